This design comes from an exercise in tuning for small area on the open sky130 flow, not from production work.
At most, simulation tests tie the RTL to the original design; equivalence was not proved.
The runs stand in the order in which they began. Some may have run side by side, so a run need not build on the results above it, and the first need not be the original design.
The series may have gaps, and a smaller design here may also do less where the tests do not look.
The RTL of runs 2 to 4 was laid out without a check of its function.
Power figures rest on the tool's default switching activity, not on a simulated workload. The clock port is modelled as an ideal driver; clocking choices that lean on that would not hold on a real chip.

--- design/flow/config.mk ---
export PLATFORM = sky130hd
export DESIGN_NAME = UART_Top_Module
export DESIGN_NICKNAME = UART_Top_Module
export VERILOG_FILES = /design/flow/design.v
export SDC_FILE = /design/flow/constraint.sdc
export NUM_CORES = 4
export LEC_CHECK = 0
export CAP_MARGIN = 20
export CORE_MARGIN = 2
export CORE_UTILIZATION = 40
export SLEW_MARGIN = 20
--- design/flow/run.sh ---
#!/bin/bash
# synth_recipe.tcl (not shown) runs the flow's synth.tcl, then flattens the netlist and writes it again
# the make line also repeats each setting of config.mk as NAME=value (left out here)
make -C /OpenROAD-flow-scripts/flow DESIGN_CONFIG=/design/flow/config.mk WORK_HOME=/design/flow/orfs CLKGATE_MAP_FILE= SYNTH_SCRIPT=/design/flow/synth_recipe.tcl finish
--- design/flow/design.v ---
`timescale 1ns / 1ps
module fifo
(
 input we,  
 input re,
 input clk,
 input rst,
 input [7:0] data_in,
 output full,
 output reg [7:0] data_o,
 output  empty
);
integer i;
reg [4:0] pr,pw;
reg [7:0] mem [31:0];
assign empty = (pw == pr);
assign full  = ((pw + 5'd1) == pr);
 always@(posedge clk )
begin
 if(!rst)
  begin
   pr<=5'd1;
   pw<=5'd1;
   for(i=0;i<=31;i=i+1)
    begin
      mem[i]<=8'b0;
    end
  end
else
begin
  if(re&&!empty)
   begin
     data_o<=mem[pr];
     pr<=pr+5'd1;
   end
  if(we&&!full )
   begin
     mem[pw]<=data_in;
     pw<=pw+5'd1;
   end
end
end
endmodule
`timescale 1ns / 1ps
module UART_User_interface(
input [7:0]data_in,
input [2:0]addr,
input wr_en,
input rd_en,
input rst,
input clk,
input fifo_full,
output reg [7:0]AXI_data_out,
output reg [7:0]data_fifo,
output reg fifo_wr_en,
output     [7:0]reg_array0,
output     [7:0]reg_array1,
output     [7:0]reg_array3,
output     [7:0]reg_array4
    );
 reg [7:0] mem [0:7];
assign reg_array0=mem[0];    
assign reg_array1=mem[1];    
assign reg_array3=mem[3];    
assign reg_array4=mem[4];    
always @ (posedge clk) begin
 if (!rst) begin
   mem[0] <= 8'b0;
   mem[1] <= 8'b0;
   mem[2] <= 8'b0;
   mem[3] <= 8'b0;
   mem[4] <= 8'b0;
   mem[5] <= 8'b0;
   mem[6] <= 8'b0;
   mem[7] <= 8'b0;
   AXI_data_out <= 8'b0;
   data_fifo <= 8'b0;
   fifo_wr_en <= 1'b0;
    end
 else begin
   if (wr_en) 
      begin
       mem[addr] <= data_in;
       AXI_data_out <= 0;
         if (addr== 3'b000&& !fifo_full && reg_array3[7] == 0)
         begin                              
            fifo_wr_en <= 1'b1;             
            data_fifo <= data_in;
            mem[5] <= 8'b11111101;
         end 
         else 
         begin
            mem[5]<= 8'b11111111;
            fifo_wr_en <= 1'b0;
            data_fifo <= 8'b0;
         end  
   end	  
   else if (rd_en) begin
	       AXI_data_out <= mem[addr];
	       fifo_wr_en <= 1'b0;
   end
   else begin
	      AXI_data_out <= 0;
	      fifo_wr_en <= 1'b0;
	      mem[5]<= 8'b11111111;
   end	 
 end
end
endmodule
`timescale 1ns / 1ps
module c_div
(
input control,               
input clk_cpu,               
input rst,
input [7:0] tx,              
input [7:0] rate,            
output reg baud_clock,       
output reg baud_tick         
);
reg [15:0] value_rate;
reg  [22:0] int_counter;
reg generate_clk;
always @( posedge clk_cpu)
begin
	if (!rst)
		begin
         value_rate <=16'b0;
		 int_counter <= 0;
	     baud_clock <=1;
         generate_clk <= 0;
         baud_tick <= 0;
		end
    else if (control) begin
         value_rate <= {rate,tx};
         generate_clk <= 1;
         baud_tick <= 0;
    end
    else if (generate_clk) begin
	      if (int_counter == ((value_rate/2)))   
		     begin
		      int_counter <= 0;
		      baud_clock <= ~baud_clock;
		      baud_tick <= ~baud_clock;
		      end
	      else begin
		      int_counter <= int_counter + 1;
		      baud_tick <= 0;
	      end
          end
    else begin
             value_rate <= 16'b0;
		     int_counter <= 0;
	         baud_clock <=1;
	         baud_tick <= 0;
         end
end
endmodule
`timescale 1ns / 1ps
module Process(
    input LCR0,                            
    input LCR1,
    input LCR2,                            
    input LCR3,                            
    input LCR4,                           
    input LCR5,
    input [7:0] data_in,  
    input fifo_empty,                      
    input clk,
    input reset,
    input tx_ready,                       
    output reg  fifo_read,                
    output reg [8:0] data_out,  
    output reg  [3:0] data_length,
    output reg [1:0] num_stop_bit,     
    output reg data_out_active         
    );
 reg  [3:0] data_in_length ;
 reg [7:0] data;
 reg [2:0] state;
 reg [2:0] next_state;
 reg parity;
 parameter  IDLE = 1'b0;
 parameter  data_processing = 1'b1;
always @(posedge clk)
begin
  if (reset==0)  state<= IDLE;
  else           state<= next_state;
end
always @*
 begin
   data_out_active =  0;
   data_out =0;
   num_stop_bit =0;
   data_length =0;
   fifo_read = 0;
   data = 0;
   data_in_length = 0;
   parity = 0;
   next_state = IDLE;
   case (state)
   IDLE:
     begin
    if ( fifo_empty == 0 && tx_ready)   
       begin                            
      fifo_read = 1;                     
     next_state = data_processing ;
       end
 end
data_processing:
    begin
    data_out_active=1;
 case({LCR0,LCR1})               
      2'b00:   begin data_in_length =5; data = {3'b000, data_in[4:0]}; end
      2'b01:   begin data_in_length =6; data = {2'b00,  data_in[5:0]}; end
      2'b10:   begin data_in_length =7; data = {1'b0,   data_in[6:0]}; end
      default: begin data_in_length =8; data = data_in;               end
 endcase
 parity = (^data) ^ LCR5;
     if (LCR3==1)
 begin
      data_length = data_in_length + 4'd1 ;
      data_out = {1'b0,data} | ({8'b0,parity} << data_in_length) ;
     end
 else
      begin
      data_length =  data_in_length;
      data_out = {1'b0,data};
      end
 case (LCR2)                             
 1'b0:    num_stop_bit=2'b01;    
 default: begin
        case({LCR0,LCR1})
        2'b00:   num_stop_bit=2'b10 ;     
        default: num_stop_bit= 2'b11 ;    
        endcase
     end
endcase
    if(!tx_ready)
       next_state=  IDLE;
    else
       next_state=  data_processing ;
    end
 default: begin
    next_state = IDLE;
 end
endcase
 end
endmodule
`timescale 1ns / 1ps
module transmitter(
    input [8:0] data_in,           
    input [1:0] num_stop_bit,
    input reset,
    input [3:0] data_length,            
    input MCR1,                   
    input clk,                   
    input baud_tick,             
    input data_valid ,            
    input n_CTS ,
    output reg  serial_data_out,
    output reg  n_RTS,                       
    output reg  tx_done,          
    output tx_ready              
    );
  reg  [9:0] data;
  reg [13:0] clk_counter;
  reg [3:0] length;
  reg [3:0] bit_counter;  
  reg start_transmit;
  reg tx;
  assign tx_ready = !tx_done;
always @(posedge clk)
 begin
   if (!reset) begin
        data <= 0;
        length <= 0;
        clk_counter <=0;
        bit_counter <= 0;
        n_RTS <= 1;
        tx_done <=0;
        serial_data_out <= 1;
        tx <=1;
       end
   else if (!baud_tick) begin
   end
   else if (data_valid && MCR1 && tx && !n_CTS) begin
         data <= {data_in[8:0],1'b0};      
         length <= data_length;
         bit_counter <= 0;
         tx_done <= 0;
         n_RTS <= 1;    
         tx <=0;
   end 
  else if ( MCR1 && !tx)begin
    n_RTS <= 0;   
    if (bit_counter <= length) begin
       if (clk_counter == 15) begin              
          clk_counter <=  0;                     
          bit_counter <= bit_counter + 1;
          serial_data_out <= data[0];
          data <= {1'b0,data[9:1]};
          end
       else  begin
          serial_data_out <= data[0];
          clk_counter <= clk_counter +1;
        end      
     end
    else begin
     n_RTS <= 0;
        case (num_stop_bit)
      2'b01: begin
           if (clk_counter == 15)begin             
             clk_counter <=  0;
             tx_done <= 1;
             tx<=1;       
             serial_data_out <= 1;
              end
           else  begin
             serial_data_out <=1;
             clk_counter <= clk_counter +1;            
           end
       end
      2'b10:begin                         
           if (clk_counter == 23)begin            
             clk_counter <=  0;
             tx_done <= 1;
             tx<=1;     
             serial_data_out <=1;
              end
           else  begin
             clk_counter <= clk_counter +1;
              serial_data_out <=1;              
              end         
       end
    2'b11:begin
           if (clk_counter == 31)begin             
             clk_counter <=  0;
             tx_done <= 1;
             tx<=1;      
             serial_data_out <=1;
              end
           else  begin
             clk_counter <= clk_counter +1;
             serial_data_out <=1;             
              end         
      end
    default begin
           if (clk_counter == 15)begin             
             clk_counter <=  0;
             tx_done <= 1;
             tx<=1;         
             serial_data_out <=1;
              end
           else  begin
             clk_counter <= clk_counter +1; 
             serial_data_out <=1;            
              end       
     end
     endcase
    end    
 end
 else begin
       data <= 0;
       length <= 0;
       clk_counter <=0;
       bit_counter <= 0;
       n_RTS <= 1;
       tx_done <=0;
       serial_data_out <= 1;
       tx <= 1;
 end 
end
endmodule
`timescale 1ns / 1ps
module UART_Top_Module(
input clk,                      
input rst,                      
input [7:0] data_in,            
input wr_en,rd_en,              
input [2:0] address,            
output  [7:0]data_o,            
output  serial_data_out,        
output  n_RTS,                  
output  tx_done,                
input   n_CTS                 
);
wire b1;
wire [7:0]b2;
wire b3;
wire [7:0]ar0;
wire [7:0]ar1;
wire [7:0]ar3;
wire [7:0]ar4;
wire e1, e2;
wire [8:0]e3;
wire [1:0]e4;
wire [3:0]e5;
wire e6;
wire c1, c3;
wire [7:0]c2;
wire  d1, d2;
assign tx_done = e6;
 UART_User_interface UI1 ( .clk(clk), .rst(rst),
  .wr_en(wr_en), .rd_en(rd_en), .data_in(data_in)
  , .addr(address), .fifo_full(b1),
  .data_fifo(b2), .fifo_wr_en(b3), .AXI_data_out(data_o),
  .reg_array0(ar0), .reg_array1(ar1), .reg_array3(ar3)
  , .reg_array4(ar4)
  );
  fifo F1( .clk(clk), .rst(rst),
  .we(b3), .data_in(b2), .re(c1),
  .full(b1), .data_o(c2), .empty(c3));
  c_div CD1( .rst(rst),
  .clk_cpu(clk), .tx(ar0), .rate(ar1), .control(ar3[7]),
  .baud_clock(d1), .baud_tick(d2));
  Process pr(
  .clk(clk), 
  .reset(rst),
  .data_in(c2), 
  .fifo_empty(c3), 
  .tx_ready(e1),
  .LCR0(ar3[0]), 
  .LCR1(ar3[1]),
  .LCR2(ar3[2]),
  .LCR3(ar3[3]),
  .LCR4(ar3[4]),
  .LCR5(ar3[5]),
  .fifo_read(c1), 
  .data_out_active(e2),
  .data_out(e3), 
  .num_stop_bit(e4),
  .data_length(e5));
  transmitter TX(  .reset(rst),
  .data_valid(e2), .data_in(e3), .num_stop_bit(e4), .data_length(e5), .MCR1(ar4[1]), .clk(clk), .baud_tick(d2),
  .serial_data_out(serial_data_out), .n_RTS(n_RTS), .tx_done(e6),.tx_ready(e1),.n_CTS(n_CTS));
 endmodule
--- design/flow/constraint.sdc ---
create_clock -name core_clock -period 5.0 [get_ports {clk}]
set_input_delay 1.0000 -clock core_clock [delete_from_list [all_inputs] [get_ports {clk}]]
set_output_delay 1.0000 -clock core_clock [all_outputs]
set_load 0.01 [all_outputs]
==> flow_summary_export.csv, run 1 <==
group,metric,value,unit
run_status,outcome,"timing/DRC/antenna clean",
die,dieHeight,224.6,microns
synth,yosysMostFrequentCell,"nor2_1",
global_routing,antenna_found_initial,0,
placement,gp_congestion,0.7913,
synth,yosys_warnings,5,
sta,setup_viol_count_final,0,
synth,synth.area.top_cells,"edfxtp_1 (51%), mux4_2 (11%), dfxtp_1 (11%)",
cells_and_area,syn_to_final_growth,13.17,%
critical_path,cp_common_cell,"buf_4",
drt,drt_wl_total,46160,microns
clock_network,clk_path_buf_depth,3,
cells_and_area,drive_gt1_share,15.15,%
critical_path,cp-start-kind,"register",
clock_network,root_buffer,"clkbuf_16",
hold_path,hold_end,"CD1.baud_tick",
sta,fmax,0.2844,GHz
clock_network,clk_latency,0.58,ns
critical_path,cp_max_fo,17,
synth,synthMuxAreaShare,12.14,%
clock_network,clock_sinks,433,
synth,synth-simple-area-share,14.86,%
synth,synth_nets,1574,
die,coreArea,47850,sq um
sta,hold_viol,0,
die,dieArea,50440,sq um
die,start_util,40.68,%
placement,io_buffers,26,
synth,synth_top_area_cell,"edfxtp_1",
drt,wl_per_cell,20.80,microns
run,maxCapViolCount,0,
synth,synth_top_area_share,50.61,%
critical_path,critPathArrivalTime,3.79,ns
placement,dpl.cell_count,2130,
clock_network,clk_pin_slew,0.06,ns
sta,layout_setup_ws,1.484,ns
cells_and_area,layout.nets,1597,
clock_network,cts_setup_buffers,0,
critical_path,end_kind,"register",
synth,netlist_area,19460,sq um
drt,drc,0,
critical_path,crit_path_top_delay_cell,"nand4_1",
sta,grt_setup_unrepaired,"false",
cells_and_area,multi_input_area,6994,sq um
clock_network,cts_resized,0,
cells_and_area,finalNonFillerCells,2219,
cells_and_area,regArea,11960,sq um
die,die_w,224.6,microns
drt,drt_iter0_drc,1089,
placement,dpl-instance-area,20430,sq um
sta,fin_skew,0.03112,ns
cells_and_area,fillerInstances,4286,
synth,synthTopCellsByCount,"nor2_1 (360), edfxtp_1 (328), nand2_1 (109)",
hold_path,holdCritPathClass,"reg -> reg",
sta,setup_tns,0,ns
global_routing,overflow,0,
synth,yosysUniqueCellTypes,59,
cells_and_area,utilization,46.04,%
critical_path,r2r_end,"F1.mem[30][0]",
critical_path,reg2reg_depth,7,
cells_and_area,n_antenna_cell,0,
critical_path,slowest_delay,0.73,ns
synth,synth_edf_count,328,
sta,slew_headroom,26.11,%
placement,dp_hpwl,30010,microns
critical_path,worstReg2RegStart,"F1.pw[2]",
clock_network,tritoncts,"built",
synth,synth_compound_area_share,4.468,%
hold_path,worstHoldPathCells,1,
die,rows,80,
global_routing,grt_pass1_wl,72310,microns
sta,fin_hold_ws,0.4422,ns
synth,synth_flop_cell,"edfxtp_1",
clock_network,h-tree-depth,2,
sta,finalCriticalPeriod,3.516,ns
clock_network,cts_made_buffers,47,
global_routing,grt_max_degree,69,
global_routing,grt_usage,18.77,%
clock_network,postCtsHoldBufs,0,
critical_path,path_cells,"xor2_1, nor2_1, o311ai_4, nand4_1, buf_4, o21ai_0, buf_4",
synth,avgSynthCellArea,12.62,sq um
critical_path,worstPathRequired,5.28,ns
power,power_leakage,7.225,nW
drt,via_count,12140,
synth,async_flop_share,0,%
global_routing,grt_pass1_vias,12180,
power,ir_worst_vdd,0.2682,mV
power,finalPower,8.734,mW
synth,synth_top_family_by_area,"simple AND/OR/NAND/NOR gates",
cells_and_area,finalInstanceArea,22030,sq um
sta,slew_viol_final,0,
synth,synth-seq-cells,433,
synth,synthAdderAreaFrac,1.029,%
power,power_density,396.5,nW/um^2
critical_path,regToRegSetupSlack,1.48,ns
sta,period_share,70.32,%
synth,synth-xor-area-share,3.401,%
drt,first_pass_iters,6,
drt,drt-vias-per-instance,5.471,
synth,synth-seq-area-share,61.41,%
synth,netlist_instances,1542,
placement,place_ws,1.376,ns
sta,worstMarginPinSlew,1.097,ns
drt,ant_nets,0,
hold_path,hp-start,"CD1.baud_clock",
die,ios,27,
critical_path,path_class,"reg -> reg",
==> layer usage <==
layer  wire [microns]  global-route usage [%]  share of wire [%]
met5                0                       0                  0
met4             1582                   7.028                3.4
met3             2967                   3.344                6.4
met2            22110                   30.47                 48
met1            19490                   25.29                 42
==> report_power, final <==
group          internal (mW)  total [mW]  switching, mW
clock network           2.11        3.55           1.44
logic                  0.512        1.09          0.578
registers               4.02        4.10         0.0778
total                   6.64        8.73           2.10
==> placed cells by master, fill, tap and decap left out, types with 4 or more instances in the layout <==
cell type and n:
inv_1 15, o21ai_1 5, bufinv_16 6, mux4_2 96, xnor2_1 41, buf_4 50
clkdlybuf4s50_1 25, a22oi_1 24, nor2_1 360, nand2b_1 11, ha_1 16, nand4b_1 4
or3_1 5, o21ai_0 44, mux2i_1 11, a21oi_1 24, xor2_1 32, nor2b_1 7
and2_1 61, edfxtp_1 328, nand2_1 109, nand4_1 19, nor3_1 16, clkinv_2 11
clkinv_1 14, nor4_1 11, dfxtp_1 103, clkbuf_16 48, mux2_2 8, a22o_1 8
nand3_1 24, a211oi_1 6
==> critical path, delay by kind of cell (launching register included) <==
kind	cells	cell delay, ns
AOI/OAI and AO/OA	2	0.81
xor gates and xnor gates	1	0.25
buffers and inverters	2	0.70
DFF	1	0.62
and+or+nand+nor	2	0.83
==> registers in the layout (all words and copies together), names as in the netlist, 4 cells and up <==
name,cells
TX.data,10
CD1.int_counter,23
UI1.data_fifo,8
F1.mem,256
CD1.value_rate,15
TX.length,4
TX.bit_counter,4
F1.pw,5
UI1.AXI_data_out,8
UI1.mem,64
F1.pr,5
F1.data_o,8
TX.clk_counter,14
==> how the worst max path moves through the flow <==
stage | start | end | slack, ns | cells past startpoint
6_report | F1.pw[2] | F1.mem[30][0] | 1.48 | 7
3_5_place_dp | address[0] | UI1.mem[1][6] | 1.38 | 5
4_1_cts | F1.pw[2] | F1.mem[3][4] | 1.48 | 5
5_1_grt | F1.pw[4] | F1.mem[30][3] | 1.22 | 6
3_3_place_gp | address[0] | UI1.mem[4][0] | 1.49 | 4
2_1_floorplan | rst | F1.mem[16][0] | 2.02 | 5
==> cell type report <==
class                   instances  share of cell area (%)
flip-flops and latches        433                   54.28
clock inverters                35                   1.528
inverters                      17                  0.2897
clock buffers                  53                   5.675
multi-input cells             988                   31.75
repair buffers                 78                   2.977
well taps                     615                   3.494
==> kinds of logic (layout without fill, tap and decap cells) <==
family,count (synthesis),in the layout
and+or+nand+nor,649,649
muxes,115,115
AOI/OAI and AO/OA,134,134
buffers and inverters,121,183
DFF,433,433
adders and majority gates,16,16
xor gates and xnor gates,74,74
==> run 2, diff against run 1 <==
==> design/flow/design.v (replaced) <==
`timescale 1ns / 1ps
module UART_Top_Module(
input clk,
input rst,
input [7:0] data_in,
input wr_en, rd_en,
input [2:0] address,
output [7:0] data_o,
output serial_data_out,
output n_RTS,
output tx_done,
input n_CTS
);
reg [7:0] r0, r1, r2, r3, r4, r6, r7;
reg m5z, m5b;               
reg rv;                     
reg [2:0] ra;               
wire full, fifo_read;
wire push = wr_en && address == 3'd0 && !full && !r3[7];
wire [7:0] r5 = {{6{m5z}}, m5b, m5z};
always @(posedge clk) begin
  if (!rst) begin
    r0 <= 0; r1 <= 0; r2 <= 0; r3 <= 0; r4 <= 0; r6 <= 0; r7 <= 0;
    m5z <= 0; m5b <= 0; rv <= 0;
  end else begin
    if (wr_en) begin
      case (address)
        3'd0: r0 <= data_in;
        3'd1: r1 <= data_in;
        3'd2: r2 <= data_in;
        3'd3: r3 <= data_in;
        3'd4: r4 <= data_in;
        3'd6: r6 <= data_in;
        3'd7: r7 <= data_in;
        default: ;
      endcase
      m5z <= 1; m5b <= !push;
    end else if (!rd_en) begin
      m5z <= 1; m5b <= 1;
    end
    rv <= rd_en && !wr_en;
  end
end
always @(posedge clk)
  ra <= address;
reg [7:0] rdata;
always @* begin
  case (ra)
    3'd0: rdata = r0;
    3'd1: rdata = r1;
    3'd2: rdata = r2;
    3'd3: rdata = r3;
    3'd4: rdata = r4;
    3'd5: rdata = r5;
    3'd6: rdata = r6;
    default: rdata = r7;
  endcase
end
assign data_o = rv ? rdata : 8'd0;
reg [7:0] slot [0:31];
reg [4:0] nc;
reg pend;
reg st;                     
wire tx_ready;
wire empty = (nc == {4'd0, pend});
assign full = !pend && nc == 5'd31;
assign fifo_read = !st && !empty && tx_ready;
wire acc = push && (nc != 5'd31 || fifo_read);
always @(posedge clk) begin
  if (!rst) begin
    nc <= 0; pend <= 0; st <= 0;
  end else begin
    nc <= nc + {4'd0, acc} - {4'd0, fifo_read};
    pend <= acc;
    st <= tx_ready && (st || !empty);
  end
end
integer i;
always @(posedge clk)
  if (acc) begin
    slot[0] <= data_in;
    for (i = 1; i < 32; i = i + 1) slot[i] <= slot[i-1];
  end
wire [7:0] c2 = slot[nc];
reg [14:0] vr;              
reg [22:0] ic;
reg bclk, btick, gen;
always @(posedge clk) begin
  if (!rst) begin
    ic <= 0; bclk <= 1; btick <= 0; gen <= 0;
  end else if (r3[7]) begin
    gen <= 1; btick <= 0;
  end else if (gen) begin
    if (ic == {8'd0, vr}) begin
      ic <= 0; bclk <= ~bclk; btick <= ~bclk;
    end else begin
      ic <= ic + 23'd1; btick <= 0;
    end
  end
end
always @(posedge clk)
  if (r3[7]) vr <= {r1, r0[7:1]};
reg tx;                     
reg S;                      
reg [13:0] K;               
reg [1:0] L;                
reg P;                      
reg par;                    
reg sdo, nrts;
assign tx_done = tx & S;
assign tx_ready = !tx_done;
assign serial_data_out = sdo;
assign n_RTS = nrts;
wire [3:0] b = K[7:4];
wire [3:0] lend = 4'd5 + {2'd0, L};
wire [3:0] len = lend + {3'd0, P};
wire [7:0] c2r = {c2[6:0], c2[7]};
wire dbit = c2r[b[2:0]];
wire fb = (b == 4'd0) ? 1'b0 : (b <= lend) ? dbit : par;
wire [4:0] T = !r3[2] ? 5'd15 : (r3[1:0] == 2'b00) ? 5'd23 : 5'd31;
wire kend = S ? (K == {9'd0, T}) : (K[3:0] == 4'hf && b == len);
wire load = st && r4[1] && tx && !n_CTS;
wire run = r4[1] && !tx;
always @(posedge clk) begin
  if (!rst) begin
    tx <= 1; S <= 0; K <= 0; sdo <= 1; nrts <= 1;
  end else if (btick) begin
    if (load) begin
      tx <= 0; S <= 0; nrts <= 1;
    end else if (run) begin
      nrts <= 0;
      sdo <= S ? 1'b1 : fb;
      if (kend) begin
        K <= 0;
        if (S) tx <= 1;
        S <= 1;
      end else
        K <= K + 14'd1;
    end else begin
      tx <= 1; S <= 0; K <= 0; sdo <= 1; nrts <= 1;
    end
  end
end
always @(posedge clk) begin
  if (btick && load) begin
    L <= {r3[0], r3[1]}; P <= r3[3]; par <= r3[5];
  end else if (btick && run && !S && K[3:0] == 4'hf && b != 4'd0 && b <= lend)
    par <= par ^ dbit;
end
endmodule
--- a/design/flow/config.mk
+++ b/design/flow/config.mk
@@ -7,5 +7,7 @@
 export LEC_CHECK = 0
 export CAP_MARGIN = 20
 export CORE_MARGIN = 2
-export CORE_UTILIZATION = 40
+export CORE_UTILIZATION = 60
+export CTS_BUF_LIST = sky130_fd_sc_hd__clkbuf_8
+export CTS_CLUSTER_SIZE = 30
 export SLEW_MARGIN = 20
==> run 2 against run 1 <==
Global-route usage is 11 points higher. Largest cell class unchanged. Clock skew is 0.0082 ns lower. Utilization is 22 points higher. Final area is 19% lower. Routed wire length is 11% lower. Combinational power is 53% higher. Sequential power is 11% lower. Largest power group unchanged. Critical path depth is 2 lower. Sequential share of layout area is 4.4 points higher.
==> flow_summary_export.csv, run 2 <==
group,metric,value,unit
critical_path,crit_end,"data_o[1]",
critical_path,critPathLaunch,"ra[2]",
placement,gp_congestion,0.8837,
clock_network,postCtsHoldBufs,0,
clock_network,tritoncts,"built",
synth,synth_edf_count,275,
power,switching_share,31.58,%
drt,drt_iter0_drc,1439,
die,start_util,61.38,%
synth,synth.area.top_cells,"edfxtp_1 (51%), dfxtp_1 (14%), nand2_1 (3.9%)",
cells_and_area,top_regs,"slot (256), ic (23), vr (15)",
hold_path,holdCritPathClass,"reg -> reg",
sta,hold_viol,0,
power,comb_power_share,21.6,%
sta,fin_skew,0.02293,ns
drt,drc,0,
global_routing,overflow,0,
critical_path,crit_family,"flip-flops",
clock_network,h-tree-depth,2,
synth,synth_nets,1325,
power,power_density,431.6,nW/um^2
power,pwr-share-clk,31.2,%
cells_and_area,fillerInstances,1910,
critical_path,crit_path_top_delay_cell,"dfxtp_1",
die,dieArea,28140,sq um
power,finalPower,7.743,mW
drt,drt-vias-per-instance,6.385,
synth,avgSynthCellArea,12.46,sq um
sta,fin_hold_ws,0.4409,ns
critical_path,end_kind,"output pin",
critical_path,worstReg2RegStart,"nc[2]",
critical_path,r2r_end,"par",
clock_network,clock_sinks,388,
critical_path,path_cells,"nor2_1, a211oi_1, a31oi_1, o221a_2, clkdlybuf4s50_1",
die,dieHeight,167.7,microns
drt,wl_per_cell,23.70,microns
placement,dp_hpwl,27080,microns
critical_path,slowest_delay,0.93,ns
synth,netlist_area,16090,sq um
cells_and_area,final_cell_mix,"edfxtp_1 (275), nand2_1 (165), dfxtp_1 (110)",
synth,yosysUniqueCellTypes,76,
clock_network,cts_made_buffers,60,
die,coreArea,26210,sq um
synth,async_flop_share,0,%
synth,yosys_warnings,2,
cells_and_area,finalInstanceArea,17940,sq um
synth,synth_top_area_cell,"edfxtp_1",
clock_network,root_buffer,"clkbuf_8",
synth,synth_top_area_share,51.33,%
sta,period_share,79.31,%
drt,first_pass_iters,6,
cells_and_area,syn_to_final_growth,11.52,%
synth,synth-simple-area-share,12.83,%
sta,fmax,0.2522,GHz
synth,yosysMostFrequentCell,"edfxtp_1",
power,pwr-share-seq,47.2,%
critical_path,reg2reg_depth,11,
synth,synthTopCellsByCount,"edfxtp_1 (275), nand2_1 (165), dfxtp_1 (113)",
synth,netlist_instances,1291,
sta,worstMarginPinSlew,1.025,ns
global_routing,grt_usage,29.28,%
synth,synthMuxAreaShare,3.321,%
run_status,outcome,"timing/DRC/antenna clean",
drt,via_count,11050,
drt,drt_wl_total,41010,microns
cells_and_area,layout.nets,1380,
global_routing,grt_pass1_wl,62690,microns
global_routing,grt_pass1_vias,10560,
global_routing,antenna_found_initial,1,
critical_path,critPathArrivalTime,2.97,ns
sta,setup_viol_count_final,0,
critical_path,regToRegSetupSlack,1.15,ns
cells_and_area,layout_commonest_cell,"edfxtp_1",
critical_path,path_class,"reg -> out",
critical_path,cp_max_fo,25,
clock_network,clk_pin_slew,0.06,ns
cells_and_area,finalNonFillerCells,1730,
drt,ant_nets,0,
power,power_leakage,6.018,nW
cells_and_area,n_antenna_cell,0,
clock_network,clk_path_buf_depth,3,
synth,synth-seq-area-share,65.40,%
power,ir_worst_vdd,0.2837,mV
cells_and_area,top_register,"slot",
power,switchingPower,2.445,mW
clock_network,cts_resized,0,
global_routing,grt_max_degree,52,
cells_and_area,drive_gt1_share,11.83,%
power,p_int,5.298,mW
clock_network,cts_setup_buffers,0,
sta,slew_viol_final,0,
cells_and_area,largest_reg_flops,256,
synth,synth-seq-cells,388,
run,maxCapViolCount,0,
synth,synth_compound_area_share,11.37,%
synth,synth-xor-area-share,3.158,%
placement,dpl.cell_count,1619,
die,ios,27,
synth,synthAdderAreaFrac,1.493,%
placement,dpl-instance-area,16840,sq um
critical_path,crit_cells,5,
die,rows,59,
synth,synth_top_family_by_area,"simple AND/OR/NAND/NOR gates",
clock_network,clk_latency,0.60,ns
critical_path,critPathBufInv,1,
sta,finalCriticalPeriod,3.966,ns
sta,slew_headroom,31.12,%
critical_path,worstPathRequired,4.00,ns
synth,synth_flop_cell,"edfxtp_1",
critical_path,cp-start-kind,"register",
sta,grt_setup_unrepaired,"false",
placement,io_buffers,26,
die,die_w,167.7,microns
sta,setup_tns,0,ns
## run 2: cell types whose count changed after synthesis, moves of 21 or more
| cell | change |
|---|---|
| buf_1 | -23 |
| and2_1 | -55 |
| nand2_1 | +56 |
| mux4_2 | -92 |
| a21oi_1 | +42 |
| edfxtp_1 | -53 |
| a32oi_1 | +26 |
| nor2_1 | -271 |
| buf_2 | -21 |
## run 2: layout make-up
class / instances / area (sq um) / share of cell area [%]
multi-input cells: 815 / 5243 / 29.22
clock buffers: 65 / 894.6 / 4.987
flip-flops and latches: 388 / 10520 / 58.66
repair buffers: 63 / 588.1 / 3.278
well taps: 335 / 419.2 / 2.336
clock inverters: 46 / 200.2 / 1.116
inverters: 18 / 71.32 / 0.3975
## run 2: cell families after synthesis
logic type | Yosys count
DFF | 388
and+or+nand+nor | 431
xor gates and xnor gates | 58
AOI/OAI and AO/OA | 262
muxes | 46
buffers and inverters | 88
adders and majority gates | 18
## run 2: through the flow
stage | worst slack (ns) | util (%)
5_1_grt | 0.8928 | 68.46
3_5_place_dp | 0.8182 | 64.28
2_1_floorplan | -0.8093 | -
4_1_cts | 1.100 | 68.46
3_3_place_gp | 0.8980 | 64.28
6_report | 1.034 | 68.46
## run 2: how the worst min path moves through the flow
stage           startpoint          end  slack, ns  cells after the start
3_3_place_gp    slot[6][6]   slot[7][6]       0.42                      0
2_1_floorplan   slot[6][6]   slot[7][6]       0.42                      0
3_5_place_dp    slot[6][6]   slot[7][6]       0.43                      0
4_1_cts        slot[26][7]  slot[27][7]       0.44                      0
6_report       slot[26][7]  slot[27][7]       0.44                      0
5_1_grt        slot[28][2]  slot[29][2]       0.46                      0
## run 2: metal layers
metal	vias to the layer above	global-route usage [%]	routed length, microns	share of wire [%]
li1	4988	-	-	-
met1	5382	45.11	18470	45
met2	594	41.39	17530	43
met3	82	6.523	3950	9.6
met4	0	9.527	1058	2.6
met5	-	0	0	0
## run 2: power groups by stage
stage | logic (mW) | registers (mW) | clock network [mW]
after floorplan | 1.18 | 3.60 | 0
after global placement | 1.60 | 3.71 | 0
after detailed placement | 1.62 | 3.72 | 0
after CTS | 1.62 | 3.65 | 2.46
after global routing | 1.77 | 3.66 | 2.61
final | 1.67 | 3.65 | 2.42
==> run 3, diff against run 2 <==
--- a/design/flow/config.mk
+++ b/design/flow/config.mk
@@ -8,6 +8,5 @@
 export CAP_MARGIN = 20
 export CORE_MARGIN = 2
 export CORE_UTILIZATION = 60
-export CTS_BUF_LIST = sky130_fd_sc_hd__clkbuf_8
-export CTS_CLUSTER_SIZE = 30
+export CTS_BUF_LIST = sky130_fd_sc_hd__clkbuf_4
 export SLEW_MARGIN = 20
==> run 3 against run 2 <==
Critical path depth did not move. Clock power is 18% higher. Via count rose by 2.8%. First-iteration DRC count increased by 2.4%. Final area rose by 1.5%. Sequential power is essentially flat. Clock skew up 0.015 ns. Critical path type unchanged.
==> flow_summary_export.csv, run 3 <==
group,metric,value,unit
synth,synth_edf_count,275,
sta,slew_headroom,30.74,%
drt,drt-vias-per-instance,6.314,
die,dieArea,28140,sq um
sta,worstMarginPinSlew,1.038,ns
cells_and_area,largest_reg_flops,256,
critical_path,critPathArrivalTime,3.05,ns
drt,first_pass_iters,5,
clock_network,clock_sinks,388,
critical_path,reg2reg_depth,11,
cells_and_area,layout_commonest_cell,"edfxtp_1",
cells_and_area,fillerInstances,1938,
placement,dpl.cell_count,1619,
clock_network,clk_latency,0.72,ns
clock_network,clk_path_buf_depth,3,
placement,dpl-instance-area,16840,sq um
hold_path,hold_end,"slot[20][5]",
synth,synth_flop_cell,"edfxtp_1",
global_routing,overflow,0,
drt,drt_iter0_drc,1474,
synth,async_flop_share,0,%
critical_path,cp_max_fo,25,
clock_network,root_buffer,"clkbuf_4",
clock_network,h-tree-depth,3,
die,rows,59,
hold_path,holdCritPathClass,"reg -> reg",
clock_network,tritoncts,"built",
cells_and_area,final_cell_mix,"edfxtp_1 (275), clkbuf_4 (168), nand2_1 (165)",
sta,finalCriticalPeriod,4.050,ns
synth,avgSynthCellArea,12.46,sq um
sta,fmax,0.2469,GHz
critical_path,cp-start-kind,"register",
placement,gp_congestion,0.8837,
synth,yosysMostFrequentCell,"edfxtp_1",
synth,synth_top_area_cell,"edfxtp_1",
sta,fin_skew,0.03778,ns
clock_network,clk_pin_slew,0.07,ns
synth,synth_nets,1325,
drt,wl_met3,4285,microns
global_routing,grt_pass1_vias,10990,
clock_network,postCtsHoldBufs,0,
die,ios,27,
power,power_density,449.7,nW/um^2
synth,netlist_area,16090,sq um
synth,netlist_instances,1291,
drt,ant_nets,0,
placement,io_buffers,26,
hold_path,worstHoldPathCells,0,
synth,synth_top_area_share,51.33,%
synth,synthTopCellsByCount,"edfxtp_1 (275), nand2_1 (165), dfxtp_1 (113)",
sta,slew_viol_final,0,
drt,wl_per_cell,23.15,microns
global_routing,grt_max_degree,52,
critical_path,path_class,"reg -> out",
run,maxCapViolCount,0,
cells_and_area,drive_gt1_share,17.74,%
die,start_util,61.38,%
global_routing,grt_usage,29.82,%
power,power_leakage,6.200,nW
global_routing,grt_pass1_wl,63630,microns
die,coreArea,26210,sq um
drt,drt_wl_total,41630,microns
sta,hold_viol,0,
critical_path,regToRegSetupSlack,1.17,ns
placement,dp_hpwl,27080,microns
critical_path,worstPathRequired,4.00,ns
synth,synth-seq-cells,388,
hold_path,hp-start,"slot[19][5]",
drt,top_layer_used,"met4",
sta,layout_setup_ws,0.9504,ns
synth,yosysUniqueCellTypes,76,
cells_and_area,utilization,69.49,%
critical_path,end_kind,"output pin",
placement,place_ws,0.8182,ns
drt,via_count,11350,
clock_network,cts_made_buffers,98,
power,ir_worst_vdd,0.3033,mV
sta,setup_tns,0,ns
clock_network,cts_setup_buffers,0,
cells_and_area,syn_to_final_growth,13.20,%
clock_network,cts_resized,0,
cells_and_area,layout.nets,1418,
sta,setup_viol_count_final,0,
cells_and_area,regArea,10520,sq um
synth,synth.area.top_cells,"edfxtp_1 (51%), dfxtp_1 (14%), nand2_1 (3.9%)",
critical_path,r2r_end,"par",
sta,fin_hold_ws,0.4408,ns
drt,drc,0,
cells_and_area,top_register,"slot",
die,die_w,167.7,microns
cells_and_area,multi_input_area,5243,sq um
run_status,outcome,"timing/DRC/antenna clean",
synth,synth-seq-area-share,65.40,%
cells_and_area,finalNonFillerCells,1798,
sta,period_share,80.99,%
drt,m1WireLength,18270,microns
sta,grt_setup_unrepaired,"false",
die,dieHeight,167.7,microns
critical_path,critPathLaunch,"ra[2]",
drt,wl_met2,17930,microns
cells_and_area,top_regs,"slot (256), ic (23), vr (15)",
critical_path,worstReg2RegStart,"nc[2]",
power,finalPower,8.188,mW
global_routing,antenna_found_initial,2,
cells_and_area,finalInstanceArea,18210,sq um
synth,yosys_warnings,2,
[run 3: cell counts after synthesis]
Identical to the previous run, type by type.
[run 3: cell type report]
cell class	instances	share of cell area, %
clock inverters	8	0.5291
inverters	18	0.3916
clock buffers	168	6.926
repair buffers	63	3.229
flip-flops and latches	388	57.79
multi-input cells	815	28.79
well taps	335	2.302
diodes	3	0.04123
[run 3: how the worst max path moves through the flow]
stage | endpoint | slack (ns)
final | data_o[1] | 0.95
after global routing | data_o[1] | 0.74
after CTS | data_o[1] | 0.97
after detailed placement | nc[4] | 0.82
after global placement | nc[4] | 0.90
after floorplan | slot[0][0] | -0.81
[run 3: report_power, final]
group          total (mW)  switching, mW  leakage, nW  internal [mW]
logic                1.68           1.07         1.95          0.604
clock network        2.86           1.26        0.815           1.60
registers            3.65          0.160         3.44           3.49
[run 3: cells by family after synthesis]
family                     share of synthesized area, %
buffers and inverters                             2.427
and+or+nand+nor                                   12.83
adders and majority gates                         1.493
AOI/OAI and AO/OA                                 11.37
muxes                                             3.321
DFF                                               65.40
xor gates and xnor gates                          3.158
[run 3: worst max-delay path: stages, from the launching register on]
cell and delay [ns]:
dfxtp_1 0.95, nor2_1 0.15, a211oi_1 0.38, a31oi_1 0.11, o221a_2 0.27, clkdlybuf4s50_1 0.47
[run 3: metal layers]
| layer | up-vias | global-route usage [%] |
|---|---|---|
| met3 | 95 | 8.390 |
| met1 | 5497 | 44.19 |
| met4 | 0 | 10.28 |
| met5 | - | 0 |
| li1 | 5136 | - |
| met2 | 624 | 42.51 |
==> run 4, diff against run 3 <==
--- a/design/flow/design.v
+++ b/design/flow/design.v
@@ -58,30 +58,37 @@
 end
 assign data_o = rv ? rdata : 8'd0;
 reg [7:0] slot [0:31];
-reg [4:0] nc;
-reg pend;
+reg [4:0] n;
+reg sh, shn;                
+reg [7:0] dfifo;            
 reg st;                     
+reg [2:0] ph;
 wire tx_ready;
-wire empty = (nc == {4'd0, pend});
-assign full = !pend && nc == 5'd31;
+wire empty = (n == 5'd0);
+assign full = (n == 5'd31);
 assign fifo_read = !st && !empty && tx_ready;
-wire acc = push && (nc != 5'd31 || fifo_read);
+wire acc = push && !(n == 5'd30 && sh && !fifo_read);
 always @(posedge clk) begin
   if (!rst) begin
-    nc <= 0; pend <= 0; st <= 0;
+    n <= 0; sh <= 0; shn <= 1; st <= 0; ph <= 0;
   end else begin
-    nc <= nc + {4'd0, acc} - {4'd0, fifo_read};
-    pend <= acc;
+    n <= n + {4'd0, sh} - {4'd0, fifo_read};
+    sh <= acc;
+    shn <= !acc;
     st <= tx_ready && (st || !empty);
+    ph <= ph + 3'd1;
   end
 end
+always @(posedge clk)
+  dfifo <= data_in;
+wire [15:0] din2 = {dfifo, dfifo} >> (ph + 3'd1);
+wire [7:0] din_rot = din2[7:0] ^ {8{ph[0]}};
 integer i;
-always @(posedge clk)
-  if (acc) begin
-    slot[0] <= data_in;
-    for (i = 1; i < 32; i = i + 1) slot[i] <= slot[i-1];
-  end
-wire [7:0] c2 = slot[nc];
+always @(posedge clk) begin
+  slot[0] <= ~((din_rot | {8{shn}}) & ({slot[0][0], slot[0][7:1]} | {8{sh}}));
+  for (i = 1; i < 32; i = i + 1)
+    slot[i] <= ~(({slot[i-1][0], slot[i-1][7:1]} | {8{shn}}) & ({slot[i][0], slot[i][7:1]} | {8{sh}}));
+end
 reg [14:0] vr;              
 reg [22:0] ic;
 reg bclk, btick, gen;
@@ -106,6 +113,7 @@
 reg [1:0] L;                
 reg P;                      
 reg par;                    
+reg nxt;                    
 reg sdo, nrts;
 assign tx_done = tx & S;
 assign tx_ready = !tx_done;
@@ -114,9 +122,8 @@
 wire [3:0] b = K[7:4];
 wire [3:0] lend = 4'd5 + {2'd0, L};
 wire [3:0] len = lend + {3'd0, P};
-wire [7:0] c2r = {c2[6:0], c2[7]};
-wire dbit = c2r[b[2:0]];
-wire fb = (b == 4'd0) ? 1'b0 : (b <= lend) ? dbit : par;
+wire fb = (b == 4'd0) ? 1'b0 : (b <= lend) ? nxt : par;
+wire first = (K[3:0] == 4'd0);
 wire [4:0] T = !r3[2] ? 5'd15 : (r3[1:0] == 2'b00) ? 5'd23 : 5'd31;
 wire kend = S ? (K == {9'd0, T}) : (K[3:0] == 4'hf && b == len);
 wire load = st && r4[1] && tx && !n_CTS;
@@ -129,7 +136,8 @@
       tx <= 0; S <= 0; nrts <= 1;
     end else if (run) begin
       nrts <= 0;
-      sdo <= S ? 1'b1 : fb;
+      if (S) sdo <= 1'b1;
+      else if (first) sdo <= fb;
       if (kend) begin
         K <= 0;
         if (S) tx <= 1;
@@ -145,6 +153,9 @@
   if (btick && load) begin
     L <= {r3[0], r3[1]}; P <= r3[3]; par <= r3[5];
   end else if (btick && run && !S && K[3:0] == 4'hf && b != 4'd0 && b <= lend)
-    par <= par ^ dbit;
+    par <= par ^ sdo;
 end
+always @(posedge clk)
+  if (!tx && !S && !first && ph == b[2:0])
+    nxt <= slot[n][0] ^ ph[0];
 endmodule
--- a/design/flow/config.mk
+++ b/design/flow/config.mk
@@ -8,5 +8,7 @@
 export CAP_MARGIN = 20
 export CORE_MARGIN = 2
 export CORE_UTILIZATION = 60
-export CTS_BUF_LIST = sky130_fd_sc_hd__clkbuf_4
+export CTS_BUF_LIST = sky130_fd_sc_hd__clkbuf_16
+export CTS_CLUSTER_DIAMETER = 100
+export CTS_CLUSTER_SIZE = 30
 export SLEW_MARGIN = 20
==> run 4 against run 3 <==
Still clean. Synthesized cell count is 7.3% higher. Fmax is 1.1% higher. Routed wire length is 33% lower. Sequential power is 18% higher.
==> flow_summary_export.csv, run 4 <==
group,metric,value,unit
run_status,outcome,"timing/DRC/antenna clean",
cells_and_area,drive_gt1_share,4.296,%
sta,grt_setup_unrepaired,"false",
run,maxCapViolCount,0,
critical_path,regToRegSetupSlack,2.28,ns
die,die_w,157.2,microns
cells_and_area,final_cell_mix,"dfxtp_1 (379), o22ai_1 (258), nand2_1 (135)",
sta,hold_viol,0,
placement,dpl-instance-area,14470,sq um
cells_and_area,n_antenna_cell,0,
critical_path,crit_path_top_delay_cell,"dfxtp_1",
cells_and_area,fillerInstances,1963,
global_routing,overflow,0,
clock_network,clk_path_buf_depth,3,
synth,yosys_warnings,2,
hold_path,worstHoldPathCells,1,
drt,drt_wl_total,28080,microns
die,coreArea,23260,sq um
global_routing,grt_usage,22.47,%
hold_path,hp-start,"slot[31][4]",
synth,yosysMostFrequentCell,"dfxtp_1",
synth,synth-xor-area-share,4.538,%
synth,synth_compound_area_share,16.96,%
cells_and_area,top_regs,"slot (256), ic (23), vr (15)",
cells_and_area,largest_reg_flops,256,
sta,setup_tns,0,ns
sta,period_share,80.12,%
die,dieArea,24720,sq um
critical_path,crit_family,"flip-flops",
clock_network,tritoncts,"built",
synth,avgSynthCellArea,10.17,sq um
power,power_density,461.3,nW/um^2
drt,drt-vias-per-instance,5.798,
sta,setup_viol_count_final,0,
synth,netlist_instances,1385,
critical_path,path_class,"reg -> out",
cells_and_area,multi_input_area,5416,sq um
die,ios,27,
cells_and_area,finalInstanceArea,14950,sq um
power,power_leakage,5.351,nW
synth,yosysUniqueCellTypes,51,
cells_and_area,top_register,"slot",
synth,synth_nets,1421,
drt,drt_iter0_drc,696,
placement,io_buffers,26,
global_routing,antenna_found_initial,0,
sta,slew_headroom,25.65,%
global_routing,grt_pass1_vias,8882,
sta,finalCriticalPeriod,4.006,ns
critical_path,reg2reg_depth,11,
drt,first_pass_iters,5,
clock_network,clk_latency,0.52,ns
placement,gp_congestion,0.8702,
die,dieHeight,157.2,microns
drt,via_count,9677,
cells_and_area,regArea,8235,sq um
global_routing,grt_max_degree,257,
synth,synth_flop_cell,"dfxtp_1",
clock_network,h-tree-depth,1,
sta,slew_viol_final,0,
clock_network,postCtsHoldBufs,0,
critical_path,end_kind,"output pin",
synth,netlist_area,14090,sq um
synth,synth.area.top_cells,"dfxtp_1 (54%), o22ai_1 (11%), edfxtp_1 (4.3%)",
synth,async_flop_share,0,%
critical_path,critPathArrivalTime,3.01,ns
hold_path,hold_end,"slot[31][3]",
synth,synthAdderAreaFrac,1.883,%
synth,synthMuxAreaShare,4.129,%
critical_path,critPathBufInv,1,
sta,worstMarginPinSlew,1.115,ns
synth,synth-simple-area-share,10.93,%
sta,fmax,0.2496,GHz
drt,ant_nets,0,
critical_path,cp-start-kind,"register",
drt,wl_per_cell,16.82,microns
critical_path,worstPathRequired,4.00,ns
synth,synth_top_family_by_area,"compound AO/OA/AOI/OAI gates",
clock_network,cts_made_buffers,17,
clock_network,clk_pin_slew,0.10,ns
critical_path,slowest_delay,0.95,ns
clock_network,cts_resized,0,
die,start_util,60.57,%
synth,synth-seq-area-share,58.40,%
clock_network,clock_sinks,401,
critical_path,cp_max_fo,26,
sta,fin_skew,0.008641,ns
cells_and_area,layout.nets,1381,
global_routing,grt_pass1_wl,45130,microns
critical_path,worstReg2RegStart,"sh",
die,rows,56,
cells_and_area,layout_commonest_cell,"dfxtp_1",
placement,dp_hpwl,18390,microns
hold_path,holdCritPathClass,"reg -> reg",
synth,synth_top_area_share,54.13,%
drt,drc,0,
cells_and_area,syn_to_final_growth,6.092,%
synth,synthTopCellsByCount,"dfxtp_1 (381), o22ai_1 (258), nand2_1 (135)",
critical_path,path_cells,"mux2_2, a221oi_1, a21oi_1, o221a_2, clkdlybuf4s50_1",
critical_path,r2r_end,"n[4]",
synth,synth_top_area_cell,"dfxtp_1",
clock_network,cts_setup_buffers,0,
power,ir_worst_vdd,0.2715,mV
synth,synth-seq-cells,401,
synth,synth_edf_count,20,
clock_network,root_buffer,"clkbuf_16",
==> run 4: changes by cell type after synthesis, moves of 12 or more <==
| cell | change |
|---|---|
| o22ai_1 | +247 |
| clkbuf_1 | +36 |
| a32oi_1 | -26 |
| nand3_1 | -12 |
| mux2_2 | -14 |
| xnor2_1 | +21 |
| edfxtp_1 | -255 |
| a22oi_1 | -31 |
| dfxtp_1 | +268 |
| nand2_1 | -30 |
| buf_2 | -13 |
==> run 4: worst register-to-register path, stage by stage (launching register included) <==
cell,delay [ns]
dfxtp_4,0.99
inv_1,0.16
ha_1,0.31
inv_1,0.04
ha_1,0.18
inv_1,0.07
fa_1,0.20
inv_1,0.05
a21oi_1,0.12
nor2_1,0.07
or3_1,0.34
a21oi_1,0.14
==> run 4: where the power goes <==
group          leakage (nW)  switching, mW  internal, mW
clock                 0.247          0.954         0.637
sequential             3.37          0.427          3.89
combinational          1.74          0.456         0.535
==> run 4: worst max-delay path by stage <==
stage | to | from | depth (start not counted)
2_1_floorplan | data_o[6] | ra[0] | 5
3_3_place_gp | data_o[4] | ra[1] | 5
3_5_place_dp | data_o[4] | ra[1] | 5
4_1_cts | data_o[4] | ra[1] | 5
5_1_grt | data_o[4] | ra[1] | 5
6_report | data_o[4] | ra[1] | 5
==> run 4: per-stage QoR <==
step	power, mW	setup slack [ns]	hold slack (ns)	std cells	util [%]
finish	6.896	0.9942	0.4205	1669	64.26
global route	7.260	0.8431	0.4313	1669	64.26
CTS	6.943	1.018	0.4220	1669	64.26
detailed placement	5.373	1.564	0.4068	1645	62.22
global placement	5.345	1.618	0.4059	1645	62.22
floorplan	5.060	2.353	0.3993	1385	-
==> run 4: kinds of logic after synthesis <==
logic type / after synthesis
xor gates and xnor gates: 73
buffers and inverters: 117
adders and majority gates: 20
DFF: 401
muxes: 45
and+or+nand+nor: 339
AOI/OAI and AO/OA: 390
==> run 4: layout make-up <==
type | count | share of cell area (%)
Clock buffer | 17 | 2.846
Clock inverter | 7 | 0.3264
Inverter | 24 | 0.6027
Multi-Input combinational cell | 867 | 36.23
Sequential cell | 401 | 55.09
Tap cell | 319 | 2.670
Timing Repair Buffer | 34 | 2.226
==> run 4: routing by layer <==
metal	share of wire (%)	GRT usage, %	up-vias	routed length, microns
li1	-	-	4930	-
met1	49	32.32	4614	13620
met2	47	36.99	101	13240
met3	2.7	2.395	32	752
met4	1.6	4.589	0	459
met5	0	0	-	0
==> run 5, diff against run 4 <==
--- a/design/flow/design.v
+++ b/design/flow/design.v
@@ -18,22 +18,22 @@
 wire full, fifo_read;
 wire push = wr_en && address == 3'd0 && !full && !r3[7];
 wire [7:0] r5 = {{6{m5z}}, m5b, m5z};
+wire [7:0] wdata = data_in & {8{rst}};
+wire wr = wr_en || !rst;
+always @(posedge clk) begin
+  if (wr && (address == 3'd0 || !rst)) r0 <= wdata;
+  if (wr && (address == 3'd1 || !rst)) r1 <= wdata;
+  if (wr && (address == 3'd2 || !rst)) r2 <= wdata;
+  if (wr && (address == 3'd3 || !rst)) r3 <= wdata;
+  if (wr && (address == 3'd4 || !rst)) r4 <= wdata;
+  if (wr && (address == 3'd6 || !rst)) r6 <= wdata;
+  if (wr && (address == 3'd7 || !rst)) r7 <= wdata;
+end
 always @(posedge clk) begin
   if (!rst) begin
-    r0 <= 0; r1 <= 0; r2 <= 0; r3 <= 0; r4 <= 0; r6 <= 0; r7 <= 0;
     m5z <= 0; m5b <= 0; rv <= 0;
   end else begin
     if (wr_en) begin
-      case (address)
-        3'd0: r0 <= data_in;
-        3'd1: r1 <= data_in;
-        3'd2: r2 <= data_in;
-        3'd3: r3 <= data_in;
-        3'd4: r4 <= data_in;
-        3'd6: r6 <= data_in;
-        3'd7: r7 <= data_in;
-        default: ;
-      endcase
       m5z <= 1; m5b <= !push;
     end else if (!rd_en) begin
       m5z <= 1; m5b <= 1;
==> run 5 against run 4 <==
Die area is 0.43% lower. Clock skew increased by 0.012 ns. Combinational power shrank 7.3%. Non-clock buffer count down 2. Register-to-register slack improved by 0.13 ns. Count of clock-buffer cells in the layout is the same. Sequential power barely moved. Critical path type unchanged. Critical endpoint is now data_o[5]. Largest power group unchanged.
==> flow_summary_export.csv, run 5 <==
group,metric,value,unit
synth,synth_compound_area_share,15.68,%
die,rows,55,
cells_and_area,regArea,8796,sq um
clock_network,root_buffer,"clkbuf_16",
critical_path,worstPathRequired,4.00,ns
global_routing,grt_pass1_wl,43400,microns
die,dieHeight,156.9,microns
global_routing,grt_pass1_vias,8396,
synth,avgSynthCellArea,11.46,sq um
synth,synthAdderAreaFrac,1.891,%
sta,worstMarginPinSlew,1.028,ns
run,maxCapViolCount,0,
critical_path,critPathBufInv,1,
placement,gp_congestion,0.8569,
die,coreArea,22780,sq um
sta,finalCriticalPeriod,4.023,ns
synth,netlist_area,14030,sq um
synth,yosys_warnings,2,
cells_and_area,top_regs,"slot (256), ic (23), vr (15)",
synth,synth-seq-area-share,62.65,%
critical_path,regToRegSetupSlack,2.41,ns
critical_path,crit_family,"flip-flops",
drt,via_count,8951,
run_status,outcome,"timing/DRC/antenna clean",
critical_path,critPathLaunch,"ra[1]",
drt,drt_wl_total,27090,microns
hold_path,holdCritPathClass,"reg -> reg",
synth,synth_top_area_cell,"dfxtp_1",
drt,drc,0,
critical_path,r2r_end,"n[4]",
clock_network,h-tree-depth,1,
power,comb_power_share,13.5,%
power,switchingPower,1.776,mW
cells_and_area,final_cell_mix,"dfxtp_1 (323), o22ai_1 (260), edfxtp_1 (76)",
synth,synth_edf_count,76,
sta,hold_viol,0,
critical_path,crit_path_top_delay_cell,"dfxtp_1",
synth,synth.area.top_cells,"dfxtp_1 (46%), edfxtp_1 (16%), o22ai_1 (12%)",
drt,drt_iter0_drc,765,
synth,async_flop_share,0,%
placement,io_buffers,26,
cells_and_area,finalInstanceArea,14820,sq um
critical_path,path_class,"reg -> out",
critical_path,crit_cells,6,
synth,synth_flop_cell,"dfxtp_1",
critical_path,critPathArrivalTime,3.02,ns
sta,slew_headroom,30.72,%
cells_and_area,top_register,"slot",
sta,fin_skew,0.02028,ns
global_routing,grt_max_degree,169,
synth,synth_nets,1260,
power,pwr-share-seq,63.5,%
power,power_density,460.9,nW/um^2
critical_path,slowest_delay,1.00,ns
placement,dp_hpwl,18060,microns
clock_network,clk_pin_slew,0.11,ns
synth,synthTopCellsByCount,"dfxtp_1 (325), o22ai_1 (260), edfxtp_1 (76)",
clock_network,clk_latency,0.52,ns
global_routing,overflow,0,
clock_network,cts_setup_buffers,0,
clock_network,clk_path_buf_depth,3,
clock_network,tritoncts,"built",
critical_path,cp-start-kind,"register",
cells_and_area,fillerInstances,1806,
sta,setup_tns,0,ns
sta,slew_viol_final,0,
synth,synth_top_area_share,46.38,%
critical_path,worstReg2RegStart,"n[2]",
cells_and_area,layout.nets,1220,
clock_network,cts_made_buffers,17,
drt,wl_per_cell,18.03,microns
critical_path,end_kind,"output pin",
sta,grt_setup_unrepaired,"false",
critical_path,reg2reg_depth,15,
critical_path,cp_max_fo,29,
sta,fmax,0.2486,GHz
cells_and_area,syn_to_final_growth,5.628,%
cells_and_area,largest_reg_flops,256,
drt,first_pass_iters,5,
cells_and_area,layout_commonest_cell,"dfxtp_1",
clock_network,postCtsHoldBufs,0,
power,p_int,5.053,mW
critical_path,crit_end,"data_o[5]",
power,ir_worst_vdd,0.3935,mV
synth,netlist_instances,1224,
sta,period_share,80.46,%
power,pwr-share-clk,23.1,%
global_routing,grt_usage,22.07,%
synth,synth-seq-cells,401,
die,start_util,61.59,%
power,switching_share,26.01,%
drt,ant_nets,0,
synth,synthMuxAreaShare,3.095,%
synth,synth-simple-area-share,8.651,%
drt,drt-vias-per-instance,5.959,
clock_network,cts_resized,0,
synth,yosysMostFrequentCell,"dfxtp_1",
cells_and_area,n_antenna_cell,0,
clock_network,clock_sinks,401,
die,ios,27,
cells_and_area,drive_gt1_share,5.046,%
die,dieArea,24620,sq um
synth,synth-xor-area-share,4.486,%
power,power_leakage,5.351,nW
die,die_w,156.9,microns
global_routing,antenna_found_initial,0,
sta,setup_viol_count_final,0,
synth,synth_top_family_by_area,"compound AO/OA/AOI/OAI gates",
cells_and_area,multi_input_area,4742,sq um
placement,dpl-instance-area,14350,sq um
critical_path,path_cells,"mux2_2, a221oi_1, a31oi_1, a21oi_1, nor2_1, clkdlybuf4s50_1",
synth,yosysUniqueCellTypes,65,
[run 5: worst reg2reg max path: stages (launching register included)]
cell      delay, ns
dfxtp_1        0.38
inv_1          0.09
ha_1           0.26
nand2b_1       0.15
nor3_1         0.06
nor3_1         0.19
ha_1           0.26
inv_1          0.05
ha_1           0.15
inv_1          0.06
fa_1           0.39
inv_1          0.08
a21oi_1        0.06
nor2_1         0.12
or3_1          0.12
a21oi_1        0.06
[run 5: layout make-up]
class	count	area share [%]
Tap cell	313	2.643
Inverter	26	0.6586
Multi-Input combinational cell	706	32.00
Sequential cell	401	59.36
Clock buffer	17	2.871
Timing Repair Buffer	32	2.145
Clock inverter	7	0.3209
[run 5: worst min path at each step]
stage / startpoint / end / slack [ns] / cells after the start
2_1_floorplan: slot[31][1] / slot[31][0] / 0.40 / 1
5_1_grt: slot[8][1] / slot[9][0] / 0.43 / 1
4_1_cts: slot[31][6] / slot[31][5] / 0.42 / 1
3_5_place_dp: slot[31][6] / slot[31][5] / 0.41 / 1
3_3_place_gp: slot[31][5] / slot[31][4] / 0.40 / 1
6_report: slot[31][6] / slot[31][5] / 0.42 / 1
[run 5: routing by layer]
| metal | global-route usage [%] | up-vias | wire length [microns] |
|---|---|---|---|
| met5 | 0 | - | 0 |
| met4 | 4.325 | 0 | 357 |
| met3 | 3.414 | 23 | 1160 |
| met2 | 33.69 | 131 | 11850 |
| met1 | 33.62 | 4329 | 13720 |
| li1 | - | 4468 | - |
[run 5: through the flow]
step | hold slack [ns] | setup WS, ns | util [%] | power (mW) | std cells
after floorplan | 0.3993 | 2.463 | - | 5.028 | 1224
after global placement | 0.4038 | 1.537 | 62.98 | 5.299 | 1478
after CTS | 0.4206 | 0.9657 | 65.05 | 6.881 | 1502
final | 0.4169 | 0.9769 | 65.05 | 6.830 | 1502
after detailed placement | 0.4051 | 1.551 | 62.98 | 5.323 | 1478
after global routing | 0.4343 | 0.8058 | 65.05 | 7.178 | 1502
[run 5: kinds of logic after synthesis]
group	count (synthesis)
adder cells (fa/ha/maj)	20
flip-flops	401
buffers and inverters	117
AND/OR/NAND/NOR	238
AO/OA/AOI/OAI	348
multiplexers	29
XOR/XNOR	71
[run 5: power groups by stage]
| stage | sequential, mW | clock, mW | combinational [mW] |
|---|---|---|---|
| final | 4.33 | 1.58 | 0.919 |
| after global routing | 4.41 | 1.73 | 1.03 |
| after CTS | 4.33 | 1.62 | 0.923 |
| after detailed placement | 4.41 | 0 | 0.915 |
| after global placement | 4.41 | 0 | 0.892 |
| after floorplan | 4.22 | 0 | 0.804 |
==> run 6, diff against run 5 <==
==> design/flow/flow/run.sh (new file) <==
#!/bin/bash
# Standard layout with two changes: the clock tree uses only clkbuf_16 cells in
# clusters of up to 30 registers and no dummy loads, and the ports are buffered
# with buf_1 cells. Every tool's output goes to orfs/logs and to standard.log.
set -euo pipefail
export CTS_ARGS="-sink_clustering_enable -repair_clock_nets -dont_use_dummy_load -buf_list sky130_fd_sc_hd__clkbuf_16 -sink_clustering_size 30 -sink_clustering_max_diameter 100"
export BUFFER_PORTS_ARGS="-buffer_cell sky130_fd_sc_hd__buf_1"
bash standard.sh > standard.log 2>&1
==> design/flow/standard.sh (new file) <==
#!/bin/bash
# synth_recipe.tcl (not shown) runs the flow's synth.tcl, then flattens the netlist and writes it again
# the make line also repeats each setting of config.mk as NAME=value (left out here)
make -C /OpenROAD-flow-scripts/flow DESIGN_CONFIG=/design/flow/config.mk WORK_HOME=/design/flow/orfs CLKGATE_MAP_FILE= SYNTH_SCRIPT=/design/flow/synth_recipe.tcl "${@:-finish}"
removed: design/flow/run.sh
==> run 6 against run 5 <==
Sequential cell count unchanged. Worst hold slack lost 0.023 ns. Critical endpoint unchanged. Still clean. Register-to-register slack lost 0.02 ns. Highest routed layer unchanged. Sequential power about the same. Largest cell class unchanged.
==> flow_summary_export.csv, run 6 <==
group,metric,value,unit
hold_path,worstHoldPathCells,1,
synth,synth_top_area_share,46.38,%
critical_path,critPathArrivalTime,2.65,ns
clock_network,tritoncts,"built",
critical_path,worstReg2RegStart,"n[2]",
clock_network,postCtsHoldBufs,0,
global_routing,grt_usage,21.99,%
drt,ant_nets,0,
cells_and_area,final_cell_mix,"dfxtp_1 (323), o22ai_1 (260), edfxtp_1 (76)",
cells_and_area,layout_commonest_cell,"dfxtp_1",
clock_network,clock_sinks,401,
cells_and_area,layout.nets,1224,
critical_path,path_class,"reg -> out",
global_routing,overflow,0,
synth,synth-seq-area-share,62.65,%
synth,avgSynthCellArea,11.46,sq um
sta,fin_skew,0.04378,ns
placement,dp_hpwl,18230,microns
clock_network,clk_path_buf_depth,3,
clock_network,root_buffer,"clkbuf_16",
synth,yosysUniqueCellTypes,65,
die,rows,55,
drt,via_count,8953,
hold_path,hold_end,"slot[8][2]",
sta,slew_headroom,30.11,%
cells_and_area,top_register,"slot",
placement,gp_congestion,0.8666,
sta,setup_viol_count_final,0,
drt,wl_per_cell,18.05,microns
synth,synth.area.top_cells,"dfxtp_1 (46%), edfxtp_1 (16%), o22ai_1 (12%)",
global_routing,grt_max_degree,166,
run_status,outcome,"timing/DRC/antenna clean",
cells_and_area,syn_to_final_growth,4.379,%
global_routing,grt_pass1_wl,43280,microns
clock_network,clk_pin_slew,0.11,ns
sta,worstMarginPinSlew,1.048,ns
cells_and_area,top_regs,"slot (256), ic (23), vr (15)",
synth,yosysMostFrequentCell,"dfxtp_1",
global_routing,grt_pass1_vias,8335,
critical_path,slowest_delay,1.00,ns
synth,synth_compound_area_share,15.68,%
synth,synth_edf_count,76,
drt,drt_wl_total,27050,microns
synth,synth_nets,1260,
drt,drt-vias-per-instance,5.973,
die,dieHeight,156.9,microns
cells_and_area,regArea,8796,sq um
die,die_w,156.9,microns
synth,async_flop_share,0,%
sta,period_share,72.96,%
critical_path,regToRegSetupSlack,2.39,ns
critical_path,path_cells,"mux2_2, a221oi_1, a31oi_1, a21oi_1, nor2_1, buf_1",
power,power_density,462.0,nW/um^2
drt,drt_iter0_drc,805,
cells_and_area,utilization,64.28,%
synth,synthMuxAreaShare,3.095,%
die,start_util,61.59,%
synth,synth_top_family_by_area,"compound AO/OA/AOI/OAI gates",
run,maxCapViolCount,0,
clock_network,cts_setup_buffers,0,
synth,synth-xor-area-share,4.486,%
sta,fmax,0.2741,GHz
cells_and_area,drive_gt1_share,5.312,%
synth,netlist_instances,1224,
critical_path,cp_max_fo,29,
global_routing,antenna_found_initial,0,
critical_path,worstPathRequired,4.00,ns
hold_path,holdCritPathClass,"reg -> reg",
critical_path,r2r_end,"n[4]",
clock_network,cts_resized,0,
critical_path,reg2reg_depth,15,
sta,grt_setup_unrepaired,"false",
power,finalPower,6.765,mW
synth,synth-seq-cells,401,
sta,hold_viol,0,
power,ir_worst_vdd,0.3552,mV
critical_path,end_kind,"output pin",
sta,finalCriticalPeriod,3.648,ns
sta,slew_viol_final,0,
clock_network,cts_made_buffers,17,
synth,netlist_area,14030,sq um
die,ios,27,
synth,yosys_warnings,2,
synth,synth_top_area_cell,"dfxtp_1",
drt,first_pass_iters,5,
critical_path,crit_path_top_delay_cell,"dfxtp_1",
die,dieArea,24620,sq um
power,power_leakage,5.263,nW
synth,synthTopCellsByCount,"dfxtp_1 (325), o22ai_1 (260), edfxtp_1 (76)",
die,coreArea,22780,sq um
cells_and_area,multi_input_area,4747,sq um
synth,synth-simple-area-share,8.651,%
synth,synthAdderAreaFrac,1.891,%
placement,io_buffers,26,
drt,drc,0,
cells_and_area,n_antenna_cell,0,
clock_network,clk_latency,0.52,ns
hold_path,hp-start,"slot[8][3]",
cells_and_area,fillerInstances,1841,
sta,setup_tns,0,ns
critical_path,cp-start-kind,"register",
synth,synth_flop_cell,"dfxtp_1",
cells_and_area,largest_reg_flops,256,
clock_network,h-tree-depth,1,
## run 6: cell counts after synthesis
Identical to the previous run, type by type.
## run 6: power by group
group / total, mW / internal, mW / switching, mW
registers: 4.33 / 3.91 / 0.418
clock network: 1.52 / 0.617 / 0.903
logic: 0.914 / 0.494 / 0.420
## run 6: layout make-up
class	instances	share of cell area, %
Sequential cell	401	60.07
Clock buffer	17	2.905
Tap cell	313	2.675
Inverter	26	0.6665
Multi-Input combinational cell	706	32.42
Timing Repair Buffer	36	1.265
## run 6: per-layer routing
metal,track usage [%],up-vias,share of wire (%)
met5,0,-,0
met4,3.757,0,1.1
met3,2.781,23,3.8
met2,33.58,136,44
met1,34.10,4333,51
li1,-,4461,-
## run 6: stage by stage
stage | hold WS (ns) | cells | instance area, sq um | worst slack, ns
floorplan | 0.3993 | 1224 | 14030 | 2.463
global placement | 0.4046 | 1482 | 14220 | 1.916
detailed placement | 0.4053 | 1482 | 14220 | 1.877
CTS | 0.3958 | 1499 | 14640 | 1.334
global route | 0.4150 | 1499 | 14640 | 1.137
finish | 0.3941 | 1499 | 14640 | 1.352
## run 6: worst max-delay path by stage
stage | from | endpoint | slack, ns | cells past startpoint
after floorplan | sh | n[4] | 2.46 | 14
final | ra[1] | data_o[5] | 1.35 | 6
after CTS | ra[1] | data_o[5] | 1.33 | 6
after detailed placement | ra[1] | data_o[5] | 1.88 | 6
after global routing | ra[1] | data_o[5] | 1.14 | 6
after global placement | ra[1] | data_o[5] | 1.92 | 6
## run 6: kinds of logic after synthesis
| family | after synthesis |
|---|---|
| and+or+nand+nor | 238 |
| muxes | 29 |
| DFF | 401 |
| AOI/OAI and AO/OA | 348 |
| xor gates and xnor gates | 71 |
| buffers and inverters | 117 |
| adders and majority gates | 20 |
## run 6: worst max-delay path: cells and delay by family, from the launching register on
kind	cells	cell delay, ns
AO/OA/AOI/OAI	3	0.52
buffers and inverters	1	0.13
flip-flops	1	1.00
multiplexers	1	0.43
AND/OR/NAND/NOR	1	0.07
==> run 7, diff against run 6 <==
==> design/flow/flow/run.sh (replaced) <==
#!/bin/bash
# Standard layout with two changes: the clock tree uses clkbuf_8 and clkbuf_16 cells in
# clusters of up to 24 registers and no dummy loads, and the ports are buffered
# with buf_1 cells. Every tool's output goes to orfs/logs and to standard.log.
set -euo pipefail
export CTS_ARGS="-sink_clustering_enable -repair_clock_nets -dont_use_dummy_load -buf_list {sky130_fd_sc_hd__clkbuf_8 sky130_fd_sc_hd__clkbuf_16} -sink_clustering_size 24 -sink_clustering_max_diameter 90"
export BUFFER_PORTS_ARGS="-buffer_cell sky130_fd_sc_hd__buf_1"
bash standard.sh > standard.log 2>&1
==> run 7 against run 6 <==
Synthesized cell count unchanged. Worst setup slack got worse by 0.026 ns. Critical endpoint unchanged. Power up 2.0%. Still clean on timing, DRC and antenna. Sequential cell count stayed put. Fmax shrank 0.71%. Combinational power about the same. Clock skew down 0.0074 ns. Critical path depth unchanged. Worst hold slack improved by 0.015 ns. Final cell count up 0.20%. First-iteration DRC count shrank 1.6%. Count of clock-buffer cells in the layout rose by 3. Critical path type unchanged.
==> flow_summary_export.csv, run 7 <==
group,metric,value,unit
clock_network,h-tree-depth,1,
global_routing,globalRouteMet3Util,2.808,%
clock_network,clk_pin_slew,0.09,ns
placement,dpl-instance-area,14220,sq um
die,dieHeight,156.9,microns
placement,dp_hpwl,18230,microns
die,start_util,61.59,%
sta,period_share,73.48,%
die,ios,27,
power,comb_power_share,13.3,%
synth,avgSynthCellArea,11.46,sq um
critical_path,worstPathRequired,4.00,ns
global_routing,overflow,0,
cells_and_area,layout_commonest_cell,"dfxtp_1",
global_routing,grt_max_degree,166,
synth,yosys_warnings,2,
clock_network,cts_made_buffers,20,
drt,first_pass_iters,5,
global_routing,grt_pass1_wl,43480,microns
power,power_leakage,5.300,nW
die,dieArea,24620,sq um
synth,netlist_instances,1224,
power,p_int,5.125,mW
drt,wl_per_cell,18.13,microns
power,finalPower,6.898,mW
cells_and_area,top_regs,"slot (256), ic (23), vr (15)",
synth,synth-seq-cells,401,
sta,grt_setup_unrepaired,"false",
synth,synth_top_area_share,46.38,%
global_routing,antenna_found_initial,0,
sta,slew_headroom,29.56,%
power,pwr-share-seq,62.8,%
die,rows,55,
global_routing,grt_pass1_vias,8374,
clock_network,clock_sinks,401,
clock_network,cts_setup_buffers,0,
global_routing,grtUsageMet2,33.83,%
critical_path,path_class,"reg -> out",
die,coreArea,22780,sq um
critical_path,critPathArrivalTime,2.67,ns
global_routing,grt_usage,22.06,%
run,maxCapViolCount,0,
cells_and_area,layout.nets,1227,
critical_path,cp-start-kind,"register",
synth,synth_nets,1260,
clock_network,root_buffer,"clkbuf_16",
hold_path,holdCritPathClass,"reg -> reg",
synth,yosysUniqueCellTypes,65,
placement,io_buffers,26,
drt,via_count,9020,
critical_path,slowest_delay,1.00,ns
run_status,outcome,"timing/DRC/antenna clean",
cells_and_area,n_antenna_cell,0,
power,pwr-share-clk,23.9,%
drt,drt_wl_total,27240,microns
die,die_w,156.9,microns
cells_and_area,drive_gt1_share,5.551,%
critical_path,end_kind,"output pin",
synth,synth_flop_cell,"dfxtp_1",
cells_and_area,largest_reg_flops,256,
global_routing,use_met1,33.95,%
synth,synth.area.top_cells,"dfxtp_1 (46%), edfxtp_1 (16%), o22ai_1 (12%)",
synth,async_flop_share,0,%
power,power_density,468.7,nW/um^2
power,switchingPower,1.773,mW
sta,slew_viol_final,0,
synth,yosysMostFrequentCell,"dfxtp_1",
power,ir_worst_vdd,0.3343,mV
sta,hold_viol,0,
synth,synth_top_area_cell,"dfxtp_1",
drt,drt-vias-per-instance,6.005,
critical_path,crit_path_top_delay_cell,"dfxtp_1",
synth,synthTopCellsByCount,"dfxtp_1 (325), o22ai_1 (260), edfxtp_1 (76)",
drt,drc,0,
cells_and_area,final_cell_mix,"dfxtp_1 (323), o22ai_1 (260), edfxtp_1 (76)",
cells_and_area,finalInstanceArea,14720,sq um
global_routing,top_usage_layer,"met1",
critical_path,path_cells,"mux2_2, a221oi_1, a31oi_1, a21oi_1, nor2_1, buf_1",
placement,gp_congestion,0.8666,
clock_network,tritoncts,"built",
sta,fmax,0.2722,GHz
critical_path,cp_max_fo,29,
sta,setup_tns,0,ns
clock_network,cts_resized,0,
sta,finalCriticalPeriod,3.674,ns
sta,setup_viol_count_final,0,
clock_network,clk_path_buf_depth,3,
drt,drt_iter0_drc,792,
power,switching_share,25.71,%
synth,synth_edf_count,76,
clock_network,postCtsHoldBufs,0,
synth,synth-seq-area-share,62.65,%
clock_network,clk_latency,0.52,ns
cells_and_area,top_register,"slot",
cells_and_area,syn_to_final_growth,4.915,%
sta,fin_skew,0.03634,ns
sta,fin_hold_ws,0.4092,ns
synth,netlist_area,14030,sq um
sta,worstMarginPinSlew,1.057,ns
drt,ant_nets,0,
-- run 7: cell types whose count changed in the layout (fill, tap and decap cells not counted), sizes merged --
| cell | previous run | this run |
|---|---|---|
| clkbuf | 17 | 20 |
-- run 7: layout make-up --
class,count,area (sq um)
inverters,26,97.59
clock buffers,20,500.5
flip-flops and latches,401,8796
repair buffers,36,185.2
multi-input cells,706,4747
well taps,313,391.6
fillers,1835,8060
-- run 7: metrics by stage --
stage                     utilization [%]  std cells  worst slack (ns)
after floorplan                         -       1224             2.463
after global placement              62.42       1482             1.916
after detailed placement            62.42       1482             1.877
after CTS                           64.61       1502             1.329
after global routing                64.61       1502             1.124
final                               64.61       1502             1.326
-- run 7: power by group through the flow --
stage | logic (mW) | clock network (mW) | registers [mW]
6_report | 0.914 | 1.65 | 4.34
5_1_grt | 1.03 | 1.79 | 4.41
4_1_cts | 0.918 | 1.69 | 4.34
3_5_place_dp | 0.911 | 0 | 4.41
3_3_place_gp | 0.891 | 0 | 4.40
2_1_floorplan | 0.804 | 0 | 4.22
-- run 7: worst paths after layout --
check | from | endpoint | slack, ns | cells past startpoint
worst min-delay path | slot[31][7] | slot[31][6] | 0.41 | 1
worst min register to register | slot[31][7] | slot[31][6] | 0.41 | 1
worst max-delay path | ra[1] | data_o[5] | 1.33 | 6
worst max register to register | n[2] | n[4] | 2.37 | 15
-- run 7: cell families after synthesis --
kind of cell | Yosys count | synth area share, %
flops | 401 | 62.65
compound gates | 348 | 15.68
simple gates | 238 | 8.652
buf+inv | 117 | 3.550
xor+xnor | 71 | 4.486
mux | 29 | 3.095
fa+ha+maj | 20 | 1.891
-- run 7: critical path: cells and delay by family, from the launching register on --
family                 cells  cell delay, ns
buffers and inverters      1            0.13
flip-flops                 1            1.00
AO/OA/AOI/OAI              3            0.52
AND/OR/NAND/NOR            1            0.07
multiplexers               1            0.43
-- run 7: routing by layer --
metal / vias up / wire, microns
li1: 4475 / -
met1: 4361 / 13790
met2: 156 / 11970
met3: 28 / 1051
met4: 0 / 427
met5: - / 0
==> run 8, diff against run 7 <==
--- a/design/flow/design.v
+++ b/design/flow/design.v
@@ -114,28 +114,27 @@
 reg P;                      
 reg par;                    
 reg nxt;                    
-reg sdo, nrts;
+reg sdo;
 assign tx_done = tx & S;
 assign tx_ready = !tx_done;
 assign serial_data_out = sdo;
-assign n_RTS = nrts;
 wire [3:0] b = K[7:4];
 wire [3:0] lend = 4'd5 + {2'd0, L};
 wire [3:0] len = lend + {3'd0, P};
-wire fb = (b == 4'd0) ? 1'b0 : (b <= lend) ? nxt : par;
+wire fb = (b <= lend) ? nxt : par;
 wire first = (K[3:0] == 4'd0);
+assign n_RTS = !S && (tx || (first && b == 4'd0));
 wire [4:0] T = !r3[2] ? 5'd15 : (r3[1:0] == 2'b00) ? 5'd23 : 5'd31;
 wire kend = S ? (K == {9'd0, T}) : (K[3:0] == 4'hf && b == len);
 wire load = st && r4[1] && tx && !n_CTS;
 wire run = r4[1] && !tx;
 always @(posedge clk) begin
   if (!rst) begin
-    tx <= 1; S <= 0; K <= 0; sdo <= 1; nrts <= 1;
+    tx <= 1; S <= 0; K <= 0; sdo <= 1;
   end else if (btick) begin
     if (load) begin
-      tx <= 0; S <= 0; nrts <= 1;
+      tx <= 0; S <= 0;
     end else if (run) begin
-      nrts <= 0;
       if (S) sdo <= 1'b1;
       else if (first) sdo <= fb;
       if (kend) begin
@@ -145,17 +144,19 @@
       end else
         K <= K + 14'd1;
     end else begin
-      tx <= 1; S <= 0; K <= 0; sdo <= 1; nrts <= 1;
+      tx <= 1; S <= 0; K <= 0; sdo <= 1;
     end
   end
 end
 always @(posedge clk) begin
   if (btick && load) begin
     L <= {r3[0], r3[1]}; P <= r3[3]; par <= r3[5];
-  end else if (btick && run && !S && K[3:0] == 4'hf && b != 4'd0 && b <= lend)
-    par <= par ^ sdo;
+  end else if (btick && run && !S && K[3:0] == 4'hf)
+    par <= par ^ sdo;       
 end
 always @(posedge clk)
-  if (!tx && !S && !first && ph == b[2:0])
+  if (btick && load)
+    nxt <= 1'b0;
+  else if (!tx && !S && !first && ph == b[2:0])
     nxt <= slot[n][0] ^ ph[0];
 endmodule
==> design/flow/flow/run.sh (replaced) <==
#!/bin/bash
# Standard layout with two changes: the clock tree uses only clkbuf_16 cells in
# clusters of up to 30 registers and no dummy loads, and the ports are buffered
# with buf_1 cells. Every tool's output goes to orfs/logs and to standard.log.
set -euo pipefail
export CTS_ARGS="-sink_clustering_enable -repair_clock_nets -dont_use_dummy_load -buf_list sky130_fd_sc_hd__clkbuf_16 -sink_clustering_size 30 -sink_clustering_max_diameter 100"
export BUFFER_PORTS_ARGS="-buffer_cell sky130_fd_sc_hd__buf_1"
bash standard.sh > standard.log 2>&1
==> run 8 against run 7 <==
Fmax up 4.7%. Final cell count down 3.7%. Clock power shrank 8%. Clock skew is 0.015 ns lower. Worst hold slack better by 0.0050 ns. Utilization is 0.67 points lower. Highest routed layer unchanged.
==> flow_summary_export.csv, run 8 <==
group,metric,value,unit
run_status,outcome,"timing/DRC/antenna clean",
die,die_w,156.1,microns
sta,hold_viol,0,
cells_and_area,multi_input_area,4682,sq um
synth,synth_top_area_share,46.90,%
power,finalPower,6.713,mW
drt,drt_iter0_drc,748,
drt,drt-vias-per-instance,6.081,
clock_network,cts_resized,0,
clock_network,clk_latency,0.52,ns
die,ios,27,
drt,wl_per_cell,17.88,microns
critical_path,cp_max_fo,18,
placement,io_buffers,26,
cells_and_area,largest_reg_flops,256,
clock_network,cts_setup_buffers,0,
sta,layout_setup_ws,1.493,ns
clock_network,clock_sinks,400,
synth,synth-seq-cells,400,
synth,netlist_area,13870,sq um
power,ir_worst_vdd,0.3628,mV
synth,yosysMostFrequentCell,"dfxtp_1",
die,start_util,61.27,%
drt,drc,0,
synth,yosys_warnings,2,
drt,via_count,8793,
power,power_leakage,5.259,nW
cells_and_area,layout_commonest_cell,"dfxtp_1",
clock_network,clk_path_buf_depth,3,
critical_path,worstPathRequired,4.00,ns
critical_path,path_class,"reg -> out",
sta,period_share,70.15,%
sta,worstMarginPinSlew,1.075,ns
cells_and_area,final_cell_mix,"dfxtp_1 (323), o22ai_1 (258), nor2_1 (79)",
clock_network,clk_pin_slew,0.11,ns
die,rows,55,
drt,drt_wl_total,25860,microns
global_routing,antenna_found_initial,0,
synth,synth_top_area_cell,"dfxtp_1",
cells_and_area,regArea,8766,sq um
clock_network,cts_made_buffers,17,
cells_and_area,finalInstanceArea,14480,sq um
cells_and_area,drive_gt1_share,4.565,%
cells_and_area,top_regs,"slot (256), ic (23), vr (15)",
critical_path,slowest_delay,0.58,ns
die,coreArea,22640,sq um
global_routing,grt_usage,21.10,%
run,maxCapViolCount,0,
critical_path,r2r_end,"ic[15]",
die,dieArea,24350,sq um
synth,synth.area.top_cells,"dfxtp_1 (47%), edfxtp_1 (16%), o22ai_1 (12%)",
clock_network,root_buffer,"clkbuf_16",
synth,synth_nets,1234,
sta,setup_tns,0,ns
placement,dpl-instance-area,14050,sq um
critical_path,crit_path_top_delay_cell,"dfxtp_1",
hold_path,holdCritPathClass,"reg -> reg",
placement,place_ws,2.048,ns
sta,grt_setup_unrepaired,"false",
cells_and_area,n_antenna_cell,0,
hold_path,worstHoldPathCells,1,
cells_and_area,layout.nets,1199,
critical_path,critPathArrivalTime,2.51,ns
sta,fin_hold_ws,0.4142,ns
global_routing,overflow,0,
placement,gp_congestion,0.8940,
critical_path,end_kind,"output pin",
synth,synth_edf_count,75,
sta,slew_headroom,28.35,%
clock_network,tritoncts,"built",
placement,dp_hpwl,16590,microns
drt,first_pass_iters,4,
global_routing,grt_pass1_vias,8182,
cells_and_area,fillerInstances,1844,
hold_path,hold_end,"slot[31][3]",
synth,synth_flop_cell,"dfxtp_1",
critical_path,regToRegSetupSlack,2.32,ns
cells_and_area,finalNonFillerCells,1446,
power,power_density,463.7,nW/um^2
global_routing,grt_max_degree,164,
critical_path,worstReg2RegStart,"r3[7]",
critical_path,path_cells,"buf_4, mux2_2, a221oi_1, a31oi_1, o221a_2, buf_1",
synth,synth-seq-area-share,63.14,%
sta,finalCriticalPeriod,3.507,ns
global_routing,grt_pass1_wl,41720,microns
clock_network,postCtsHoldBufs,0,
critical_path,cp-start-kind,"register",
cells_and_area,top_register,"slot",
sta,setup_viol_count_final,0,
sta,fin_skew,0.02180,ns
drt,ant_nets,0,
synth,yosysUniqueCellTypes,57,
die,dieHeight,156.1,microns
critical_path,reg2reg_depth,6,
clock_network,h-tree-depth,1,
placement,dpl.cell_count,1428,
cells_and_area,utilization,63.94,%
sta,slew_viol_final,0,
hold_path,hp-start,"slot[31][4]",
sta,fmax,0.2851,GHz
cells_and_area,syn_to_final_growth,4.357,%
synth,synthTopCellsByCount,"dfxtp_1 (325), o22ai_1 (258), nor2_1 (79)",
synth,async_flop_share,0,%
synth,netlist_instances,1198,
synth,avgSynthCellArea,11.58,sq um
-- run 8: how the worst max path moves through the flow --
stage	start	endpoint	depth (start not counted)	slack (ns)
detailed placement	ra[1]	data_o[5]	6	2.05
finish	ra[1]	data_o[5]	6	1.49
CTS	ra[1]	data_o[5]	6	1.48
global placement	ra[1]	data_o[5]	6	2.07
floorplan	ra[1]	data_o[2]	5	2.38
global route	ra[1]	data_o[5]	6	1.32
-- run 8: area by class of cell --
| class | count | share of cell area (%) |
|---|---|---|
| Clock buffer | 17 | 2.939 |
| Inverter | 23 | 0.5964 |
| Multi-Input combinational cell | 688 | 32.34 |
| Sequential cell | 400 | 60.55 |
| Tap cell | 285 | 2.463 |
| Timing Repair Buffer | 33 | 1.106 |
-- run 8: cell families (layout without fill, tap and decap cells) --
logic type      count (synthesis)  after routing  share of synthesized area [%]
fa+ha+maj                      20             20                          1.912
xor+xnor                       71             71                          4.483
simple gates                  225            225                          8.127
compound gates                337            337                          15.46
buf+inv                       110             73                          3.148
flops                         400            400                          63.14
mux                            35             35                          3.734
-- run 8: worst max-delay path: cells and delay by family (launching register included) --
| family | cells | cell delay (ns) |
|---|---|---|
| AOI/OAI and AO/OA | 3 | 0.62 |
| DFF | 1 | 0.58 |
| buffers and inverters | 2 | 0.44 |
| muxes | 1 | 0.36 |
-- run 8: routing by layer --
layer | vias to the layer above | track usage [%] | routed length, microns
li1 | 4389 | - | -
met1 | 4265 | 32.58 | 13230
met2 | 115 | 32.41 | 11380
met3 | 24 | 2.750 | 874
met4 | 0 | 3.670 | 380
met5 | - | 0 | 0
-- run 8: report_power, final --
group	internal (mW)	leakage (nW)	total, mW	switching [mW]
registers	3.90	3.43	4.32	0.416
logic	0.478	1.62	0.873	0.395
clock network	0.617	0.209	1.52	0.907
total	4.99	5.26	6.71	1.72
==> run 9, diff against run 8 <==
==> design/flow/flow/run.sh (replaced) <==
#!/bin/bash
# Standard layout with two changes: the clock tree uses only clkbuf_16 cells in
# clusters of up to 34 registers and no dummy loads, and the ports are buffered
# with buf_1 cells. Every tool's output goes to orfs/logs and to standard.log.
set -euo pipefail
export CTS_ARGS="-sink_clustering_enable -repair_clock_nets -dont_use_dummy_load -buf_list sky130_fd_sc_hd__clkbuf_16 -sink_clustering_size 34 -sink_clustering_max_diameter 70"
export BUFFER_PORTS_ARGS="-buffer_cell sky130_fd_sc_hd__buf_1"
bash standard.sh > standard.log 2>&1
--- a/design/flow/config.mk
+++ b/design/flow/config.mk
@@ -7,8 +7,9 @@
 export LEC_CHECK = 0
 export CAP_MARGIN = 20
 export CORE_MARGIN = 2
-export CORE_UTILIZATION = 60
+export CORE_UTILIZATION = 80
 export CTS_BUF_LIST = sky130_fd_sc_hd__clkbuf_16
 export CTS_CLUSTER_DIAMETER = 100
 export CTS_CLUSTER_SIZE = 30
+export PLACE_DENSITY = 0.85
 export SLEW_MARGIN = 20
==> run 9 against run 8 <==
Still clean. Fmax decreased by 6.3%. Register-to-register slack got worse by 0.15 ns. Combinational power increased by 4.5%.
==> flow_summary_export.csv, run 9 <==
group,metric,value,unit
die,start_util,81.05,%
synth,synth_flop_cell,"dfxtp_1",
sta,layout_setup_ws,1.255,ns
synth,synth_top_area_share,46.90,%
sta,fin_skew,0.04053,ns
drt,drt_iter0_drc,953,
synth,netlist_instances,1198,
critical_path,worstReg2RegStart,"r3[7]",
critical_path,crit_cells,5,
sta,fin_hold_ws,0.4225,ns
drt,m1WireLength,12350,microns
global_routing,grt_usage,29.49,%
hold_path,worstHoldPathCells,1,
sta,hold_viol,0,
synth,avgSynthCellArea,11.58,sq um
synth,synth_edf_count,75,
synth,yosys_warnings,2,
drt,wl_met2,13200,microns
global_routing,grt_pass1_vias,8458,
cells_and_area,final_cell_mix,"dfxtp_1 (323), o22ai_1 (258), nor2_1 (79)",
cells_and_area,syn_to_final_growth,3.572,%
sta,worstMarginPinSlew,1.100,ns
run,maxCapViolCount,0,
cells_and_area,layout_commonest_cell,"dfxtp_1",
critical_path,r2r_end,"ic[15]",
synth,synth_nets,1234,
power,ir_worst_vdd,0.4716,mV
critical_path,cp_max_fo,28,
clock_network,cts_resized,0,
die,rows,48,
clock_network,clk_path_buf_depth,3,
global_routing,overflow,0,
cells_and_area,finalInstanceArea,14370,sq um
synth,yosysMostFrequentCell,"dfxtp_1",
sta,finalCriticalPeriod,3.745,ns
placement,dpl.cell_count,1368,
clock_network,cts_setup_buffers,0,
clock_network,clk_latency,0.51,ns
drt,drt_wl_total,27810,microns
drt,top_layer_used,"met4",
critical_path,worstPathRequired,4.00,ns
critical_path,critPathBufInv,1,
placement,dpl-instance-area,13950,sq um
critical_path,crit_end,"data_o[5]",
drt,wl_met3,1750,microns
synth,yosysUniqueCellTypes,57,
sta,period_share,74.90,%
cells_and_area,top_register,"slot",
drt,ant_nets,0,
critical_path,crit_path_top_delay_cell,"dfxtp_1",
clock_network,h-tree-depth,1,
synth,synth-seq-area-share,63.14,%
clock_network,tritoncts,"built",
drt,wl_per_cell,20.05,microns
sta,setup_viol_count_final,0,
critical_path,end_kind,"output pin",
critical_path,reg2reg_depth,6,
cells_and_area,layout.nets,1199,
placement,place_ws,1.806,ns
synth,synth-seq-cells,400,
die,dieArea,18410,sq um
sta,setup_tns,0,ns
cells_and_area,largest_reg_flops,256,
placement,gp_congestion,0.9154,
global_routing,grt_max_degree,110,
critical_path,cp-start-kind,"register",
die,ios,27,
synth,synth_top_area_cell,"dfxtp_1",
sta,grt_setup_unrepaired,"false",
power,power_density,468.3,nW/um^2
synth,synth.area.top_cells,"dfxtp_1 (47%), edfxtp_1 (16%), o22ai_1 (12%)",
synth,netlist_area,13870,sq um
critical_path,path_cells,"mux2_2, a221oi_1, a31oi_1, o221a_2, buf_1",
critical_path,regToRegSetupSlack,2.17,ns
clock_network,cts_made_buffers,16,
synth,synthTopCellsByCount,"dfxtp_1 (325), o22ai_1 (258), nor2_1 (79)",
synth,async_flop_share,0,%
power,finalPower,6.728,mW
placement,io_buffers,26,
clock_network,clock_sinks,400,
critical_path,crit_family,"flip-flops",
sta,slew_headroom,26.54,%
clock_network,postCtsHoldBufs,0,
placement,dp_hpwl,18090,microns
sta,slew_viol_final,0,
drt,first_pass_iters,5,
drt,drt-vias-per-instance,6.652,
global_routing,antenna_found_initial,1,
cells_and_area,finalNonFillerCells,1387,
die,coreArea,17120,sq um
clock_network,root_buffer,"clkbuf_16",
drt,drc,0,
cells_and_area,utilization,83.94,%
die,dieHeight,135.7,microns
critical_path,slowest_delay,1.06,ns
sta,fmax,0.2670,GHz
power,power_leakage,5.245,nW
hold_path,holdCritPathClass,"reg -> reg",
cells_and_area,top_regs,"slot (256), ic (23), vr (15)",
global_routing,grt_pass1_wl,42960,microns
cells_and_area,drive_gt1_share,4.565,%
run_status,outcome,"timing/DRC/antenna clean",
critical_path,critPathLaunch,"ra[1]",
critical_path,path_class,"reg -> out",
drt,via_count,9227,
die,die_w,135.7,microns
critical_path,critPathArrivalTime,2.75,ns
clock_network,clk_pin_slew,0.11,ns
==> run 9: changes by cell type in the layout (fill, tap and decap cells not counted), sizes merged <==
cell	previous run	this run
clkbuf	18	19
diode	0	1
buf	32	31
==> run 9: worst min path at each step <==
stage	start	to	slack [ns]
final	slot[31][4]	slot[31][3]	0.42
after global routing	slot[31][4]	slot[31][3]	0.43
after CTS	slot[31][3]	slot[31][2]	0.42
after detailed placement	slot[31][3]	slot[31][2]	0.41
after global placement	slot[31][3]	slot[31][2]	0.40
after floorplan	slot[31][1]	slot[31][0]	0.40
==> run 9: kinds of logic after synthesis <==
logic type               after synthesis  share of synthesized area, %
adder cells (fa/ha/maj)               20                         1.912
flip-flops                           400                         63.14
multiplexers                          35                         3.734
XOR/XNOR                              71                         4.483
AO/OA/AOI/OAI                        337                         15.46
AND/OR/NAND/NOR                      225                         8.127
buffers and inverters                110                         3.148
==> run 9: report_power, final <==
| part | internal (mW) | switching (mW) | total (mW) |
|---|---|---|---|
| Sequential | 3.90 | 0.456 | 4.36 |
| Combinational | 0.480 | 0.431 | 0.912 |
| Clock | 0.582 | 0.877 | 1.46 |
| Total | 4.96 | 1.76 | 6.73 |
==> run 9: cell type report <==
| class | instances | area, sq um |
|---|---|---|
| antenna | 1 | 2.502 |
| clock buffer | 16 | 400.4 |
| fill | 910 | 2749 |
| inverter | 23 | 86.33 |
| multi-input combinational | 688 | 4677 |
| sequential | 400 | 8766 |
| tap | 225 | 281.5 |
| timing repair buffer | 34 | 153.9 |
==> run 9: worst reg2reg max path: stages (launching register included) <==
cell      delay, ns
edfxtp_1       0.75
nor2b_1        0.65
nand4_1        0.34
nor3_1         0.55
nand3_1        0.16
xor2_1         0.15
nor2_1         0.05
==> run 9: metal layers <==
metal	vias to the layer above	GRT usage, %
li1	4399	-
met1	4483	43.50
met2	300	47.33
met3	45	4.153
met4	0	6.366
met5	-	0
==> run 10, diff against run 9 <==
--- a/design/flow/design.v
+++ b/design/flow/design.v
@@ -60,7 +60,6 @@
 reg [7:0] slot [0:31];
 reg [4:0] n;
 reg sh, shn;                
-reg [7:0] dfifo;            
 reg st;                     
 reg [2:0] ph;
 wire tx_ready;
@@ -79,9 +78,7 @@
     ph <= ph + 3'd1;
   end
 end
-always @(posedge clk)
-  dfifo <= data_in;
-wire [15:0] din2 = {dfifo, dfifo} >> (ph + 3'd1);
+wire [15:0] din2 = {r0, r0} >> (ph + 3'd1);
 wire [7:0] din_rot = din2[7:0] ^ {8{ph[0]}};
 integer i;
 always @(posedge clk) begin
==> run 10 against run 9 <==
Still clean on timing, DRC and antenna. Via count down 1.0%. Register-to-register slack better by 0.05 ns. Critical path depth up 1. Combinational power up 4.9%. Clock power about the same. Worst setup slack worse by 0.0076 ns. First-iteration DRC count up 2.7%. Sequential cell count down 8. Final area down 1.2%. Global-route usage down 0.96 points. Worst hold slack worse by 0.0022 ns. Clock skew up 0.0048 ns. Largest cell class unchanged.
==> flow_summary_export.csv, run 10 <==
group,metric,value,unit
cells_and_area,n_antenna_cell,0,
synth,synth_top_area_cell,"dfxtp_1",
clock_network,clk_path_buf_depth,3,
cells_and_area,top_register,"slot",
clock_network,h-tree-depth,1,
synth,synth_top_area_share,46.21,%
critical_path,crit_cells,6,
synth,yosys_warnings,2,
global_routing,grt_pass1_wl,41920,microns
critical_path,path_cells,"mux2i_1, nor2_1, a311oi_1, a31oi_1, o221a_1, buf_1",
sta,grt_setup_unrepaired,"false",
critical_path,critPathArrivalTime,2.75,ns
critical_path,slowest_delay,1.06,ns
cells_and_area,drive_gt1_share,4.052,%
cells_and_area,syn_to_final_growth,3.399,%
power,power_leakage,5.080,nW
sta,worstMarginPinSlew,1.107,ns
cells_and_area,final_cell_mix,"dfxtp_1 (314), o22ai_1 (259), nor2_1 (78)",
critical_path,crit_family,"flip-flops",
hold_path,hp-start,"slot[31][3]",
power,p_int,4.922,mW
die,rows,47,
drt,first_pass_iters,5,
clock_network,clk_latency,0.51,ns
sta,setup_viol_count_final,0,
critical_path,path_class,"reg -> out",
clock_network,clock_sinks,392,
die,coreArea,16700,sq um
sta,setup_tns,0,ns
critical_path,crit_path_top_delay_cell,"dfxtp_1",
clock_network,clk_pin_slew,0.11,ns
sta,fin_hold_ws,0.4203,ns
die,die_w,135.0,microns
synth,synth_edf_count,75,
critical_path,end_kind,"output pin",
placement,place_ws,1.925,ns
sta,layout_setup_ws,1.247,ns
sta,period_share,75.06,%
drt,ant_nets,0,
clock_network,cts_setup_buffers,0,
global_routing,grt_pass1_vias,8560,
synth,yosysMostFrequentCell,"dfxtp_1",
hold_path,worstHoldPathCells,1,
die,dieHeight,135.0,microns
synth,async_flop_share,0,%
power,comb_power_share,14.3,%
synth,synthTopCellsByCount,"dfxtp_1 (317), o22ai_1 (259), nor2_1 (78)",
placement,dpl.cell_count,1364,
synth,netlist_area,13730,sq um
synth,yosysUniqueCellTypes,58,
power,ir_worst_vdd,0.4172,mV
hold_path,holdCritPathClass,"reg -> reg",
run_status,outcome,"timing/DRC/antenna clean",
cells_and_area,layout.nets,1198,
critical_path,reg2reg_depth,9,
critical_path,critPathLaunch,"ra[1]",
sta,slew_headroom,26.13,%
synth,synth_nets,1235,
cells_and_area,multi_input_area,4682,sq um
placement,dp_hpwl,16700,microns
power,pwr-share-seq,64.1,%
placement,io_buffers,26,
synth,synth-seq-area-share,62.62,%
global_routing,antenna_found_initial,0,
sta,slew_viol_final,0,
sta,fmax,0.2665,GHz
run,maxCapViolCount,0,
synth,synth.area.top_cells,"dfxtp_1 (46%), edfxtp_1 (16%), o22ai_1 (12%)",
cells_and_area,finalNonFillerCells,1380,
die,start_util,82.22,%
synth,avgSynthCellArea,11.45,sq um
synth,synth-seq-cells,392,
cells_and_area,largest_reg_flops,256,
drt,via_count,9132,
critical_path,cp_max_fo,30,
sta,fin_skew,0.04531,ns
drt,drc,0,
global_routing,overflow,0,
power,power_density,470.1,nW/um^2
cells_and_area,top_regs,"slot (256), ic (23), vr (15)",
critical_path,critPathBufInv,1,
global_routing,grt_usage,28.54,%
power,switching_share,26.25,%
drt,wl_per_cell,19.00,microns
critical_path,worstPathRequired,4.00,ns
clock_network,cts_made_buffers,16,
die,ios,27,
cells_and_area,layout_commonest_cell,"dfxtp_1",
clock_network,cts_resized,0,
clock_network,postCtsHoldBufs,0,
global_routing,grt_max_degree,180,
drt,drt-vias-per-instance,6.617,
sta,hold_viol,0,
critical_path,cp-start-kind,"register",
drt,drt_iter0_drc,979,
die,dieArea,18230,sq um
clock_network,tritoncts,"built",
cells_and_area,fillerInstances,945,
placement,dpl-instance-area,13800,sq um
cells_and_area,finalInstanceArea,14200,sq um
sta,finalCriticalPeriod,3.753,ns
clock_network,root_buffer,"clkbuf_16",
cells_and_area,regArea,8607,sq um
power,switchingPower,1.752,mW
synth,synth_flop_cell,"dfxtp_1",
placement,gp_congestion,0.8389,
power,pwr-share-clk,21.5,%
synth,netlist_instances,1199,
critical_path,worstReg2RegStart,"L[0]",
drt,drt_wl_total,26220,microns
## run 10: cell types whose count changed in the layout (fill, tap and decap cells not counted), sizes merged, moves of 4 or more
cell and delta:
nand2 +11, xnor2 -6, a21oi +5, dfxtp -8, xor2 +7, o211ai -4, and3 -7, a22oi -4
a221oi +7, nand4 -4
## run 10: path summary, 6_finish.rpt
path | end | slack, ns
max | data_o[3] | 1.25
min | slot[31][2] | 0.42
max reg2reg | K[8] | 2.22
min reg2reg | slot[31][2] | 0.42
## run 10: metrics by stage
step	power, mW	util (%)
6_report	6.674	85.02
5_1_grt	6.953	85.02
4_1_cts	6.670	85.01
3_5_place_dp	5.263	82.61
3_3_place_gp	5.188	82.61
2_1_floorplan	4.981	-
## run 10: logic make-up (layout without fill, tap and decap cells)
logic type               Yosys count  in the layout  synth area share, %
flip-flops                       392            392                62.62
adder cells (fa/ha/maj)           20             20                1.932
multiplexers                      34             34                3.444
XOR/XNOR                          72             72                4.647
buffers and inverters            109             70                3.289
AND/OR/NAND/NOR                  227            227                8.082
AO/OA/AOI/OAI                    345            345                15.99
## run 10: routing by layer
metal  vias up  global-route usage (%)  part of all wire (%)
li1       4373                       -                     -
met1      4447                   41.65                    45
met2       277                   46.36                    48
met3        35                   4.167                   5.7
met4         0                   5.903                   1.7
met5         -                       0                     0
## run 10: area by class of cell
cell class                 instances  area share, %
clock buffer                      16          2.820
inverter                          23         0.6080
multi-input combinational        698          32.98
sequential                       392          60.62
tap                              220          1.939
timing repair buffer              31          1.040
## run 10: power by group through the flow
stage / clock (mW) / sequential, mW / combinational (mW)
6_report: 1.44 / 4.28 / 0.957
5_1_grt: 1.56 / 4.34 / 1.05
4_1_cts: 1.45 / 4.27 / 0.950
3_5_place_dp: 0 / 4.33 / 0.932
3_3_place_gp: 0 / 4.30 / 0.884
2_1_floorplan: 0 / 4.15 / 0.833
## run 10: worst reg2reg max path, cell delays in order, from the launching register on
cell and delay [ns]:
edfxtp_1 0.44, inv_1 0.09, ha_1 0.21, fa_1 0.49, xnor2_1 0.11, nand2_1 0.07, nor4_1 0.29, nor3_1 0.15
o21ai_1 0.65, nor2_1 0.12
==> run 11, diff against run 10 <==
--- a/design/flow/design.v
+++ b/design/flow/design.v
@@ -116,13 +116,27 @@
 assign tx_ready = !tx_done;
 assign serial_data_out = sdo;
 wire [3:0] b = K[7:4];
-wire [3:0] lend = 4'd5 + {2'd0, L};
-wire [3:0] len = lend + {3'd0, P};
-wire fb = (b <= lend) ? nxt : par;
+reg bdata, blast;
+always @* begin
+  case (L)
+    2'd0: bdata = (b <= 4'd5);
+    2'd1: bdata = (b <= 4'd6);
+    2'd2: bdata = (b <= 4'd7);
+    default: bdata = (b <= 4'd8);
+  endcase
+  case ({L, P})
+    3'd0: blast = (b == 4'd5);
+    3'd1, 3'd2: blast = (b == 4'd6);
+    3'd3, 3'd4: blast = (b == 4'd7);
+    3'd5, 3'd6: blast = (b == 4'd8);
+    default: blast = (b == 4'd9);
+  endcase
+end
+wire fb = bdata ? nxt : par;
 wire first = (K[3:0] == 4'd0);
 assign n_RTS = !S && (tx || (first && b == 4'd0));
 wire [4:0] T = !r3[2] ? 5'd15 : (r3[1:0] == 2'b00) ? 5'd23 : 5'd31;
-wire kend = S ? (K == {9'd0, T}) : (K[3:0] == 4'hf && b == len);
+wire kend = S ? (K == {9'd0, T}) : (K[3:0] == 4'hf && blast);
 wire load = st && r4[1] && tx && !n_CTS;
 wire run = r4[1] && !tx;
 always @(posedge clk) begin
==> design/flow/flow/run.sh (replaced) <==
#!/bin/bash
# Standard layout (standard.sh) with three changes:
# - synthesis is the standard synthesis script, except that ABC maps the
#   logic with an area-oriented script (flow/abc_area.script, see synth_area.tcl);
# - the clock tree uses only clkbuf_16 cells in clusters of up to 34 registers
#   and no dummy loads;
# - the ports are buffered with buf_1 cells.
# Every tool's output goes to orfs/logs; make's output goes to standard.log.
set -euo pipefail
export FLOW_WORK="$(pwd)"
export CTS_ARGS="-sink_clustering_enable -repair_clock_nets -dont_use_dummy_load -buf_list sky130_fd_sc_hd__clkbuf_16 -sink_clustering_size 34 -sink_clustering_max_diameter 70"
export BUFFER_PORTS_ARGS="-buffer_cell sky130_fd_sc_hd__buf_1"
sed "s#SYNTH_SCRIPT=$FLOW_WORK/synth_recipe.tcl#SYNTH_SCRIPT=$FLOW_WORK/flow/synth_area.tcl#" standard.sh > standard_area.sh
grep -q "SYNTH_SCRIPT=$FLOW_WORK/flow/synth_area.tcl" standard_area.sh
bash standard_area.sh > standard.log 2>&1
==> design/flow/flow/abc_area.script (new file) <==
strash
&get -n
&fraig -x
&put
dc2
strash
&get -n
&dch -f
&nf -R 1000
&put
topo
stime -c
==> design/flow/flow/synth_area.tcl (new file) <==
# The standard synthesis (synth_recipe.tcl), with ABC run on an
# area-oriented script instead of ORFS's delay-oriented one. Only the ABC
# call changes, so the registers are the standard synthesis's.
proc abc {args} {
  set i [lsearch $args -script]
  lset args [expr {$i + 1}] $::env(FLOW_WORK)/flow/abc_area.script
  set j [lsearch $args -D]
  if {$j >= 0} {
    set args [lreplace $args $j [expr {$j + 1}]]
  }
  yosys abc {*}$args
}
source $::env(FLOW_WORK)/synth_recipe.tcl
==> run 11 against run 10 <==
Still clean on timing, DRC and antenna. Worst setup slack better by 0.38 ns. Final cell count increased by 0.80%. Worst hold slack worse by 0.036 ns. Utilization up 2.5 points. Sequential cell count stayed put.
==> flow_summary_export.csv, run 11 <==
group,metric,value,unit
sta,fin_skew,0.07079,ns
synth,synth-seq-area-share,66.14,%
synth,avgSynthCellArea,11.61,sq um
power,switching_share,26.80,%
clock_network,clk_path_buf_depth,3,
critical_path,crit_path_top_delay_cell,"a222oi_1",
drt,wl_per_cell,20.61,microns
die,dieHeight,131.5,microns
critical_path,cp-start-kind,"register",
critical_path,worstReg2RegStart,"gen",
cells_and_area,final_cell_mix,"dfxtp_1 (315), o22ai_1 (257), edfxtp_1 (75)",
critical_path,slowest_delay,0.49,ns
critical_path,critPathArrivalTime,2.37,ns
hold_path,hp-start,"slot[31][4]",
die,dieArea,17290,sq um
sta,hold_viol,0,
synth,synth-seq-cells,392,
critical_path,reg2reg_depth,14,
die,start_util,81.84,%
drt,first_pass_iters,6,
critical_path,path_class,"reg -> out",
hold_path,worstHoldPathCells,1,
power,switchingPower,1.774,mW
critical_path,crit_cells,6,
sta,worstMarginPinSlew,1.068,ns
drt,drc,0,
cells_and_area,finalNonFillerCells,1391,
critical_path,worstPathRequired,4.00,ns
synth,synth.area.top_cells,"dfxtp_1 (49%), edfxtp_1 (17%), o22ai_1 (12%)",
synth,yosys_warnings,2,
power,pwr-share-clk,21.8,%
drt,drt_iter0_drc,1106,
synth,synth_nets,1149,
hold_path,holdCritPathClass,"reg -> reg",
drt,ant_nets,0,
power,power_density,476.3,nW/um^2
cells_and_area,n_antenna_cell,0,
sta,slew_viol_final,0,
critical_path,crit_family,"compound AO/OA/AOI/OAI gates",
die,coreArea,15890,sq um
die,rows,46,
clock_network,h-tree-depth,1,
sta,period_share,67.44,%
cells_and_area,drive_gt1_share,2.809,%
cells_and_area,largest_reg_flops,256,
synth,synth_top_area_share,48.82,%
cells_and_area,layout_commonest_cell,"dfxtp_1",
cells_and_area,top_regs,"slot (256), ic (23), vr (15)",
power,ir_worst_vdd,0.4394,mV
cells_and_area,utilization,87.48,%
clock_network,clk_pin_slew,0.11,ns
sta,setup_viol_count_final,0,
global_routing,grt_max_degree,257,
synth,synthTopCellsByCount,"dfxtp_1 (317), o22ai_1 (257), edfxtp_1 (75)",
clock_network,clock_sinks,392,
die,die_w,131.5,microns
global_routing,antenna_found_initial,0,
synth,yosysUniqueCellTypes,45,
placement,io_buffers,26,
drt,via_count,9600,
sta,fmax,0.2966,GHz
cells_and_area,top_register,"slot",
sta,finalCriticalPeriod,3.372,ns
critical_path,cp_max_fo,8,
global_routing,overflow,0,
placement,gp_congestion,0.8970,
clock_network,clk_latency,0.52,ns
sta,grt_setup_unrepaired,"false",
synth,yosysMostFrequentCell,"dfxtp_1",
synth,synth_top_area_cell,"dfxtp_1",
cells_and_area,finalInstanceArea,13900,sq um
die,ios,27,
clock_network,tritoncts,"built",
synth,netlist_instances,1120,
hold_path,hold_end,"slot[31][3]",
synth,synth_edf_count,75,
run_status,outcome,"timing/DRC/antenna clean",
placement,dpl-instance-area,13490,sq um
synth,async_flop_share,0,%
power,p_int,4.845,mW
power,pwr-share-seq,64.5,%
run,maxCapViolCount,0,
clock_network,root_buffer,"clkbuf_16",
global_routing,grt_pass1_vias,8979,
synth,netlist_area,13000,sq um
drt,drt_wl_total,28670,microns
critical_path,path_cells,"and3b_1, a222oi_1, nand4_1, a21oi_1, nor2_1, buf_1",
critical_path,r2r_end,"ic[21]",
power,finalPower,6.618,mW
clock_network,cts_made_buffers,16,
placement,dp_hpwl,17800,microns
clock_network,postCtsHoldBufs,0,
sta,slew_headroom,28.72,%
critical_path,end_kind,"output pin",
global_routing,grt_usage,32.74,%
critical_path,regToRegSetupSlack,1.83,ns
clock_network,cts_resized,0,
power,comb_power_share,13.7,%
power,power_leakage,5.023,nW
cells_and_area,layout.nets,1206,
cells_and_area,syn_to_final_growth,6.891,%
synth,synth_flop_cell,"dfxtp_1",
sta,setup_tns,0,ns
global_routing,grt_pass1_wl,45770,microns
drt,drt-vias-per-instance,6.902,
clock_network,cts_setup_buffers,0,
critical_path,critPathBufInv,1,
placement,dpl.cell_count,1375,
## run 11: metrics by stage
stage,worst slack (ns),hold WS [ns]
3_5_place_dp,1.900,0.4084
2_1_floorplan,0.7091,0.3993
3_3_place_gp,2.037,0.4028
4_1_cts,1.318,0.3849
5_1_grt,1.515,0.3960
6_report,1.628,0.3844
## run 11: how the worst max path moves through the flow
stage | start | endpoint | slack (ns)
2_1_floorplan | sh | n[4] | 0.71
3_3_place_gp | ra[2] | data_o[0] | 2.04
3_5_place_dp | ra[2] | data_o[2] | 1.90
4_1_cts | ra[2] | data_o[2] | 1.32
5_1_grt | gen | ic[21] | 1.51
6_report | ra[2] | data_o[6] | 1.63
## run 11: kinds of logic after synthesis
group                      after synthesis  share of synthesized area [%]
xor gates and xnor gates                34                          2.291
adders and majority gates               13                          1.309
AOI/OAI and AO/OA                      397                          18.93
and+or+nand+nor                        248                          9.557
DFF                                    392                          66.14
buffers and inverters                   22                         0.6352
muxes                                   14                          1.136
## run 11: power by group through the flow
| stage | combinational [mW] | sequential [mW] | clock [mW] |
|---|---|---|---|
| after floorplan | 0.664 | 4.18 | 0 |
| after global placement | 0.807 | 4.26 | 0 |
| after detailed placement | 0.864 | 4.30 | 0 |
| after CTS | 0.893 | 4.25 | 1.45 |
| after global routing | 0.995 | 4.32 | 1.55 |
| final | 0.910 | 4.27 | 1.44 |
## run 11: area by class of cell
cell class | count | area (sq um)
Sequential cell | 392 | 8606
Multi-Input combinational cell | 706 | 4329
Fill cell | 781 | 1989
Clock buffer | 16 | 400.4
Tap cell | 216 | 270.3
Timing Repair Buffer | 39 | 207.7
Inverter | 22 | 82.58
## run 11: routing by layer
layer	global-route usage, %	up-vias	part of all wire, %
li1	-	4490	-
met1	46.24	4563	41
met2	54.16	471	49
met3	4.205	76	7.9
met4	9.058	0	2.5
met5	0	-	0
==> run 12, diff against run 11 <==
==> design/flow/flow/run.sh (replaced) <==
#!/bin/bash
# Standard layout (standard.sh) with three changes:
# - synthesis is the standard synthesis script, except that ABC maps the
#   logic with an area-oriented script (flow/abc_area.script, see synth_area.tcl),
#   and adders are left to ABC too: no full/half-adder cell extraction
#   (ADDER_MAP_FILE empty) and Yosys's own carry logic instead of ORFS's
#   Kogge-Stone map (SYNTH_OPERATIONS_ARGS set to a no-op flag);
# - the clock tree uses only clkbuf_16 cells in clusters of up to 34 registers
#   and no dummy loads;
# - the ports are buffered with buf_1 cells.
# Every tool's output goes to orfs/logs; make's output goes to standard.log.
set -euo pipefail
export FLOW_WORK="$(pwd)"
export CTS_ARGS="-sink_clustering_enable -repair_clock_nets -dont_use_dummy_load -buf_list sky130_fd_sc_hd__clkbuf_16 -sink_clustering_size 34 -sink_clustering_max_diameter 70"
export BUFFER_PORTS_ARGS="-buffer_cell sky130_fd_sc_hd__buf_1"
sed "s#SYNTH_SCRIPT=$FLOW_WORK/synth_recipe.tcl#SYNTH_SCRIPT=$FLOW_WORK/flow/synth_area.tcl ADDER_MAP_FILE= SYNTH_OPERATIONS_ARGS=-noshare#" standard.sh > standard_area.sh
grep -q "SYNTH_SCRIPT=$FLOW_WORK/flow/synth_area.tcl" standard_area.sh
bash standard_area.sh > standard.log 2>&1
==> run 12 against run 11 <==
Via count decreased by 2.2%. Register-to-register slack improved by 0.04 ns. Utilization decreased by 0.58 points. Clock power about the same. Critical path depth unchanged. Die area decreased by 1.2%. Count of clock-buffer cells in the layout unchanged. Fmax decreased by 5.2%. Sequential power increased by 0.9%. Global-route usage about the same. Sequential cell count unchanged. Largest cell class unchanged.
==> flow_summary_export.csv, run 12 <==
group,metric,value,unit
critical_path,worstReg2RegStart,"r3[7]",
sta,setup_viol_count_final,0,
synth,async_flop_share,0,%
drt,drt_iter0_drc,1032,
global_routing,overflow,0,
synth,synth_edf_count,75,
critical_path,slowest_delay,0.85,ns
cells_and_area,multi_input_area,4178,sq um
cells_and_area,syn_to_final_growth,6.765,%
drt,ant_nets,0,
cells_and_area,final_cell_mix,"dfxtp_1 (315), o22ai_1 (257), edfxtp_1 (75)",
clock_network,clk_pin_slew,0.11,ns
power,power_leakage,4.825,nW
power,comb_power_share,12.9,%
clock_network,postCtsHoldBufs,0,
global_routing,antenna_found_initial,0,
critical_path,path_cells,"nor3b_1, a222oi_1, nand3_1, a21oi_1, nor2_1, buf_1",
power,ir_worst_vdd,0.4426,mV
synth,synth.area.top_cells,"dfxtp_1 (49%), edfxtp_1 (18%), o22ai_1 (13%)",
drt,drc,0,
critical_path,end_kind,"output pin",
cells_and_area,top_regs,"slot (256), ic (23), vr (15)",
critical_path,crit_path_top_delay_cell,"nor3b_1",
sta,setup_tns,0,ns
cells_and_area,top_register,"slot",
clock_network,tritoncts,"built",
sta,fin_skew,0.04136,ns
placement,io_buffers,26,
sta,grt_setup_unrepaired,"false",
run,maxCapViolCount,0,
clock_network,cts_resized,0,
die,ios,27,
global_routing,grt_max_degree,133,
placement,gp_congestion,0.9034,
drt,drt-vias-per-instance,6.865,
clock_network,cts_setup_buffers,0,
placement,dp_hpwl,17640,microns
clock_network,clk_latency,0.51,ns
synth,synth-seq-cells,392,
synth,netlist_instances,1099,
synth,synthTopCellsByCount,"dfxtp_1 (317), o22ai_1 (257), edfxtp_1 (75)",
synth,yosysUniqueCellTypes,47,
clock_network,cts_made_buffers,16,
sta,hold_viol,0,
critical_path,critPathLaunch,"ra[1]",
die,rows,46,
drt,wl_per_cell,21.00,microns
global_routing,grt_pass1_vias,8461,
die,start_util,81.39,%
synth,yosysMostFrequentCell,"dfxtp_1",
critical_path,path_class,"reg -> out",
synth,avgSynthCellArea,11.68,sq um
cells_and_area,n_antenna_cell,0,
global_routing,grt_pass1_wl,43550,microns
drt,via_count,9385,
synth,synth_flop_cell,"dfxtp_1",
critical_path,cp-start-kind,"register",
synth,yosys_warnings,2,
critical_path,cp_max_fo,9,
synth,synth-seq-area-share,66.99,%
synth,synth_nets,1115,
sta,finalCriticalPeriod,3.559,ns
cells_and_area,layout_commonest_cell,"dfxtp_1",
power,switchingPower,1.801,mW
cells_and_area,fillerInstances,792,
critical_path,critPathArrivalTime,2.56,ns
power,pwr-share-seq,65.0,%
power,power_density,483.5,nW/um^2
cells_and_area,regArea,8606,sq um
cells_and_area,largest_reg_flops,256,
synth,synth_top_area_cell,"dfxtp_1",
die,dieArea,17070,sq um
hold_path,holdCritPathClass,"reg -> reg",
drt,drt_wl_total,28710,microns
sta,worstMarginPinSlew,1.139,ns
clock_network,clock_sinks,392,
sta,slew_viol_final,0,
die,die_w,130.7,microns
clock_network,clk_path_buf_depth,3,
critical_path,crit_family,"simple AND/OR/NAND/NOR gates",
clock_network,root_buffer,"clkbuf_16",
synth,synth_top_area_share,49.44,%
die,coreArea,15770,sq um
cells_and_area,layout.nets,1169,
run_status,outcome,"timing/DRC/antenna clean",
sta,fmax,0.2810,GHz
power,switching_share,27.19,%
clock_network,h-tree-depth,1,
global_routing,grt_usage,32.72,%
cells_and_area,drive_gt1_share,2.606,%
synth,netlist_area,12830,sq um
power,p_int,4.824,mW
power,pwr-share-clk,22.1,%
hold_path,hp-start,"slot[31][3]",
sta,fin_hold_ws,0.4210,ns
drt,first_pass_iters,6,
sta,period_share,71.17,%
sta,slew_headroom,23.99,%
critical_path,worstPathRequired,4.00,ns
critical_path,critPathBufInv,1,
die,dieHeight,130.7,microns
-- run 12: cell count changes after synthesis, moves of 4 or more --
cell      change
ha_1         -12
o21ai_0       +5
nor4_1        +5
a41oi_1       +4
nor2b_1       +4
a21oi_1      -18
a22oi_1       +5
nor3_1        -4
and3_1       -17
mux2i_1       +4
nand3_1       +6
nand2b_1      +4
-- run 12: area by class of cell --
class | instances | area share [%]
clock buffer | 16 | 2.922
inverter | 19 | 0.5205
multi-input combinational | 688 | 30.49
tap | 216 | 1.972
sequential | 392 | 62.80
timing repair buffer | 36 | 1.297
-- run 12: final timing paths --
kind,to,slack [ns],depth (start not counted)
worst max register to register,ic[14],1.87,9
worst min register to register,slot[31][2],0.42,1
worst min-delay path,slot[31][2],0.42,1
worst max-delay path,data_o[0],1.44,6
-- run 12: stage by stage --
step | util, % | area, sq um | std cells | total power, mW | setup WS, ns
6_report | 86.89 | 13700 | 1367 | 6.625 | 1.441
5_1_grt | 86.89 | 13700 | 1367 | 6.849 | 1.246
4_1_cts | 86.80 | 13690 | 1367 | 6.590 | 1.479
3_5_place_dp | 84.26 | 13290 | 1351 | 5.136 | 1.961
3_3_place_gp | 84.20 | 13280 | 1350 | 5.057 | 2.103
2_1_floorplan | - | 12840 | 1099 | 4.823 | 1.145
-- run 12: logic make-up (layout without fill, tap and decap cells) --
kind of cell | Yosys count | in the layout | synth area share [%]
XOR/XNOR | 35 | 35 | 2.388
flip-flops | 392 | 392 | 66.99
AO/OA/AOI/OAI | 394 | 394 | 19.26
AND/OR/NAND/NOR | 243 | 243 | 9.515
buffers and inverters | 19 | 71 | 0.5557
multiplexers | 16 | 16 | 1.287
-- run 12: layer usage --
metal / up-vias / wire, microns / GRT usage (%)
met5: - / 0 / 0
met4: 0 / 811 / 10.08
met1: 4475 / 11810 / 44.60
li1: 4403 / - / -
met2: 434 / 14010 / 55.09
met3: 73 / 2085 / 4.886
-- run 12: power groups by stage --
stage	Clock (mW)	Sequential (mW)	Combinational, mW
after global placement	0	4.29	0.766
after global routing	1.56	4.35	0.937
after detailed placement	0	4.32	0.811
after CTS	1.46	4.28	0.842
after floorplan	0	4.19	0.635
final	1.46	4.31	0.856
==> run 13, diff against run 12 <==
==> design/flow/flow/run.sh (replaced) <==
#!/bin/bash
# Standard layout (standard.sh) with three changes:
# - synthesis is the standard synthesis script, except that ABC maps the
#   logic with an area-oriented script (flow/abc_area.script, see synth_area.tcl),
#   and adders are left to ABC too: no full/half-adder cell extraction
#   (ADDER_MAP_FILE empty) and Yosys's own carry logic instead of ORFS's
#   Kogge-Stone map (SYNTH_OPERATIONS_ARGS set to a no-op flag);
# - the clock tree uses only clkbuf_8 cells in clusters of up to 20 registers
#   and no dummy loads;
# - the ports are buffered with buf_1 cells.
# Every tool's output goes to orfs/logs; make's output goes to standard.log.
set -euo pipefail
export FLOW_WORK="$(pwd)"
export CTS_ARGS="-sink_clustering_enable -repair_clock_nets -dont_use_dummy_load -buf_list sky130_fd_sc_hd__clkbuf_8 -sink_clustering_size 20 -sink_clustering_max_diameter 45"
export BUFFER_PORTS_ARGS="-buffer_cell sky130_fd_sc_hd__buf_1"
sed "s#SYNTH_SCRIPT=$FLOW_WORK/synth_recipe.tcl#SYNTH_SCRIPT=$FLOW_WORK/flow/synth_area.tcl ADDER_MAP_FILE= SYNTH_OPERATIONS_ARGS=-noshare#" standard.sh > standard_area.sh
grep -q "SYNTH_SCRIPT=$FLOW_WORK/flow/synth_area.tcl" standard_area.sh
bash standard_area.sh > standard.log 2>&1
==> run 13 against run 12 <==
Via count is 1.8% higher. Register-to-register slack improved by 0.02 ns. Critical endpoint unchanged. Sequential share of layout area fell by 0.37 points. Power grew 0.99%. Global-route usage fell by 0.14 points. Utilization increased by 0.52 points. Synthesized cell count unchanged. Sequential power about the same. Final cell count grew 1.4%. Die area did not move. Final area is 0.59% higher. Routed wire length shrank 0.54%.
==> flow_summary_export.csv, run 13 <==
group,metric,value,unit
drt,wl_per_cell,20.60,microns
synth,synth_nets,1115,
clock_network,clk_pin_slew,0.09,ns
drt,first_pass_iters,5,
synth,synth_top_area_share,49.44,%
synth,async_flop_share,0,%
hold_path,holdCritPathClass,"reg -> reg",
placement,dp_hpwl,17640,microns
die,die_w,130.7,microns
cells_and_area,fillerInstances,780,
synth,synth_flop_cell,"dfxtp_1",
die,ios,27,
critical_path,cp-start-kind,"register",
sta,fin_skew,0.04914,ns
drt,drt_iter0_drc,993,
synth,netlist_instances,1099,
critical_path,crit_path_top_delay_cell,"nor3b_1",
sta,layout_setup_ws,1.380,ns
synth,synth-seq-cells,392,
sta,slew_viol_final,0,
cells_and_area,final_cell_mix,"dfxtp_1 (315), o22ai_1 (257), edfxtp_1 (75)",
run,maxCapViolCount,0,
synth,synth-xor-area-share,2.388,%
drt,drt-vias-per-instance,6.892,
critical_path,path_class,"reg -> out",
sta,grt_setup_unrepaired,"false",
die,rows,46,
critical_path,worstPathRequired,4.00,ns
critical_path,slowest_delay,0.91,ns
global_routing,globalRouteMet3Util,4.805,%
power,ir_worst_vdd,0.3751,mV
critical_path,critPathArrivalTime,2.62,ns
sta,hold_viol,0,
cells_and_area,n_antenna_cell,0,
power,switching_share,27.16,%
synth,synthMuxAreaShare,1.287,%
sta,slew_headroom,26.60,%
placement,gp_congestion,0.9034,
global_routing,top_usage_layer,"met2",
clock_network,clk_path_buf_depth,3,
die,dieArea,17070,sq um
global_routing,grt_max_degree,133,
power,switchingPower,1.817,mW
sta,worstMarginPinSlew,1.099,ns
synth,yosys_warnings,2,
synth,synthAdderAreaFrac,0,%
synth,yosysMostFrequentCell,"dfxtp_1",
global_routing,overflow,0,
synth,synth-seq-area-share,66.99,%
clock_network,clock_sinks,392,
cells_and_area,top_regs,"slot (256), ic (23), vr (15)",
clock_network,cts_resized,0,
global_routing,grt_pass1_wl,43240,microns
synth,yosysUniqueCellTypes,47,
global_routing,antenna_found_initial,1,
cells_and_area,multi_input_area,4178,sq um
global_routing,grt_usage,32.58,%
cells_and_area,layout.nets,1188,
synth,avgSynthCellArea,11.68,sq um
power,pwr-share-clk,23.2,%
drt,drt_wl_total,28560,microns
power,finalPower,6.691,mW
global_routing,use_met1,45.46,%
critical_path,cp_max_fo,9,
sta,period_share,72.40,%
cells_and_area,drive_gt1_share,4.188,%
cells_and_area,layout_commonest_cell,"dfxtp_1",
power,power_density,485.4,nW/um^2
synth,synth_top_area_cell,"dfxtp_1",
placement,io_buffers,26,
clock_network,clk_latency,0.55,ns
synth,synthTopCellsByCount,"dfxtp_1 (317), o22ai_1 (257), edfxtp_1 (75)",
synth,netlist_area,12830,sq um
clock_network,postCtsHoldBufs,0,
critical_path,crit_family,"simple AND/OR/NAND/NOR gates",
synth,synth.area.top_cells,"dfxtp_1 (49%), edfxtp_1 (18%), o22ai_1 (13%)",
global_routing,grtUsageMet2,53.00,%
critical_path,critPathBufInv,1,
synth,synth_compound_area_share,19.26,%
clock_network,tritoncts,"built",
clock_network,cts_made_buffers,35,
sta,fin_hold_ws,0.3916,ns
power,p_int,4.873,mW
die,dieHeight,130.7,microns
synth,synth-simple-area-share,9.515,%
global_routing,grt_pass1_vias,8559,
sta,fmax,0.2763,GHz
cells_and_area,utilization,87.41,%
placement,place_ws,1.961,ns
critical_path,end_kind,"output pin",
drt,via_count,9552,
sta,setup_viol_count_final,0,
power,power_leakage,4.880,nW
cells_and_area,top_register,"slot",
critical_path,path_cells,"nor3b_1, a222oi_1, nand3_1, a21oi_1, nor2_1, buf_1",
sta,finalCriticalPeriod,3.620,ns
clock_network,root_buffer,"clkbuf_8",
clock_network,cts_setup_buffers,0,
run_status,outcome,"timing/DRC/antenna clean",
power,comb_power_share,12.7,%
power,pwr-share-seq,64.2,%
cells_and_area,regArea,8606,sq um
drt,ant_nets,0,
synth,synth_edf_count,75,
die,start_util,81.39,%
cells_and_area,syn_to_final_growth,7.399,%
sta,setup_tns,0,ns
synth,synth_top_family_by_area,"compound AO/OA/AOI/OAI gates",
cells_and_area,largest_reg_flops,256,
die,coreArea,15770,sq um
drt,drc,0,
clock_network,h-tree-depth,2,
## run 13: cell counts after synthesis
No cell type changed its count.
## run 13: worst paths after layout
check	start	end	slack, ns	depth (start not counted)
min reg2reg	slot[31][5]	slot[31][4]	0.39	1
min	slot[31][5]	slot[31][4]	0.39	1
max reg2reg	r3[7]	ic[14]	1.89	9
max	ra[1]	data_o[0]	1.38	6
## run 13: through the flow
step | area, sq um | cells
floorplan | 12840 | 1099
detailed placement | 13290 | 1351
finish | 13780 | 1386
global placement | 13280 | 1350
global route | 13780 | 1386
CTS | 13770 | 1386
## run 13: worst reg2reg max path, stage by stage (launching register included)
cell and delay, ns:
edfxtp_1 0.71, nor2b_1 0.43, nand2_1 0.17, nor3_1 0.50
nand4_1 0.20, nor2_1 0.29, nor3b_1 0.35, nand2_1 0.14
xor2_1 0.14, nor2_1 0.05
## run 13: logic make-up (layout without fill, tap and decap cells)
kind of cell / count (synthesis) / count (layout)
compound gates: 394 / 394
flops: 392 / 392
simple gates: 243 / 243
xor+xnor: 35 / 35
buf+inv: 19 / 90
mux: 16 / 16
## run 13: layout make-up
type	count	share of cell area, %
flip-flops and latches	392	62.43
well taps	216	1.961
multi-input cells	688	30.31
repair buffers	36	1.289
clock buffers	35	3.495
inverters	19	0.5174
## run 13: power groups by stage
stage	registers, mW	clock network (mW)	logic, mW
after detailed placement	4.32	0	0.811
after CTS	4.27	1.55	0.832
final	4.29	1.55	0.847
after global placement	4.29	0	0.766
after global routing	4.34	1.66	0.925
after floorplan	4.19	0	0.635
## run 13: routing by layer
layer  up-vias  wire [microns]
met2       431           13650
met5         -              11
met3        81            2106
li1       4448               -
met4         2             761
met1      4590           12030
==> run 14, diff against run 13 <==
==> design/flow/flow/run.sh (replaced) <==
#!/bin/bash
# Standard layout (standard.sh) with three changes:
# - synthesis is the standard synthesis script, except that ABC maps the
#   logic with an area-oriented script (flow/abc_area.script, see synth_area.tcl),
#   and adders are left to ABC too: no full/half-adder cell extraction
#   (ADDER_MAP_FILE empty) and Yosys's own carry logic instead of ORFS's
#   Kogge-Stone map (SYNTH_OPERATIONS_ARGS set to a no-op flag);
# - the clock tree uses only clkbuf_16 cells in clusters of up to 40 registers
#   and no dummy loads;
# - the ports are buffered with buf_1 cells.
# Every tool's output goes to orfs/logs; make's output goes to standard.log.
set -euo pipefail
export FLOW_WORK="$(pwd)"
export CTS_ARGS="-sink_clustering_enable -repair_clock_nets -dont_use_dummy_load -buf_list sky130_fd_sc_hd__clkbuf_16 -sink_clustering_size 40 -sink_clustering_max_diameter 50"
export BUFFER_PORTS_ARGS="-buffer_cell sky130_fd_sc_hd__buf_1"
sed "s#SYNTH_SCRIPT=$FLOW_WORK/synth_recipe.tcl#SYNTH_SCRIPT=$FLOW_WORK/flow/synth_area.tcl ADDER_MAP_FILE= SYNTH_OPERATIONS_ARGS=-noshare#" standard.sh > standard_area.sh
grep -q "SYNTH_SCRIPT=$FLOW_WORK/flow/synth_area.tcl" standard_area.sh
bash standard_area.sh > standard.log 2>&1
==> run 14 against run 13 <==
Critical endpoint is now data_o[7]. Critical path type unchanged. First-iteration DRC count grew 1.9%. Die area is the same. Sequential share of layout area shrank 0.78 points. Register-to-register slack lost 0.10 ns. Sequential cell count is the same. Combinational power grew 3.3%. Sequential power grew 0.9%. Non-clock buffer count is the same. Still clean. Count of clock-buffer cells in the layout shrank 9. Utilization grew 1.1 points. Worst hold slack gained 0.023 ns.
==> flow_summary_export.csv, run 14 <==
group,metric,value,unit
cells_and_area,largest_reg_flops,256,
cells_and_area,top_register,"slot",
sta,slew_viol_final,0,
global_routing,top_usage_layer,"met2",
clock_network,clk_pin_slew,0.08,ns
global_routing,grtUsageMet2,59.83,%
sta,worstMarginPinSlew,1.093,ns
clock_network,cts_resized,0,
placement,dp_hpwl,17640,microns
run,maxCapViolCount,0,
synth,synth_edf_count,75,
synth,synth-seq-cells,392,
synth,yosys_warnings,2,
synth,synthTopCellsByCount,"dfxtp_1 (317), o22ai_1 (257), edfxtp_1 (75)",
drt,drt_iter0_drc,1012,
global_routing,grt_pass1_vias,8880,
cells_and_area,finalNonFillerCells,1377,
global_routing,globalRouteMet3Util,5.863,%
drt,first_pass_iters,7,
cells_and_area,utilization,88.51,%
cells_and_area,layout.nets,1179,
sta,slew_headroom,27.00,%
cells_and_area,drive_gt1_share,3.531,%
critical_path,cp_max_fo,9,
synth,synth_top_area_share,49.44,%
sta,setup_viol_count_final,0,
placement,gp_congestion,0.9034,
sta,fin_skew,0.04516,ns
cells_and_area,multi_input_area,4183,sq um
synth,synth-seq-area-share,66.99,%
die,ios,27,
die,coreArea,15770,sq um
sta,period_share,71.75,%
synth,synth_flop_cell,"dfxtp_1",
sta,grt_setup_unrepaired,"false",
drt,drt-vias-per-instance,7.048,
synth,yosysUniqueCellTypes,47,
run_status,outcome,"timing/DRC/antenna clean",
placement,place_ws,1.961,ns
global_routing,antenna_found_initial,0,
synth,netlist_instances,1099,
drt,drt_wl_total,31120,microns
synth,synth.area.top_cells,"dfxtp_1 (49%), edfxtp_1 (18%), o22ai_1 (13%)",
global_routing,grt_usage,35.77,%
sta,layout_setup_ws,1.412,ns
clock_network,clock_sinks,392,
clock_network,tritoncts,"built",
die,dieHeight,130.7,microns
global_routing,grt_pass1_wl,47240,microns
hold_path,worstHoldPathCells,1,
cells_and_area,final_cell_mix,"dfxtp_1 (315), o22ai_1 (257), edfxtp_1 (75)",
drt,drc,0,
drt,via_count,9705,
power,ir_worst_vdd,0.4270,mV
sta,setup_tns,0,ns
critical_path,path_class,"reg -> out",
die,start_util,81.39,%
critical_path,critPathArrivalTime,2.59,ns
sta,fmax,0.2787,GHz
critical_path,worstPathRequired,4.00,ns
power,power_density,508.1,nW/um^2
placement,dpl.cell_count,1351,
synth,synth_top_area_cell,"dfxtp_1",
clock_network,postCtsHoldBufs,0,
synth,yosysMostFrequentCell,"dfxtp_1",
cells_and_area,layout_commonest_cell,"dfxtp_1",
clock_network,cts_setup_buffers,0,
global_routing,overflow,0,
die,dieArea,17070,sq um
clock_network,clk_path_buf_depth,3,
die,die_w,130.7,microns
synth,netlist_area,12830,sq um
drt,wl_per_cell,22.60,microns
critical_path,end_kind,"output pin",
global_routing,grt_max_degree,133,
synth,async_flop_share,0,%
cells_and_area,syn_to_final_growth,8.754,%
clock_network,clk_latency,0.55,ns
sta,finalCriticalPeriod,3.588,ns
cells_and_area,regArea,8606,sq um
synth,avgSynthCellArea,11.68,sq um
hold_path,holdCritPathClass,"reg -> reg",
cells_and_area,fillerInstances,716,
placement,io_buffers,26,
synth,synth_nets,1115,
critical_path,cp-start-kind,"register",
clock_network,root_buffer,"clkbuf_16",
drt,ant_nets,0,
clock_network,h-tree-depth,1,
cells_and_area,top_regs,"slot (256), ic (23), vr (15)",
sta,hold_viol,0,
global_routing,use_met1,47.89,%
critical_path,reg2reg_depth,9,
cells_and_area,n_antenna_cell,0,
clock_network,cts_made_buffers,26,
power,power_leakage,4.950,nW
die,rows,46,
## run 14: cell types whose count changed in the layout (fill, tap and decap cells not counted), sizes merged
cell    change
clkbuf      -9
## run 14: routing by layer
layer | vias up | part of all wire, %
met5 | - | 0
met3 | 103 | 8.1
met4 | 0 | 3.5
met1 | 4633 | 40
li1 | 4443 | -
met2 | 526 | 49
## run 14: worst paths after layout
kind               start  slack, ns          end
max                ra[2]       1.41    data_o[7]
min          slot[31][2]       0.41  slot[31][1]
max reg2reg        r3[7]       1.79       ic[14]
min reg2reg  slot[31][2]       0.41  slot[31][1]
## run 14: logic make-up after synthesis
family,after synthesis,synth area share (%)
buffers and inverters,19,0.5557
flip-flops,392,66.99
XOR/XNOR,35,2.388
AND/OR/NAND/NOR,243,9.515
multiplexers,16,1.287
AO/OA/AOI/OAI,394,19.26
## run 14: report_power, final
part	total [mW]	switching, mW	internal [mW]
Clock	1.89	0.970	0.918
Sequential	4.33	0.482	3.85
Combinational	0.875	0.476	0.400
Total	7.09	1.93	5.16
## run 14: cell type report
type | instances | share of cell area, %
Timing Repair Buffer | 36 | 1.273
Tap cell | 216 | 1.936
Sequential cell | 392 | 61.65
Clock buffer | 26 | 4.661
Multi-Input combinational cell | 688 | 29.97
Inverter | 19 | 0.5109
## run 14: critical path, stage by stage (launching register included)
cell	delay [ns]
dfxtp_1	0.49
nor3b_1	0.88
a22oi_1	0.25
a41oi_1	0.26
buf_1	0.18
## run 14: through the flow
step	power (mW)	hold slack, ns	cell area [sq um]
4_1_cts	7.028	0.4145	13940
2_1_floorplan	4.823	0.3993	12840
5_1_grt	7.291	0.4316	13960
3_3_place_gp	5.057	0.4008	13280
3_5_place_dp	5.136	0.4049	13290
6_report	7.092	0.4144	13960
==> run 15, diff against run 14 <==
==> design/flow/flow/run.sh (replaced) <==
#!/bin/bash
# Standard layout (standard.sh) with three changes:
# - synthesis is the standard synthesis script, except that ABC maps the
#   logic with an area-oriented script (flow/abc_area.script, see synth_area.tcl),
#   and adders are left to ABC too: no full/half-adder cell extraction
#   (ADDER_MAP_FILE empty) and Yosys's own carry logic instead of ORFS's
#   Kogge-Stone map (SYNTH_OPERATIONS_ARGS set to a no-op flag);
# - the clock tree uses only clkbuf_16 cells in clusters of up to 34 registers
#   and no dummy loads;
# - the ports are buffered with buf_1 cells.
# Every tool's output goes to orfs/logs; make's output goes to standard.log.
set -euo pipefail
export FLOW_WORK="$(pwd)"
export CTS_ARGS="-sink_clustering_enable -repair_clock_nets -dont_use_dummy_load -buf_list sky130_fd_sc_hd__clkbuf_16 -sink_clustering_size 34 -sink_clustering_max_diameter 70"
export BUFFER_PORTS_ARGS="-buffer_cell sky130_fd_sc_hd__buf_1"
sed "s#SYNTH_SCRIPT=$FLOW_WORK/synth_recipe.tcl#SYNTH_SCRIPT=$FLOW_WORK/flow/synth_area.tcl ADDER_MAP_FILE= SYNTH_OPERATIONS_ARGS=-noshare#" standard.sh > standard_area.sh
grep -q "SYNTH_SCRIPT=$FLOW_WORK/flow/synth_area.tcl" standard_area.sh
bash standard_area.sh > standard.log 2>&1
==> design/flow/flow/abc_area.script (replaced) <==
strash
&get -n
&fraig -x
&put
dc2
dc2
strash
&get -n
&dch -f
&nf -R 1000
&put
strash
dc2
strash
&get -n
&dch -f
&nf -R 1000
&put
strash
dc2
strash
&get -n
&dch -f
&nf -R 1000
&put
topo
stime -c
==> run 15 against run 14 <==
Clock power shrank 24%. Critical path type is now reg -> reg. Highest routed layer unchanged. Sequential cell count unchanged. Worst hold slack worse by 0.0065 ns.
==> flow_summary_export.csv, run 15 <==
group,metric,value,unit
run_status,outcome,"timing/DRC/antenna clean",
die,start_util,80.98,%
critical_path,worstReg2RegStart,"gen",
sta,hold_viol,0,
global_routing,overflow,0,
sta,setup_tns,0,ns
hold_path,worstHoldPathCells,1,
drt,drt-vias-per-instance,6.861,
placement,io_buffers,26,
sta,period_share,82.20,%
power,pwr-share-clk,21.9,%
critical_path,cp_common_cell,"and3_1",
cells_and_area,top_regs,"slot (256), ic (23), vr (15)",
synth,synth_top_area_cell,"dfxtp_1",
clock_network,cts_made_buffers,16,
placement,gp_congestion,0.9254,
power,power_leakage,4.894,nW
clock_network,postCtsHoldBufs,0,
die,die_w,130.1,microns
power,ir_worst_vdd,0.4286,mV
global_routing,globalRouteMet3Util,5.248,%
synth,avgSynthCellArea,11.81,sq um
synth,synth_compound_area_share,20.50,%
cells_and_area,finalInstanceArea,13680,sq um
synth,synth.area.top_cells,"dfxtp_1 (50%), edfxtp_1 (18%), o22ai_1 (13%)",
sta,finalCriticalPeriod,4.110,ns
clock_network,clk_pin_slew,0.11,ns
drt,wl_per_cell,20.29,microns
drt,first_pass_iters,6,
synth,synthAdderAreaFrac,0,%
synth,synth-simple-area-share,8.092,%
global_routing,grt_max_degree,143,
synth,yosysMostFrequentCell,"dfxtp_1",
critical_path,slowest_delay,0.39,ns
clock_network,clk_latency,0.51,ns
synth,synth_top_area_share,49.87,%
critical_path,critPathArrivalTime,4.50,ns
sta,grt_setup_unrepaired,"false",
critical_path,cp-start-kind,"register",
power,comb_power_share,13.6,%
critical_path,crit_family,"simple AND/OR/NAND/NOR gates",
power,p_int,4.837,mW
drt,drt_iter0_drc,1081,
power,switchingPower,1.758,mW
cells_and_area,top_register,"slot",
cells_and_area,fillerInstances,777,
global_routing,grt_pass1_wl,42330,microns
synth,synth_nets,1093,
die,dieHeight,130.1,microns
cells_and_area,n_antenna_cell,0,
synth,synthMuxAreaShare,1.298,%
global_routing,top_usage_layer,"met2",
cells_and_area,final_cell_mix,"dfxtp_1 (315), o22ai_1 (260), edfxtp_1 (75)",
synth,synth-seq-cells,392,
synth,netlist_area,12720,sq um
cells_and_area,utilization,87.04,%
critical_path,end_kind,"register",
critical_path,r2r_end,"ic[22]",
sta,worstMarginPinSlew,1.156,ns
hold_path,hp-start,"slot[28][3]",
clock_network,cts_resized,0,
sta,setup_viol_count_final,0,
synth,synth_top_family_by_area,"compound AO/OA/AOI/OAI gates",
cells_and_area,largest_reg_flops,256,
critical_path,regToRegSetupSlack,0.89,ns
placement,dp_hpwl,16730,microns
hold_path,hold_end,"slot[28][2]",
clock_network,tritoncts,"built",
drt,via_count,9262,
cells_and_area,layout_commonest_cell,"dfxtp_1",
critical_path,crit_path_top_delay_cell,"dfxtp_1",
die,ios,27,
power,switching_share,26.66,%
placement,dpl-instance-area,13200,sq um
power,pwr-share-seq,64.5,%
critical_path,worstPathRequired,5.39,ns
drt,drc,0,
critical_path,cp_max_fo,5,
synth,synth_edf_count,75,
drt,ant_nets,0,
sta,slew_headroom,22.67,%
global_routing,grtUsageMet2,53.03,%
die,rows,46,
synth,synth-xor-area-share,1.858,%
critical_path,critPathBufInv,0,
critical_path,crit_cells,16,
hold_path,holdCritPathClass,"reg -> reg",
placement,place_ws,0.9513,ns
drt,drt_wl_total,27390,microns
global_routing,grt_usage,31.77,%
die,coreArea,15710,sq um
global_routing,antenna_found_initial,0,
clock_network,root_buffer,"clkbuf_16",
clock_network,clock_sinks,392,
die,dieArea,16930,sq um
synth,yosys_warnings,2,
synth,netlist_instances,1077,
synth,synth-seq-area-share,67.57,%
cells_and_area,syn_to_final_growth,7.473,%
global_routing,use_met1,44.60,%
clock_network,h-tree-depth,1,
cells_and_area,layout.nets,1152,
synth,synth_flop_cell,"dfxtp_1",
critical_path,path_cells,"nor2b_1, and3_1, and2_0, and3_1, and2_0, and3_1, and3_1, and3_1, and2_0, and3_1, and2_0, and3_1, and2_0, and3_1, and3_1, nor3_1",
cells_and_area,drive_gt1_share,3.086,%
power,finalPower,6.595,mW
synth,async_flop_share,0,%
synth,synthTopCellsByCount,"dfxtp_1 (317), o22ai_1 (260), edfxtp_1 (75)",
sta,fin_skew,0.04288,ns
critical_path,reg2reg_depth,16,
synth,yosysUniqueCellTypes,47,
power,power_density,482.3,nW/um^2
clock_network,cts_setup_buffers,0,
sta,slew_viol_final,0,
sta,fmax,0.2433,GHz
global_routing,grt_pass1_vias,8348,
sta,layout_setup_ws,0.8899,ns
critical_path,path_class,"reg -> reg",
run,maxCapViolCount,0,
clock_network,clk_path_buf_depth,3,
-- run 15: cell types whose count changed in the layout (fill, tap and decap cells not counted), moves of 7 or more --
cell,delta
nand4_1,-10
clkbuf_16,-10
nor2_1,-7
nand3_1,-7
nand2_1,-11
-- run 15: how the worst max path moves through the flow --
stage / startpoint / to / slack, ns
detailed placement: gen / ic[22] / 0.95
floorplan: r3[7] / ic[22] / 1.08
global route: gen / ic[22] / 0.50
CTS: gen / ic[22] / 0.90
global placement: gen / ic[22] / 1.16
finish: gen / ic[22] / 0.89
-- run 15: power by group through the flow --
stage	logic (mW)	registers [mW]	clock network (mW)
after global routing	0.979	4.32	1.55
final	0.897	4.26	1.44
after CTS	0.864	4.24	1.45
after floorplan	0.651	4.18	0
after global placement	0.796	4.27	0
after detailed placement	0.834	4.30	0
-- run 15: worst reg2reg max path: stages (launching register included) --
cell	delay (ns)
dfxtp_1	0.39
nor2b_1	0.28
and3_1	0.24
and2_0	0.24
and3_1	0.24
and2_0	0.25
and3_1	0.24
and3_1	0.24
and3_1	0.21
and2_0	0.25
and3_1	0.23
and2_0	0.24
and3_1	0.22
and2_0	0.24
and3_1	0.28
and3_1	0.18
nor3_1	0.04
-- run 15: metrics by stage --
| step | hold WS [ns] | std cells |
|---|---|---|
| 6_report | 0.4079 | 1350 |
| 5_1_grt | 0.4073 | 1350 |
| 4_1_cts | 0.4056 | 1347 |
| 3_5_place_dp | 0.4066 | 1331 |
| 3_3_place_gp | 0.4027 | 1331 |
| 2_1_floorplan | 0.3993 | 1077 |
-- run 15: layer usage --
metal,routed length (microns),part of all wire [%]
met5,0,0
met4,482,1.8
met3,2181,8.0
met2,13370,49
met1,11360,41
-- run 15: final cells by class --
cell class,count,area (sq um),area share [%]
Sequential cell,392,8606,62.93
Multi-Input combinational cell,662,4050,29.62
Clock buffer,16,400.4,2.928
Tap cell,216,270.3,1.976
Timing Repair Buffer,41,262.8,1.921
Inverter,23,86.33,0.6313
-- run 15: cell families (layout without fill, tap and decap cells) --
family,after synthesis,after routing
mux,16,16
xor+xnor,27,27
buf+inv,23,80
compound gates,412,412
simple gates,207,207
flops,392,392
==> run 16, diff against run 15 <==
--- a/design/flow/flow/run.sh
+++ b/design/flow/flow/run.sh
@@ -6,12 +6,12 @@
 #   (ADDER_MAP_FILE empty) and Yosys's own carry logic instead of ORFS's
 #   Kogge-Stone map (SYNTH_OPERATIONS_ARGS set to a no-op flag);
 # - the clock tree uses only clkbuf_16 cells in clusters of up to 34 registers
-#   and no dummy loads;
+#   and no dummy loads, with clkbuf_8 cells above the leaves;
 # - the ports are buffered with buf_1 cells.
 # Every tool's output goes to orfs/logs; make's output goes to standard.log.
 set -euo pipefail
 export FLOW_WORK="$(pwd)"
-export CTS_ARGS="-sink_clustering_enable -repair_clock_nets -dont_use_dummy_load -buf_list sky130_fd_sc_hd__clkbuf_16 -sink_clustering_size 34 -sink_clustering_max_diameter 70"
+export CTS_ARGS="-sink_clustering_enable -repair_clock_nets -dont_use_dummy_load -buf_list sky130_fd_sc_hd__clkbuf_16 -root_buf sky130_fd_sc_hd__clkbuf_8 -tree_buf sky130_fd_sc_hd__clkbuf_8 -sink_clustering_size 34 -sink_clustering_max_diameter 70"
 export BUFFER_PORTS_ARGS="-buffer_cell sky130_fd_sc_hd__buf_1"
 sed "s#SYNTH_SCRIPT=$FLOW_WORK/synth_recipe.tcl#SYNTH_SCRIPT=$FLOW_WORK/flow/synth_area.tcl ADDER_MAP_FILE= SYNTH_OPERATIONS_ARGS=-noshare#" standard.sh > standard_area.sh
 grep -q "SYNTH_SCRIPT=$FLOW_WORK/flow/synth_area.tcl" standard_area.sh
==> run 16 against run 15 <==
Register-to-register slack barely moved. Largest power group unchanged. Sequential power barely moved. Global-route usage fell by 0.24 points. Final cell count did not move. Highest routed layer unchanged.
==> flow_summary_export.csv, run 16 <==
group,metric,value,unit
sta,slew_headroom,23.65,%
drt,wl_met3,2182,microns
critical_path,critPathBufInv,0,
sta,fin_hold_ws,0.4091,ns
clock_network,cts_resized,0,
critical_path,path_class,"reg -> reg",
clock_network,h-tree-depth,1,
cells_and_area,layout.nets,1152,
synth,synth.area.top_cells,"dfxtp_1 (50%), edfxtp_1 (18%), o22ai_1 (13%)",
synth,synth_top_area_cell,"dfxtp_1",
sta,grt_setup_unrepaired,"false",
critical_path,critPathArrivalTime,4.56,ns
placement,dp_hpwl,16730,microns
run_status,outcome,"timing/DRC/antenna clean",
sta,setup_viol_count_final,0,
synth,async_flop_share,0,%
run,maxCapViolCount,0,
synth,yosysMostFrequentCell,"dfxtp_1",
clock_network,tritoncts,"built",
synth,netlist_instances,1077,
drt,wl_met2,13100,microns
die,ios,27,
synth,synth_top_area_share,49.87,%
global_routing,grt_usage,31.53,%
clock_network,clk_pin_slew,0.12,ns
critical_path,cp-start-kind,"register",
die,dieHeight,130.1,microns
critical_path,crit_family,"simple AND/OR/NAND/NOR gates",
sta,setup_tns,0,ns
drt,via_count,9194,
clock_network,postCtsHoldBufs,0,
clock_network,clk_latency,0.57,ns
drt,drc,0,
synth,synthTopCellsByCount,"dfxtp_1 (317), o22ai_1 (260), edfxtp_1 (75)",
sta,finalCriticalPeriod,4.110,ns
synth,synth_nets,1093,
cells_and_area,top_regs,"slot (256), ic (23), vr (15)",
die,rows,46,
global_routing,overflow,0,
drt,top_layer_used,"met4",
drt,ant_nets,0,
drt,first_pass_iters,5,
sta,fin_skew,0.03905,ns
die,dieArea,16930,sq um
global_routing,antenna_found_initial,0,
placement,gp_congestion,0.9254,
clock_network,clk_path_buf_depth,3,
global_routing,grt_pass1_wl,42010,microns
cells_and_area,top_register,"slot",
clock_network,cts_setup_buffers,0,
sta,slew_viol_final,0,
synth,yosysUniqueCellTypes,47,
power,ir_worst_vdd,0.4275,mV
cells_and_area,final_cell_mix,"dfxtp_1 (315), o22ai_1 (260), edfxtp_1 (75)",
placement,io_buffers,26,
hold_path,holdCritPathClass,"reg -> reg",
clock_network,cts_made_buffers,16,
critical_path,path_cells,"nor2b_1, and3_1, and2_0, and3_1, and2_0, and3_1, and3_1, and3_1, and2_0, and3_1, and2_0, and3_1, and2_0, and3_1, and3_1, nor3_1",
placement,place_ws,0.9513,ns
cells_and_area,syn_to_final_growth,7.207,%
global_routing,grt_pass1_vias,8305,
sta,fmax,0.2433,GHz
cells_and_area,drive_gt1_share,3.086,%
synth,synth-seq-area-share,67.57,%
synth,synth-seq-cells,392,
sta,worstMarginPinSlew,1.141,ns
critical_path,end_kind,"register",
sta,layout_setup_ws,0.8903,ns
die,start_util,80.98,%
die,coreArea,15710,sq um
clock_network,root_buffer,"clkbuf_8",
sta,period_share,82.19,%
clock_network,clock_sinks,392,
synth,avgSynthCellArea,11.81,sq um
synth,yosys_warnings,2,
drt,drt-vias-per-instance,6.810,
critical_path,slowest_delay,0.39,ns
power,power_density,477.9,nW/um^2
critical_path,crit_path_top_delay_cell,"dfxtp_1",
sta,hold_viol,0,
synth,synth_flop_cell,"dfxtp_1",
die,die_w,130.1,microns
global_routing,grt_max_degree,143,
power,power_leakage,4.878,nW
cells_and_area,layout_commonest_cell,"dfxtp_1",
critical_path,cp_max_fo,5,
cells_and_area,n_antenna_cell,0,
drt,drt_wl_total,27220,microns
critical_path,cp_common_cell,"and3_1",
synth,netlist_area,12720,sq um
drt,m1WireLength,11430,microns
drt,drt_iter0_drc,1056,
critical_path,worstPathRequired,5.45,ns
cells_and_area,largest_reg_flops,256,
drt,wl_per_cell,20.16,microns
synth,synth_edf_count,75,
-- run 16: report_power, final --
| group | internal (mW) | switching (mW) |
|---|---|---|
| Sequential | 3.84 | 0.418 |
| Combinational | 0.420 | 0.461 |
| Clock | 0.525 | 0.860 |
-- run 16: area by class of cell --
cell class	instances	area, sq um
multi-input cells	662	4050
clock buffers	16	366.6
well taps	216	270.3
repair buffers	41	262.8
inverters	23	86.33
fillers	782	2071
flip-flops and latches	392	8606
-- run 16: through the flow --
step | util (%) | cell area [sq um] | instances | total power [mW]
after floorplan | - | 12730 | 1077 | 4.833
after global placement | 84.03 | 13200 | 1331 | 5.070
after detailed placement | 84.03 | 13200 | 1331 | 5.137
after CTS | 86.36 | 13570 | 1347 | 6.487
after global routing | 86.82 | 13640 | 1350 | 6.773
final | 86.82 | 13640 | 1350 | 6.519
-- run 16: cell families after synthesis --
logic type | share of synthesized area [%]
xor gates and xnor gates | 1.858
muxes | 1.298
and+or+nand+nor | 8.092
AOI/OAI and AO/OA | 20.50
DFF | 67.57
buffers and inverters | 0.6784
-- run 16: worst paths after layout --
path / from / to / slack (ns) / cells after the start
worst max-delay path: gen / ic[22] / 0.89 / 16
worst min-delay path: slot[28][3] / slot[28][2] / 0.41 / 1
worst max register to register: gen / ic[22] / 0.89 / 16
worst min register to register: slot[28][3] / slot[28][2] / 0.41 / 1
-- run 16: metal layers --
| layer | vias to the layer above | GRT usage, % |
|---|---|---|
| met5 | - | 0 |
| met1 | 4359 | 44.49 |
| met3 | 62 | 5.535 |
| li1 | 4371 | - |
| met2 | 402 | 51.99 |
| met4 | 0 | 7.084 |
-- run 16: worst reg2reg max path, stage by stage (launching register included) --
cell     delay (ns)
dfxtp_1        0.39
nor2b_1        0.27
and3_1         0.24
and2_0         0.24
and3_1         0.24
and2_0         0.25
and3_1         0.24
and3_1         0.25
and3_1         0.22
and2_0         0.25
and3_1         0.23
and2_0         0.23
and3_1         0.22
and2_0         0.24
and3_1         0.28
and3_1         0.18
nor3_1         0.04
==> run 17, diff against run 16 <==
--- a/design/flow/config.mk
+++ b/design/flow/config.mk
@@ -5,11 +5,11 @@
 export SDC_FILE = /design/flow/constraint.sdc
 export NUM_CORES = 4
 export LEC_CHECK = 0
-export CAP_MARGIN = 20
+export CAP_MARGIN = 0
 export CORE_MARGIN = 2
 export CORE_UTILIZATION = 80
 export CTS_BUF_LIST = sky130_fd_sc_hd__clkbuf_16
 export CTS_CLUSTER_DIAMETER = 100
 export CTS_CLUSTER_SIZE = 30
 export PLACE_DENSITY = 0.85
-export SLEW_MARGIN = 20
+export SLEW_MARGIN = 0
==> run 17 against run 16 <==
Critical path depth stayed put. Area after synthesis stayed put. Utilization is 0.46 points lower. Clock power hardly changed. Power is 0.30% lower. Routed wire length is 1.3% lower. Worst hold slack worse by 0.0022 ns. First-iteration DRC count is 5.4% higher. Global-route usage stayed put. Highest routed layer unchanged.
==> flow_summary_export.csv, run 17 <==
group,metric,value,unit
placement,gp_congestion,0.9254,
synth,avgSynthCellArea,11.81,sq um
cells_and_area,syn_to_final_growth,6.637,%
run,maxCapViolCount,0,
die,coreArea,15710,sq um
drt,m1WireLength,11380,microns
cells_and_area,finalInstanceArea,13570,sq um
power,power_density,479.0,nW/um^2
drt,drt_wl_total,26870,microns
clock_network,clock_sinks,392,
drt,top_layer_used,"met4",
critical_path,path_cells,"nor2b_1, and3_1, and2_0, and3_1, and2_0, and3_1, and3_1, and3_1, and2_0, and3_1, and2_0, and3_1, and2_0, and3_1, and3_1, nor3_1",
synth,synthTopCellsByCount,"dfxtp_1 (317), o22ai_1 (260), edfxtp_1 (75)",
critical_path,regToRegSetupSlack,0.90,ns
placement,dpl-instance-area,13200,sq um
drt,via_count,9151,
global_routing,grt_usage,31.53,%
sta,worstMarginPinSlew,1.264,ns
critical_path,cp_max_fo,5,
placement,dp_hpwl,16730,microns
synth,synth_top_area_share,49.87,%
critical_path,cp-start-kind,"register",
power,power_leakage,4.844,nW
sta,period_share,82.09,%
synth,synth_edf_count,75,
critical_path,slowest_delay,0.39,ns
cells_and_area,largest_reg_flops,256,
drt,drt_iter0_drc,1113,
clock_network,cts_setup_buffers,0,
synth,synth_nets,1093,
synth,synth-seq-area-share,67.57,%
clock_network,cts_made_buffers,16,
synth,yosys_warnings,2,
cells_and_area,fillerInstances,804,
clock_network,tritoncts,"built",
hold_path,holdCritPathClass,"reg -> reg",
synth,synth.area.top_cells,"dfxtp_1 (50%), edfxtp_1 (18%), o22ai_1 (13%)",
synth,synth_top_area_cell,"dfxtp_1",
clock_network,clk_path_buf_depth,3,
global_routing,grt_pass1_wl,42010,microns
die,die_w,130.1,microns
placement,place_ws,0.9513,ns
sta,slew_viol_final,0,
synth,synth_flop_cell,"dfxtp_1",
placement,io_buffers,26,
sta,setup_viol_count_final,0,
drt,wl_met2,12930,microns
clock_network,h-tree-depth,1,
global_routing,antenna_found_initial,0,
synth,yosysMostFrequentCell,"dfxtp_1",
clock_network,clk_latency,0.56,ns
drt,drt-vias-per-instance,6.794,
sta,fmax,0.2436,GHz
critical_path,path_class,"reg -> reg",
cells_and_area,final_cell_mix,"dfxtp_1 (315), o22ai_1 (260), edfxtp_1 (75)",
synth,yosysUniqueCellTypes,47,
cells_and_area,n_antenna_cell,0,
die,rows,46,
sta,slew_headroom,15.58,%
sta,grt_setup_unrepaired,"false",
critical_path,end_kind,"register",
drt,wl_per_cell,19.95,microns
sta,fin_skew,0.04088,ns
die,ios,27,
global_routing,grt_max_degree,143,
cells_and_area,drive_gt1_share,2.653,%
sta,layout_setup_ws,0.8957,ns
critical_path,crit_path_top_delay_cell,"dfxtp_1",
cells_and_area,layout_commonest_cell,"dfxtp_1",
global_routing,grt_pass1_vias,8305,
drt,wl_met3,2088,microns
clock_network,root_buffer,"clkbuf_8",
synth,async_flop_share,0,%
sta,setup_tns,0,ns
drt,drc,0,
run_status,outcome,"timing/DRC/antenna clean",
cells_and_area,layout.nets,1149,
critical_path,worstPathRequired,5.44,ns
die,dieHeight,130.1,microns
global_routing,overflow,0,
die,start_util,80.98,%
clock_network,clk_pin_slew,0.11,ns
critical_path,cp_common_cell,"and3_1",
sta,finalCriticalPeriod,4.104,ns
clock_network,postCtsHoldBufs,0,
cells_and_area,top_register,"slot",
critical_path,critPathArrivalTime,4.55,ns
synth,netlist_instances,1077,
clock_network,cts_resized,0,
cells_and_area,top_regs,"slot (256), ic (23), vr (15)",
sta,hold_viol,0,
drt,first_pass_iters,7,
synth,netlist_area,12720,sq um
die,dieArea,16930,sq um
power,ir_worst_vdd,0.4247,mV
synth,synth-seq-cells,392,
drt,ant_nets,0,
[run 17: cell counts after synthesis]
Identical to the previous run, type by type.
[run 17: area by class of cell]
class | instances | area, sq um | share of cell area (%)
multi-input cells | 662 | 4040 | 29.77
repair buffers | 38 | 200.2 | 1.475
well taps | 216 | 270.3 | 1.992
flip-flops and latches | 392 | 8606 | 63.42
inverters | 23 | 86.33 | 0.6362
clock buffers | 16 | 366.6 | 2.702
[run 17: final timing paths]
path | start | cells past startpoint | endpoint
min | slot[28][3] | 1 | slot[28][2]
max | gen | 16 | ic[22]
min reg2reg | slot[28][3] | 1 | slot[28][2]
max reg2reg | gen | 16 | ic[22]
[run 17: logic make-up after synthesis]
family	count (synthesis)	share of synthesized area (%)
AOI/OAI and AO/OA	412	20.50
xor gates and xnor gates	27	1.858
buffers and inverters	23	0.6784
DFF	392	67.57
muxes	16	1.298
and+or+nand+nor	207	8.092
[run 17: report_power, final]
group          switching [mW]  internal, mW  leakage, nW
registers               0.419          3.84         3.36
logic                   0.450         0.417         1.30
clock network           0.853         0.524        0.182
total                    1.72          4.78         4.84
[run 17: stage by stage]
stage / instances / utilization (%) / hold slack (ns) / total power [mW]
finish: 1347 / 86.36 / 0.4069 / 6.499
global route: 1347 / 86.36 / 0.4053 / 6.763
CTS: 1347 / 86.36 / 0.4048 / 6.487
detailed placement: 1331 / 84.03 / 0.4066 / 5.137
global placement: 1331 / 84.03 / 0.4027 / 5.070
floorplan: 1077 / - / 0.3993 / 4.833
[run 17: critical path: cells and delay by family (launching register included)]
| kind | cells | cell delay, ns |
|---|---|---|
| simple gates | 16 | 3.61 |
| flops | 1 | 0.39 |
[run 17: layer usage]
metal / global-route usage [%] / vias to the layer above
met2: 51.99 / 371
met1: 44.49 / 4354
met5: 0 / -
met4: 7.084 / 0
li1: - / 4369
met3: 5.535 / 57
==> run 18, diff against run 17 <==
==> design/flow/flow/run.sh (replaced) <==
#!/bin/bash
# Standard layout (standard.sh) with three changes:
# - synthesis is the standard synthesis script, except that ABC maps the
#   logic with an area-oriented script (flow/abc_area.script, see synth_area.tcl),
#   and adders are left to ABC too: no full/half-adder cell extraction
#   (ADDER_MAP_FILE empty) and Yosys's own carry logic instead of ORFS's
#   Kogge-Stone map (SYNTH_OPERATIONS_ARGS set to a no-op flag);
# - the clock tree uses only clkbuf_16 cells in clusters of up to 36 registers
#   and no dummy loads, with clkbuf_8 cells above the leaves;
# - the ports are buffered with buf_1 cells.
# Every tool's output goes to orfs/logs; make's output goes to standard.log.
set -euo pipefail
export FLOW_WORK="$(pwd)"
export CTS_ARGS="-sink_clustering_enable -repair_clock_nets -dont_use_dummy_load -buf_list sky130_fd_sc_hd__clkbuf_16 -root_buf sky130_fd_sc_hd__clkbuf_8 -tree_buf sky130_fd_sc_hd__clkbuf_8 -sink_clustering_size 36 -sink_clustering_max_diameter 70"
export BUFFER_PORTS_ARGS="-buffer_cell sky130_fd_sc_hd__buf_1"
sed "s#SYNTH_SCRIPT=$FLOW_WORK/synth_recipe.tcl#SYNTH_SCRIPT=$FLOW_WORK/flow/synth_area.tcl ADDER_MAP_FILE= SYNTH_OPERATIONS_ARGS=-noshare#" standard.sh > standard_area.sh
grep -q "SYNTH_SCRIPT=$FLOW_WORK/flow/synth_area.tcl" standard_area.sh
bash standard_area.sh > standard.log 2>&1
==> run 18 against run 17 <==
Critical endpoint unchanged. Utilization down 0.16 points. Clock power about the same. Count of clock-buffer cells in the layout down 1. Critical path depth unchanged. Worst hold slack better by 0.012 ns. Sequential cell count unchanged. Critical path type unchanged. Clock skew up 0.014 ns. Global-route usage down 1.2 points. Sequential power about the same. Largest power group unchanged. Power down 0.57%. Worst setup slack better by 0.035 ns.
==> flow_summary_export.csv, run 18 <==
group,metric,value,unit
synth,synth-seq-area-share,67.57,%
synth,async_flop_share,0,%
cells_and_area,final_cell_mix,"dfxtp_1 (315), o22ai_1 (260), edfxtp_1 (75)",
drt,ant_nets,0,
clock_network,cts_resized,0,
synth,synthTopCellsByCount,"dfxtp_1 (317), o22ai_1 (260), edfxtp_1 (75)",
synth,synth_top_area_cell,"dfxtp_1",
power,power_leakage,4.832,nW
global_routing,antenna_found_initial,0,
drt,drt_iter0_drc,1085,
synth,netlist_instances,1077,
sta,slew_headroom,18.88,%
global_routing,grt_pass1_wl,40360,microns
synth,synth_nets,1093,
clock_network,cts_made_buffers,15,
synth,synth_flop_cell,"dfxtp_1",
clock_network,tritoncts,"built",
cells_and_area,syn_to_final_growth,6.440,%
critical_path,r2r_end,"ic[22]",
sta,hold_viol,0,
global_routing,grt_usage,30.29,%
synth,synth_top_area_share,49.87,%
drt,first_pass_iters,6,
critical_path,critPathArrivalTime,4.53,ns
sta,worstMarginPinSlew,1.214,ns
synth,netlist_area,12720,sq um
die,die_w,130.1,microns
critical_path,cp-start-kind,"register",
global_routing,grt_max_degree,143,
cells_and_area,layout_commonest_cell,"dfxtp_1",
clock_network,h-tree-depth,1,
sta,period_share,81.39,%
placement,gp_congestion,0.9254,
placement,dp_hpwl,16730,microns
drt,wl_per_cell,19.35,microns
hold_path,hold_end,"slot[28][2]",
clock_network,clock_sinks,392,
power,ir_worst_vdd,0.4876,mV
sta,setup_tns,0,ns
clock_network,clk_latency,0.57,ns
critical_path,path_class,"reg -> reg",
global_routing,grt_pass1_vias,8199,
sta,layout_setup_ws,0.9307,ns
critical_path,worstPathRequired,5.46,ns
die,start_util,80.98,%
synth,yosysMostFrequentCell,"dfxtp_1",
sta,fmax,0.2457,GHz
clock_network,clk_pin_slew,0.12,ns
drt,drt_wl_total,26050,microns
clock_network,root_buffer,"clkbuf_8",
sta,setup_viol_count_final,0,
sta,grt_setup_unrepaired,"false",
cells_and_area,n_antenna_cell,0,
synth,yosysUniqueCellTypes,47,
critical_path,reg2reg_depth,16,
run,maxCapViolCount,0,
power,power_density,477.1,nW/um^2
placement,io_buffers,26,
die,coreArea,15710,sq um
hold_path,hp-start,"slot[28][3]",
die,ios,27,
clock_network,postCtsHoldBufs,0,
sta,slew_viol_final,0,
critical_path,regToRegSetupSlack,0.93,ns
critical_path,worstReg2RegStart,"r3[7]",
die,rows,46,
synth,synth.area.top_cells,"dfxtp_1 (50%), edfxtp_1 (18%), o22ai_1 (13%)",
synth,synth-seq-cells,392,
clock_network,cts_setup_buffers,0,
cells_and_area,top_register,"slot",
drt,drt-vias-per-instance,6.710,
critical_path,cp_max_fo,5,
synth,synth_edf_count,75,
global_routing,overflow,0,
drt,via_count,9032,
hold_path,worstHoldPathCells,1,
critical_path,end_kind,"register",
sta,fin_skew,0.05468,ns
clock_network,clk_path_buf_depth,3,
cells_and_area,largest_reg_flops,256,
synth,avgSynthCellArea,11.81,sq um
cells_and_area,top_regs,"slot (256), ic (23), vr (15)",
die,dieHeight,130.1,microns
cells_and_area,layout.nets,1148,
synth,yosys_warnings,2,
die,dieArea,16930,sq um
drt,drc,0,
placement,place_ws,0.9513,ns
cells_and_area,drive_gt1_share,2.566,%
sta,finalCriticalPeriod,4.069,ns
run_status,outcome,"timing/DRC/antenna clean",
hold_path,holdCritPathClass,"reg -> reg",
run 18: worst max path at each step:
stage | from | end | slack (ns) | cells past startpoint
final | r3[7] | ic[22] | 0.93 | 16
after global routing | gen | ic[21] | 0.49 | 16
after CTS | gen | ic[22] | 0.97 | 16
after detailed placement | gen | ic[22] | 0.95 | 16
after global placement | gen | ic[22] | 1.16 | 16
after floorplan | r3[7] | ic[22] | 1.08 | 16
run 18: per-stage QoR:
step / utilization (%) / hold WS [ns] / cells / total power, mW / instance area [sq um]
floorplan: - / 0.3993 / 1077 / 4.833 / 12730
global placement: 84.03 / 0.4027 / 1331 / 5.070 / 13200
detailed placement: 84.03 / 0.4066 / 1331 / 5.137 / 13200
CTS: 86.20 / 0.4055 / 1346 / 6.446 / 13540
global route: 86.20 / 0.4332 / 1346 / 6.713 / 13540
finish: 86.20 / 0.4186 / 1346 / 6.462 / 13540
run 18: cell families after synthesis:
group	count (synthesis)	share of synthesized area, %
AOI/OAI and AO/OA	412	20.50
muxes	16	1.298
DFF	392	67.57
xor gates and xnor gates	27	1.858
and+or+nand+nor	207	8.092
buffers and inverters	23	0.6784
run 18: metal layers:
| layer | GRT usage (%) | vias up | part of all wire [%] |
|---|---|---|---|
| li1 | - | 4346 | - |
| met1 | 42.82 | 4298 | 43 |
| met2 | 48.57 | 340 | 47 |
| met3 | 5.330 | 48 | 7.4 |
| met4 | 9.424 | 0 | 1.7 |
| met5 | 0 | - | 0 |
run 18: layout make-up:
class                           count  area [sq um]
Sequential cell                   392          8606
Inverter                           23         86.33
Timing Repair Buffer               38         200.2
Fill cell                         819          2168
Clock buffer                       15         341.6
Multi-Input combinational cell    662          4040
Tap cell                          216         270.3
run 18: worst max-delay path, stage by stage, from the launching register on:
cell	delay, ns
edfxtp_1	0.41
nor2b_1	0.25
and3_1	0.24
and2_0	0.24
and3_1	0.24
and2_0	0.25
and3_1	0.23
and3_1	0.24
and3_1	0.21
and2_0	0.25
and3_1	0.23
and2_0	0.24
and3_1	0.22
and2_0	0.25
and3_1	0.27
and3_1	0.17
nor3_1	0.04
run 18: power by group:
part	total (mW)	internal [mW]	switching, mW
registers	4.25	3.84	0.414
logic	0.864	0.417	0.447
clock network	1.35	0.491	0.857
==> run 19, diff against run 18 <==
==> design/flow/flow/run.sh (replaced) <==
#!/bin/bash
# Standard layout (standard.sh) with three changes:
# - synthesis is the standard synthesis script, except that ABC maps the
#   logic with an area-oriented script (flow/abc_area.script, see synth_area.tcl),
#   and adders are left to ABC too: no full/half-adder cell extraction
#   (ADDER_MAP_FILE empty) and Yosys's own carry logic instead of ORFS's
#   Kogge-Stone map (SYNTH_OPERATIONS_ARGS set to a no-op flag);
# - the clock tree uses only clkbuf_16 cells in clusters of up to 36 registers
#   and no dummy loads, with clkbuf_4 cells above the leaves;
# - the ports are buffered with buf_1 cells.
# Every tool's output goes to orfs/logs; make's output goes to standard.log.
set -euo pipefail
export FLOW_WORK="$(pwd)"
export CTS_ARGS="-sink_clustering_enable -repair_clock_nets -dont_use_dummy_load -buf_list sky130_fd_sc_hd__clkbuf_16 -root_buf sky130_fd_sc_hd__clkbuf_4 -tree_buf sky130_fd_sc_hd__clkbuf_4 -sink_clustering_size 36 -sink_clustering_max_diameter 70"
export BUFFER_PORTS_ARGS="-buffer_cell sky130_fd_sc_hd__buf_1"
sed "s#SYNTH_SCRIPT=$FLOW_WORK/synth_recipe.tcl#SYNTH_SCRIPT=$FLOW_WORK/flow/synth_area.tcl ADDER_MAP_FILE= SYNTH_OPERATIONS_ARGS=-noshare#" standard.sh > standard_area.sh
grep -q "SYNTH_SCRIPT=$FLOW_WORK/flow/synth_area.tcl" standard_area.sh
bash standard_area.sh > standard.log 2>&1
==> run 19 against run 18 <==
Die area did not move. Worst setup slack improved by 0.028 ns. Largest power group unchanged. Register-to-register slack improved by 0.03 ns. Global-route usage barely moved. Final area fell by 0.12%. Routed wire length fell by 0.32%.
==> flow_summary_export.csv, run 19 <==
group,metric,value,unit
run_status,outcome,"timing/DRC/antenna clean",
synth,netlist_area,12720,sq um
sta,hold_viol,0,
synth,synth_top_family_by_area,"compound AO/OA/AOI/OAI gates",
drt,via_count,9066,
cells_and_area,drive_gt1_share,2.566,%
clock_network,clock_sinks,392,
critical_path,regToRegSetupSlack,0.96,ns
synth,synthAdderAreaFrac,0,%
critical_path,cp-start-kind,"register",
synth,synth_edf_count,75,
placement,io_buffers,26,
synth,avgSynthCellArea,11.81,sq um
synth,synth-xor-area-share,1.858,%
cells_and_area,final_cell_mix,"dfxtp_1 (315), o22ai_1 (260), edfxtp_1 (75)",
global_routing,grt_pass1_wl,40380,microns
global_routing,grt_usage,30.32,%
critical_path,reg2reg_depth,16,
drt,drc,0,
critical_path,critPathLaunch,"gen",
clock_network,root_buffer,"clkbuf_4",
cells_and_area,finalInstanceArea,13530,sq um
die,dieArea,16930,sq um
cells_and_area,finalNonFillerCells,1347,
power,power_density,474.8,nW/um^2
die,dieHeight,130.1,microns
critical_path,path_class,"reg -> reg",
synth,async_flop_share,0,%
die,coreArea,15710,sq um
synth,synthMuxAreaShare,1.298,%
power,pwr-share-clk,20.4,%
sta,worstMarginPinSlew,1.200,ns
synth,synth_flop_cell,"dfxtp_1",
synth,synth_compound_area_share,20.50,%
synth,synthTopCellsByCount,"dfxtp_1 (317), o22ai_1 (260), edfxtp_1 (75)",
sta,setup_tns,0,ns
placement,gp_congestion,0.9254,
critical_path,cp_max_fo,5,
global_routing,use_met1,42.63,%
placement,place_ws,0.9513,ns
sta,fin_skew,0.08907,ns
power,p_int,4.710,mW
critical_path,worstPathRequired,5.60,ns
sta,layout_setup_ws,0.9586,ns
global_routing,globalRouteMet3Util,5.494,%
clock_network,cts_made_buffers,15,
power,switchingPower,1.713,mW
cells_and_area,top_regs,"slot (256), ic (23), vr (15)",
synth,synth-simple-area-share,8.092,%
clock_network,h-tree-depth,1,
global_routing,grt_max_degree,143,
critical_path,r2r_end,"ic[21]",
cells_and_area,layout.nets,1148,
drt,wl_per_cell,19.28,microns
clock_network,clk_path_buf_depth,3,
synth,synth_nets,1093,
critical_path,crit_end,"ic[21]",
cells_and_area,largest_reg_flops,256,
global_routing,grtUsageMet2,48.66,%
hold_path,holdCritPathClass,"reg -> reg",
clock_network,postCtsHoldBufs,0,
clock_network,clk_pin_slew,0.12,ns
cells_and_area,top_register,"slot",
placement,dp_hpwl,16730,microns
global_routing,top_usage_layer,"met2",
clock_network,tritoncts,"built",
critical_path,end_kind,"register",
drt,drt_wl_total,25970,microns
cells_and_area,layout_commonest_cell,"dfxtp_1",
die,rows,46,
synth,synth_top_area_cell,"dfxtp_1",
sta,finalCriticalPeriod,4.041,ns
clock_network,cts_setup_buffers,0,
global_routing,antenna_found_initial,1,
die,ios,27,
synth,synth_top_area_share,49.87,%
run,maxCapViolCount,0,
cells_and_area,syn_to_final_growth,6.313,%
clock_network,clk_latency,0.73,ns
sta,fmax,0.2474,GHz
drt,first_pass_iters,6,
synth,yosysUniqueCellTypes,47,
drt,drt-vias-per-instance,6.731,
sta,slew_headroom,19.84,%
critical_path,critPathArrivalTime,4.64,ns
placement,dpl.cell_count,1331,
synth,yosysMostFrequentCell,"dfxtp_1",
global_routing,overflow,0,
drt,ant_nets,0,
sta,grt_setup_unrepaired,"false",
sta,slew_viol_final,0,
synth,yosys_warnings,2,
synth,synth-seq-cells,392,
critical_path,worstReg2RegStart,"gen",
die,start_util,80.98,%
clock_network,cts_resized,0,
synth,synth-seq-area-share,67.57,%
synth,netlist_instances,1077,
power,power_leakage,4.824,nW
power,ir_worst_vdd,0.4873,mV
sta,setup_viol_count_final,0,
drt,drt_iter0_drc,1054,
placement,dpl-instance-area,13200,sq um
global_routing,grt_pass1_vias,8228,
power,finalPower,6.423,mW
power,comb_power_share,13.4,%
synth,synth.area.top_cells,"dfxtp_1 (50%), edfxtp_1 (18%), o22ai_1 (13%)",
die,die_w,130.1,microns
sta,period_share,80.83,%
power,switching_share,26.67,%
power,pwr-share-seq,66.2,%
## run 19: cell counts after synthesis
No cell type changed its count.
## run 19: layout make-up
| type | count | area [sq um] |
|---|---|---|
| sequential | 392 | 8606 |
| timing repair buffer | 38 | 200.2 |
| fill | 815 | 2185 |
| multi-input combinational | 662 | 4040 |
| tap | 216 | 270.3 |
| inverter | 23 | 86.33 |
| antenna | 1 | 2.502 |
| clock buffer | 15 | 322.8 |
## run 19: kinds of logic (layout without fill, tap and decap cells)
kind of cell    count (synthesis)  in the layout
buf+inv                        23             76
simple gates                  207            207
mux                            16             16
xor+xnor                       27             27
other cells                     0              1
compound gates                412            412
flops                         392            392
## run 19: how the worst min path moves through the flow
stage                              to  slack (ns)  cells past startpoint         from
final                     slot[28][2]        0.39                      1  slot[28][3]
after CTS                 slot[28][2]        0.39                      1  slot[28][3]
after global routing      slot[28][2]        0.39                      1  slot[28][3]
after global placement    slot[31][2]        0.40                      1  slot[31][3]
after detailed placement  slot[31][6]        0.41                      1  slot[31][7]
after floorplan           slot[31][0]        0.40                      1  slot[31][1]
## run 19: worst max-delay path, cell delays in order, from the launching register on
cell and delay, ns:
dfxtp_1 0.39, nor2b_1 0.27, and3_1 0.24, and2_0 0.23, and3_1 0.24, and2_0 0.25
and3_1 0.24, and3_1 0.24, and3_1 0.21, and2_0 0.25, and3_1 0.23, and2_0 0.24
and3_1 0.22, and2_0 0.23, and3_1 0.27, o21ai_0 0.09, a21oi_1 0.11
## run 19: per-stage QoR
| stage | hold slack (ns) | utilization (%) |
|---|---|---|
| floorplan | 0.3993 | - |
| global placement | 0.4027 | 84.03 |
| detailed placement | 0.4066 | 84.03 |
| CTS | 0.3892 | 86.08 |
| global route | 0.3908 | 86.10 |
| finish | 0.3871 | 86.10 |
## run 19: power by group through the flow
stage	clock network [mW]	registers, mW	logic, mW
floorplan	0	4.18	0.651
global placement	0	4.27	0.796
detailed placement	0	4.30	0.834
CTS	1.32	4.24	0.851
global route	1.42	4.32	0.949
finish	1.31	4.25	0.861
## run 19: layer usage
metal	share of wire, %	routed length [microns]
met3	7.5	1946
met2	47	12310
met5	0	0
met1	43	11190
met4	2.0	523
==> run 20, diff against run 19 <==
--- a/design/flow/flow/run.sh
+++ b/design/flow/flow/run.sh
@@ -11,7 +11,7 @@
 # Every tool's output goes to orfs/logs; make's output goes to standard.log.
 set -euo pipefail
 export FLOW_WORK="$(pwd)"
-export CTS_ARGS="-sink_clustering_enable -repair_clock_nets -dont_use_dummy_load -buf_list sky130_fd_sc_hd__clkbuf_16 -root_buf sky130_fd_sc_hd__clkbuf_4 -tree_buf sky130_fd_sc_hd__clkbuf_4 -sink_clustering_size 36 -sink_clustering_max_diameter 70"
+export CTS_ARGS="-sink_clustering_enable -repair_clock_nets -dont_use_dummy_load -buf_list sky130_fd_sc_hd__clkbuf_16 -root_buf sky130_fd_sc_hd__clkbuf_4 -tree_buf sky130_fd_sc_hd__clkbuf_4 -sink_clustering_size 36 -sink_clustering_max_diameter 60"
 export BUFFER_PORTS_ARGS="-buffer_cell sky130_fd_sc_hd__buf_1"
 sed "s#SYNTH_SCRIPT=$FLOW_WORK/synth_recipe.tcl#SYNTH_SCRIPT=$FLOW_WORK/flow/synth_area.tcl ADDER_MAP_FILE= SYNTH_OPERATIONS_ARGS=-noshare#" standard.sh > standard_area.sh
 grep -q "SYNTH_SCRIPT=$FLOW_WORK/flow/synth_area.tcl" standard_area.sh
==> run 20 against run 19 <==
Still clean. Sequential cell count unchanged. First-iteration DRC count grew 9.3%. Count of clock-buffer cells in the layout grew 2. Combinational power increased by 0.7%. Clock power is 6% higher. Sequential power about the same. Critical path depth unchanged. Area after synthesis unchanged. Worst hold slack improved by 0.039 ns. Routed wire length grew 3.4%.
==> flow_summary_export.csv, run 20 <==
group,metric,value,unit
cells_and_area,final_cell_mix,"dfxtp_1 (315), o22ai_1 (260), edfxtp_1 (75)",
synth,yosysUniqueCellTypes,47,
power,power_density,479.7,nW/um^2
clock_network,root_buffer,"clkbuf_4",
power,comb_power_share,13.3,%
synth,synthTopCellsByCount,"dfxtp_1 (317), o22ai_1 (260), edfxtp_1 (75)",
synth,synth_edf_count,75,
sta,fin_hold_ws,0.4258,ns
placement,dp_hpwl,16730,microns
synth,synth_nets,1093,
sta,period_share,81.98,%
drt,drc,0,
run,maxCapViolCount,0,
synth,synth_top_area_cell,"dfxtp_1",
sta,hold_viol,0,
run_status,outcome,"timing/DRC/antenna clean",
power,switching_share,26.66,%
synth,yosysMostFrequentCell,"dfxtp_1",
critical_path,cp-start-kind,"register",
hold_path,holdCritPathClass,"reg -> reg",
drt,ant_nets,0,
sta,grt_setup_unrepaired,"false",
sta,setup_tns,0,ns
placement,io_buffers,26,
cells_and_area,finalInstanceArea,13580,sq um
global_routing,grt_max_degree,143,
die,ios,27,
power,ir_worst_vdd,0.4571,mV
sta,fmax,0.2440,GHz
drt,drt_iter0_drc,1152,
die,dieArea,16930,sq um
cells_and_area,utilization,86.41,%
die,dieHeight,130.1,microns
die,start_util,80.98,%
synth,synth_flop_cell,"dfxtp_1",
sta,slew_viol_final,0,
clock_network,h-tree-depth,1,
global_routing,grt_pass1_wl,41680,microns
drt,drt_wl_total,26840,microns
cells_and_area,layout_commonest_cell,"dfxtp_1",
clock_network,clk_path_buf_depth,3,
global_routing,grt_usage,31.29,%
clock_network,clock_sinks,392,
synth,async_flop_share,0,%
cells_and_area,top_regs,"slot (256), ic (23), vr (15)",
cells_and_area,layout.nets,1150,
synth,avgSynthCellArea,11.81,sq um
synth,synth-seq-area-share,67.57,%
cells_and_area,top_register,"slot",
global_routing,grt_pass1_vias,8346,
clock_network,cts_setup_buffers,0,
drt,via_count,9247,
synth,synth_top_area_share,49.87,%
power,finalPower,6.513,mW
power,pwr-share-clk,21.3,%
global_routing,overflow,0,
synth,yosys_warnings,2,
power,switchingPower,1.736,mW
drt,drt-vias-per-instance,6.855,
synth,netlist_area,12720,sq um
critical_path,worstPathRequired,5.59,ns
synth,synth.area.top_cells,"dfxtp_1 (50%), edfxtp_1 (18%), o22ai_1 (13%)",
power,p_int,4.777,mW
critical_path,cp_max_fo,5,
cells_and_area,drive_gt1_share,2.739,%
clock_network,cts_resized,0,
critical_path,critPathArrivalTime,4.69,ns
sta,slew_headroom,17.09,%
sta,finalCriticalPeriod,4.099,ns
clock_network,postCtsHoldBufs,0,
critical_path,end_kind,"register",
power,power_leakage,4.849,nW
die,die_w,130.1,microns
clock_network,clk_latency,0.71,ns
cells_and_area,syn_to_final_growth,6.706,%
die,coreArea,15710,sq um
die,rows,46,
critical_path,path_class,"reg -> reg",
clock_network,cts_made_buffers,17,
cells_and_area,largest_reg_flops,256,
power,pwr-share-seq,65.4,%
placement,gp_congestion,0.9254,
drt,wl_per_cell,19.90,microns
global_routing,antenna_found_initial,1,
placement,dpl-instance-area,13200,sq um
sta,worstMarginPinSlew,1.241,ns
sta,fin_skew,0.04768,ns
clock_network,tritoncts,"built",
drt,first_pass_iters,6,
sta,setup_viol_count_final,0,
synth,synth-seq-cells,392,
synth,netlist_instances,1077,
clock_network,clk_pin_slew,0.12,ns
## run 20: cell counts after synthesis
Identical to the previous run, type by type.
## run 20: path summary, 6_finish.rpt
| kind | cells past startpoint | slack (ns) | from | endpoint |
|---|---|---|---|---|
| max | 16 | 0.90 | gen | ic[22] |
| min | 1 | 0.43 | slot[31][7] | slot[31][6] |
| min reg2reg | 1 | 0.43 | slot[31][7] | slot[31][6] |
| max reg2reg | 16 | 0.90 | gen | ic[22] |
## run 20: critical path: stages, from the launching register on
cell     delay [ns]
dfxtp_1        0.38
nor2b_1        0.28
and3_1         0.24
and2_0         0.23
and3_1         0.24
and2_0         0.25
and3_1         0.24
and3_1         0.24
and3_1         0.21
and2_0         0.25
and3_1         0.23
and2_0         0.24
and3_1         0.22
and2_0         0.24
and3_1         0.29
and3_1         0.18
nor3_1         0.04
## run 20: stage by stage
step	instances	setup slack (ns)
finish	1349	0.9010
global route	1349	0.4777
CTS	1348	0.9181
detailed placement	1331	0.9513
global placement	1331	1.159
floorplan	1077	1.076
## run 20: cells by family (layout without fill, tap and decap cells)
| group | Yosys count | after routing | share of synthesized area, % |
|---|---|---|---|
| and+or+nand+nor | 207 | 207 | 8.092 |
| AOI/OAI and AO/OA | 412 | 412 | 20.50 |
| other | 0 | 1 | 0 |
| DFF | 392 | 392 | 67.57 |
| xor gates and xnor gates | 27 | 27 | 1.858 |
| buffers and inverters | 23 | 78 | 0.6784 |
| muxes | 16 | 16 | 1.298 |
## run 20: final cells by class
| cell class | instances | area [sq um] |
|---|---|---|
| Inverter | 23 | 86.33 |
| Timing Repair Buffer | 38 | 200.2 |
| Clock buffer | 17 | 372.9 |
| Antenna cell | 1 | 2.502 |
| Multi-Input combinational cell | 662 | 4040 |
| Sequential cell | 392 | 8606 |
| Fill cell | 806 | 2135 |
| Tap cell | 216 | 270.3 |
## run 20: power by group through the flow
stage	sequential (mW)	clock (mW)	combinational, mW
6_report	4.26	1.39	0.867
5_1_grt	4.32	1.49	0.952
4_1_cts	4.25	1.39	0.855
3_5_place_dp	4.30	0	0.834
3_3_place_gp	4.27	0	0.796
2_1_floorplan	4.18	0	0.651
## run 20: metal layers
metal / global-route usage [%] / vias up / routed length [microns] / part of all wire (%)
met5: 0 / - / 0 / 0
li1: - / 4365 / - / -
met2: 51.06 / 425 / 12880 / 48
met3: 4.633 / 54 / 2018 / 7.5
met1: 44.29 / 4403 / 11300 / 42
met4: 9.108 / 0 / 643 / 2.4

[port drivers added, routing unchanged]
No port has a modelled driver above. Below, the same layouts with a new extraction and two added sets of constraints. Step 1 (the two cells are an assumption about what drives the block):
set clk [get_ports {clk}]
set_driving_cell -lib_cell sky130_fd_sc_hd__clkbuf_16 $clk
set_driving_cell -lib_cell sky130_fd_sc_hd__buf_2 [delete_from_list [all_inputs] $clk]
Step 2, shift: input delay + t, output delay - t, t = (earliest + latest rising clock arrival at the registers) / 2. This alone moves slack from input paths to output paths. a / b / c = ideal ports / drivers / drivers and shift; a / b = the first two.
| run | t (ns) | setup WS [ns] | worst hold slack (ns) | clock arrival spread, ns | worst data-port slew with drivers (ns) |
|---|---|---|---|---|---|
| run 1 | 0.622 | 1.484 / 1.484 / 1.391 | 0.442 / 0.442 / 0.442 | 0.033 / 0.032 | 0.04 |
| run 2 | 0.639 | 1.034 / 0.984 / 0.779 | 0.441 / 0.441 / 0.441 | 0.023 / 0.023 | 0.03 |
| run 3 | 0.746 | 0.950 / 0.904 / 0.724 | 0.441 / 0.441 / 0.441 | 0.038 / 0.038 | 0.03 |
| run 4 | 0.561 | 0.994 / 0.946 / 1.507 | 0.420 / 0.420 / 0.420 | 0.010 / 0.011 | 0.05 |
| run 5 | 0.559 | 0.977 / 0.928 / 1.487 | 0.417 / 0.417 / 0.417 | 0.020 / 0.020 | 0.06 |
| run 6 | 0.542 | 1.352 / 1.303 / 1.845 | 0.394 / 0.394 / 0.394 | 0.045 / 0.045 | 0.06 |
| run 7 | 0.553 | 1.326 / 1.276 / 1.829 | 0.409 / 0.409 / 0.409 | 0.039 / 0.039 | 0.06 |
| run 8 | 0.546 | 1.493 / 1.446 / 1.992 | 0.414 / 0.414 / 0.414 | 0.037 / 0.037 | 0.03 |
| run 9 | 0.542 | 1.255 / 1.206 / 1.748 | 0.423 / 0.423 / 0.423 | 0.040 / 0.040 | 0.03 |
| run 10 | 0.536 | 1.247 / 1.203 / 1.739 | 0.420 / 0.420 / 0.420 | 0.047 / 0.047 | 0.03 |
| run 11 | 0.537 | 1.628 / 1.580 / 1.834 | 0.384 / 0.384 / 0.384 | 0.071 / 0.071 | 0.04 |
| run 12 | 0.540 | 1.441 / 1.397 / 1.871 | 0.421 / 0.421 / 0.421 | 0.044 / 0.044 | 0.06 |
| run 13 | 0.564 | 1.380 / 1.339 / 1.888 | 0.392 / 0.392 / 0.392 | 0.058 / 0.058 | 0.06 |
| run 14 | 0.578 | 1.412 / 1.363 / 1.790 | 0.414 / 0.414 / 0.414 | 0.052 / 0.051 | 0.06 |
| run 15 | 0.538 | 0.890 / 0.890 / 0.890 | 0.408 / 0.408 / 0.408 | 0.043 / 0.043 | 0.04 |
| run 16 | 0.591 | 0.890 / 0.890 / 0.890 | 0.409 / 0.409 / 0.409 | 0.041 / 0.040 | 0.04 |
| run 17 | 0.587 | 0.896 / 0.896 / 0.896 | 0.407 / 0.407 / 0.407 | 0.041 / 0.041 | 0.04 |
| run 18 | 0.591 | 0.931 / 0.931 / 0.931 | 0.419 / 0.419 / 0.419 | 0.061 / 0.060 | 0.04 |
| run 19 | 0.724 | 0.959 / 0.959 / 0.959 | 0.387 / 0.387 / 0.387 | 0.092 / 0.092 | 0.04 |
| run 20 | 0.729 | 0.901 / 0.901 / 0.901 | 0.426 / 0.426 / 0.426 | 0.054 / 0.054 | 0.03 |
After both steps every run listed still meets setup and hold. For run 2, which loses most, drivers alone change the setup slack by -0.050 ns; drivers and shift together by -0.255 ns.
